Context: an optimization exercise on an open-source flow, tuned for small area. The choices shown serve that exercise and are no tape-out recipe. Where RTL was checked, it was by simulation tests only, not by an equivalence proof against the original. The runs stand in the order in which they began. Some may have run side by side, so a run need not build on the results above it, and the first need not be the original design. Not every run is shown, and edits may drop behaviour that the tests do not exercise. The RTL of runs 3, 4, 8, 9, 12 and 16 to 18 was laid out without a check of its function.

==> flow/config.mk <==
export PLATFORM = sky130hd
export DESIGN_NAME = ARM
export DESIGN_NICKNAME = ARM
export VERILOG_FILES = /design/flow/design.v
export SDC_FILE = /design/flow/constraint.sdc
export NUM_CORES = 4
export LEC_CHECK = 0
export CAP_MARGIN = 20
export CORE_MARGIN = 2
export CORE_UTILIZATION = 40
export PLACE_DENSITY = 0.6
export SLEW_MARGIN = 20
==> flow/constraint.sdc <==
create_clock -name core_clock -period 12.0 [get_ports {clk}]
set_input_delay 2.4000 -clock core_clock [delete_from_list [all_inputs] [get_ports {clk}]]
set_output_delay 2.4000 -clock core_clock [all_outputs]
set_load 0.01 [all_outputs]
==> flow/design.v <==
module ALU(input [31:0] a,b,input [3:0] EXE_CMD,input c,v, output reg [31:0] result, output [3:0] SR);
  reg C,V;
  wire N,Z;
  always@(*)begin
    result=32'b0;
    C=c;
    V=v;
    if(EXE_CMD==4'b0001)
      result=b;
    else if(EXE_CMD==4'b1001)
      result=~b;
    else if(EXE_CMD==4'b0010) begin
      {C,result}=a+b;
      V=(a[31]==b[31])&(a[31]!=result[31]);
    end
    else if(EXE_CMD==4'b0011) begin
      {C,result}=a+b+{31'b0,c};
      V=(a[31]==b[31])&(a[31]!=result[31]);
    end
    else if(EXE_CMD==4'b0100) begin
      {C,result}=a-b;
      V=(a[31]!=b[31])&(a[31]!=result[31]);
    end
    else if(EXE_CMD==4'b0101) begin
      {C,result}=a-b-{31'b0,~c};
      V=(a[31]!=b[31])&(a[31]!=result[31]);
    end
    else if(EXE_CMD==4'b0110)
      result=a&b;
    else if(EXE_CMD==4'b0111)
      result=a|b;
    else if(EXE_CMD==4'b1000)
      result=a^b;
  end
  assign N=result[31];
  assign Z=(result==32'b0);
  assign SR={N,Z,C,V};
endmodule
module ARM(input clk,rst,
           output [31:0] imem_addr,
           input [31:0] imem_rdata,
           output [31:0] dmem_addr,dmem_wdata,
           output dmem_we,
           input [31:0] dmem_rdata);
  wire [3:0] Dest_wb,SR,new_status,src1,src2;
  wire [3:0] ID_Stage_EXE_CMD,ID_Stage_Dest;
  wire [3:0] EXE_Stage_EXE_CMD,EXE_Stage_Dest;
  wire [3:0] MEM_Stage_EXE_CMD,MEM_Stage_Dest;
  wire [11:0] Shift_operand_IN,Shift_operand;
  wire [23:0] Signed_imm_24_IN,Signed_imm_24;
  wire [31:0] ID_Stage_pc,EXE_Stage_pc;
  wire [31:0] IF_Stage_instruction,ID_Stage_instruction_In;
  wire [31:0] Val_Rn_IN,Val_Rm_IN,Val_Rn,Val_Rm,MEM_Stage_Val_Rm;
  wire [31:0] EXE_Stage_ALU_result,MEM_Stage_ALU_result,WB_Stage_ALU_result;
  wire [31:0] BranchAddr;
  wire [31:0] Result_WB;
  wire [31:0] MEM_result,WB_Stage_MEM_result;
  wire [31:0] IF_Stage_pc;
  wire [3:0] SR_cond;
  wire Hazard_Detected,Branch_taken,writeBackEn;
  wire ID_Stage_WB_EN,ID_Stage_MEM_R_EN,ID_Stage_MEM_W_EN,ID_Stage_B,ID_Stage_S;
  wire imm_IN,imm,Two_Src,Rn_is_valid;
  wire EXE_Stage_WB_EN,EXE_Stage_MEM_R_EN,EXE_Stage_MEM_W_EN,EXE_Stage_S;
  wire MEM_Stage_WB_EN,MEM_Stage_MEM_R_EN,MEM_Stage_MEM_W_EN;
  wire WB_Stage_MEM_R_EN;
  assign SR_cond=EXE_Stage_S ? new_status : SR;
  IF_Stage if_stage(.clk(clk),
        .rst(rst),
        .freeze(Hazard_Detected),
        .Branch_taken(Branch_taken),
        .BranchAddr(BranchAddr),
        .imem_rdata(imem_rdata),
        .imem_addr(imem_addr),
        .PC(IF_Stage_pc),
        .Instruction(IF_Stage_instruction));
  IF_Stage_Reg if_stage_reg(.clk(clk),
        .rst(rst),
        .freeze(Hazard_Detected),
        .flush(Branch_taken),
        .PC_in(IF_Stage_pc),
        .Instruction_in(IF_Stage_instruction),
        .PC(ID_Stage_pc),
        .Instruction(ID_Stage_instruction_In));
  ID_Stage id_stage(.clk(clk),
        .rst(rst),
        .Instruction(ID_Stage_instruction_In),
        .Result_WB(Result_WB),
        .writeBackEn(writeBackEn),
        .Dest_wb(Dest_wb),
        .hazard(Hazard_Detected),
        .SR(SR_cond),
        .WB_EN(ID_Stage_WB_EN),
        .MEM_R_EN(ID_Stage_MEM_R_EN),
        .MEM_W_EN(ID_Stage_MEM_W_EN),
        .B(ID_Stage_B),
        .S(ID_Stage_S),
        .EXE_CMD(ID_Stage_EXE_CMD),
        .Val_Rn(Val_Rn_IN),
        .Val_Rm(Val_Rm_IN),
        .imm(imm_IN),
        .Shift_operand(Shift_operand_IN),
        .Signed_imm_24(Signed_imm_24_IN),
        .Dest(ID_Stage_Dest),
        .src1(src1),
        .src2(src2),
        .Two_src(Two_Src),
        .Rn_is_valid(Rn_is_valid));
  ID_Stage_Reg id_stage_reg(.clk(clk),
        .rst(rst),
        .flush(Branch_taken),
        .WB_EN_IN(ID_Stage_WB_EN),
        .MEM_R_EN_IN(ID_Stage_MEM_R_EN),
        .MEM_W_EN_IN(ID_Stage_MEM_W_EN),
        .B_IN(ID_Stage_B),
        .S_IN(ID_Stage_S),
        .EXE_CMD_IN(ID_Stage_EXE_CMD),
        .PC_IN(ID_Stage_pc),
        .Val_Rn_IN(Val_Rn_IN),
        .Val_Rm_IN(Val_Rm_IN),
        .imm_IN(imm_IN),
        .Shift_operand_IN(Shift_operand_IN),
        .Signed_imm_24_IN(Signed_imm_24_IN),
        .Dest_IN(ID_Stage_Dest),
        .WB_EN(EXE_Stage_WB_EN),
        .MEM_R_EN(EXE_Stage_MEM_R_EN),
        .MEM_W_EN(EXE_Stage_MEM_W_EN),
        .B(Branch_taken),
        .S(EXE_Stage_S),
        .EXE_CMD(EXE_Stage_EXE_CMD),
        .PC(EXE_Stage_pc),
        .Val_Rn(Val_Rn),
        .Val_Rm(Val_Rm),
        .imm(imm),
        .Shift_operand(Shift_operand),
        .Signed_imm_24(Signed_imm_24),
        .Dest(EXE_Stage_Dest));
  EXE_Stage exe_stage(.clk(clk),
        .EXE_CMD(EXE_Stage_EXE_CMD),
        .MEM_R_EN(EXE_Stage_MEM_R_EN),
        .MEM_W_EN(EXE_Stage_MEM_W_EN),
        .PC(EXE_Stage_pc),
        .Val_Rn(Val_Rn),
        .Val_Rm(Val_Rm),
        .imm(imm),
        .Shift_operand(Shift_operand),
        .Signed_imm_24(Signed_imm_24),
        .SR(SR),
        .ALU_result(EXE_Stage_ALU_result),
        .Br_addr(BranchAddr),
        .status(new_status));
  EXE_Stage_Reg exe_stage_reg(.clk(clk),
        .rst(rst),
        .WB_en_in(EXE_Stage_WB_EN),
        .MEM_R_EN_in(EXE_Stage_MEM_R_EN),
        .MEM_W_EN_in(EXE_Stage_MEM_W_EN),
        .ALU_result_in(EXE_Stage_ALU_result),
        .ST_val_in(Val_Rm),
        .Dest_in(EXE_Stage_Dest),
        .WB_en(MEM_Stage_WB_EN),
        .MEM_R_EN(MEM_Stage_MEM_R_EN),
        .MEM_W_EN(MEM_Stage_MEM_W_EN),
        .ALU_result(MEM_Stage_ALU_result),
        .ST_val(MEM_Stage_Val_Rm),
        .Dest(MEM_Stage_Dest));
  assign dmem_addr=MEM_Stage_ALU_result;
  assign dmem_wdata=MEM_Stage_Val_Rm;
  assign dmem_we=MEM_Stage_MEM_W_EN;
  assign MEM_result=dmem_rdata;
  MEM_reg mem_reg(.clk(clk),
        .rst(rst),
        .WB_en_in(MEM_Stage_WB_EN),
        .MEM_R_en_in(MEM_Stage_MEM_R_EN),
        .ALU_result_in(MEM_Stage_ALU_result),
        .Mem_read_value_in(MEM_result),
        .Dest_in(MEM_Stage_Dest),
        .WB_en(writeBackEn),
        .MEM_R_en(WB_Stage_MEM_R_EN),
        .ALU_result(WB_Stage_ALU_result),
        .Mem_read_value(WB_Stage_MEM_result),
        .Dest(Dest_wb));
  WB_Stage wb_stage(.ALU_result(WB_Stage_ALU_result),
        .MEM_result(WB_Stage_MEM_result),
        .MEM_R_en(WB_Stage_MEM_R_EN),
        .out(Result_WB));
  HazardDetectionUnit hazard_detection_unit(.src1(src1),
        .src2(src2),
        .Two_Src(Two_Src),
        .Rn_is_valid(Rn_is_valid),
        .Exe_Dest(EXE_Stage_Dest),
        .Exe_WB_EN(EXE_Stage_WB_EN),
        .Mem_Dest(MEM_Stage_Dest),
        .Mem_WB_EN(MEM_Stage_WB_EN),
        .Hazard_Detected(Hazard_Detected));
  StatusRegister status_register(.clk(clk),
        .rst(rst),
        .change_status(EXE_Stage_S),
        .status_in(new_status),
        .status_out(SR));
endmodule
module Adder#(parameter n=32)(input [n-1:0] a,b, output [n-1:0] result);
  assign result = a+b;
endmodule
module ConditionCheck(input [3:0] condition,SR,
                      output reg condition_check_result);
  wire n,z,c,v;
  assign {n,z,c,v}=SR;
  always@(*)begin
    condition_check_result=1'b0;
    if(condition==4'd0)
      condition_check_result=z;
    else if(condition==4'd1)
      condition_check_result=!z;
    else if(condition==4'd2)
      condition_check_result=c;
    else if(condition==4'd3)
      condition_check_result=!c;
    else if(condition==4'd4)
      condition_check_result=n;
    else if(condition==4'd5)
      condition_check_result=!n;
    else if(condition==4'd6)
      condition_check_result=v;
    else if(condition==4'd7)
      condition_check_result=!v;
    else if(condition==4'd8)
      condition_check_result=c&!z;
    else if(condition==4'd9)
      condition_check_result=!c|z;
    else if(condition==4'd10)
      condition_check_result=(n==v);
    else if(condition==4'd11)
      condition_check_result=(n!=v);
    else if(condition==4'd12)
      condition_check_result=!z &(n==v);
    else if(condition==4'd13)
      condition_check_result=z|(n!=v);
    else if(condition==4'd14)
      condition_check_result=1'b1;
  end  
endmodule
module ControlUnit(input [1:0] mode,
                   input [3:0] opcode,
                   input s,
                   output reg [3:0] EXE_CMD,
                   output reg memory_read_en,memory_write_en,WB_Enable,B,S,Rn_is_valid);
  always@(*)begin
    EXE_CMD=4'b0000;
    memory_read_en=1'b0;
    memory_write_en=1'b0;
    WB_Enable=1'b0;
    B=1'b0;
    S=1'b0;
    Rn_is_valid=1'b0;
    if(mode==2'b00) begin
      if(opcode==4'b1101) begin  
        EXE_CMD=4'b0001;
        memory_read_en=1'b0;
        memory_write_en=1'b0;
        WB_Enable=1'b1;
        B=1'b0;
        S=s;
        Rn_is_valid=1'b0;
      end
      else if(opcode==4'b1111) begin
        EXE_CMD=4'b1001;
        memory_read_en=1'b0;
        memory_write_en=1'b0;
        WB_Enable=1'b1;
        B=1'b0;
        S=s;
        Rn_is_valid=1'b0;
      end
      else if(opcode==4'b0100) begin
        EXE_CMD=4'b0010;
        memory_read_en=1'b0;
        memory_write_en=1'b0;
        WB_Enable=1'b1;
        B=1'b0;
        S=s;
        Rn_is_valid=1'b1;
      end
      else if(opcode==4'b0101) begin
        EXE_CMD=4'b0011;
        memory_read_en=1'b0;
        memory_write_en=1'b0;
        WB_Enable=1'b1;
        B=1'b0;
        S=s;
        Rn_is_valid=1'b1;
      end
      else if(opcode==4'b0010) begin
        EXE_CMD=4'b0100;
        memory_read_en=1'b0;
        memory_write_en=1'b0;
        WB_Enable=1'b1;
        B=1'b0;
        S=s;
        Rn_is_valid=1'b1;
      end
      else if(opcode==4'b0110) begin
        EXE_CMD=4'b0101;
        memory_read_en=1'b0;
        memory_write_en=1'b0;
        WB_Enable=1'b1;
        B=1'b0;
        S=s;
        Rn_is_valid=1'b1;
      end
      else if(opcode==4'b0000) begin
        EXE_CMD=4'b0110;
        memory_read_en=1'b0;
        memory_write_en=1'b0;
        WB_Enable=1'b1;
        B=1'b0;
        S=s;
        Rn_is_valid=1'b1;
      end
      else if(opcode==4'b1100) begin
        EXE_CMD=4'b0111;
        memory_read_en=1'b0;
        memory_write_en=1'b0;
        WB_Enable=1'b1;
        B=1'b0;
        S=s;
        Rn_is_valid=1'b1;
      end
      else if(opcode==4'b0001) begin
        EXE_CMD=4'b1000;
        memory_read_en=1'b0;
        memory_write_en=1'b0;
        WB_Enable=1'b1;
        B=1'b0;
        S=s;
        Rn_is_valid=1'b1;
      end
      else if(opcode==4'b1010) begin
        EXE_CMD=4'b0100;
        memory_read_en=1'b0;
        memory_write_en=1'b0;
        WB_Enable=1'b0;
        B=1'b0;
        S=1'b1;
        Rn_is_valid=1'b1;
      end
      else if(opcode==4'b1000) begin
        EXE_CMD=4'b0110;
        memory_read_en=1'b0;
        memory_write_en=1'b0;
        WB_Enable=1'b0;
        B=1'b0;
        S=1'b1;
        Rn_is_valid=1'b1;
      end
    end
    else if(mode==2'b01 && opcode==4'b0100) begin
      if(s==1'b1) begin
        EXE_CMD=4'b0010;
        memory_read_en=1'b1;
        memory_write_en=1'b0;
        WB_Enable=1'b1;
        B=1'b0;
        S=1'b0;
        Rn_is_valid=1'b1;
      end
      else if(s==1'b0) begin
        EXE_CMD=4'b0010;
        memory_read_en=1'b0;
        memory_write_en=1'b1;
        WB_Enable=1'b0;
        B=1'b0;
        S=1'b0;
        Rn_is_valid=1'b1;
      end
    end
    else if(mode==2'b10) begin
      memory_read_en=1'b0;
      memory_write_en=1'b0;
      WB_Enable=1'b0;
      B=1'b1;
      S=1'b0;
      Rn_is_valid=1'b0;
    end
  end
endmodule
module EXE_Stage(input clk,
                input [3:0] EXE_CMD,
                input MEM_R_EN,MEM_W_EN,
                input [31:0] PC,Val_Rn,Val_Rm,
                input imm,
                input [11:0] Shift_operand,
                input [23:0] Signed_imm_24,
                input [3:0] SR,
                output [31:0] ALU_result,Br_addr,
                output [3:0] status);
  wire [31:0] alu_b;
  wire [31:0] branch_immediate;
  assign branch_immediate={{8{Signed_imm_24[23]}},Signed_imm_24}<<2;
  wire memory_type_instruction;
  or _or(memory_type_instruction,MEM_R_EN,MEM_W_EN);
  ALU alu(.a(Val_Rn),
        .b(alu_b),
        .EXE_CMD(EXE_CMD),
        .c(SR[1]),
        .v(SR[0]),
        .result(ALU_result),
        .SR(status));
  Shifter shifter(.Val_Rm(Val_Rm),
        .Shift_operand(Shift_operand),
        .imm(imm),
        .memory_type_instruction(memory_type_instruction),
        .alu_b(alu_b));
  Adder #(32) adder(.a(PC),
        .b(branch_immediate),
        .result(Br_addr));
endmodule
module EXE_Stage_Reg(
                input clk,rst,WB_en_in,MEM_R_EN_in,MEM_W_EN_in,
                input [31:0] ALU_result_in,ST_val_in,
                input [3:0] Dest_in,
                output reg WB_en,MEM_R_EN,MEM_W_EN,
                output reg [31:0] ALU_result,ST_val,
                output reg [3:0] Dest);
  always@(posedge clk,posedge rst)begin
    if(rst) begin
      WB_en<=1'b0;
      MEM_R_EN<=1'b0;
      MEM_W_EN<=1'b0;
      ALU_result<=32'd0;
      ST_val<=32'd0;
      Dest<=4'd0;
    end
    else begin
    WB_en<=WB_en_in;
    MEM_R_EN<=MEM_R_EN_in;
    MEM_W_EN<=MEM_W_EN_in;
    ALU_result<=ALU_result_in;
    ST_val<=ST_val_in;
    Dest<=Dest_in; 
    end
  end
endmodule
module HazardDetectionUnit(input [3:0] src1,src2,
                            input Two_Src,Rn_is_valid,
                            input [3:0] Exe_Dest,
                            input Exe_WB_EN,
                            input [3:0] Mem_Dest,
                            input Mem_WB_EN,
                            output Hazard_Detected);
  reg execution_stage_hazard,memory_stage_hazard;
  always@(*) begin
    execution_stage_hazard=1'b0;
    memory_stage_hazard=1'b0;
    if(Exe_WB_EN) begin
      if((src1==Exe_Dest && Rn_is_valid) || (src2==Exe_Dest && Two_Src))
        execution_stage_hazard=1'b1;
    end
    if(Mem_WB_EN) begin
      if((src1==Mem_Dest && Rn_is_valid) || (src2==Mem_Dest && Two_Src))
        memory_stage_hazard=1'b1;
    end
  end
  or _or(Hazard_Detected,execution_stage_hazard,memory_stage_hazard);
endmodule
module ID_Stage(input clk,rst,
                input [31:0] Instruction,Result_WB,
                input writeBackEn,
                input [3:0] Dest_wb,
                input hazard,
                input [3:0] SR,
                output WB_EN,MEM_R_EN,MEM_W_EN,B,S,
                output [3:0] EXE_CMD,
                output [31:0] Val_Rn,Val_Rm,
                output imm,
                output [11:0] Shift_operand,
                output [23:0] Signed_imm_24,
                output [3:0] Dest,src1,src2,
                output Two_src,Rn_is_valid);
    wire [3:0] pre_EXE_CMD;
    wire s,pre_MEM_R_EN,pre_MEM_W_EN,pre_WB_EN,pre_B,pre_S;
    wire condition_check_result,imm_not,control_signal_selector;
    assign Dest=Instruction[15:12];
    assign s=Instruction[20];
    assign imm=Instruction[25];
    assign Shift_operand=Instruction[11:0];
    assign Signed_imm_24=Instruction[23:0];
    assign src1=Instruction[19:16];
    RegisterFile register_file(.clk(clk),
          .rst(rst),
          .src1(src1),
          .src2(src2),
          .Dest_wb(Dest_wb),
          .Result_WB(Result_WB),
          .writeBackEn(writeBackEn),
          .reg1(Val_Rn),
          .reg2(Val_Rm));
    ControlUnit control_unit(.mode(Instruction[27:26]),
          .opcode(Instruction[24:21]),
          .s(s),
          .EXE_CMD(pre_EXE_CMD),
          .memory_read_en(pre_MEM_R_EN),
          .memory_write_en(pre_MEM_W_EN),
          .WB_Enable(pre_WB_EN),
          .B(pre_B),
          .S(pre_S),
          .Rn_is_valid(Rn_is_valid));
    ConditionCheck condition_check(.condition(Instruction[31:28]),
          .SR(SR),
          .condition_check_result(condition_check_result));
    not _not(imm_not,imm);
    or _or(Two_src,imm_not,pre_MEM_W_EN); 
    and _and(control_signal_selector,condition_check_result,!hazard);
    Mux#(4) _mux1(.a(Instruction[3:0]),
          .b(Dest),
          .selector(pre_MEM_W_EN),
          .result(src2));
    Mux#(9) _mux2(.a(9'b000000000),
          .b({pre_EXE_CMD,pre_MEM_R_EN,pre_MEM_W_EN,pre_WB_EN,pre_B,pre_S}),
          .selector(control_signal_selector),
          .result({EXE_CMD,MEM_R_EN,MEM_W_EN,WB_EN,B,S}));
endmodule
module ID_Stage_Reg(input clk,rst,flush,
                input WB_EN_IN,MEM_R_EN_IN,MEM_W_EN_IN,
                input B_IN,S_IN,
                input [3:0] EXE_CMD_IN,
                input [31:0] PC_IN,
                input [31:0] Val_Rn_IN,Val_Rm_IN,
                input imm_IN,
                input [11:0] Shift_operand_IN,
                input [23:0] Signed_imm_24_IN,
                input [3:0] Dest_IN,
                output reg WB_EN,MEM_R_EN,MEM_W_EN,B,S,
                output reg [3:0] EXE_CMD,
                output reg [31:0] PC,
                output reg [31:0] Val_Rn,Val_Rm,
                output reg imm,
                output reg [11:0] Shift_operand,
                output reg [23:0] Signed_imm_24,
                output reg [3:0] Dest);
  always@(posedge clk,posedge rst)begin
    if(rst)begin
      WB_EN<=1'b0;
      MEM_R_EN<=1'b0;
      MEM_W_EN<=1'b0;
      B<=1'b0;
      S<=1'b0;
      EXE_CMD<=4'd0;
      PC<=32'd0;
      Val_Rn<=32'd0;
      Val_Rm<=32'd0;
      imm<=1'b0;
      Shift_operand<=12'd0;
      Signed_imm_24<=24'd0;
      Dest<=4'd0;
    end
    else if(flush)begin
      WB_EN<=1'b0;
      MEM_R_EN<=1'b0;
      MEM_W_EN<=1'b0;
      B<=1'b0;
      S<=1'b0;
      EXE_CMD<=4'd0;
      PC<=32'd0;
      Val_Rn<=32'd0;
      Val_Rm<=32'd0;
      imm<=1'b0;
      Shift_operand<=12'd0;
      Signed_imm_24<=24'd0;
      Dest<=4'd0;
    end
    else begin
      WB_EN<=WB_EN_IN;
      MEM_R_EN<=MEM_R_EN_IN;
      MEM_W_EN<=MEM_W_EN_IN;
      B<=B_IN;
      S<=S_IN;
      EXE_CMD<=EXE_CMD_IN;
      PC<=PC_IN;
      Val_Rn<=Val_Rn_IN;
      Val_Rm<=Val_Rm_IN;
      imm<=imm_IN;
      Shift_operand<=Shift_operand_IN;
      Signed_imm_24<=Signed_imm_24_IN;
      Dest<=Dest_IN;
    end
  end
endmodule
module IF_Stage(input clk,rst,freeze,Branch_taken,
                input [31:0] BranchAddr,
                input [31:0] imem_rdata,
                output [31:0] imem_addr,
                output [31:0] PC,Instruction);
  wire [31:0] buffered_pc;
  assign imem_addr=buffered_pc;
  assign Instruction=imem_rdata;
  PC_Handler pc_handler(.clk(clk),
        .rst(rst),
        .freeze(freeze),
        .Branch_taken(Branch_taken),
        .BranchAddr(BranchAddr),
        .buffered_pc(buffered_pc));
  Adder #(32) adder(.a(buffered_pc),
        .b(32'd4),
        .result(PC));
endmodule
module IF_Stage_Reg(input clk,rst,freeze,flush,
                input [31:0] PC_in,Instruction_in,
                output reg [31:0] PC,Instruction);
  always@(posedge clk,posedge rst)begin
    if(rst) begin
      PC<=32'd0;
      Instruction<=32'd0;
    end
    else if(flush) begin
      PC<=32'd0;
      Instruction<=32'd0;
    end
    else begin
      if(freeze) begin
        PC<=PC;
        Instruction<=Instruction;
      end
      else begin
        PC<=PC_in;
        Instruction<=Instruction_in;
      end
    end
  end
endmodule
module MEM_reg(input clk,rst,WB_en_in,MEM_R_en_in,
               input [31:0] ALU_result_in, Mem_read_value_in,
               input [3:0] Dest_in,
               output reg WB_en,MEM_R_en,
               output reg [31:0] ALU_result,Mem_read_value,
               output reg [3:0] Dest);
  always@(posedge clk,posedge rst)begin
    if(rst) begin
      WB_en<=1'b0;
      MEM_R_en<=1'b0;
      Dest<=4'd0;
      ALU_result<=32'd0;
      Mem_read_value<=32'd0;
    end
    else begin
    WB_en<=WB_en_in;
    MEM_R_en<=MEM_R_en_in;
    Dest<=Dest_in;
    ALU_result<=ALU_result_in;
    Mem_read_value<=Mem_read_value_in;
    end
  end
endmodule
module Mux#(parameter n=9)(input [n-1:0] a,b,input selector,output [n-1:0]result);
  assign result = selector?b:a;
endmodule
module PC_Handler(input clk,rst,freeze,Branch_taken,
                  input [31:0] BranchAddr,
                  output [31:0] buffered_pc);
  reg [31:0] pc;
  always@(posedge clk,posedge rst)begin
    if(rst) begin
      pc<=32'b0;
    end
    else if(Branch_taken)
      pc<=BranchAddr;
    else begin
      if(freeze)
        pc<=pc;
      else
        pc<=pc+32'd4;
    end
  end
  assign buffered_pc=pc;
endmodule
module RegisterFile(input clk,rst,
                    input [3:0] src1,src2,Dest_wb,
                    input [31:0] Result_WB,
                    input writeBackEn,
                    output [31:0] reg1,reg2);
  reg [31:0] registers[0:14];
  integer i;
  always@(posedge clk,posedge rst)begin
    if(rst) begin
      for(i=0;i<15;i=i+1)
        registers[i]<=i;
    end
    else if(writeBackEn && Dest_wb!=4'd15)
      registers[Dest_wb]<=Result_WB;
  end
  assign reg1=(src1==4'd15) ? 32'd0 :
              (writeBackEn && Dest_wb==src1) ? Result_WB : registers[src1];
  assign reg2=(src2==4'd15) ? 32'd0 :
              (writeBackEn && Dest_wb==src2) ? Result_WB : registers[src2];
endmodule
module Shifter(input [31:0] Val_Rm,
               input [11:0] Shift_operand,
               input imm,memory_type_instruction,
               output reg [31:0] alu_b);
  reg [4:0] rotate_imm;
  reg [39:0] immed,first_pre_value;
  reg [63:0] second_pre_value;
  always@(*)begin
    alu_b=Val_Rm;
    rotate_imm=5'b0;
    first_pre_value=40'b0;
    second_pre_value=64'b0;
    if(memory_type_instruction)
      alu_b={{20{Shift_operand[11]}},Shift_operand};
    else if(imm) begin
      rotate_imm={Shift_operand[11:8],1'b0};
      first_pre_value = {Shift_operand[7:0],24'b000000000000000000000000,Shift_operand[7:0]}>>rotate_imm;
      alu_b=first_pre_value[31:0];
    end
    else if(Shift_operand[4]==0) begin
      if(Shift_operand[6:5]==2'b00)
        alu_b=Val_Rm<<Shift_operand[11:7];
      if(Shift_operand[6:5]==2'b01)
        alu_b=Val_Rm>>Shift_operand[11:7];
      if(Shift_operand[6:5]==2'b10)
        alu_b=$signed(Val_Rm)>>>Shift_operand[11:7];
      if(Shift_operand[6:5]==2'b11) begin
        second_pre_value={Val_Rm,Val_Rm}>>Shift_operand[11:7];
        alu_b=second_pre_value[31:0];
      end
    end
  end 
endmodule
module StatusRegister(input clk,rst,change_status,
                      input [3:0] status_in,
                      output reg [3:0] status_out);
  always@(posedge clk,posedge rst)begin
    if(rst)
	    status_out<=4'b0000;
    else if(change_status)
      status_out<=status_in;
  end
endmodule
module WB_Stage(input [31:0] ALU_result,MEM_result,
                input MEM_R_en,
                output [31:0] out);
  Mux #(32) _mux(.a(ALU_result),
        .b(MEM_result),
        .selector(MEM_R_en),
        .result(out));
endmodule
==> flow/run.sh <==
#!/bin/bash
# synth_recipe.tcl (not shown) runs the flow's synth.tcl, then flattens the netlist and writes it again
# the make line also repeats each setting of config.mk as NAME=value (left out here)
make -C /OpenROAD-flow-scripts/flow DESIGN_CONFIG=/design/flow/config.mk WORK_HOME=/design/flow/orfs CLKGATE_MAP_FILE= SYNTH_SCRIPT=/design/flow/synth_recipe.tcl finish
==> run_results.csv, run 1 <==
group,metric,value,unit
floorplanning,start_util,40.32,%
grt,grt_antenna_before_repair,19,
sta,rsz0062_at_grt,"no",
detailed_routing,wl,258100,um
grt,grt_start_max_net_pins,172,
critical_path,critPathMaxFanout,38,
clocking,postCtsSetupRepairBufs,0,
min_path,hold_class,"flip-flop to flip-flop",
status,status,"finished clean",
detailed_routing,wl_per_cell,32.01,um
grt,grt_pass1_vias,51600,
synthesis,synth_area,54620,sq um
sta,setup_ws,1543,ps
floorplanning,core_region_area,135500,sq um
placement,place.gp.congestion,1.067,
clocking,clk_pin_slew,70,ps
detailed_routing,ant_nets,0,
clocking,hold_buffers,0,
clocking,htree_levels,3,
critical_path,cp-start-kind,"flip-flop",
detailed_routing,drtIter0Drc,8337,
placement,dp_hpwl,169300,um
clocking,numCtsBuffers,96,
floorplanning,rows,135,
synthesis,syn_inst,6272,
synthesis,syn_avg_cell_area,8.708,sq um
placement,post-place-ws,2290,ps
cells_and_area,area_growth,13.03,%
placement,io_buffers,162,
clocking,cts-root-buf,"clkbuf_16",
grt,grt_util_met1,46.68,%
clocking,cts_resized,0,
sta,finalMaxSlewViolations,0,
sta,fin_crit_sh,87.14,%
cells_and_area,post-route-cell-area,61730,sq um
floorplanning,die_y,373.5,um
sta,setup_viol,0,
sta,hold_viol,0,
grt,grt_pass1_wl,369900,um
synthesis,ys_ff_latch,851,
floorplanning,io_pins,163,
sta,max_slew.worst_pin.slew,1274,ps
detailed_routing,drtPass1Iterations,12,
clocking,clk_latency,750,ps
synthesis,yosys_warnings,13,
critical_path,worstPathRequired,12560,ps
placement,place_area,58460,sq um
synthesis,ys.flop_type,"dfrtp_1",
sta,slew_headroom,14.27,%
grt,grt.met3_usage,11.88,%
detailed_routing,vias_per_cell,6.738,
synthesis,async_flop_share,100.0,%
run,drv_cap,0,
floorplanning,die_x,373.5,um
sta,fin_skew,66.65,ps
floorplanning,dieArea,139500,sq um
critical_path,cp.arrival,11020,ps
sta,fmax,95.63,MHz
cells_and_area,layout.nets,6397,
critical_path,reg2regPathDepth,26,
synthesis,yosysSeqAreaShare,39.06,%
critical_path,crit_type,"flip-flop to flip-flop",
clocking,clk_path_buf_depth,3,
min_path,hold_path_depth,0,
detailed_routing,via_count,54330,
grt,grt_usage,35.97,%
cells_and_area,drive_above_1_share,11.62,%
grt,grt-ovfl-total,0,
grt,use_met2,51.71,%
detailed_routing,post-route-drc-count,0,
sta,final.min_clock_period,10460,ps
clocking,cts.sinks,851,
synthesis,yosysUniqueCellTypes,103,
critical_path,setup.worst_path.end_class,"flip-flop",
clocking,cts_tree,"built",
synthesis,synth_edf_count,0,
grt,busiest_layer,"met2",
## cell families after synthesis
family	after synthesis	synth area share [%]
AOI/OAI and AO/OA	2053	24.38
and+or+nand+nor	2043	17.50
DFF	851	39.06
buffers and inverters	672	4.719
muxes	341	8.389
xor gates and xnor gates	179	2.870
adders and majority gates	133	3.088
## metal layers
metal	share of wire, %	wire, um	vias to the layer above
met5	0.048	124	-
met2	41	106500	3984
met4	7.3	18800	20
met3	13	34690	991
met1	38	97930	26360
li1	-	-	22970
## synthesized netlist by cell type (all sizes together), types with 28 or more instances
library cell | count | area, sq um
nor2b | 105 | 656.9
and3 | 33 | 206.5
or3 | 37 | 236.5
xnor2 | 119 | 1042
mux4 | 82 | 1847
nor2 | 730 | 2740
xor2 | 60 | 525.5
nand2b | 57 | 356.6
buf | 83 | 366.6
o21ai | 379 | 1897
inv | 142 | 533.0
dfstp | 28 | 735.7
a21oi | 646 | 3244
dfrtp | 823 | 20590
a22oi | 320 | 2402
mux2i | 145 | 1451
o21a | 32 | 240.2
a211oi | 68 | 515.5
a31oi | 48 | 300.3
clkbuf | 444 | 1667
o31ai | 29 | 231.5
a221oi | 39 | 341.6
o211ai | 49 | 367.9
a21o | 43 | 322.8
mux2 | 114 | 1284
nand2 | 507 | 1903
nand4 | 111 | 694.4
ha | 130 | 1627
nor3 | 109 | 555.5
o221ai | 28 | 245.2
nand3 | 170 | 868.3
nor4 | 42 | 262.8
o22ai | 89 | 556.8
a222oi | 55 | 550.5
## critical path: stages, from the launching register on
cell and delay [ps]:
dfrtp_4 720, clkinv_1 670, buf_4 490, nor2_1 170, a21oi_1 80, a21oi_1 670, a21oi_1 170, o31ai_1 840
inv_1 160, ha_1 570, nor4_1 540, nor2_1 120, a21oi_1 390, a2bb2oi_1 250, or4_1 670, nor4_1 690
nand3_1 190, xnor2_1 190, o221ai_1 140, nand4b_1 230, nor4b_1 610, nand4b_1 300, nor3_2 370, mux2i_1 230
o2111ai_1 180, o31ai_4 410, a21oi_1 160
## path summary, 6_finish.rpt
| check | end | slack (ps) | startpoint |
|---|---|---|---|
| worst min-delay path | mem_reg.MEM_R_en | 350 | exe_stage_reg.MEM_R_EN |
| worst max-delay path | id_stage_reg.MEM_R_EN | 1540 | id_stage_reg.Shift_operand[10] |
| worst min register to register | mem_reg.MEM_R_en | 350 | exe_stage_reg.MEM_R_EN |
| min in group asynchronous | exe_stage_reg.ST_val[24] | 2140 | rst |
| worst max register to register | id_stage_reg.MEM_R_EN | 1540 | id_stage_reg.Shift_operand[10] |
| max in group asynchronous | id_stage_reg.Signed_imm_24[21] | 7510 | rst |
## metrics by stage
stage / utilization [%] / setup TNS (ps) / cells / hold slack, ps
after detailed placement: 43.15 / 0 / 7881 / 336.3
after CTS: 45.55 / 0 / 8057 / 350.3
after global placement: 43.14 / 0 / 7881 / 332.5
final: 45.57 / 0 / 8063 / 348.5
after floorplan: - / -1704620 / 6272 / 331.2
after global routing: 45.56 / 0 / 8057 / 357.0
## placed cells by master, fill, tap and decap left out, types with 28 or more instances in the layout
master / netlist / routed
a211oi_1: 67 / 66
a21o_1: 43 / 43
a21oi_1: 645 / 645
a221oi_1: 39 / 39
a222oi_1: 55 / 55
a22oi_1: 320 / 320
a31oi_1: 48 / 48
and3_1: 33 / 33
buf_4: 3 / 186
clkbuf_16: 0 / 98
clkdlybuf4s50_1: 0 / 162
dfrtp_1: 823 / 814
dfstp_2: 28 / 28
ha_1: 130 / 130
inv_1: 139 / 137
mux2_2: 114 / 114
mux2i_1: 145 / 119
mux4_2: 82 / 82
nand2_1: 507 / 506
nand2b_1: 57 / 54
nand3_1: 168 / 168
nand4_1: 111 / 111
nor2_1: 730 / 697
nor2_4: 0 / 28
nor2b_1: 105 / 102
nor3_1: 107 / 101
nor4_1: 42 / 40
o211ai_1: 49 / 49
o21a_1: 32 / 32
o21ai_0: 374 / 371
o221ai_1: 28 / 28
o22ai_1: 89 / 89
o31ai_1: 28 / 28
or3_1: 36 / 35
xnor2_1: 119 / 119
xor2_1: 60 / 60
## flip-flops by register name (all words and copies together), names as in the netlist, 11 cells and up
name,count
id_stage_reg.Val_Rn,32
id_stage_reg.Signed_imm_24,13
id_stage_reg.PC,32
if_stage_reg.Instruction,32
exe_stage_reg.ST_val,32
if_stage_reg.PC,32
exe_stage_reg.ALU_result,32
id_stage.register_file.registers,480
mem_reg.ALU_result,32
if_stage.pc_handler.pc,32
id_stage_reg.Val_Rm,32
mem_reg.Mem_read_value,32
id_stage_reg.Shift_operand,11
## cell type report
cell class / count / area (sq um)
Fill cell: 13150 / 73730
Multi-Input combinational cell: 4749 / 31180
Sequential cell: 851 / 21350
Timing Repair Buffer: 355 / 3158
Clock buffer: 137 / 2829
Tap cell: 1781 / 2228
Inverter: 145 / 548.0
Clock inverter: 39 / 415.4
Antenna cell: 6 / 15.01
Power of run 1 is not shown: the default activity estimate is doubtful for this run.
==> run 2, diff against run 1 <==
==> flow/design.v (replaced) <==
module ALU(input [7:0] a,b,
           input [3:0] op,          
           input cin,
           output reg [7:0] result,
           output cout,
           output [7:0] bx);
  wire sub = (op==4'b0010)|(op==4'b0110)|(op==4'b1010);
  assign bx = b ^ {8{sub}};
  wire [8:0] sum = a + bx + cin;
  assign cout = sum[8];
  always@(*) begin
    case(op)
      4'b1101: result=b;
      4'b1111: result=~b;
      4'b0000,4'b1000: result=a&b;
      4'b1100: result=a|b;
      4'b0001: result=a^b;
      default: result=sum[7:0];
    endcase
  end
endmodule
module ARM(input clk,rst,
           output [31:0] imem_addr,
           input [31:0] imem_rdata,
           output [31:0] dmem_addr,dmem_wdata,
           output dmem_we,
           input [31:0] dmem_rdata);
  reg [1:0] ph;
  reg init, second, st_pend;
  reg [31:2] pc;
  reg N,Z,C,V;
  reg cy, zacc;
  reg [31:0] line;
  reg [31:0] addr;
  wire last = (ph==2'd3);
  wire first = ~init & ~second;
  wire [31:0] ins = imem_rdata;
  wire [1:0] mode = ins[27:26];
  wire I = ins[25];
  wire [3:0] opc = ins[24:21];
  wire S = ins[20];
  wire [3:0] Rn = ins[19:16];
  wire [3:0] Rd = ins[15:12];
  wire [11:0] op12 = ins[11:0];
  wire exec;
  ConditionCheck condition_check(.condition(ins[31:28]), .SR({N,Z,C,V}),
        .condition_check_result(exec));
  reg dp_ok, dp_wb, dp_flags;
  always@(*) begin
    dp_ok=1'b1; dp_wb=1'b1; dp_flags=S;
    case(opc)
      4'b1101,4'b1111,4'b0100,4'b0101,4'b0010,4'b0110,4'b0000,4'b1100,4'b0001: ;
      4'b1010,4'b1000: begin dp_wb=1'b0; dp_flags=1'b1; end
      default: begin dp_ok=1'b0; dp_wb=1'b0; dp_flags=1'b0; end
    endcase
  end
  wire dp = (mode==2'b00) & dp_ok;
  wire ldst = (mode==2'b01) & (opc==4'b0100);
  wire ld = ldst & S;
  wire st = ldst & ~S;
  wire br = (mode==2'b10);
  wire two_round = exec & (dp | ldst);
  wire stageA = first & exec & (dp | st);                   
  wire addr_round = (first & exec & ld) | (second & st);    
  wire exe_round = second & dp;                              
  wire wb_round = second & ld;                               
  wire [3:0] ra = stageA ? (st ? Rd : op12[3:0]) : Rn;
  wire [7:0] rdat;
  wire [7:0] res;
  wire [7:0] dslice = (ph==2'd0) ? dmem_rdata[7:0] :
                      (ph==2'd1) ? dmem_rdata[15:8] :
                      (ph==2'd2) ? dmem_rdata[23:16] : dmem_rdata[31:24];
  RegisterFile register_file(.clk(clk), .ph(ph), .init(init),
        .we((exe_round & dp_wb) | wb_round),
        .wa(Rd),
        .wd(wb_round ? dslice : res),
        .ra(ra),
        .rd(rdat));
  wire [7:0] streamA = (dp & I) ? ((ph==2'd0) ? op12[7:0] : 8'd0) : rdat;
  wire [4:0] amount = I ? {op12[11:8],1'b0} : (op12[4] ? 5'd0 : op12[11:7]);
  wire [1:0] kind = I ? 2'b11 : op12[6:5];
  wire [7:0] op2;
  Shifter shifter(.L(line), .ph(ph), .amount(amount), .kind(kind), .out(op2));
  wire [7:0] imm12 = (ph==2'd0) ? op12[7:0] :
                     (ph==2'd1) ? {{4{op12[11]}},op12[11:8]} : {8{op12[11]}};
  wire [3:0] aop = addr_round ? 4'b0100 : opc;
  wire usec = ~addr_round & ((opc==4'b0101)|(opc==4'b0110));
  wire subop = ~addr_round & ((opc==4'b0010)|(opc==4'b0110)|(opc==4'b1010));
  wire cin = (ph==2'd0) ? (usec ? C : subop) : cy;
  wire cout;
  wire [7:0] bx;
  ALU alu(.a(rdat), .b(addr_round ? imm12 : op2), .op(aop), .cin(cin),
        .result(res), .cout(cout), .bx(bx));
  wire arith = (opc==4'b0100)|(opc==4'b0101)|(opc==4'b0010)|(opc==4'b0110)|(opc==4'b1010);
  wire znow = ((ph==2'd0) | zacc) & (res==8'd0);
  always@(posedge clk) begin
    cy <= cout;
    zacc <= znow;
    line <= {stageA ? streamA : line[7:0], line[31:8]};
    if(addr_round)
      addr <= {res, addr[31:8]};
  end
  always@(posedge clk,posedge rst) begin
    if(rst) begin
      ph <= 2'd0;
      init <= 1'b1;
      second <= 1'b0;
      st_pend <= 1'b0;
      pc <= 30'd0;
      {N,Z,C,V} <= 4'd0;
    end
    else begin
      ph <= ph + 2'd1;
      st_pend <= last & second & st;
      if(last) begin
        init <= 1'b0;
        second <= first & two_round;
        if(~init & (second | ~two_round))
          pc <= pc + 30'd1 + ((br & exec) ? {{6{ins[23]}},ins[23:0]} : 30'd0);
        if(exe_round & dp_flags) begin
          N <= res[7];
          Z <= znow;
          if(arith) begin
            C <= cout ^ subop;
            V <= (rdat[7]==bx[7]) & (rdat[7]!=res[7]);
          end
        end
      end
    end
  end
  assign imem_addr = {pc,2'b00};
  assign dmem_addr = {addr[31:2],2'b00};
  assign dmem_wdata = line;
  assign dmem_we = st_pend;
endmodule
module ConditionCheck(input [3:0] condition,SR,
                      output reg condition_check_result);
  wire n,z,c,v;
  assign {n,z,c,v}=SR;
  always@(*)begin
    case(condition)
      4'd0: condition_check_result=z;
      4'd1: condition_check_result=!z;
      4'd2: condition_check_result=c;
      4'd3: condition_check_result=!c;
      4'd4: condition_check_result=n;
      4'd5: condition_check_result=!n;
      4'd6: condition_check_result=v;
      4'd7: condition_check_result=!v;
      4'd8: condition_check_result=c&!z;
      4'd9: condition_check_result=!c|z;
      4'd10: condition_check_result=(n==v);
      4'd11: condition_check_result=(n!=v);
      4'd12: condition_check_result=!z&(n==v);
      4'd13: condition_check_result=z|(n!=v);
      4'd14: condition_check_result=1'b1;
      default: condition_check_result=1'b0;
    endcase
  end
endmodule
module RegisterFile(input clk,
                    input [1:0] ph,
                    input init,           
                    input we,
                    input [3:0] wa,
                    input [7:0] wd,
                    input [3:0] ra,
                    output reg [7:0] rd);
  wire [7:0] low [0:15];
  genvar i;
  generate
    for(i=0;i<15;i=i+1) begin : r
      reg [31:0] q;
      wire wen = init | (we && wa==i);
      wire [7:0] wdi = init ? ((ph==2'd0) ? i : 8'd0) : wd;
      always@(posedge clk)
        q <= {wen ? wdi : q[7:0], q[31:8]};
      assign low[i] = q[7:0];
    end
  endgenerate
  assign low[15] = 8'd0;
  always@(*) rd = low[ra];
endmodule
module Shifter(input [31:0] L,
               input [1:0] ph,
               input [4:0] amount,
               input [1:0] kind,           
               output [7:0] out);
  wire [4:0] sr = (kind==2'd0) ? (5'd0-amount) : amount;
  wire [63:0] dbl = {L,L} >> sr;
  wire [7:0] rot = dbl[7:0];
  wire [5:0] base = {1'b0,ph,3'b000};
  reg sign;
  always@(*) case(ph)
    2'd0: sign=L[31];
    2'd1: sign=L[23];
    2'd2: sign=L[15];
    default: sign=L[7];
  endcase
  genvar b;
  generate
    for(b=0;b<8;b=b+1) begin : bit_
      wire in_r = (base + b + amount) < 6'd32;    
      wire in_l = (base + b) >= {1'b0,amount};    
      assign out[b] = (kind==2'd3) ? rot[b] :
                      (kind==2'd0) ? (in_l & rot[b]) :
                      in_r ? rot[b] : (kind==2'd2 & sign);
    end
  endgenerate
endmodule
==> run_results.csv, run 2 <==
group,metric,value,unit
sta,setup_viol,0,
critical_path,rrSetupSlack,4690,ps
placement,io_buffers,158,
synthesis,yosysUniqueCellTypes,103,
cells_and_area,final_common_cell,"dfxtp_1",
detailed_routing,wl_met1,30000,um
detailed_routing,wl,68060,um
clocking,postCtsSetupRepairBufs,0,
min_path,holdPathEnd,"register_file.r[8].q[1]",
detailed_routing,vias_per_cell,5.485,
synthesis,synth-compound-area-share,16.21,%
synthesis,yosysSeqAreaShare,54.86,%
critical_path,reg2regPathDepth,24,
clocking,cts_resized,0,
min_path,hold_path_depth,0,
synthesis,synth_common_cells,"dfxtp_1, o21ai_0, nand2_1, nor2_1, nand3_1",
critical_path,reg2reg_from,"C",
synthesis,synth_top_family_by_area,"compound AO/OA/AOI/OAI gates",
clocking,cts-root-buf,"clkbuf_16",
detailed_routing,wl_per_cell,21.99,um
cells_and_area,top_register,"register_file.r.q",
critical_path,cp-start-kind,"primary input",
floorplanning,start_util,40.34,%
min_path,min_from,"register_file.r[8].q[9]",
detailed_routing,drtIter0Drc,1973,
sta,fin_skew,38.85,ps
synthesis,synthXorXnorAreaFrac,1.343,%
grt,grt_pass1_wl,102400,um
cells_and_area,reg.largest.list,"register_file.r.q x480, line x32",
detailed_routing,via_count,16980,
sta,final.min_clock_period,9689,ps
grt,grt_usage,23.56,%
floorplanning,rows,86,
detailed_routing,routed.top_layer,"met4",
floorplanning,die_y,239.5,um
cells_and_area,antennaDiodeCount,0,
synthesis,synth_largest_area_cell,"dfxtp_1",
clocking,htree_levels,2,
sta,fmax,103.2,MHz
clocking,cts_tree,"built",
synthesis,synthTopCellsByArea,"dfxtp_1, mux2i_1, dfrtp_1",
synthesis,synth-simple-area-share,13.36,%
clocking,clk_path_buf_depth,3,
placement,place.gp.congestion,0.9046,
cells_and_area,final_cell_mix,"dfxtp_1, o21ai_0, nand2_1, clkdlybuf4s50_1, nor2_1",
synthesis,ys_ff_latch,583,
cells_and_area,largest_reg_flops,480,
detailed_routing,met3_length,3156,um
placement,dp_hpwl,48330,um
sta,max_slew.worst_pin.slew,1042,ps
detailed_routing,drtPass1Iterations,6,
synthesis,synthAdderAreaFrac,3.881,%
synthesis,async_flop_share,6.690,%
clocking,hold_buffers,0,
critical_path,critPathMaxFanout,29,
sta,fin_crit_sh,80.74,%
critical_path,crit_type,"primary input to flip-flop",
synthesis,syn_inst,2177,
detailed_routing,ant_nets,0,
clocking,cts.sinks,583,
synthesis,synth_area,22180,sq um
critical_path,r2r_end,"Z",
synthesis,ys.flop_type,"dfxtp_1",
synthesis,synth_edf_count,30,
synthesis,yosysMostFrequentCell,"dfxtp_1",
sta,hold_viol,0,
sta,rsz0062_at_grt,"no",
critical_path,cp.arrival,10210,ps
cells_and_area,drive_above_1_share,8.053,%
min_path,hold_class,"flip-flop to flip-flop",
floorplanning,die_x,239.5,um
status,status,"finished clean",
cells_and_area,fillers,5085,
synthesis,muxShareOfSynthArea,6.335,%
grt,grt_start_max_net_pins,63,
cells_and_area,layout.nets,2431,
grt,grt_antenna_before_repair,1,
sta,finalMaxSlewViolations,0,
detailed_routing,wl_met2,31950,um
critical_path,setup.worst_path.end_class,"flip-flop",
detailed_routing,post-route-drc-count,0,
synthesis,syn_avg_cell_area,10.19,sq um
sta,slew_headroom,30.30,%
synthesis,yosys_warnings,5,
clocking,numCtsBuffers,57,
floorplanning,io_pins,163,
synthesis,synth_top_area_share,46.40,%
cells_and_area,area_growth,18.85,%
grt,grt_pass1_vias,16590,
critical_path,worstPathRequired,12520,ps
clocking,clk_pin_slew,60,ps
sta,final.setup.tns,0,ps
clocking,clk_latency,640,ps
floorplanning,dieArea,57350,sq um
floorplanning,core_region_area,54990,sq um
grt,grt-ovfl-total,0,
run,drv_cap,0,
## run 2: final cells by class
type / count / area [sq um] / area share, %
Sequential cell: 583 / 12170 / 46.16
Multi-Input combinational cell: 1402 / 9174 / 34.80
Timing Repair Buffer: 188 / 1807 / 6.854
Clock buffer: 87 / 1693 / 6.422
Tap cell: 748 / 935.9 / 3.551
Clock inverter: 21 / 329.1 / 1.248
Inverter: 66 / 252.7 / 0.9588
## run 2: layer usage
metal	up-vias	GRT usage (%)
li1	8027	-
met1	8235	30.99
met2	570	39.09
met3	145	2.512
met4	0	10.66
met5	-	0
## run 2: through the flow
step / utilization (%) / hold slack (ps) / cells / worst slack, ps / area [sq um]
3_3_place_gp: 44.23 / 309.9 / 2985 / 1953 / 24320
3_5_place_dp: 44.23 / 312.1 / 2985 / 1627 / 24320
4_1_cts: 47.91 / 296.1 / 3093 / 2283 / 26340
6_report: 47.94 / 290.0 / 3095 / 2311 / 26360
5_1_grt: 47.94 / 309.9 / 3095 / 1823 / 26360
2_1_floorplan: - / 309.6 / 2180 / 3522 / 22190
## run 2: logic make-up after synthesis
logic type / after synthesis
other: 1
flip-flops: 583
buffers and inverters: 195
multiplexers: 132
AO/OA/AOI/OAI: 554
AND/OR/NAND/NOR: 611
XOR/XNOR: 34
adder cells (fa/ha/maj): 67
## run 2: critical path, stage by stage
cell and delay (ps):
clkdlybuf4s50_1 890, nor2_1 420, nand4b_1 250, o21ai_0 310, nand4_1 370, o21ai_1 580, nand2_1 720, o311a_1 370
a31o_2 220, a41oi_1 560, inv_1 180, fa_1 480, fa_1 400, nor2b_1 160, o21ai_0 90, nand2b_1 100
and2_1 150, o21a_1 110, nor2_1 50, xnor2_1 120, a21oi_1 150, o21ai_0 100, buf_4 170, or4_4 540
o41ai_2 310
## run 2: how the worst max path moves through the flow
| stage | start | end | slack (ps) |
|---|---|---|---|
| floorplan | imem_rdata[25] | Z | 3520 |
| global placement | imem_rdata[22] | register_file.r[10].q[30] | 1950 |
| detailed placement | imem_rdata[22] | register_file.r[14].q[30] | 1630 |
| CTS | imem_rdata[22] | register_file.r[2].q[30] | 2280 |
| global route | imem_rdata[22] | Z | 1820 |
| finish | imem_rdata[22] | Z | 2310 |
Power of run 2 is not shown: the default activity estimate is doubtful for this run.
==> run 3, diff against run 2 <==
--- a/flow/design.v
+++ b/flow/design.v
@@ -101,4 +101,6 @@
       addr <= {res, addr[31:8]};
   end
+  wire [29:0] boff = (br & exec) ? {{6{ins[23]}},ins[23:0]} : 30'd0;
+  wire [30:0] pc_next = {pc,1'b1} + {boff,1'b1};
   always@(posedge clk,posedge rst) begin
     if(rst) begin
@@ -117,5 +119,5 @@
         second <= first & two_round;
         if(~init & (second | ~two_round))
-          pc <= pc + 30'd1 + ((br & exec) ? {{6{ins[23]}},ins[23:0]} : 30'd0);
+          pc <= pc_next[30:1];
         if(exe_round & dp_flags) begin
           N <= res[7];
@@ -187,8 +189,32 @@
                input [1:0] kind,           
                output [7:0] out);
-  wire [4:0] sr = (kind==2'd0) ? (5'd0-amount) : amount;
-  wire [63:0] dbl = {L,L} >> sr;
-  wire [7:0] rot = dbl[7:0];
-  wire [5:0] base = {1'b0,ph,3'b000};
+  wire lsl = (kind==2'd0);
+  wire [4:0] sr = lsl ? (5'd0-amount) : amount;
+  wire [22:0] t1;
+  wire [14:0] t2;
+  wire [10:0] t3;
+  wire [8:0] t4;
+  wire [7:0] rot;
+  genvar i;
+  generate
+    for(i=0;i<23;i=i+1) begin : s16
+      assign t1[i] = sr[4] ? L[(i+16)%32] : L[i];
+    end
+    for(i=0;i<15;i=i+1) begin : s8
+      assign t2[i] = sr[3] ? t1[i+8] : t1[i];
+    end
+    for(i=0;i<11;i=i+1) begin : s4
+      assign t3[i] = sr[2] ? t2[i+4] : t2[i];
+    end
+    for(i=0;i<9;i=i+1) begin : s2
+      assign t4[i] = sr[1] ? t3[i+2] : t3[i];
+    end
+    for(i=0;i<8;i=i+1) begin : s1
+      assign rot[i] = sr[0] ? t4[i+1] : t4[i];
+    end
+  endgenerate
+  wire [5:0] y = lsl ? {1'b0,amount} : (6'd32-{1'b0,amount});
+  wire gt = (y[5:3] > {1'b0,ph});
+  wire eq = (y[5:3] == {1'b0,ph});
   reg sign;
   always@(*) case(ph)
@@ -198,12 +224,10 @@
     default: sign=L[7];
   endcase
-  genvar b;
   generate
-    for(b=0;b<8;b=b+1) begin : bit_
-      wire in_r = (base + b + amount) < 6'd32;    
-      wire in_l = (base + b) >= {1'b0,amount};    
-      assign out[b] = (kind==2'd3) ? rot[b] :
-                      (kind==2'd0) ? (in_l & rot[b]) :
-                      in_r ? rot[b] : (kind==2'd2 & sign);
+    for(i=0;i<8;i=i+1) begin : fill
+      wire below = gt | (eq & (i < y[2:0]));
+      assign out[i] = (kind==2'd3) ? rot[i] :
+                      lsl ? (~below & rot[i]) :
+                      below ? rot[i] : (kind==2'd2 & sign);
     end
   endgenerate
--- a/flow/config.mk
+++ b/flow/config.mk
@@ -6,7 +6,11 @@
 export NUM_CORES = 4
 export LEC_CHECK = 0
+export ABC_AREA = 1
 export CAP_MARGIN = 20
 export CORE_MARGIN = 2
-export CORE_UTILIZATION = 40
-export PLACE_DENSITY = 0.6
+export CORE_UTILIZATION = 60
+export CTS_BUF_LIST = sky130_fd_sc_hd__clkbuf_8
+export CTS_CLUSTER_DIAMETER = 50
+export CTS_CLUSTER_SIZE = 16
+export PLACE_DENSITY = 0.75
 export SLEW_MARGIN = 20
==> run_results.csv, run 3 <==
group,metric,value,unit
floorplanning,core_region_area,34370,sq um
sta,slew_headroom,26.09,%
critical_path,critPathMaxFanout,26,
synthesis,synth_top_family_by_area,"simple AND/OR/NAND/NOR gates",
critical_path,worstPathRequired,12510,ps
sta,final.setup.tns,0,ps
synthesis,synth-simple-area-share,20.22,%
grt,grt_pass1_vias,15060,
placement,io_buffers,158,
synthesis,synth-compound-area-share,10.75,%
clocking,cts.sinks,583,
synthesis,syn_avg_cell_area,9.296,sq um
cells_and_area,multi_input_area,7552,sq um
min_path,hold_class,"flip-flop to flip-flop",
detailed_routing,post-route-drc-count,0,
clocking,postCtsSetupRepairBufs,0,
synthesis,ys.flop_type,"dfxtp_1",
detailed_routing,drtIter0Drc,1232,
cells_and_area,top_register,"register_file.r.q",
cells_and_area,fillers,2770,
grt,grt.met3_usage,4.233,%
synthesis,yosysSeqAreaShare,58.33,%
critical_path,cp_slowest_cell,"clkdlybuf4s50_1",
floorplanning,dieArea,36280,sq um
synthesis,synth_edf_count,30,
cells_and_area,largest_reg_flops,480,
clocking,clk_pin_slew,90,ps
grt,grt_start_max_net_pins,58,
synthesis,ys_ff_latch,583,
synthesis,synthTopCellsByArea,"dfxtp_1, nand2_1, dfrtp_1",
synthesis,async_flop_share,6.690,%
critical_path,cp-start-kind,"primary input",
cells_and_area,reg.largest.list,"register_file.r.q x480, line x32",
detailed_routing,drtPass1Iterations,6,
sta,finalMaxSlewViolations,0,
sta,hold_viol,0,
floorplanning,start_util,60.69,%
synthesis,yosysMostFrequentCell,"dfxtp_1",
synthesis,synth_largest_area_cell,"dfxtp_1",
cells_and_area,seq_area,12170,sq um
synthesis,yosysUniqueCellTypes,68,
cells_and_area,final_cell_mix,"dfxtp_1, nand2_1, inv_1",
critical_path,rrSetupSlack,5880,ps
synthesis,muxShareOfSynthArea,0,%
critical_path,setup.worst_path.end_class,"flip-flop",
clocking,clk_path_buf_depth,3,
placement,place.gp.congestion,0.9198,
detailed_routing,via_count,15630,
floorplanning,die_x,190.5,um
clocking,hold_buffers,0,
cells_and_area,final_common_cell,"dfxtp_1",
detailed_routing,ant_nets,0,
detailed_routing,wl,52140,um
detailed_routing,wl_per_cell,18.17,um
synthesis,synthAdderAreaFrac,3.827,%
floorplanning,io_pins,163,
sta,fin_skew,25.98,ps
run,drv_cap,0,
clocking,htree_levels,2,
clocking,cts_tree,"built",
sta,max_slew.worst_pin.slew,1109,ps
synthesis,synth_area,20860,sq um
grt,grt_usage,28.99,%
placement,dp_hpwl,37970,um
critical_path,cp_slowest_stage_delay,530,ps
cells_and_area,area_growth,13.10,%
floorplanning,rows,68,
sta,setup_viol,0,
clocking,numCtsBuffers,48,
critical_path,crit_top_cell,"nand3_1",
clocking,cts_resized,0,
grt,busiest_layer,"met2",
floorplanning,die_y,190.5,um
synthesis,yosys_warnings,5,
synthesis,syn_inst,2244,
sta,rsz0062_at_grt,"no",
clocking,clk_latency,670,ps
clocking,cts-root-buf,"clkbuf_8",
synthesis,synthXorXnorAreaFrac,1.302,%
cells_and_area,antennaDiodeCount,0,
sta,final.min_clock_period,8119,ps
grt,use_met2,45.64,%
grt,grt_util_met1,40.44,%
grt,grt-ovfl-total,0,
synthesis,synth_common_cells,"dfxtp_1, nand2_1, nand3_1, inv_1, nor2_1",
critical_path,crit_type,"primary input to flip-flop",
cells_and_area,finalCoreUtilization,68.64,%
sta,fin_crit_sh,67.66,%
cells_and_area,layout.nets,2523,
synthesis,synth_top_area_share,49.33,%
detailed_routing,vias_per_cell,5.448,
grt,grt_pass1_wl,81720,um
cells_and_area,drive_above_1_share,9.155,%
grt,grt_antenna_before_repair,1,
sta,fmax,123.2,MHz
status,status,"finished clean",
critical_path,cp.arrival,8630,ps
## run 3: cell families (layout without fill, tap and decap cells)
kind of cell / Yosys count / in the layout
xor+xnor: 31 / 31
fa+ha+maj: 62 / 62
flops: 583 / 583
compound gates: 364 / 364
other cells: 1 / 4
buf+inv: 259 / 426
simple gates: 944 / 944
## run 3: path summary, 6_finish.rpt
kind / from / cells past startpoint / end
min: register_file.r[9].q[25] / 0 / register_file.r[9].q[17]
max in group asynchronous: rst / 3 / init
max: imem_rdata[4] / 30 / register_file.r[12].q[30]
min reg2reg: register_file.r[9].q[25] / 0 / register_file.r[9].q[17]
max reg2reg: N / 29 / register_file.r[12].q[30]
min in group asynchronous: rst / 3 / pc[2]
## run 3: metal layers
| layer | vias up | routed length [um] | part of all wire [%] |
|---|---|---|---|
| met5 | - | 0 | 0 |
| met4 | 0 | 1751 | 3.4 |
| met3 | 101 | 3336 | 6.4 |
| met2 | 546 | 23130 | 44 |
| met1 | 7361 | 23920 | 46 |
| li1 | 7621 | - | - |
## run 3: worst max-delay path: cells and delay by family
kind / cells / cell delay (ps)
and+or+nand+nor: 17 / 2860
adders and majority gates: 3 / 1300
AOI/OAI and AO/OA: 5 / 1080
buffers and inverters: 4 / 790
xor gates and xnor gates: 1 / 160
## run 3: layout make-up
type | count | area share (%)
flip-flops and latches | 583 | 51.57
clock buffers | 50 | 2.917
multi-input cells | 1405 | 32.01
well taps | 455 | 2.413
clock inverters | 19 | 0.8431
repair buffers | 174 | 7.328
inverters | 183 | 2.922
## run 3: metrics by stage
| step | hold WS, ps | setup slack [ps] | cells | area (sq um) |
|---|---|---|---|---|
| after floorplan | 309.6 | 5025 | 2247 | 20870 |
| after global placement | 309.7 | 3469 | 2798 | 22670 |
| after detailed placement | 312.1 | 3266 | 2799 | 22680 |
| after CTS | 320.6 | 3963 | 2868 | 23570 |
| after global routing | 323.3 | 3412 | 2869 | 23600 |
| final | 320.8 | 3881 | 2869 | 23600 |
Power of run 3 is not shown: the default activity estimate is doubtful for this run.
==> run 4, diff against run 3 <==
--- a/flow/config.mk
+++ b/flow/config.mk
@@ -9,8 +9,8 @@
 export CAP_MARGIN = 20
 export CORE_MARGIN = 2
-export CORE_UTILIZATION = 60
+export CORE_UTILIZATION = 40
 export CTS_BUF_LIST = sky130_fd_sc_hd__clkbuf_8
-export CTS_CLUSTER_DIAMETER = 50
-export CTS_CLUSTER_SIZE = 16
-export PLACE_DENSITY = 0.75
+export CTS_CLUSTER_DIAMETER = 60
+export CTS_CLUSTER_SIZE = 20
+export PLACE_DENSITY = 0.6
 export SLEW_MARGIN = 20
==> run_results.csv, run 4 <==
group,metric,value,unit
status,status,"finished clean",
detailed_routing,drtIter0Drc,1005,
synthesis,ys.flop_type,"dfxtp_1",
sta,fin_crit_sh,66.80,%
critical_path,worstPathRequired,12540,ps
min_path,hold_class,"flip-flop to flip-flop",
floorplanning,start_util,40.58,%
placement,place.gp.congestion,0.9239,
clocking,postCtsSetupRepairBufs,0,
cells_and_area,multi_input_area,7560,sq um
synthesis,synth_top_area_share,49.33,%
critical_path,critPathMaxFanout,15,
sta,setup_viol,0,
detailed_routing,drtPass1Iterations,5,
sta,rsz0062_at_grt,"no",
placement,dp_hpwl,39870,um
floorplanning,die_x,232.4,um
clocking,hold_buffers,0,
floorplanning,io_pins,163,
grt,grt_usage,20.12,%
grt,grt_pass1_wl,84340,um
run,drv_cap,0,
floorplanning,die_y,232.4,um
grt,grt_start_max_net_pins,58,
clocking,numCtsBuffers,45,
sta,max_slew.worst_pin.slew,991.7,ps
synthesis,synth_largest_area_cell,"dfxtp_1",
clocking,cts.sinks,583,
synthesis,synthTopCellsByArea,"dfxtp_1, nand2_1, dfrtp_1",
synthesis,yosysSeqAreaShare,58.33,%
clocking,clk_path_buf_depth,3,
cells_and_area,layout.nets,2523,
critical_path,crit_top_cell,"nand3_1",
clocking,cts_resized,0,
clocking,clk_pin_slew,110,ps
cells_and_area,top_register,"register_file.r.q",
critical_path,cp_slowest_stage_delay,680,ps
sta,final.setup.tns,0,ps
clocking,clk_latency,670,ps
clocking,htree_levels,2,
synthesis,yosys_warnings,5,
cells_and_area,drive_above_1_share,9.632,%
critical_path,crit_buf_inv,5,
critical_path,crit_type,"primary input to flip-flop",
synthesis,synth_edf_count,30,
detailed_routing,via_count,15170,
detailed_routing,ant_nets,0,
cells_and_area,final_common_cell,"dfxtp_1",
sta,hold_viol,0,
detailed_routing,vias_per_cell,4.890,
synthesis,yosysUniqueCellTypes,68,
cells_and_area,largest_reg_flops,480,
sta,fmax,124.8,MHz
sta,final.min_clock_period,8016,ps
synthesis,synth_common_cells,"dfxtp_1, nand2_1, nand3_1, inv_1, nor2_1",
synthesis,syn_inst,2244,
cells_and_area,seq_area,12170,sq um
synthesis,yosysMostFrequentCell,"dfxtp_1",
synthesis,ys_ff_latch,583,
floorplanning,rows,83,
detailed_routing,wl_per_cell,17.50,um
sta,slew_headroom,33.88,%
detailed_routing,wl,54280,um
cells_and_area,area_growth,14.77,%
critical_path,setup.worst_path.end_class,"flip-flop",
synthesis,synth_area,20860,sq um
sta,fin_skew,45.53,ps
grt,grt_pass1_vias,14800,
cells_and_area,fillers,4954,
synthesis,async_flop_share,6.690,%
floorplanning,core_region_area,51410,sq um
clocking,cts-root-buf,"clkbuf_8",
placement,io_buffers,158,
critical_path,cp_slowest_cell,"o21ai_1",
grt,grt_antenna_before_repair,3,
critical_path,cp.arrival,8560,ps
floorplanning,dieArea,54000,sq um
synthesis,syn_avg_cell_area,9.296,sq um
critical_path,cp-start-kind,"primary input",
critical_path,crit_family,"simple AND/OR/NAND/NOR gates",
cells_and_area,final_cell_mix,"dfxtp_1, nand2_1, inv_1",
grt,grt-ovfl-total,0,
sta,finalMaxSlewViolations,0,
cells_and_area,reg.largest.list,"register_file.r.q x480, line x32",
clocking,cts_tree,"built",
detailed_routing,post-route-drc-count,0,
run 4: path summary, 6_finish.rpt:
| kind | startpoint | to | slack (ps) | cells past startpoint |
|---|---|---|---|---|
| max in group asynchronous | rst | V | 9430 | 3 |
| worst max register to register | N | register_file.r[11].q[30] | 6050 | 27 |
| worst min-delay path | register_file.r[0].q[22] | register_file.r[0].q[14] | 310 | 0 |
| worst min register to register | register_file.r[0].q[22] | register_file.r[0].q[14] | 310 | 0 |
| worst max-delay path | imem_rdata[4] | register_file.r[11].q[30] | 3980 | 27 |
| min in group asynchronous | rst | pc[15] | 2180 | 3 |
run 4: final cells by class:
type	instances	area share, %
sequential	583	50.82
multi-input combinational	1405	31.58
timing repair buffer	177	7.201
tap	680	3.554
inverter	183	2.880
clock buffer	47	2.702
clock inverter	24	1.233
antenna	3	0.03136
run 4: kinds of logic (layout without fill, tap and decap cells):
group	Yosys count	in the layout	synth area share, %
compound gates	364	364	10.75
xor+xnor	31	31	1.302
fa+ha+maj	62	62	3.827
buf+inv	259	431	5.548
flops	583	583	58.33
other cells	1	7	0.01798
simple gates	944	944	20.22
run 4: worst register-to-register path, cell delays in order (launching register included):
cell and delay [ps]:
dfrtp_1 430, xor2_1 260, nand2_1 100, nand2_1 90, o211ai_1 100, nand2_2 170, nand3_4 340, o21ai_1 350
nor2_2 130, and2_0 340, nand2_1 130, nand4_1 90, nor2_1 250, nand3_1 230, nand2_1 170, inv_1 90
fa_1 440, fa_1 420, nand3_1 100, nand2_1 80, a21oi_1 120, o21ai_0 130, xor2_1 160, or2_2 290
nand2_1 90, inv_2 50, o21ai_4 480, o21ai_0 170
run 4: per-layer routing:
layer	share of wire (%)	global-route usage, %	vias up
li1	-	-	7626
met1	47	27.29	7088
met2	46	33.12	377
met3	4.9	2.941	79
met4	2.6	6.130	0
met5	0	0	-
run 4: metrics by stage:
stage                     hold slack, ps  util [%]  setup WS, ps  area [sq um]  std cells
after CTS                          305.9     46.55          4026         23930       3099
after floorplan                    309.6         -          5025         20870       2247
after global routing               293.7     46.57          3489         23940       3102
after detailed placement           312.1     44.72          3287         22990       3028
after global placement             310.0     44.72          3439         22990       3028
final                              310.3     46.57          3984         23940       3102
Power of run 4 is not shown: the default activity estimate is doubtful for this run.
==> run 5, diff against run 4 <==
--- a/flow/design.v
+++ b/flow/design.v
@@ -7,6 +7,13 @@
   wire sub = (op==4'b0010)|(op==4'b0110)|(op==4'b1010);
   assign bx = b ^ {8{sub}};
-  wire [8:0] sum = a + bx + cin;
-  assign cout = sum[8];
+  wire [8:0] c;
+  wire [7:0] sum;
+  assign c[0] = cin;
+  genvar i;
+  generate for(i=0;i<8;i=i+1) begin : rc
+    assign sum[i] = a[i] ^ bx[i] ^ c[i];
+    assign c[i+1] = (a[i] & bx[i]) | (c[i] & (a[i] ^ bx[i]));
+  end endgenerate
+  assign cout = c[8];
   always@(*) begin
     case(op)
@@ -27,5 +34,6 @@
            input [31:0] dmem_rdata);
   reg [1:0] ph;
-  reg init, second, st_pend;
+  reg [3:0] icnt;                
+  reg second, st_pend;
   reg [31:2] pc;
   reg N,Z,C,V;
@@ -34,4 +42,5 @@
   reg [31:0] addr;
   wire last = (ph==2'd3);
+  wire init = (icnt!=4'd15);
   wire first = ~init & ~second;
   wire [31:0] ins = imem_rdata;
@@ -71,8 +80,9 @@
                       (ph==2'd1) ? dmem_rdata[15:8] :
                       (ph==2'd2) ? dmem_rdata[23:16] : dmem_rdata[31:24];
-  RegisterFile register_file(.clk(clk), .ph(ph), .init(init),
-        .we((exe_round & dp_wb) | wb_round),
-        .wa(Rd),
-        .wd(wb_round ? dslice : res),
+  wire [7:0] wd = init ? ((ph==2'd0) ? {4'd0,icnt} : 8'd0) : (wb_round ? dslice : res);
+  RegisterFile register_file(.clk(clk),
+        .we(init | (exe_round & dp_wb) | wb_round),
+        .wa(init ? icnt : Rd),
+        .wd(wd),
         .ra(ra),
         .rd(rdat));
@@ -101,10 +111,20 @@
       addr <= {res, addr[31:8]};
   end
-  wire [29:0] boff = (br & exec) ? {{6{ins[23]}},ins[23:0]} : 30'd0;
-  wire [30:0] pc_next = {pc,1'b1} + {boff,1'b1};
+  wire pc_step = last & ~init & (second | ~two_round);
+  wire [29:0] boff = (pc_step & br & exec) ? {{6{ins[23]}},ins[23:0]} : 30'd0;
+  wire [30:0] pcc;
+  wire [29:0] pc_next;
+  assign pcc[0] = pc_step;
+  genvar gi;
+  generate
+    for(gi=0;gi<30;gi=gi+1) begin : pc_add
+      assign pc_next[gi] = pc[gi+2] ^ boff[gi] ^ pcc[gi];
+      assign pcc[gi+1] = (pc[gi+2] & boff[gi]) | (pcc[gi] & (pc[gi+2] ^ boff[gi]));
+    end
+  endgenerate
   always@(posedge clk,posedge rst) begin
     if(rst) begin
       ph <= 2'd0;
-      init <= 1'b1;
+      icnt <= 4'd0;
       second <= 1'b0;
       st_pend <= 1'b0;
@@ -114,10 +134,10 @@
     else begin
       ph <= ph + 2'd1;
+      pc <= pc_next;
       st_pend <= last & second & st;
       if(last) begin
-        init <= 1'b0;
+        if(init)
+          icnt <= icnt + 4'd1;
         second <= first & two_round;
-        if(~init & (second | ~two_round))
-          pc <= pc_next[30:1];
         if(exe_round & dp_flags) begin
           N <= res[7];
@@ -162,6 +182,4 @@
 endmodule
 module RegisterFile(input clk,
-                    input [1:0] ph,
-                    input init,           
                     input we,
                     input [3:0] wa,
@@ -174,8 +192,7 @@
     for(i=0;i<15;i=i+1) begin : r
       reg [31:0] q;
-      wire wen = init | (we && wa==i);
-      wire [7:0] wdi = init ? ((ph==2'd0) ? i : 8'd0) : wd;
+      wire wen = we && wa==i;
       always@(posedge clk)
-        q <= {wen ? wdi : q[7:0], q[31:8]};
+        q <= {wen ? wd : q[7:0], q[31:8]};
       assign low[i] = q[7:0];
     end
@@ -190,5 +207,16 @@
                output [7:0] out);
   wire lsl = (kind==2'd0);
-  wire [4:0] sr = lsl ? (5'd0-amount) : amount;
+  wire [4:0] na = ~amount;
+  wire [5:0] nc;
+  wire [4:0] neg;
+  assign nc[0] = 1'b1;
+  genvar i;
+  generate
+    for(i=0;i<5;i=i+1) begin : ng
+      assign neg[i] = na[i] ^ nc[i];
+      assign nc[i+1] = na[i] & nc[i];
+    end
+  endgenerate
+  wire [4:0] sr = lsl ? neg : amount;
   wire [22:0] t1;
   wire [14:0] t2;
@@ -196,5 +224,4 @@
   wire [8:0] t4;
   wire [7:0] rot;
-  genvar i;
   generate
     for(i=0;i<23;i=i+1) begin : s16
@@ -214,7 +241,7 @@
     end
   endgenerate
-  wire [5:0] y = lsl ? {1'b0,amount} : (6'd32-{1'b0,amount});
-  wire gt = (y[5:3] > {1'b0,ph});
-  wire eq = (y[5:3] == {1'b0,ph});
+  wire [4:0] t = lsl ? amount : na;
+  wire qgt = (ph > t[4:3]);
+  wire qeq = (ph == t[4:3]);
   reg sign;
   always@(*) case(ph)
@@ -226,9 +253,10 @@
   generate
     for(i=0;i<8;i=i+1) begin : fill
-      wire below = gt | (eq & (i < y[2:0]));
+      wire ge = qgt | (qeq & (i >= t[2:0]));
+      wire le = ~qgt & (~qeq | (i <= t[2:0]));
       assign out[i] = (kind==2'd3) ? rot[i] :
-                      lsl ? (~below & rot[i]) :
-                      below ? rot[i] : (kind==2'd2 & sign);
-    end
-  endgenerate
-endmodule
+                      lsl ? (ge & rot[i]) :
+                      le ? rot[i] : (kind==2'd2 & sign);
+    end
+  endgenerate
+endmodule
--- a/flow/config.mk
+++ b/flow/config.mk
@@ -9,8 +9,8 @@
 export CAP_MARGIN = 20
 export CORE_MARGIN = 2
-export CORE_UTILIZATION = 40
+export CORE_UTILIZATION = 60
 export CTS_BUF_LIST = sky130_fd_sc_hd__clkbuf_8
-export CTS_CLUSTER_DIAMETER = 60
-export CTS_CLUSTER_SIZE = 20
-export PLACE_DENSITY = 0.6
+export CTS_CLUSTER_DIAMETER = 50
+export CTS_CLUSTER_SIZE = 16
+export PLACE_DENSITY = 0.75
 export SLEW_MARGIN = 20
==> run_results.csv, run 5 <==
group,metric,value,unit
status,status,"finished with violations",
status,check.faults,"setup timing",
detailed_routing,vias_per_cell,5.291,
sta,rsz0062_at_grt,"yes",
grt,grt_pass1_vias,14070,
clocking,htree_levels,2,
floorplanning,rows,66,
detailed_routing,drtIter0Drc,1090,
critical_path,critPathMaxFanout,6,
cells_and_area,top_register,"register_file.r.q",
run,drv_cap,0,
clocking,clk_path_buf_depth,3,
cells_and_area,final_cell_mix,"nand2_1, dfxtp_1, nand3_1",
floorplanning,start_util,60.83,%
synthesis,ys.flop_type,"dfxtp_1",
grt,grt.met3_usage,4.778,%
cells_and_area,area_growth,15.87,%
cells_and_area,layout.nets,2381,
floorplanning,io_pins,163,
cells_and_area,final_common_cell,"nand2_1",
grt,grt_start_max_net_pins,43,
grt,grt_pass1_wl,75220,um
clocking,cts.sinks,586,
placement,dp_hpwl,35120,um
critical_path,reg2reg_from,"V",
synthesis,synth_area,19740,sq um
detailed_routing,wl_per_cell,17.92,um
detailed_routing,wl,48530,um
cells_and_area,reg.largest.list,"register_file.r.q x480, line x32",
floorplanning,dieArea,34370,sq um
min_path,hold_class,"flip-flop to flip-flop",
synthesis,yosys_warnings,5,
cells_and_area,antennaDiodeCount,0,
clocking,clk_pin_slew,100,ps
detailed_routing,drtPass1Iterations,6,
critical_path,r2r_end,"pc[31]",
grt,grt_antenna_before_repair,0,
clocking,numCtsBuffers,47,
critical_path,worstPathRequired,12470,ps
critical_path,cp-start-kind,"primary input",
synthesis,synth_common_cells,"nand2_1, dfxtp_1, nand3_1, inv_1, nor2_1",
grt,busiest_layer,"met2",
critical_path,rrSetupSlack,10,ps
synthesis,yosysMostFrequentCell,"nand2_1",
synthesis,yosysUniqueCellTypes,52,
synthesis,yosysSeqAreaShare,62.01,%
clocking,clk_latency,650,ps
synthesis,synth_largest_area_cell,"dfxtp_1",
sta,final.setup.tns,-4135,ps
synthesis,syn_inst,2051,
clocking,hold_buffers,0,
critical_path,cp.arrival,13920,ps
critical_path,crit_type,"primary input to flip-flop",
sta,hold_viol,0,
synthesis,syn_avg_cell_area,9.625,sq um
critical_path,startpoint,"imem_rdata[31]",
cells_and_area,drive_above_1_share,10.64,%
detailed_routing,ant_nets,0,
floorplanning,die_x,185.4,um
grt,grt_util_met1,37.38,%
cells_and_area,largest_reg_flops,480,
placement,place.gp.congestion,0.9436,
sta,setup_ws,-1450,ps
clocking,cts_tree,"built",
sta,setup_viol,5,
sta,slew_headroom,18.60,%
sta,max_slew.worst_pin.slew,1221,ps
synthesis,synth_edf_count,30,
synthesis,ys_ff_latch,586,
placement,io_buffers,158,
synthesis,synthTopCellsByArea,"dfxtp_1, nand2_1, dfrtp_1",
critical_path,cp_slowest_stage_delay,390,ps
critical_path,reg2regPathDepth,41,
sta,final.min_clock_period,13450,ps
sta,fin_crit_sh,112.1,%
grt,use_met2,47.06,%
sta,fmax,74.35,MHz
grt,grt-ovfl-total,0,
critical_path,cp_slowest_cell,"fa_2",
synthesis,synth_top_area_share,52.12,%
synthesis,async_flop_share,7.167,%
clocking,cts-root-buf,"clkbuf_8",
critical_path,crit_top_cell,"fa_2",
critical_path,setup.worst_path.end_class,"flip-flop",
floorplanning,core_region_area,32450,sq um
detailed_routing,post-route-drc-count,0,
detailed_routing,via_count,14330,
critical_path,cp-endpoint,"pc[31]",
floorplanning,die_y,185.4,um
grt,grt_usage,28.64,%
sta,fin_skew,21.82,ps
sta,finalMaxSlewViolations,0,
sta,hold_ws,313.8,ps
-- run 5: worst min path at each step --
stage,start,cells past startpoint,to
final,register_file.r[12].q[19],0,register_file.r[12].q[11]
after global routing,register_file.r[5].q[9],0,register_file.r[5].q[1]
after CTS,register_file.r[5].q[25],0,register_file.r[5].q[17]
after detailed placement,register_file.r[0].q[30],0,register_file.r[0].q[22]
after global placement,register_file.r[5].q[12],0,register_file.r[5].q[4]
after floorplan,register_file.r[0].q[8],0,register_file.r[0].q[0]
-- run 5: kinds of logic (layout without fill, tap and decap cells) --
family | after synthesis | count (layout) | synth area share, %
xor+xnor | 12 | 12 | 0.5705
buf+inv | 238 | 450 | 5.235
other cells | 1 | 4 | 0.01900
flops | 586 | 586 | 62.01
fa+ha+maj | 65 | 65 | 5.527
compound gates | 208 | 208 | 6.192
simple gates | 941 | 941 | 20.45
-- run 5: worst max-delay path, delay by kind of cell --
family                   cells  cell delay, ps
AND/OR/NAND/NOR              7             590
adder cells (fa/ha/maj)     29           10020
AO/OA/AOI/OAI                3             350
buffers and inverters        2             220
XOR/XNOR                     2             330
-- run 5: final cells by class --
cell class	count	area (sq um)
timing repair buffer	200	1886
tap	442	553.0
clock inverter	16	172.7
multi-input combinational	1230	6650
sequential	586	12240
clock buffer	49	674.4
fill	2525	9579
inverter	185	696.9
-- run 5: timing repair --
| item | 4_1_cts | 5_1_grt |
|---|---|---|
| endpoints found under the setup margin | 6 | 6 |
| gates resized for setup | 28 | 19 |
| pin swaps | 9 | 4 |
| buffers inserted | 3 | 2 |
-- run 5: per-layer routing --
metal	routed length [um]	vias up
met5	0	-
met1	20670	6742
met4	2052	0
met3	3425	132
li1	-	6890
met2	22380	565
-- run 5: per-stage QoR --
step                      utilization, %  instances  cell area, sq um  worst slack, ps
after CTS                          70.46       2707             22870            -1426
after global placement             67.70       2639             21970            -2186
after detailed placement           67.70       2639             21970            -2493
after floorplan                        -       2054             19890            -1498
after global routing               70.48       2708             22870            -1697
final                              70.48       2708             22870            -1450
Power of run 5 is not shown: the default activity estimate is doubtful for this run.
==> run 6, diff against run 5 <==
--- a/flow/design.v
+++ b/flow/design.v
@@ -111,16 +111,27 @@
       addr <= {res, addr[31:8]};
   end
-  wire pc_step = last & ~init & (second | ~two_round);
-  wire [29:0] boff = (pc_step & br & exec) ? {{6{ins[23]}},ins[23:0]} : 30'd0;
-  wire [30:0] pcc;
+  wire lastrnd = ~init & (second | ~two_round);     
+  wire pc_step = last & lastrnd;
+  wire [29:0] boff = (br & exec) ? {{6{ins[23]}},ins[23:0]} : 30'd0;
+  wire [29:0] bg = pc_step ? boff : 30'd0;
+  reg c10, c20;
+  wire [30:0] pcc, shc;
   wire [29:0] pc_next;
-  assign pcc[0] = pc_step;
   genvar gi;
   generate
     for(gi=0;gi<30;gi=gi+1) begin : pc_add
-      assign pc_next[gi] = pc[gi+2] ^ boff[gi] ^ pcc[gi];
-      assign pcc[gi+1] = (pc[gi+2] & boff[gi]) | (pcc[gi] & (pc[gi+2] ^ boff[gi]));
-    end
-  endgenerate
+      wire ci = (gi==0) ? pc_step : (gi==10) ? (pc_step & c10) : (gi==20) ? (pc_step & c20) : pcc[gi];
+      assign pc_next[gi] = pc[gi+2] ^ bg[gi] ^ ci;
+      assign pcc[gi+1] = (pc[gi+2] & bg[gi]) | (ci & (pc[gi+2] ^ bg[gi]));
+    end
+    for(gi=0;gi<20;gi=gi+1) begin : pc_carry
+      wire ci = (gi==0) ? 1'b1 : (gi==10) ? c10 : shc[gi];
+      assign shc[gi+1] = (pc[gi+2] & boff[gi]) | (ci & (pc[gi+2] | boff[gi]));
+    end
+  endgenerate
+  always@(posedge clk) begin
+    c10 <= shc[10];
+    c20 <= shc[20];
+  end
   always@(posedge clk,posedge rst) begin
     if(rst) begin
==> run_results.csv, run 6 <==
group,metric,value,unit
status,status,"finished clean",
cells_and_area,antennaDiodeCount,0,
clocking,postCtsSetupRepairBufs,0,
grt,grt_antenna_before_repair,0,
critical_path,crit_family,"adder cells",
synthesis,syn_inst,2195,
critical_path,crit_type,"primary input to flip-flop",
critical_path,crit_top_cell,"fa_1",
critical_path,cp.arrival,10600,ps
critical_path,worstPathRequired,12490,ps
synthesis,yosysUniqueCellTypes,53,
sta,final.min_clock_period,10110,ps
detailed_routing,post-route-drc-count,0,
sta,rsz0062_at_grt,"no",
clocking,clk_pin_slew,100,ps
floorplanning,rows,67,
run,drv_cap,0,
grt,grt_usage,27.63,%
floorplanning,die_x,187.7,um
clocking,clk_latency,650,ps
synthesis,synthTopCellsByArea,"dfxtp_1, nand2_1, dfrtp_1",
sta,fin_crit_sh,84.28,%
cells_and_area,layout.nets,2492,
critical_path,cp-start-kind,"primary input",
critical_path,setup.worst_path.end_class,"flip-flop",
detailed_routing,wl_per_cell,16.97,um
placement,io_buffers,158,
sta,final.setup.tns,0,ps
synthesis,synth_common_cells,"nand2_1, dfxtp_1, nand3_1, inv_1, nor2_1",
cells_and_area,final_common_cell,"nand2_1",
placement,dp_hpwl,35490,um
placement,dp_cells,2762,
critical_path,crit_buf_inv,9,
sta,setup_viol,0,
cells_and_area,finalNonFillerCells,2831,
clocking,clk_path_buf_depth,3,
floorplanning,core_region_area,33360,sq um
floorplanning,start_util,60.70,%
clocking,numCtsBuffers,47,
synthesis,ys_ff_latch,588,
synthesis,yosys_warnings,5,
sta,finalMaxSlewViolations,0,
synthesis,async_flop_share,7.143,%
detailed_routing,drtIter0Drc,1051,
cells_and_area,top_register,"register_file.r.q",
cells_and_area,largest_reg_flops,480,
clocking,cts-root-buf,"clkbuf_8",
clocking,cts_resized,0,
floorplanning,dieArea,35240,sq um
grt,grt-ovfl-total,0,
critical_path,rrSetupSlack,3870,ps
detailed_routing,drtPass1Iterations,6,
placement,place.gp.congestion,0.9445,
cells_and_area,area_growth,13.86,%
cells_and_area,drive_above_1_share,6.798,%
grt,grt_pass1_wl,76560,um
sta,fin_skew,26.95,ps
synthesis,synth_area,20250,sq um
synthesis,yosysSeqAreaShare,60.65,%
synthesis,ys.flop_type,"dfxtp_1",
sta,slew_headroom,26.63,%
sta,fmax,98.88,MHz
min_path,hold_class,"flip-flop to flip-flop",
sta,max_slew.worst_pin.slew,1101,ps
detailed_routing,wl,48040,um
grt,grt_start_max_net_pins,45,
cells_and_area,reg.largest.list,"register_file.r.q x480, line x32",
synthesis,synth_edf_count,30,
synthesis,synth_largest_area_cell,"dfxtp_1",
detailed_routing,vias_per_cell,5.201,
synthesis,yosysMostFrequentCell,"nand2_1",
synthesis,syn_avg_cell_area,9.226,sq um
critical_path,cp_slowest_stage_delay,570,ps
grt,grt_pass1_vias,14360,
clocking,hold_buffers,0,
clocking,htree_levels,2,
cells_and_area,final_cell_mix,"nand2_1, dfxtp_1, nand3_1",
detailed_routing,ant_nets,0,
synthesis,synth_top_area_share,51.01,%
floorplanning,die_y,187.7,um
critical_path,cp_slowest_cell,"o21ai_2",
sta,hold_viol,0,
cells_and_area,fillers,2712,
clocking,cts.sinks,588,
floorplanning,io_pins,163,
critical_path,critPathMaxFanout,24,
clocking,cts_tree,"built",
detailed_routing,via_count,14730,
[run 6: worst paths after layout]
path	to	cells past startpoint	startpoint
min in group asynchronous	pc[9]	3	rst
setup / recovery	register_file.r[6].q[31]	38	imem_rdata[4]
max in group asynchronous	pc[15]	3	rst
hold / removal	register_file.r[3].q[6]	0	register_file.r[3].q[14]
setup reg to reg	register_file.r[6].q[31]	33	icnt[0]
hold reg to reg	register_file.r[3].q[6]	0	register_file.r[3].q[14]
[run 6: kinds of logic (layout without fill, tap and decap cells)]
group | after synthesis | after routing | synth area share, %
adder cells (fa/ha/maj) | 63 | 63 | 5.190
flip-flops | 588 | 588 | 60.65
AO/OA/AOI/OAI | 188 | 188 | 5.375
multiplexers | 2 | 2 | 0.1050
buffers and inverters | 251 | 436 | 5.245
AND/OR/NAND/NOR | 1084 | 1084 | 22.64
XOR/XNOR | 18 | 18 | 0.7784
other | 1 | 4 | 0.01852
[run 6: final cells by class]
class	instances	area [sq um]	share of cell area, %
sequential	588	12280	53.26
inverter	199	747.0	3.239
timing repair buffer	168	1657	7.184
clock inverter	18	188.9	0.8194
tap	448	560.5	2.431
clock buffer	51	701.9	3.044
multi-input combinational	1359	6922	30.02
[run 6: layer usage]
| metal | global-route usage (%) | wire length (um) |
|---|---|---|
| met1 | 36.67 | 21000 |
| met2 | 44.03 | 21720 |
| met3 | 5.334 | 3164 |
| met4 | 12.81 | 2156 |
| met5 | 0 | 0 |
[run 6: metrics by stage]
step | setup slack [ps] | instance area, sq um | utilization (%) | hold slack, ps
2_1_floorplan | 3429 | 20260 | - | 309.6
3_3_place_gp | 1465 | 22170 | 66.44 | 309.7
3_5_place_dp | 1301 | 22170 | 66.44 | 312.1
4_1_cts | 1989 | 23060 | 69.11 | 321.9
5_1_grt | 1227 | 23060 | 69.11 | 323.5
6_report | 1887 | 23060 | 69.11 | 323.8
Power of run 6 is not shown: the default activity estimate is doubtful for this run.
==> run 7, diff against run 6 <==
==> flow/flow/run.sh (new file) <==
#!/bin/bash
# Standard layout (standard.sh, with its standard synthesis) with three changes:
#  - after floorplanning, OpenROAD's restructure re-maps the combinational logic for area
#    (flow/restructure.tcl); registers are not touched
#  - the input and output ports get sky130_fd_sc_hd__buf_1 port buffers
#  - clock tree: clkbuf_8 buffers, no dummy loads
set -euo pipefail
export BUFFER_PORTS_ARGS="-buffer_cell sky130_fd_sc_hd__buf_1"
export CTS_ARGS="-sink_clustering_enable -repair_clock_nets -sink_clustering_size 16 -sink_clustering_max_diameter 50 -buf_list sky130_fd_sc_hd__clkbuf_8 -dont_use_dummy_load"
bash standard.sh floorplan > standard_floorplan.log 2>&1
RES=orfs/results/$FLOW_PLATFORM/ARM/base
cp $RES/2_floorplan.odb restructure_in.odb
openroad -no_init -exit flow/restructure.tcl > restructure.log 2>&1
bash standard.sh finish > standard_finish.log 2>&1
==> flow/flow/restructure.tcl (new file) <==
# Re-map the combinational logic of the floorplanned design for area with OpenROAD's
# restructure (ABC); flip-flops and ports stay as they are.
set res orfs/results/$::env(FLOW_PLATFORM)/ARM/base
set lib $::env(FLOW_HOME)/platforms/$::env(FLOW_PLATFORM)/lib/sky130_fd_sc_hd__tt_025C_1v80.lib
read_db restructure_in.odb
read_liberty $lib
read_sdc $res/2_floorplan.sdc
set_dont_use {sky130_fd_sc_hd__probe_p_8 sky130_fd_sc_hd__probec_p_8 sky130_fd_sc_hd__lpflow_*}
report_design_area
file mkdir rmp_work
restructure -target area -liberty_file $lib -tielo_port sky130_fd_sc_hd__conb_1/LO -tiehi_port sky130_fd_sc_hd__conb_1/HI -work_dir rmp_work -abc_logfile rmp_work/abc.log
report_design_area
# refuse cells the platform marks don't-use
foreach inst [[ord::get_db_block] getInsts] {
  set m [[$inst getMaster] getName]
  if {[string match sky130_fd_sc_hd__lpflow_* $m] || [string match sky130_fd_sc_hd__probe* $m]} {
    error "restructure used don't-use cell $m"
  }
}
write_db $res/2_floorplan.odb
==> flow/standard.sh (new file) <==
#!/bin/bash
# synth_recipe.tcl (not shown) runs the flow's synth.tcl, then flattens the netlist and writes it again
# the make line also repeats each setting of config.mk as NAME=value (left out here)
make -C /OpenROAD-flow-scripts/flow DESIGN_CONFIG=/design/flow/config.mk WORK_HOME=/design/flow/orfs CLKGATE_MAP_FILE= SYNTH_SCRIPT=/design/flow/synth_recipe.tcl "${@:-finish}"
removed: flow/run.sh
==> run_results.csv, run 7 <==
group,metric,value,unit
synthesis,yosysMostFrequentCell,"nand2_1",
synthesis,synth_common_cells,"nand2_1, dfxtp_1, nand3_1, inv_1, nor2_1",
synthesis,synth_area,20250,sq um
cells_and_area,top_register,"register_file.r.q",
placement,post-place-ws,2518,ps
synthesis,yosysSeqAreaShare,60.65,%
sta,final.min_clock_period,9194,ps
synthesis,synth_largest_area_cell,"dfxtp_1",
clocking,clk_path_buf_depth,3,
clocking,clk_latency,630,ps
critical_path,crit_type,"primary input to flip-flop",
clocking,cts.sinks,588,
clocking,cts-root-buf,"clkbuf_8",
detailed_routing,vias_per_cell,5.770,
synthesis,yosys_warnings,5,
synthesis,synth-simple-area-share,22.64,%
detailed_routing,via_count,13760,
critical_path,worstPathRequired,12500,ps
clocking,cts_resized,0,
detailed_routing,ant_nets,0,
clocking,hold_buffers,0,
cells_and_area,layout.nets,2004,
cells_and_area,antennaDiodeCount,0,
grt,grt_pass1_wl,72370,um
detailed_routing,drtPass1Iterations,6,
synthesis,synth_edf_count,30,
run,drv_cap,0,
synthesis,yosysUniqueCellTypes,53,
clocking,cts_tree,"built",
floorplanning,core_region_area,33360,sq um
clocking,numCtsBuffers,47,
floorplanning,io_pins,163,
clocking,htree_levels,2,
grt,grt-ovfl-total,0,
synthesis,synthAdderAreaFrac,5.190,%
sta,slew_headroom,30.66,%
synthesis,ys_ff_latch,588,
detailed_routing,wl,47620,um
floorplanning,start_util,60.70,%
cells_and_area,largest_reg_flops,480,
synthesis,synthTopCellsByArea,"dfxtp_1, nand2_1, dfrtp_1",
status,status,"finished clean",
detailed_routing,drtIter0Drc,1519,
synthesis,syn_avg_cell_area,9.226,sq um
critical_path,cp_slowest_stage_delay,490,ps
cells_and_area,final_common_cell,"dfxtp_1",
floorplanning,dieArea,35240,sq um
synthesis,synth-compound-area-share,5.375,%
floorplanning,die_y,187.7,um
synthesis,muxShareOfSynthArea,0.1050,%
synthesis,synth_top_family_by_area,"simple AND/OR/NAND/NOR gates",
grt,grt_antenna_before_repair,0,
cells_and_area,drive_above_1_share,3.719,%
sta,setup_viol,0,
synthesis,async_flop_share,7.143,%
grt,grt_usage,26.47,%
floorplanning,die_x,187.7,um
placement,dp_hpwl,34970,um
cells_and_area,area_growth,-0.09887,%
critical_path,critPathMaxFanout,15,
clocking,clk_pin_slew,100,ps
grt,grt_start_max_net_pins,43,
critical_path,setup.worst_path.end_class,"flip-flop",
placement,place.gp.congestion,1.005,
sta,hold_viol,0,
sta,fmax,108.8,MHz
critical_path,cp_slowest_cell,"nor4_1",
synthesis,syn_inst,2195,
critical_path,cp-start-kind,"primary input",
clocking,postCtsSetupRepairBufs,0,
sta,setup_ws,2806,ps
cells_and_area,final_cell_mix,"dfxtp_1, clkinv_1, o22ai_1",
floorplanning,rows,67,
placement,io_buffers,158,
cells_and_area,reg.largest.list,"register_file.r.q x480, line x32",
grt,grt_pass1_vias,12570,
detailed_routing,wl_per_cell,19.98,um
min_path,hold_class,"flip-flop to flip-flop",
synthesis,ys.flop_type,"dfxtp_1",
critical_path,crit_top_cell,"nor2_1",
synthesis,synth_top_area_share,51.01,%
critical_path,cp.arrival,9700,ps
sta,fin_crit_sh,76.62,%
sta,final.setup.tns,0,ps
sta,max_slew.worst_pin.slew,1032,ps
sta,fin_skew,112.3,ps
sta,finalMaxSlewViolations,0,
detailed_routing,post-route-drc-count,0,
synthesis,synthXorXnorAreaFrac,0.7785,%
sta,rsz0062_at_grt,"no",
run 7: metrics by stage:
stage	util (%)	area [sq um]	hold slack [ps]	cells
6_report	60.64	20230	297.5	2384
3_3_place_gp	58.70	19590	309.6	2337
4_1_cts	60.64	20230	299.1	2384
5_1_grt	60.64	20230	296.7	2384
3_5_place_dp	58.70	19590	312.1	2337
2_1_floorplan	-	20260	309.6	2198
run 7: layout make-up:
cell class,count,area [sq um]
Fill cell,2799,13130
Sequential cell,588,12280
Multi-Input combinational cell,899,5151
Inverter,222,833.3
Timing Repair Buffer,180,758.2
Clock buffer,47,646.9
Tap cell,448,560.5
run 7: per-layer routing:
layer	global-route usage (%)	share of wire, %
met4	9.116	3.1
met1	37.66	44
met5	0	0
met3	4.454	9.3
met2	41.11	44
run 7: cell families after synthesis:
| group | after synthesis |
|---|---|
| XOR/XNOR | 18 |
| multiplexers | 2 |
| AO/OA/AOI/OAI | 188 |
| buffers and inverters | 251 |
| other | 1 |
| flip-flops | 588 |
| adder cells (fa/ha/maj) | 63 |
| AND/OR/NAND/NOR | 1084 |
run 7: worst paths after layout:
check	start	to	slack, ps	cells past startpoint
worst min-delay path	register_file.r[2].q[31]	register_file.r[2].q[23]	300	0
worst max-delay path	imem_rdata[31]	register_file.r[12].q[31]	2810	33
max in group asynchronous	rst	Z	9640	3
worst max register to register	icnt[0]	register_file.r[12].q[31]	4080	30
min in group asynchronous	rst	pc[30]	1870	3
worst min register to register	register_file.r[2].q[31]	register_file.r[2].q[23]	300	0
run 7: worst max-delay path: cells and delay by family:
kind                   cells  cell delay, ps
AND/OR/NAND/NOR           10            2350
AO/OA/AOI/OAI             17            3670
XOR/XNOR                   1              90
buffers and inverters      5            1180
Power of run 7 is not shown: the default activity estimate is doubtful for this run.
==> run 8, diff against run 7 <==
--- a/flow/design.v
+++ b/flow/design.v
@@ -39,4 +39,5 @@
   reg N,Z,C,V;
   reg cy, zacc;
+  reg pol;                       
   reg [31:0] line;
   reg [31:0] addr;
@@ -81,5 +82,5 @@
                       (ph==2'd2) ? dmem_rdata[23:16] : dmem_rdata[31:24];
   wire [7:0] wd = init ? ((ph==2'd0) ? {4'd0,icnt} : 8'd0) : (wb_round ? dslice : res);
-  RegisterFile register_file(.clk(clk),
+  RegisterFile register_file(.clk(clk), .pol(pol),
         .we(init | (exe_round & dp_wb) | wb_round),
         .wa(init ? icnt : Rd),
@@ -137,4 +138,5 @@
     if(rst) begin
       ph <= 2'd0;
+      pol <= 1'b0;
       icnt <= 4'd0;
       second <= 1'b0;
@@ -145,4 +147,5 @@
     else begin
       ph <= ph + 2'd1;
+      pol <= pol ^ last;
       pc <= pc_next;
       st_pend <= last & second & st;
@@ -193,10 +196,12 @@
 endmodule
 module RegisterFile(input clk,
+                    input pol,
                     input we,
                     input [3:0] wa,
                     input [7:0] wd,
                     input [3:0] ra,
-                    output reg [7:0] rd);
+                    output [7:0] rd);
   wire [7:0] low [0:15];
+  wire [7:0] wdp = wd ^ {8{~pol}};
   genvar i;
   generate
@@ -205,10 +210,10 @@
       wire wen = we && wa==i;
       always@(posedge clk)
-        q <= {wen ? wd : q[7:0], q[31:8]};
+        q <= {wen ? wdp : ~q[7:0], q[31:8]};
       assign low[i] = q[7:0];
     end
   endgenerate
-  assign low[15] = 8'd0;
-  always@(*) rd = low[ra];
+  assign low[15] = {8{pol}};
+  assign rd = low[ra] ^ {8{pol}};
 endmodule
 module Shifter(input [31:0] L,
--- a/flow/flow/run.sh
+++ b/flow/flow/run.sh
@@ -11,4 +11,5 @@
 RES=orfs/results/$FLOW_PLATFORM/ARM/base
 cp $RES/2_floorplan.odb restructure_in.odb
+python3 flow/filter_lib.py $FLOW_HOME/platforms/$FLOW_PLATFORM/lib/sky130_fd_sc_hd__tt_025C_1v80.lib restructure_lib.lib 'sky130_fd_sc_hd__lpflow_*' 'sky130_fd_sc_hd__probe*' > filter_lib.log 2>&1
 openroad -no_init -exit flow/restructure.tcl > restructure.log 2>&1
 bash standard.sh finish > standard_finish.log 2>&1
==> flow/flow/filter_lib.py (new file) <==
# Copy a Liberty file without the cells matching the given name patterns (the platform's
# don't-use cells), so that restructure cannot pick them.
import fnmatch, re, sys
src, dst = sys.argv[1], sys.argv[2]
pats = sys.argv[3:]
text = open(src).read()
out = []
pos = 0
for m in re.finditer(r'\n\s*cell\s*\(\s*"?([A-Za-z0-9_]+)"?\s*\)\s*\{', text):
    if m.start() < pos:
        continue
    name = m.group(1)
    if not any(fnmatch.fnmatch(name, p) for p in pats):
        continue
    depth = 0
    i = text.index('{', m.start())
    while True:
        c = text[i]
        if c == '{':
            depth += 1
        elif c == '}':
            depth -= 1
            if depth == 0:
                break
        i += 1
    out.append(text[pos:m.start()])
    pos = i + 1
out.append(text[pos:])
open(dst, 'w').write(''.join(out))
--- a/flow/flow/restructure.tcl
+++ b/flow/flow/restructure.tcl
@@ -5,9 +5,11 @@
 read_db restructure_in.odb
 read_liberty $lib
+# ABC maps onto a copy of the library without the don't-use cells (run.sh writes it)
+set maplib restructure_lib.lib
 read_sdc $res/2_floorplan.sdc
 set_dont_use {sky130_fd_sc_hd__probe_p_8 sky130_fd_sc_hd__probec_p_8 sky130_fd_sc_hd__lpflow_*}
 report_design_area
 file mkdir rmp_work
-restructure -target area -liberty_file $lib -tielo_port sky130_fd_sc_hd__conb_1/LO -tiehi_port sky130_fd_sc_hd__conb_1/HI -work_dir rmp_work -abc_logfile rmp_work/abc.log
+restructure -target area -liberty_file $maplib -tielo_port sky130_fd_sc_hd__conb_1/LO -tiehi_port sky130_fd_sc_hd__conb_1/HI -work_dir rmp_work -abc_logfile rmp_work/abc.log
 report_design_area
 # refuse cells the platform marks don't-use
==> run_results.csv, run 8 <==
group,metric,value,unit
critical_path,rrSetupSlack,3030,ps
detailed_routing,vias_per_cell,5.987,
synthesis,synth_area,20950,sq um
synthesis,yosys_warnings,5,
synthesis,ys_ff_latch,589,
floorplanning,start_util,60.79,%
floorplanning,dieArea,36420,sq um
clocking,clk_latency,600,ps
critical_path,crit_top_cell,"o21ai_0",
grt,grt-ovfl-total,0,
sta,fin_skew,58.78,ps
floorplanning,core_region_area,34460,sq um
placement,place.gp.congestion,1.018,
critical_path,r2r_end,"register_file.r[11].q[31]",
critical_path,worstPathRequired,12440,ps
cells_and_area,layout.nets,1907,
sta,hold_viol,0,
placement,dp_cells,2245,
synthesis,syn_avg_cell_area,9.377,sq um
min_path,holdPathEnd,"register_file.r[3].q[19]",
critical_path,cp.depth,34,
sta,fin_crit_sh,88.17,%
clocking,clk_pin_slew,90,ps
clocking,cts.sinks,589,
sta,setup_viol,0,
synthesis,yosysSeqAreaShare,58.75,%
placement,io_buffers,158,
grt,grt_pass1_wl,74170,um
floorplanning,die_y,190.9,um
floorplanning,io_pins,163,
detailed_routing,post-route-drc-count,0,
critical_path,setup.worst_path.end_class,"flip-flop",
sta,hold_ws,285.7,ps
detailed_routing,via_count,13740,
cells_and_area,largest_reg_flops,480,
min_path,min_from,"register_file.r[3].q[27]",
grt,grt_start_max_net_pins,44,
floorplanning,rows,68,
critical_path,cp.arrival,11020,ps
synthesis,async_flop_share,7.301,%
synthesis,synth_edf_count,30,
grt,grt_usage,26.70,%
grt,grt_pass1_vias,12890,
synthesis,synth_top_area_share,49.31,%
sta,max_slew.worst_pin.slew,1097,ps
critical_path,cp_slowest_cell,"nor2_1",
synthesis,synth_common_cells,"nand2_1, dfxtp_1, nand3_1, inv_1, nor2_1",
detailed_routing,wl_per_cell,21.62,um
synthesis,ys.flop_type,"dfxtp_1",
detailed_routing,ant_nets,0,
synthesis,synthTopCellsByArea,"dfxtp_1, nand2_1, nand3_1",
sta,final.min_clock_period,10580,ps
cells_and_area,top_register,"register_file.r.q",
critical_path,reg2reg_from,"N",
cells_and_area,final_common_cell,"dfxtp_1",
clocking,postCtsSetupRepairBufs,0,
sta,final.setup.tns,0,ps
cells_and_area,final_cell_mix,"dfxtp_1, o22ai_1, nor2_1",
critical_path,cp_slowest_stage_delay,930,ps
status,status,"finished clean",
min_path,hold_class,"flip-flop to flip-flop",
critical_path,reg2regPathDepth,34,
critical_path,crit_buf_inv,8,
synthesis,yosysMostFrequentCell,"nand2_1",
cells_and_area,drive_above_1_share,4.676,%
run,drv_cap,0,
critical_path,crit_family,"compound AO/OA/AOI/OAI gates",
cells_and_area,finalNonFillerCells,2294,
critical_path,critPathMaxFanout,15,
synthesis,synth_largest_area_cell,"dfxtp_1",
synthesis,syn_inst,2234,
clocking,numCtsBuffers,48,
clocking,cts_tree,"built",
cells_and_area,reg.largest.list,"register_file.r.q x480, line x32",
cells_and_area,finalCoreUtilization,58.78,%
sta,fmax,94.51,MHz
clocking,hold_buffers,0,
detailed_routing,drtPass1Iterations,6,
cells_and_area,antennaDiodeCount,0,
clocking,clk_path_buf_depth,3,
grt,grt_antenna_before_repair,0,
cells_and_area,area_growth,-3.315,%
detailed_routing,wl,49610,um
sta,finalMaxSlewViolations,0,
sta,rsz0062_at_grt,"no",
critical_path,crit_type,"primary input to flip-flop",
detailed_routing,drtIter0Drc,1517,
clocking,cts-root-buf,"clkbuf_8",
clocking,cts_resized,0,
clocking,htree_levels,2,
synthesis,yosysUniqueCellTypes,51,
min_path,hold_path_depth,0,
critical_path,cp-start-kind,"primary input",
placement,dp_hpwl,36110,um
sta,slew_headroom,26.17,%
floorplanning,die_x,190.9,um
## run 8: cell count changes in the layout (fill, tap and decap cells not counted), moves of 9 or more
cell	delta
clkinv_1	-87
nand2_1	-53
a22oi_1	+33
o21ai_0	-24
o22ai_1	-22
o32ai_1	+17
a22o_1	+16
or2_0	+16
buf_4	+12
nand2b_1	-11
a21oi_1	-10
a221oi_1	+9
## run 8: logic make-up after synthesis
family          count (synthesis)  synth area share (%)
compound gates                162                 4.480
xor+xnor                       19                0.7944
fa+ha+maj                      62                 4.958
buf+inv                       226                 4.922
flops                         589                 58.75
mux                             1               0.05375
other cells                     1               0.01790
simple gates                 1174                 26.02
## run 8: worst max-delay path by stage
stage                           endpoint      startpoint  slack, ps
3_3_place_gp    register_file.r[2].q[31]  imem_rdata[31]       1600
2_1_floorplan   register_file.r[0].q[31]  imem_rdata[25]       3240
4_1_cts        register_file.r[11].q[31]  imem_rdata[31]       1810
3_5_place_dp   register_file.r[11].q[31]  imem_rdata[31]       1210
6_report       register_file.r[11].q[31]  imem_rdata[31]       1420
5_1_grt         register_file.r[2].q[31]  imem_rdata[31]        730
## run 8: final cells by class
type	count	area, sq um
clock buffers	48	660.6
flip-flops and latches	589	12310
well taps	455	569.3
multi-input cells	874	5358
repair buffers	192	848.3
fillers	2880	14200
inverters	136	510.5
## run 8: per-stage QoR
step	cell area (sq um)	setup WS (ps)
2_1_floorplan	20960	3244
3_3_place_gp	19580	1601
3_5_place_dp	19580	1212
4_1_cts	20240	1811
5_1_grt	20250	734.5
6_report	20250	1419
## run 8: per-layer routing
layer  vias up  track usage (%)  part of all wire [%]
met3       160            4.361                   7.2
li1       6357                -                     -
met2       727            43.69                    46
met5         -                0                     0
met1      6491            34.41                    41
met4         0            13.24                   5.6
Power of run 8 is not shown: the default activity estimate is doubtful for this run.
==> run 9, diff against run 8 <==
--- a/flow/design.v
+++ b/flow/design.v
@@ -112,27 +112,16 @@
       addr <= {res, addr[31:8]};
   end
-  wire lastrnd = ~init & (second | ~two_round);     
-  wire pc_step = last & lastrnd;
-  wire [29:0] boff = (br & exec) ? {{6{ins[23]}},ins[23:0]} : 30'd0;
-  wire [29:0] bg = pc_step ? boff : 30'd0;
-  reg c10, c20;
-  wire [30:0] pcc, shc;
+  wire pc_step = last & ~init & (second | ~two_round);
+  wire [29:0] bg = (pc_step & br & exec) ? {{6{ins[23]}},ins[23:0]} : 30'd0;
+  wire [30:0] pcc;
   wire [29:0] pc_next;
+  assign pcc[0] = pc_step;
   genvar gi;
   generate
     for(gi=0;gi<30;gi=gi+1) begin : pc_add
-      wire ci = (gi==0) ? pc_step : (gi==10) ? (pc_step & c10) : (gi==20) ? (pc_step & c20) : pcc[gi];
-      assign pc_next[gi] = pc[gi+2] ^ bg[gi] ^ ci;
-      assign pcc[gi+1] = (pc[gi+2] & bg[gi]) | (ci & (pc[gi+2] ^ bg[gi]));
-    end
-    for(gi=0;gi<20;gi=gi+1) begin : pc_carry
-      wire ci = (gi==0) ? 1'b1 : (gi==10) ? c10 : shc[gi];
-      assign shc[gi+1] = (pc[gi+2] & boff[gi]) | (ci & (pc[gi+2] | boff[gi]));
-    end
-  endgenerate
-  always@(posedge clk) begin
-    c10 <= shc[10];
-    c20 <= shc[20];
-  end
+      assign pc_next[gi] = pc[gi+2] ^ bg[gi] ^ pcc[gi];
+      assign pcc[gi+1] = (pc[gi+2] & bg[gi]) | (pcc[gi] & (pc[gi+2] ^ bg[gi]));
+    end
+  endgenerate
   always@(posedge clk,posedge rst) begin
     if(rst) begin
==> run_results.csv, run 9 <==
group,metric,value,unit
grt,grt_pass1_wl,74240,um
detailed_routing,drtPass1Iterations,7,
cells_and_area,seq_area,12270,sq um
synthesis,syn_avg_cell_area,9.592,sq um
detailed_routing,vias_per_cell,5.801,
synthesis,synth_largest_area_cell,"dfxtp_1",
critical_path,setup.worst_path.end_class,"flip-flop",
grt,grt_antenna_before_repair,1,
synthesis,synthAdderAreaFrac,5.284,%
sta,rsz0062_at_grt,"no",
clocking,postCtsSetupRepairBufs,0,
critical_path,r2r_end,"pc[29]",
sta,final.setup.tns,0,ps
cells_and_area,finalCoreUtilization,62.49,%
detailed_routing,via_count,14000,
cells_and_area,final_cell_mix,"dfxtp_1, clkinv_1, buf_1",
sta,finalMaxSlewViolations,0,
synthesis,synthXorXnorAreaFrac,0.6437,%
critical_path,cp.arrival,11410,ps
synthesis,synthTopCellsByArea,"dfxtp_1, nand2_1, nand3_1",
floorplanning,die_x,188.4,um
grt,grt_usage,27.20,%
synthesis,yosys_warnings,5,
synthesis,syn_inst,2128,
clocking,clk_path_buf_depth,3,
grt,grt_pass1_vias,13230,
critical_path,reg2reg_from,"ph[0]",
detailed_routing,wl,49100,um
sta,setup_viol,0,
clocking,htree_levels,2,
critical_path,cp_slowest_stage_delay,280,ps
synthesis,synth-simple-area-share,23.82,%
critical_path,worstPathRequired,12470,ps
sta,slew_headroom,33.16,%
status,status,"finished clean",
cells_and_area,drive_above_1_share,6.819,%
clocking,clk_latency,640,ps
cells_and_area,area_growth,2.654,%
placement,dp_hpwl,35420,um
floorplanning,die_y,188.4,um
synthesis,async_flop_share,7.325,%
critical_path,startpoint,"imem_rdata[29]",
critical_path,cp-start-kind,"primary input",
synthesis,synth_top_area_share,50.41,%
cells_and_area,multi_input_area,5416,sq um
synthesis,synth_common_cells,"dfxtp_1, nand2_1, nand3_1, inv_1, nor2_1",
placement,place.gp.congestion,0.9718,
sta,final.min_clock_period,10930,ps
synthesis,yosysSeqAreaShare,60.10,%
sta,fmax,91.48,MHz
grt,grt-ovfl-total,0,
critical_path,cp-endpoint,"pc[29]",
synthesis,synth-compound-area-share,4.708,%
clocking,clk_pin_slew,80,ps
detailed_routing,drtIter0Drc,1411,
clocking,cts_tree,"built",
min_path,hold_class,"flip-flop to flip-flop",
clocking,cts-root-buf,"clkbuf_8",
clocking,hold_buffers,0,
critical_path,critPathMaxFanout,3,
synthesis,synth_area,20410,sq um
critical_path,crit_top_cell,"o21ai_1",
synthesis,yosysUniqueCellTypes,44,
placement,io_buffers,158,
clocking,cts.sinks,587,
synthesis,synth_top_family_by_area,"simple AND/OR/NAND/NOR gates",
cells_and_area,largest_reg_flops,480,
detailed_routing,post-route-drc-count,0,
critical_path,crit_type,"primary input to flip-flop",
synthesis,muxShareOfSynthArea,0.1103,%
synthesis,synth_edf_count,30,
cells_and_area,top_register,"register_file.r.q",
cells_and_area,fillers,2718,
sta,fin_crit_sh,91.09,%
floorplanning,dieArea,35510,sq um
cells_and_area,layout.nets,2033,
cells_and_area,final_common_cell,"dfxtp_1",
critical_path,cp_slowest_cell,"a222oi_1",
floorplanning,core_region_area,33530,sq um
synthesis,ys.flop_type,"dfxtp_1",
detailed_routing,ant_nets,0,
critical_path,reg2regPathDepth,65,
critical_path,rrSetupSlack,2430,ps
sta,fin_skew,79.61,ps
floorplanning,io_pins,163,
sta,hold_viol,0,
floorplanning,rows,67,
sta,max_slew.worst_pin.slew,993.5,ps
clocking,numCtsBuffers,48,
synthesis,ys_ff_latch,587,
floorplanning,start_util,60.87,%
cells_and_area,reg.largest.list,"register_file.r.q x480, line x32",
run,drv_cap,0,
synthesis,yosysMostFrequentCell,"dfxtp_1",
grt,grt_start_max_net_pins,44,
detailed_routing,wl_per_cell,20.34,um
[run 9: worst min-delay path by stage]
stage          cells past startpoint                  endpoint  slack [ps]                 startpoint
4_1_cts                            0  register_file.r[14].q[4]         290  register_file.r[14].q[12]
3_5_place_dp                       0   register_file.r[5].q[7]         310   register_file.r[5].q[15]
5_1_grt                            0  register_file.r[14].q[4]         290  register_file.r[14].q[12]
6_report                           0  register_file.r[13].q[6]         290  register_file.r[13].q[14]
2_1_floorplan                      0   register_file.r[0].q[0]         310    register_file.r[0].q[8]
3_3_place_gp                       0  register_file.r[6].q[18]         310   register_file.r[6].q[26]
[run 9: worst max-delay path: cells and delay by family]
kind / cells / cell delay [ps]
AOI/OAI and AO/OA: 28 / 4620
xor gates and xnor gates: 1 / 190
and+or+nand+nor: 28 / 2140
buffers and inverters: 15 / 1990
[run 9: stage by stage]
stage / cells / hold WS, ps / area, sq um / worst slack, ps
after floorplan: 2131 / 309.6 / 20560 / -1439
after global placement: 2365 / 309.5 / 20250 / -458.8
after detailed placement: 2365 / 312.1 / 20250 / -890.6
after CTS: 2413 / 288.5 / 20910 / 16.49
after global routing: 2414 / 287.4 / 20950 / 36.24
final: 2414 / 290.1 / 20950 / 1069
[run 9: what timing repair did]
item                                    4_1_cts  5_1_grt
pin swaps                                     0        1
endpoints found under the hold margin         0        0
endpoints found under the setup margin        4        9
gates resized for setup                       5       27
[run 9: metal layers]
metal | track usage (%) | wire length (um) | vias to the layer above
met5 | 0 | 0 | -
met4 | 13.85 | 2355 | 0
met2 | 41.61 | 21660 | 626
met1 | 37.49 | 21280 | 6658
li1 | - | - | 6558
met3 | 4.489 | 3801 | 162
[run 9: cell families after synthesis]
kind of cell / Yosys count
buffers and inverters: 234
adders and majority gates: 64
AOI/OAI and AO/OA: 176
muxes: 2
and+or+nand+nor: 1049
xor gates and xnor gates: 15
DFF: 587
other: 1
[run 9: cell type report]
class,count,share of cell area (%)
Clock buffer,48,3.153
Tap cell,448,2.675
Multi-Input combinational cell,860,25.85
Timing Repair Buffer,233,5.518
Antenna cell,1,0.01194
Sequential cell,587,58.55
Inverter,237,4.246
Power of run 9 is not shown: the default activity estimate is doubtful for this run.
==> run 10, diff against run 9 <==
==> flow/design.v: back to that of run 6 <==
--- a/flow/config.mk
+++ b/flow/config.mk
@@ -13,4 +13,5 @@
 export CTS_CLUSTER_DIAMETER = 50
 export CTS_CLUSTER_SIZE = 16
+export GPL_TIMING_DRIVEN = 0
 export PLACE_DENSITY = 0.75
 export SLEW_MARGIN = 20
==> run_results.csv, run 10 <==
group,metric,value,unit
status,status,"finished clean",
cells_and_area,fillers,2827,
grt,grt_start_max_net_pins,34,
synthesis,synth_largest_area_cell,"dfxtp_1",
placement,post-place-ws,1057,ps
cells_and_area,top_register,"register_file.r.q",
floorplanning,rows,67,
sta,finalMaxSlewViolations,0,
cells_and_area,largest_reg_flops,480,
clocking,cts_tree,"built",
clocking,clk_latency,640,ps
detailed_routing,drtPass1Iterations,7,
clocking,cts.sinks,588,
clocking,cts-root-buf,"clkbuf_8",
clocking,hold_buffers,0,
critical_path,critPathMaxFanout,12,
synthesis,yosysUniqueCellTypes,53,
synthesis,synth_area,20250,sq um
detailed_routing,drtIter0Drc,1078,
run,drv_cap,0,
critical_path,cp.arrival,11180,ps
clocking,clk_pin_slew,90,ps
floorplanning,start_util,60.70,%
synthesis,synthXorXnorAreaFrac,0.7785,%
sta,setup_ws,1361,ps
synthesis,synth_edf_count,30,
sta,final.min_clock_period,10640,ps
grt,grt_pass1_wl,71600,um
synthesis,synth_common_cells,"nand2_1, dfxtp_1, nand3_1, inv_1, nor2_1",
synthesis,synth_top_area_share,51.01,%
detailed_routing,wl,47180,um
min_path,hold_class,"flip-flop to flip-flop",
sta,max_slew.worst_pin.slew,1038,ps
clocking,postCtsSetupRepairBufs,0,
synthesis,yosysMostFrequentCell,"nand2_1",
detailed_routing,wl_per_cell,19.80,um
grt,grt-ovfl-total,0,
synthesis,yosys_warnings,5,
critical_path,cp_slowest_cell,"nor4_1",
cells_and_area,final_common_cell,"dfxtp_1",
floorplanning,die_y,187.7,um
floorplanning,io_pins,163,
synthesis,synthAdderAreaFrac,5.190,%
floorplanning,core_region_area,33360,sq um
floorplanning,dieArea,35240,sq um
cells_and_area,final_cell_mix,"dfxtp_1, clkinv_1, buf_1",
synthesis,ys.flop_type,"dfxtp_1",
critical_path,worstPathRequired,12540,ps
cells_and_area,antennaDiodeCount,0,
synthesis,yosysSeqAreaShare,60.65,%
placement,io_buffers,158,
critical_path,cp_slowest_stage_delay,820,ps
critical_path,rrSetupSlack,3070,ps
sta,fmax,94.00,MHz
synthesis,syn_avg_cell_area,9.226,sq um
synthesis,synth-compound-area-share,5.375,%
sta,setup_viol,0,
synthesis,async_flop_share,7.143,%
clocking,numCtsBuffers,48,
clocking,htree_levels,2,
detailed_routing,via_count,13620,
cells_and_area,reg.largest.list,"register_file.r.q x480, line x32",
synthesis,ys_ff_latch,588,
sta,fin_crit_sh,88.65,%
cells_and_area,area_growth,0.6551,%
critical_path,startpoint,"imem_rdata[21]",
critical_path,cp-start-kind,"primary input",
critical_path,cp-endpoint,"register_file.r[4].q[31]",
critical_path,crit_type,"primary input to flip-flop",
floorplanning,die_x,187.7,um
synthesis,synth_top_family_by_area,"simple AND/OR/NAND/NOR gates",
grt,grt_antenna_before_repair,0,
min_path,min_from,"register_file.r[3].q[21]",
detailed_routing,ant_nets,0,
critical_path,r2r_end,"register_file.r[4].q[31]",
placement,dp_hpwl,35270,um
synthesis,syn_inst,2195,
sta,hold_viol,0,
sta,rsz0062_at_grt,"no",
critical_path,crit_top_cell,"o21ai_0",
synthesis,synth-simple-area-share,22.64,%
critical_path,reg2regPathDepth,33,
grt,grt_pass1_vias,12980,
detailed_routing,vias_per_cell,5.714,
sta,slew_headroom,30.25,%
cells_and_area,finalCoreUtilization,61.10,%
clocking,cts_resized,0,
synthesis,muxShareOfSynthArea,0.1050,%
clocking,clk_path_buf_depth,3,
cells_and_area,drive_above_1_share,4.083,%
grt,grt_usage,26.09,%
sta,fin_skew,98.28,ps
synthesis,synthTopCellsByArea,"dfxtp_1, nand2_1, dfrtp_1",
detailed_routing,post-route-drc-count,0,
cells_and_area,layout.nets,2003,
critical_path,reg2reg_from,"N",
critical_path,setup.worst_path.end_class,"flip-flop",
placement,place.gp.congestion,0.9488,
run 10: cell count changes in the layout (fill, tap and decap cells not counted), sizes merged, moves of 12 or more:
cell     change
a21oi       -22
a2bb2oi     -12
buf         -53
clkinv      -18
nand2       +51
nor2        +13
nor3        +15
nor4        -14
o21ai       +39
o22a        -87
o22ai       +25
o32ai       -12
xor2        -14
run 10: area by class of cell:
class                           count  area, sq um  area share (%)
Clock buffer                       48        660.6           3.241
Inverter                          219        823.3           4.039
Multi-Input combinational cell    899         5293           25.96
Sequential cell                   588        12280           60.25
Timing Repair Buffer              178        754.5           3.701
Tap cell                          448        560.5           2.750
Buffer                              3        11.26         0.05524
run 10: worst min path at each step:
stage / end / slack, ps / cells past startpoint
after CTS: register_file.r[3].q[13] / 280 / 0
after global placement: register_file.r[8].q[15] / 310 / 0
after floorplan: register_file.r[0].q[0] / 310 / 0
after detailed placement: register_file.r[7].q[23] / 310 / 0
final: register_file.r[3].q[13] / 300 / 0
after global routing: register_file.r[3].q[13] / 300 / 0
run 10: worst max-delay path: cells and delay by family:
family / cells / cell delay [ps]
buffers and inverters: 8 / 2290
AND/OR/NAND/NOR: 6 / 2000
AO/OA/AOI/OAI: 16 / 4450
run 10: kinds of logic after synthesis:
family	count (synthesis)
xor+xnor	18
other cells	1
buf+inv	251
fa+ha+maj	63
compound gates	188
flops	588
mux	2
simple gates	1084
run 10: routing by layer:
layer  share of wire, %  up-vias  track usage (%)
met2                 46      570            43.32
met5                  0        -                0
met1                 42     6391            33.55
li1                   -     6509                -
met3                6.4      146            3.462
met4                5.2        0            13.48
run 10: through the flow:
| stage | TNS (ps) | hold WS [ps] | cells | cell area (sq um) |
|---|---|---|---|---|
| 2_1_floorplan | 0 | 309.6 | 2198 | 20260 |
| 3_3_place_gp | -112000 | 309.7 | 2315 | 19520 |
| 3_5_place_dp | 0 | 312.1 | 2335 | 19720 |
| 4_1_cts | 0 | 282.7 | 2383 | 20380 |
| 5_1_grt | 0 | 299.3 | 2383 | 20380 |
| 6_report | 0 | 295.3 | 2383 | 20380 |
Power of run 10 is not shown: the default activity estimate is doubtful for this run.
==> run 11, diff against run 10 <==
--- a/flow/flow/run.sh
+++ b/flow/flow/run.sh
@@ -4,8 +4,8 @@
 #    (flow/restructure.tcl); registers are not touched
 #  - the input and output ports get sky130_fd_sc_hd__buf_1 port buffers
-#  - clock tree: clkbuf_8 buffers, no dummy loads
+#  - clock tree: clkbuf_16 buffers, no dummy loads
 set -euo pipefail
 export BUFFER_PORTS_ARGS="-buffer_cell sky130_fd_sc_hd__buf_1"
-export CTS_ARGS="-sink_clustering_enable -repair_clock_nets -sink_clustering_size 16 -sink_clustering_max_diameter 50 -buf_list sky130_fd_sc_hd__clkbuf_8 -dont_use_dummy_load"
+export CTS_ARGS="-sink_clustering_enable -repair_clock_nets -sink_clustering_size 30 -sink_clustering_max_diameter 80 -buf_list sky130_fd_sc_hd__clkbuf_16 -dont_use_dummy_load"
 bash standard.sh floorplan > standard_floorplan.log 2>&1
 RES=orfs/results/$FLOW_PLATFORM/ARM/base
==> run_results.csv, run 11 <==
group,metric,value,unit
synthesis,synth_common_cells,"nand2_1, dfxtp_1, nand3_1, inv_1, nor2_1",
sta,fin_crit_sh,89.60,%
detailed_routing,ant_nets,0,
status,status,"finished clean",
synthesis,synthTopCellsByArea,"dfxtp_1, nand2_1, dfrtp_1",
synthesis,synth_top_area_share,51.01,%
critical_path,reg2regPathDepth,33,
critical_path,cp_slowest_stage_delay,860,ps
critical_path,crit_type,"primary input to flip-flop",
sta,final.setup.tns,0,ps
clocking,cts_resized,0,
critical_path,critPathMaxFanout,14,
placement,io_buffers,158,
sta,rsz0062_at_grt,"no",
critical_path,rrSetupSlack,3170,ps
detailed_routing,post-route-drc-count,0,
floorplanning,core_region_area,33360,sq um
sta,slew_headroom,29.83,%
cells_and_area,reg.largest.list,"register_file.r.q x480, line x32",
synthesis,syn_inst,2195,
synthesis,syn_avg_cell_area,9.226,sq um
floorplanning,dieArea,35240,sq um
critical_path,reg2reg_from,"N",
synthesis,async_flop_share,7.143,%
floorplanning,io_pins,163,
grt,grt_pass1_wl,70950,um
detailed_routing,via_count,13460,
cells_and_area,layout.nets,1979,
clocking,cts-root-buf,"clkbuf_16",
run,drv_cap,0,
detailed_routing,wl,46820,um
sta,setup_viol,0,
clocking,htree_levels,1,
floorplanning,die_x,187.7,um
placement,place.gp.congestion,0.9488,
cells_and_area,finalNonFillerCells,2359,
clocking,cts_tree,"built",
synthesis,synth_area,20250,sq um
grt,grt_start_max_net_pins,34,
sta,setup_ws,1248,ps
cells_and_area,largest_reg_flops,480,
synthesis,synth_largest_area_cell,"dfxtp_1",
critical_path,crit_top_cell,"o21ai_0",
placement,post-place-ws,1057,ps
floorplanning,rows,67,
critical_path,cp_slowest_cell,"o32ai_1",
synthesis,yosysUniqueCellTypes,53,
critical_path,cp-start-kind,"primary input",
grt,grt_antenna_before_repair,0,
synthesis,yosys_warnings,5,
cells_and_area,final_cell_mix,"dfxtp_1, clkinv_1, buf_1",
sta,hold_viol,0,
detailed_routing,vias_per_cell,5.705,
critical_path,worstPathRequired,12420,ps
grt,grt_usage,25.82,%
critical_path,startpoint,"imem_rdata[25]",
cells_and_area,top_register,"register_file.r.q",
critical_path,cp.arrival,11180,ps
synthesis,yosysSeqAreaShare,60.65,%
synthesis,ys_ff_latch,588,
grt,grt_pass1_vias,12730,
floorplanning,die_y,187.7,um
clocking,hold_buffers,0,
detailed_routing,drtPass1Iterations,6,
placement,dp_hpwl,35270,um
sta,fin_skew,95.67,ps
clocking,cts.sinks,588,
cells_and_area,drive_above_1_share,2.878,%
clocking,numCtsBuffers,24,
critical_path,r2r_end,"Z",
grt,grt-ovfl-total,0,
sta,final.min_clock_period,10750,ps
floorplanning,start_util,60.70,%
detailed_routing,wl_per_cell,19.85,um
sta,fmax,93.00,MHz
sta,hold_ws,263.6,ps
critical_path,cp-endpoint,"Z",
cells_and_area,antennaDiodeCount,0,
critical_path,setup.worst_path.end_class,"flip-flop",
synthesis,synth_edf_count,30,
clocking,clk_path_buf_depth,3,
detailed_routing,drtIter0Drc,1144,
sta,max_slew.worst_pin.slew,1044,ps
clocking,clk_pin_slew,100,ps
cells_and_area,final_common_cell,"dfxtp_1",
min_path,hold_class,"flip-flop to flip-flop",
clocking,postCtsSetupRepairBufs,0,
synthesis,ys.flop_type,"dfxtp_1",
cells_and_area,area_growth,0.3584,%
sta,finalMaxSlewViolations,0,
placement,dp_cells,2335,
synthesis,yosysMostFrequentCell,"nand2_1",
clocking,clk_latency,590,ps
-- run 11: cell counts after synthesis --
Identical to the previous run, type by type.
-- run 11: kinds of logic (layout without fill, tap and decap cells) --
family	Yosys count	after routing	share of synthesized area, %
other cells	1	8	0.01852
flops	588	588	60.65
buf+inv	251	424	5.245
mux	2	1	0.1050
compound gates	188	543	5.375
xor+xnor	18	14	0.7784
fa+ha+maj	63	0	5.190
simple gates	1084	333	22.64
-- run 11: layout make-up --
cell class / instances / area, sq um
flip-flops and latches: 588 / 12280
fillers: 2831 / 13040
repair buffers: 178 / 754.5
inverters: 219 / 823.3
clock buffers: 24 / 600.6
well taps: 448 / 560.5
multi-input cells: 899 / 5293
plain buffers: 3 / 11.26
-- run 11: metal layers --
metal / global-route usage, % / wire (um) / vias to the layer above
met5: 0 / 0 / -
met4: 11.18 / 2247 / 0
met3: 3.088 / 2643 / 115
met2: 43.63 / 21980 / 547
met1: 33.62 / 19950 / 6333
li1: - / - / 6462
-- run 11: how the worst min path moves through the flow --
stage                                        start                        to  slack [ps]  depth (start not counted)
after floorplan            register_file.r[0].q[8]   register_file.r[0].q[0]         310                          0
after global placement    register_file.r[8].q[23]  register_file.r[8].q[15]         310                          0
after detailed placement  register_file.r[7].q[31]  register_file.r[7].q[23]         310                          0
after CTS                  register_file.r[2].q[8]   register_file.r[2].q[0]         260                          0
after global routing       register_file.r[2].q[8]   register_file.r[2].q[0]         280                          0
final                      register_file.r[2].q[8]   register_file.r[2].q[0]         260                          0
-- run 11: critical path: cells and delay by family --
| family | cells | cell delay (ps) |
|---|---|---|
| compound gates | 18 | 4940 |
| buf+inv | 8 | 2250 |
| simple gates | 5 | 1580 |
-- run 11: stage by stage --
| step | utilization [%] | instance area, sq um |
|---|---|---|
| floorplan | - | 20260 |
| global placement | 58.49 | 19520 |
| detailed placement | 59.12 | 19720 |
| CTS | 60.92 | 20320 |
| global route | 60.92 | 20320 |
| finish | 60.92 | 20320 |
Power of run 11 is not shown: the default activity estimate is doubtful for this run.
==> run 12, diff against run 11 <==
--- a/flow/design.v
+++ b/flow/design.v
@@ -220,5 +220,5 @@
   wire [4:0] na = ~amount;
   wire [5:0] nc;
-  wire [4:0] neg;
+  wire [4:0] neg;                          
   assign nc[0] = 1'b1;
   genvar i;
@@ -230,44 +230,36 @@
   endgenerate
   wire [4:0] sr = lsl ? neg : amount;
-  wire [22:0] t1;
-  wire [14:0] t2;
-  wire [10:0] t3;
-  wire [8:0] t4;
-  wire [7:0] rot;
-  generate
-    for(i=0;i<23;i=i+1) begin : s16
-      assign t1[i] = sr[4] ? L[(i+16)%32] : L[i];
-    end
-    for(i=0;i<15;i=i+1) begin : s8
-      assign t2[i] = sr[3] ? t1[i+8] : t1[i];
-    end
-    for(i=0;i<11;i=i+1) begin : s4
-      assign t3[i] = sr[2] ? t2[i+4] : t2[i];
-    end
-    for(i=0;i<9;i=i+1) begin : s2
-      assign t4[i] = sr[1] ? t3[i+2] : t3[i];
-    end
-    for(i=0;i<8;i=i+1) begin : s1
-      assign rot[i] = sr[0] ? t4[i+1] : t4[i];
-    end
-  endgenerate
-  wire [4:0] t = lsl ? amount : na;
-  wire qgt = (ph > t[4:3]);
-  wire qeq = (ph == t[4:3]);
+  wire [1:0] a = sr[4:3];
+  wire [1:0] a1 = a + 2'd1;
+  reg [7:0] sa;
+  reg [6:0] sb;
   reg sign;
-  always@(*) case(ph)
-    2'd0: sign=L[31];
-    2'd1: sign=L[23];
-    2'd2: sign=L[15];
-    default: sign=L[7];
-  endcase
-  generate
-    for(i=0;i<8;i=i+1) begin : fill
-      wire ge = qgt | (qeq & (i >= t[2:0]));
-      wire le = ~qgt & (~qeq | (i <= t[2:0]));
-      assign out[i] = (kind==2'd3) ? rot[i] :
-                      lsl ? (ge & rot[i]) :
-                      le ? rot[i] : (kind==2'd2 & sign);
-    end
-  endgenerate
-endmodule
+  always@(*) begin
+    case(a)
+      2'd0: sa=L[7:0];
+      2'd1: sa=L[15:8];
+      2'd2: sa=L[23:16];
+      default: sa=L[31:24];
+    endcase
+    case(a1)
+      2'd0: sb=L[6:0];
+      2'd1: sb=L[14:8];
+      2'd2: sb=L[22:16];
+      default: sb=L[30:24];
+    endcase
+    case(ph)                               
+      2'd0: sign=L[31];
+      2'd1: sign=L[23];
+      2'd2: sign=L[15];
+      default: sign=L[7];
+    endcase
+  end
+  wire [2:0] u = {1'b0,ph} + {1'b0,a};
+  wire filling = (kind!=2'd3) & (amount!=5'd0);
+  wire va = ~filling | (lsl ? u[2] : ~u[2]);
+  wire vb = ~filling | (lsl ? (u[2] | (u[1]&u[0])) : (~u[2] & ~(u[1]&u[0])));
+  wire f = (kind==2'd2) & sign;
+  wire [14:0] w = {vb ? sb : {7{f}}, va ? sa : {8{f}}};
+  wire [14:0] ws = w >> sr[2:0];
+  assign out = ws[7:0];
+endmodule
--- a/flow/flow/run.sh
+++ b/flow/flow/run.sh
@@ -4,8 +4,8 @@
 #    (flow/restructure.tcl); registers are not touched
 #  - the input and output ports get sky130_fd_sc_hd__buf_1 port buffers
-#  - clock tree: clkbuf_16 buffers, no dummy loads
+#  - clock tree: clkbuf_8 buffers, no dummy loads
 set -euo pipefail
 export BUFFER_PORTS_ARGS="-buffer_cell sky130_fd_sc_hd__buf_1"
-export CTS_ARGS="-sink_clustering_enable -repair_clock_nets -sink_clustering_size 30 -sink_clustering_max_diameter 80 -buf_list sky130_fd_sc_hd__clkbuf_16 -dont_use_dummy_load"
+export CTS_ARGS="-sink_clustering_enable -repair_clock_nets -sink_clustering_size 16 -sink_clustering_max_diameter 50 -buf_list sky130_fd_sc_hd__clkbuf_8 -dont_use_dummy_load"
 bash standard.sh floorplan > standard_floorplan.log 2>&1
 RES=orfs/results/$FLOW_PLATFORM/ARM/base
--- a/flow/config.mk
+++ b/flow/config.mk
@@ -13,5 +13,4 @@
 export CTS_CLUSTER_DIAMETER = 50
 export CTS_CLUSTER_SIZE = 16
-export GPL_TIMING_DRIVEN = 0
 export PLACE_DENSITY = 0.75
 export SLEW_MARGIN = 20
==> run_results.csv, run 12 <==
group,metric,value,unit
clocking,cts_tree,"built",
synthesis,synth_edf_count,30,
critical_path,cp-start-kind,"primary input",
cells_and_area,reg.largest.list,"register_file.r.q x480, line x32",
status,status,"finished clean",
synthesis,synth_largest_area_cell,"dfxtp_1",
sta,finalMaxSlewViolations,0,
detailed_routing,vias_per_cell,5.905,
grt,grt_pass1_wl,74070,um
critical_path,cp.arrival,11090,ps
sta,hold_ws,284.6,ps
sta,fin_crit_sh,87.73,%
grt,grt_antenna_before_repair,0,
synthesis,syn_inst,2174,
synthesis,synth_area,20220,sq um
cells_and_area,area_growth,0.08068,%
synthesis,yosysMostFrequentCell,"nand2_1",
cells_and_area,drive_above_1_share,3.741,%
sta,rsz0062_at_grt,"no",
critical_path,crit_family,"compound AO/OA/AOI/OAI gates",
critical_path,worstPathRequired,12560,ps
critical_path,crit_top_cell,"clkinv_1",
placement,io_buffers,158,
placement,place_area,19560,sq um
clocking,numCtsBuffers,49,
detailed_routing,wl_per_cell,21.07,um
critical_path,crit_buf_inv,14,
cells_and_area,largest_reg_flops,480,
floorplanning,rows,67,
sta,slew_headroom,30.68,%
sta,setup_viol,0,
detailed_routing,drtPass1Iterations,6,
grt,grt_pass1_vias,12900,
critical_path,critPathMaxFanout,15,
placement,place.gp.congestion,0.9782,
synthesis,yosysSeqAreaShare,60.75,%
cells_and_area,top_register,"register_file.r.q",
clocking,hold_buffers,0,
detailed_routing,ant_nets,0,
floorplanning,start_util,60.59,%
detailed_routing,via_count,13690,
clocking,htree_levels,2,
detailed_routing,drtIter0Drc,1336,
synthesis,yosys_warnings,5,
synthesis,syn_avg_cell_area,9.299,sq um
cells_and_area,post-route-cell-area,20230,sq um
sta,fin_skew,114.8,ps
grt,grt-ovfl-total,0,
critical_path,crit_type,"primary input to flip-flop",
critical_path,setup.worst_path.end_class,"flip-flop",
floorplanning,core_region_area,33360,sq um
grt,grt_usage,27.35,%
floorplanning,die_x,187.6,um
synthesis,synthTopCellsByArea,"dfxtp_1, nand2_1, dfrtp_1",
detailed_routing,post-route-drc-count,0,
clocking,cts.sinks,588,
sta,fmax,94.99,MHz
synthesis,ys_ff_latch,588,
clocking,cts_resized,0,
critical_path,rrSetupSlack,2860,ps
sta,hold_viol,0,
synthesis,async_flop_share,7.143,%
clocking,postCtsSetupRepairBufs,0,
cells_and_area,final_common_cell,"dfxtp_1",
floorplanning,die_y,187.6,um
placement,dp_hpwl,35310,um
sta,max_slew.worst_pin.slew,1040,ps
run,drv_cap,0,
cells_and_area,antennaDiodeCount,0,
clocking,clk_path_buf_depth,3,
sta,final.min_clock_period,10530,ps
cells_and_area,layout.nets,1939,
clocking,clk_pin_slew,100,ps
sta,final.setup.tns,0,ps
synthesis,ys.flop_type,"dfxtp_1",
synthesis,synth_common_cells,"nand2_1, dfxtp_1, inv_1, nand3_1, nor2_1",
grt,grt_start_max_net_pins,43,
min_path,hold_class,"flip-flop to flip-flop",
synthesis,synth_top_area_share,51.10,%
floorplanning,dieArea,35180,sq um
cells_and_area,final_cell_mix,"dfxtp_1, clkinv_1, buf_1",
detailed_routing,wl,48870,um
synthesis,yosysUniqueCellTypes,54,
clocking,cts-root-buf,"clkbuf_8",
floorplanning,io_pins,163,
critical_path,cp_slowest_cell,"nor3_1",
critical_path,cp_slowest_stage_delay,830,ps
clocking,clk_latency,670,ps
## run 12: cell types whose count changed after synthesis, sizes merged, moves of 6 or more
| cell | change |
|---|---|
| nand4 | +12 |
| buf | +6 |
| o21ai | +9 |
| a21oi | -7 |
| nand3 | -32 |
| clkinv | -8 |
| inv | +6 |
## run 12: cell families (layout without fill, tap and decap cells)
kind of cell    after synthesis  count (layout)  share of synthesized area [%]
buf+inv                     256             395                          5.217
mux                           1               0                        0.05570
compound gates              194             532                          5.483
other cells                   1               8                        0.01855
xor+xnor                     17              13                         0.7365
fa+ha+maj                    63               0                          5.236
simple gates               1054             335                          22.50
flops                       588             588                          60.75
## run 12: metrics by stage
step	utilization (%)	setup WS (ps)	cells
after global routing	60.64	778.9	2319
after detailed placement	58.62	1281	2270
after global placement	58.62	1511	2270
after CTS	60.64	1896	2319
final	60.64	1473	2319
after floorplan	-	2158	2177
## run 12: final timing paths
check | from | endpoint | depth (start not counted)
setup / recovery | imem_rdata[23] | register_file.r[10].q[31] | 36
hold / removal | register_file.r[0].q[23] | register_file.r[0].q[15] | 0
setup reg to reg | icnt[0] | register_file.r[10].q[31] | 34
hold reg to reg | register_file.r[0].q[23] | register_file.r[0].q[15] | 0
max in group asynchronous | rst | pc[13] | 2
min in group asynchronous | rst | pc[18] | 2
## run 12: area by class of cell
type / count / area (sq um)
multi-input cells: 888 / 5346
well taps: 448 / 560.5
repair buffers: 177 / 735.7
inverters: 169 / 634.4
fillers: 2763 / 13130
flip-flops and latches: 588 / 12280
clock buffers: 49 / 674.4
## run 12: routing by layer
layer	vias to the layer above	GRT usage (%)	wire length, um
li1	6353	-	-
met1	6574	35.34	20600
met2	637	45.26	22720
met3	130	4.585	3379
met4	0	12.51	2173
met5	-	0	0
Power of run 12 is not shown: the default activity estimate is doubtful for this run.
==> run 13, diff against run 12 <==
--- a/flow/design.v
+++ b/flow/design.v
@@ -5,23 +5,25 @@
            output cout,
            output [7:0] bx);
-  wire sub = (op==4'b0010)|(op==4'b0110)|(op==4'b1010);
+  wire mov = (op==4'b1101)|(op==4'b1111);
+  wire sub = (op==4'b0010)|(op==4'b0110)|(op==4'b1010)|(op==4'b1111);
+  wire [7:0] ax = mov ? 8'd0 : a;
   assign bx = b ^ {8{sub}};
+  wire [7:0] p = ax ^ bx;
+  wire [7:0] g = ax & bx;
   wire [8:0] c;
-  wire [7:0] sum;
   assign c[0] = cin;
   genvar i;
-  generate for(i=0;i<8;i=i+1) begin : rc
-    assign sum[i] = a[i] ^ bx[i] ^ c[i];
-    assign c[i+1] = (a[i] & bx[i]) | (c[i] & (a[i] ^ bx[i]));
-  end endgenerate
+  generate
+    for(i=0;i<8;i=i+1) begin : rc
+      assign c[i+1] = g[i] | (p[i] & c[i]);
+    end
+  endgenerate
   assign cout = c[8];
   always@(*) begin
     case(op)
-      4'b1101: result=b;
-      4'b1111: result=~b;
-      4'b0000,4'b1000: result=a&b;
-      4'b1100: result=a|b;
-      4'b0001: result=a^b;
-      default: result=sum[7:0];
+      4'b0000,4'b1000: result=g;
+      4'b1100: result=p|g;
+      4'b0001: result=p;
+      default: result=p^c[7:0];
     endcase
   end
@@ -77,7 +79,6 @@
   wire [7:0] rdat;
   wire [7:0] res;
-  wire [7:0] dslice = (ph==2'd0) ? dmem_rdata[7:0] :
-                      (ph==2'd1) ? dmem_rdata[15:8] :
-                      (ph==2'd2) ? dmem_rdata[23:16] : dmem_rdata[31:24];
+  wire ld_take = wb_round & (ph==2'd0);
+  wire [7:0] dslice = (ph==2'd0) ? dmem_rdata[7:0] : line[7:0];
   wire [7:0] wd = init ? ((ph==2'd0) ? {4'd0,icnt} : 8'd0) : (wb_round ? dslice : res);
   RegisterFile register_file(.clk(clk),
@@ -107,7 +108,9 @@
     cy <= cout;
     zacc <= znow;
-    line <= {stageA ? streamA : line[7:0], line[31:8]};
-    if(addr_round)
-      addr <= {res, addr[31:8]};
+    if(ld_take)
+      line <= {dmem_rdata[7:0], dmem_rdata[31:8]};
+    else
+      line <= {stageA ? streamA : line[7:0], line[31:8]};
+    addr <= {res, addr[31:8]};
   end
   wire lastrnd = ~init & (second | ~two_round);     
--- a/flow/config.mk
+++ b/flow/config.mk
@@ -13,4 +13,5 @@
 export CTS_CLUSTER_DIAMETER = 50
 export CTS_CLUSTER_SIZE = 16
+export GPL_TIMING_DRIVEN = 0
 export PLACE_DENSITY = 0.75
 export SLEW_MARGIN = 20
==> run_results.csv, run 13 <==
group,metric,value,unit
synthesis,yosysSeqAreaShare,60.69,%
critical_path,crit_type,"primary input to flip-flop",
detailed_routing,wl_met1,19390,um
grt,grt_antenna_before_repair,0,
detailed_routing,via_count,13240,
sta,hold_viol,0,
critical_path,worstPathRequired,12510,ps
clocking,hold_buffers,0,
sta,rsz0062_at_grt,"no",
detailed_routing,wl_met2,21250,um
cells_and_area,reg.largest.list,"register_file.r.q x480, line x32",
synthesis,synth_common_cells,"dfxtp_1, nand2_1, nand3_1, inv_1, o21ai_0",
detailed_routing,post-route-drc-count,0,
run,drv_cap,0,
detailed_routing,routed.top_layer,"met4",
clocking,clk_path_buf_depth,3,
min_path,hold_class,"flip-flop to flip-flop",
grt,grt_pass1_wl,69470,um
sta,fin_crit_sh,92.94,%
sta,max_slew.worst_pin.slew,1064,ps
critical_path,reg2regPathDepth,34,
floorplanning,core_region_area,32450,sq um
grt,grt_pass1_vias,12690,
synthesis,yosysUniqueCellTypes,52,
detailed_routing,wl_per_cell,19.69,um
detailed_routing,vias_per_cell,5.736,
sta,final.min_clock_period,11150,ps
critical_path,crit_top_cell,"clkinv_1",
detailed_routing,ant_nets,0,
floorplanning,dieArea,34370,sq um
cells_and_area,final_cell_mix,"dfxtp_1, buf_1, nor2_1",
placement,place_area,19220,sq um
synthesis,synth_largest_area_cell,"dfxtp_1",
sta,finalMaxSlewViolations,0,
detailed_routing,drtPass1Iterations,7,
floorplanning,die_y,185.4,um
floorplanning,die_x,185.4,um
grt,grt_usage,26.45,%
synthesis,synth_edf_count,0,
critical_path,cp_slowest_stage_delay,600,ps
floorplanning,rows,66,
clocking,cts-root-buf,"clkbuf_8",
detailed_routing,drtIter0Drc,1308,
clocking,clk_latency,620,ps
grt,grt-ovfl-total,0,
cells_and_area,top_register,"register_file.r.q",
detailed_routing,met3_length,3005,um
sta,fmax,89.67,MHz
floorplanning,start_util,60.83,%
cells_and_area,largest_reg_flops,480,
cells_and_area,finalNonFillerCells,2308,
sta,fin_skew,85.62,ps
synthesis,ys_ff_latch,588,
synthesis,synth_area,19740,sq um
clocking,cts_tree,"built",
critical_path,cp-start-kind,"primary input",
cells_and_area,fillers,2687,
sta,slew_headroom,29.04,%
synthesis,synth_top_area_share,55.36,%
placement,io_buffers,158,
synthesis,async_flop_share,7.143,%
synthesis,yosysMostFrequentCell,"dfxtp_1",
cells_and_area,antennaDiodeCount,0,
clocking,numCtsBuffers,50,
critical_path,cp.arrival,11660,ps
critical_path,critPathMaxFanout,12,
synthesis,yosys_warnings,5,
placement,post-place-ws,-521.1,ps
cells_and_area,seq_area,11980,sq um
critical_path,setup.worst_path.end_class,"flip-flop",
placement,dp_hpwl,33220,um
synthesis,synthTopCellsByArea,"dfxtp_1, nand2_1, nand3_1",
synthesis,ys.flop_type,"dfxtp_1",
sta,setup_ws,847.5,ps
detailed_routing,wl,45430,um
cells_and_area,layout.nets,1934,
synthesis,syn_avg_cell_area,9.247,sq um
sta,final.setup.tns,0,ps
placement,place.gp.congestion,0.9469,
clocking,htree_levels,2,
cells_and_area,multi_input_area,5431,sq um
cells_and_area,drive_above_1_share,3.698,%
cells_and_area,post-route-cell-area,19950,sq um
clocking,cts.sinks,588,
grt,grt_start_max_net_pins,39,
floorplanning,io_pins,163,
cells_and_area,final_common_cell,"dfxtp_1",
min_path,hold_path_depth,0,
status,status,"finished clean",
synthesis,syn_inst,2135,
placement,dp_cells,2255,
critical_path,cp_slowest_cell,"a2111oi_1",
sta,setup_viol,0,
cells_and_area,area_growth,1.046,%
clocking,clk_pin_slew,90,ps
-- run 13: cell type report --
cell class,instances,share of cell area [%]
Clock buffer,50,3.450
Timing Repair Buffer,167,3.588
Multi-Input combinational cell,908,27.23
Inverter,150,2.847
Buffer,3,0.05645
Tap cell,442,2.772
Sequential cell,588,60.06
-- run 13: worst paths after layout --
path	slack, ps	end	startpoint
setup reg to reg	2410	register_file.r[13].q[31]	icnt[1]
hold reg to reg	280	register_file.r[4].q[6]	register_file.r[4].q[14]
setup / recovery	850	register_file.r[13].q[31]	imem_rdata[7]
max in group asynchronous	9860	icnt[0]	rst
hold / removal	280	register_file.r[4].q[6]	register_file.r[4].q[14]
min in group asynchronous	1610	pc[16]	rst
-- run 13: what timing repair did --
| item | in CTS | in global routing |
|---|---|---|
| buffers inserted | 0 | 3 |
| endpoints found under the setup margin | 0 | 16 |
| gates resized for setup | 0 | 3 |
-- run 13: cell families (layout without fill, tap and decap cells) --
kind of cell    Yosys count  in the layout  share of synthesized area [%]
xor+xnor                 10             12                         0.4436
simple gates            950            379                          20.81
buf+inv                 271            370                          5.628
mux                       0              2                              0
fa+ha+maj                62              0                          5.298
compound gates          253            507                          7.117
other cells               1              8                        0.01899
flops                   588            588                          60.69
-- run 13: worst max-delay path, delay by kind of cell --
kind	cells	cell delay [ps]
and+or+nand+nor	6	1320
buffers and inverters	9	2030
xor gates and xnor gates	1	160
AOI/OAI and AO/OA	18	5410
muxes	1	330
-- run 13: layer usage --
metal	global-route usage (%)	vias up
met4	11.08	0
li1	-	6292
met5	0	-
met2	44.84	557
met3	4.011	114
met1	33.75	6275
-- run 13: stage by stage --
stage | utilization [%] | hold WS (ps)
final | 61.47 | 278.5
after CTS | 61.34 | 283.8
after floorplan | - | 309.6
after global placement | 58.84 | 309.7
after detailed placement | 59.22 | 312.1
after global routing | 61.47 | 286.6
Power of run 13 is not shown: the default activity estimate is doubtful for this run.
==> run 14, diff against run 13 <==
--- a/flow/design.v
+++ b/flow/design.v
@@ -36,5 +36,5 @@
            input [31:0] dmem_rdata);
   reg [1:0] ph;
-  reg [3:0] icnt;                
+  reg init;                      
   reg second, st_pend;
   reg [31:2] pc;
@@ -44,5 +44,4 @@
   reg [31:0] addr;
   wire last = (ph==2'd3);
-  wire init = (icnt!=4'd15);
   wire first = ~init & ~second;
   wire [31:0] ins = imem_rdata;
@@ -81,8 +80,9 @@
   wire ld_take = wb_round & (ph==2'd0);
   wire [7:0] dslice = (ph==2'd0) ? dmem_rdata[7:0] : line[7:0];
-  wire [7:0] wd = init ? ((ph==2'd0) ? {4'd0,icnt} : 8'd0) : (wb_round ? dslice : res);
+  wire [7:0] wd = wb_round ? dslice : res;
   RegisterFile register_file(.clk(clk),
-        .we(init | (exe_round & dp_wb) | wb_round),
-        .wa(init ? icnt : Rd),
+        .ph(ph), .init(init),
+        .we((exe_round & dp_wb) | wb_round),
+        .wa(Rd),
         .wd(wd),
         .ra(ra),
@@ -140,5 +140,5 @@
     if(rst) begin
       ph <= 2'd0;
-      icnt <= 4'd0;
+      init <= 1'b1;
       second <= 1'b0;
       st_pend <= 1'b0;
@@ -151,6 +151,5 @@
       st_pend <= last & second & st;
       if(last) begin
-        if(init)
-          icnt <= icnt + 4'd1;
+        init <= 1'b0;
         second <= first & two_round;
         if(exe_round & dp_flags) begin
@@ -196,4 +195,6 @@
 endmodule
 module RegisterFile(input clk,
+                    input [1:0] ph,
+                    input init,
                     input we,
                     input [3:0] wa,
@@ -206,7 +207,10 @@
     for(i=0;i<15;i=i+1) begin : r
       reg [31:0] q;
-      wire wen = we && wa==i;
+      wire wen = init | (we && wa==i);
+      wire [3:0] iv = i;
+      wire [7:0] wdi = {wd[7:4] & {4{~init}},
+                        init ? ({4{ph==2'd0}} & iv) : wd[3:0]};
       always@(posedge clk)
-        q <= {wen ? wd : q[7:0], q[31:8]};
+        q <= {wen ? wdi : q[7:0], q[31:8]};
       assign low[i] = q[7:0];
     end
==> run_results.csv, run 14 <==
group,metric,value,unit
synthesis,yosysSeqAreaShare,61.14,%
sta,fmax,89.32,MHz
floorplanning,core_region_area,31800,sq um
critical_path,cp_slowest_cell,"clkinvlp_4",
synthesis,ys_ff_latch,585,
floorplanning,die_y,184.2,um
detailed_routing,ant_nets,0,
min_path,hold_class,"flip-flop to flip-flop",
grt,grt.met3_usage,5.335,%
synthesis,muxShareOfSynthArea,0.1156,%
synthesis,yosysMostFrequentCell,"nand2_1",
detailed_routing,wl,47130,um
sta,max_slew.worst_pin.slew,1199,ps
clocking,clk_latency,610,ps
grt,grt_antenna_before_repair,0,
synthesis,synthAdderAreaFrac,5.242,%
synthesis,syn_inst,2104,
clocking,htree_levels,2,
critical_path,cp-start-kind,"primary input",
run,drv_cap,0,
floorplanning,start_util,61.25,%
critical_path,crit_family,"compound AO/OA/AOI/OAI gates",
cells_and_area,top_register,"register_file.r.q",
critical_path,r2r_end,"register_file.r[1].q[31]",
cells_and_area,final_cell_mix,"dfxtp_1, clkinv_1, buf_1",
placement,dp_cells,2267,
placement,place.gp.congestion,0.9339,
grt,grt-ovfl-total,0,
min_path,hold_path_depth,0,
critical_path,reg2regPathDepth,36,
detailed_routing,via_count,13350,
clocking,numCtsBuffers,47,
critical_path,crit_type,"primary input to flip-flop",
critical_path,reg2reg_from,"N",
cells_and_area,area_growth,0.9250,%
grt,grt_util_met1,39.37,%
sta,slew_headroom,19.20,%
sta,hold_viol,0,
sta,fin_crit_sh,93.29,%
synthesis,yosys_warnings,5,
critical_path,worstPathRequired,12430,ps
sta,hold_ws,282.5,ps
critical_path,critPathMaxFanout,16,
cells_and_area,layout.nets,1947,
synthesis,ys.flop_type,"dfxtp_1",
critical_path,crit_top_cell,"o21ai_0",
grt,grt_start_max_net_pins,40,
placement,io_buffers,158,
cells_and_area,antennaDiodeCount,0,
synthesis,synth_area,19480,sq um
detailed_routing,wl_per_cell,20.37,um
status,status,"finished clean",
cells_and_area,finalCoreUtilization,61.82,%
cells_and_area,final_common_cell,"dfxtp_1",
sta,fin_skew,85.03,ps
synthesis,synth-compound-area-share,7.143,%
detailed_routing,drtIter0Drc,1391,
critical_path,rrSetupSlack,2370,ps
synthesis,synth_common_cells,"nand2_1, dfxtp_1, inv_1, nand3_1, o21ai_0",
detailed_routing,drtPass1Iterations,7,
critical_path,cp_slowest_stage_delay,570,ps
cells_and_area,largest_reg_flops,480,
cells_and_area,reg.largest.list,"register_file.r.q x480, line x32",
grt,grt_pass1_wl,71370,um
cells_and_area,finalNonFillerCells,2314,
sta,finalMaxSlewViolations,0,
floorplanning,die_x,184.2,um
min_path,min_from,"register_file.r[13].q[14]",
floorplanning,io_pins,163,
synthesis,syn_avg_cell_area,9.257,sq um
critical_path,crit_buf_inv,7,
grt,grt_pass1_vias,12470,
placement,dp_hpwl,34160,um
synthesis,yosysUniqueCellTypes,51,
synthesis,synth_largest_area_cell,"dfxtp_1",
synthesis,async_flop_share,6.667,%
synthesis,synth_edf_count,0,
min_path,holdPathEnd,"register_file.r[13].q[6]",
floorplanning,rows,65,
clocking,cts.sinks,585,
sta,final.min_clock_period,11200,ps
clocking,clk_pin_slew,100,ps
synthesis,synth-simple-area-share,20.56,%
grt,grt_usage,27.51,%
clocking,cts_tree,"built",
cells_and_area,fillers,2622,
sta,rsz0062_at_grt,"no",
grt,use_met2,42.70,%
synthesis,synth_top_area_share,56.12,%
synthesis,synthTopCellsByArea,"dfxtp_1, nand2_1, dfrtp_1",
clocking,clk_path_buf_depth,3,
sta,setup_viol,0,
detailed_routing,vias_per_cell,5.770,
detailed_routing,post-route-drc-count,0,
synthesis,synthXorXnorAreaFrac,0.4047,%
critical_path,setup.worst_path.end_class,"flip-flop",
grt,busiest_layer,"met2",
cells_and_area,drive_above_1_share,3.459,%
critical_path,cp.arrival,11630,ps
clocking,cts-root-buf,"clkbuf_8",
floorplanning,dieArea,33920,sq um
synthesis,synth_top_family_by_area,"simple AND/OR/NAND/NOR gates",
run 14: changes by cell type after synthesis, sizes merged, moves of 3 or more:
cell / before / now
nand3: 216 / 155
nand2: 530 / 575
a31oi: 5 / 25
o21ai: 175 / 159
buf: 36 / 21
nor2: 154 / 144
o2111ai: 0 / 6
o221ai: 6 / 0
o22ai: 6 / 0
o211ai: 12 / 17
dfrtp: 42 / 38
nor3: 10 / 14
a221oi: 4 / 1
nand4: 26 / 29
run 14: worst max path at each step:
stage	start	endpoint	slack (ps)	cells after the start
2_1_floorplan	imem_rdata[25]	Z	1760	42
3_5_place_dp	imem_rdata[21]	register_file.r[1].q[31]	-80	33
4_1_cts	imem_rdata[21]	register_file.r[1].q[31]	520	33
6_report	imem_rdata[31]	register_file.r[1].q[31]	800	35
3_3_place_gp	imem_rdata[7]	register_file.r[10].q[31]	-340	33
5_1_grt	imem_rdata[31]	register_file.r[1].q[31]	250	34
run 14: logic make-up (layout without fill, tap and decap cells):
| kind of cell | Yosys count | count (layout) |
|---|---|---|
| XOR/XNOR | 9 | 18 |
| flip-flops | 585 | 585 |
| adder cells (fa/ha/maj) | 60 | 0 |
| multiplexers | 2 | 1 |
| other | 1 | 8 |
| buffers and inverters | 259 | 402 |
| AND/OR/NAND/NOR | 936 | 327 |
| AO/OA/AOI/OAI | 252 | 538 |
run 14: routing by layer:
layer  vias to the layer above  part of all wire (%)
li1                       6317                     -
met1                      6376                    45
met2                       582                    44
met3                        77                   8.6
met4                         0                   2.5
met5                         -                     0
run 14: stage by stage:
| stage | area [sq um] | worst slack (ps) | TNS, ps |
|---|---|---|---|
| 4_1_cts | 19640 | 517.2 | 0 |
| 3_5_place_dp | 18990 | -76.36 | -245.0 |
| 6_report | 19660 | 804.6 | 0 |
| 3_3_place_gp | 18920 | -344.0 | -3945 |
| 2_1_floorplan | 19490 | 1761 | 0 |
| 5_1_grt | 19660 | 253.8 | 0 |
run 14: final cells by class:
| class | count | area [sq um] | area share (%) |
|---|---|---|---|
| sequential | 585 | 11910 | 60.58 |
| multi-input combinational | 892 | 5216 | 26.54 |
| inverter | 193 | 729.5 | 3.711 |
| clock buffer | 47 | 646.9 | 3.291 |
| timing repair buffer | 160 | 605.6 | 3.081 |
| tap | 435 | 544.3 | 2.769 |
| buffer | 2 | 7.507 | 0.03819 |
run 14: what timing repair did:
action / in CTS / in global routing
endpoints found under the setup margin: 0 / 11
setup buffers: 0 / 0
hold buffers: 0 / 0
gates resized for setup: 0 / 2
Power of run 14 is not shown: the default activity estimate is doubtful for this run.
==> run 15, diff against run 14 <==
--- a/flow/flow/run.sh
+++ b/flow/flow/run.sh
@@ -4,8 +4,8 @@
 #    (flow/restructure.tcl); registers are not touched
 #  - the input and output ports get sky130_fd_sc_hd__buf_1 port buffers
-#  - clock tree: clkbuf_8 buffers, no dummy loads
+#  - clock tree: clkbuf_4 buffers, no dummy loads
 set -euo pipefail
 export BUFFER_PORTS_ARGS="-buffer_cell sky130_fd_sc_hd__buf_1"
-export CTS_ARGS="-sink_clustering_enable -repair_clock_nets -sink_clustering_size 16 -sink_clustering_max_diameter 50 -buf_list sky130_fd_sc_hd__clkbuf_8 -dont_use_dummy_load"
+export CTS_ARGS="-sink_clustering_enable -repair_clock_nets -sink_clustering_size 10 -sink_clustering_max_diameter 40 -buf_list sky130_fd_sc_hd__clkbuf_4 -dont_use_dummy_load"
 bash standard.sh floorplan > standard_floorplan.log 2>&1
 RES=orfs/results/$FLOW_PLATFORM/ARM/base
--- a/flow/config.mk
+++ b/flow/config.mk
@@ -10,7 +10,4 @@
 export CORE_MARGIN = 2
 export CORE_UTILIZATION = 60
-export CTS_BUF_LIST = sky130_fd_sc_hd__clkbuf_8
-export CTS_CLUSTER_DIAMETER = 50
-export CTS_CLUSTER_SIZE = 16
 export GPL_TIMING_DRIVEN = 0
 export PLACE_DENSITY = 0.75
==> run_results.csv, run 15 <==
group,metric,value,unit
synthesis,ys_ff_latch,585,
floorplanning,core_region_area,31800,sq um
sta,hold_viol,0,
placement,place_area,18990,sq um
synthesis,yosysMostFrequentCell,"nand2_1",
sta,fin_skew,114.7,ps
clocking,numCtsBuffers,73,
sta,fmax,88.68,MHz
clocking,cts_tree,"built",
synthesis,synth_area,19480,sq um
cells_and_area,final_common_cell,"dfxtp_1",
grt,grt_start_max_net_pins,40,
cells_and_area,layout.nets,1973,
grt,grt_antenna_before_repair,1,
critical_path,cp-start-kind,"primary input",
floorplanning,die_x,184.2,um
cells_and_area,area_growth,0.4239,%
synthesis,synth_largest_area_cell,"dfxtp_1",
clocking,hold_buffers,0,
floorplanning,dieArea,33920,sq um
clocking,htree_levels,3,
sta,max_slew.worst_pin.slew,1216,ps
floorplanning,rows,65,
critical_path,r2r_end,"register_file.r[10].q[31]",
cells_and_area,drive_above_1_share,4.724,%
status,status,"finished clean",
sta,fin_crit_sh,93.97,%
sta,final.min_clock_period,11280,ps
floorplanning,die_y,184.2,um
critical_path,setup.worst_path.end_class,"flip-flop",
detailed_routing,drtIter0Drc,1610,
detailed_routing,post-route-drc-count,0,
grt,grt_usage,27.91,%
cells_and_area,seq_area,11910,sq um
detailed_routing,via_count,13590,
synthesis,synthTopCellsByArea,"dfxtp_1, nand2_1, dfrtp_1",
critical_path,worstPathRequired,12530,ps
cells_and_area,reg.largest.list,"register_file.r.q x480, line x32",
critical_path,reg2regPathDepth,36,
detailed_routing,ant_nets,0,
detailed_routing,drtPass1Iterations,7,
critical_path,cp.arrival,11800,ps
clocking,clk_latency,750,ps
cells_and_area,largest_reg_flops,480,
synthesis,syn_avg_cell_area,9.257,sq um
sta,finalMaxSlewViolations,0,
critical_path,cp_slowest_stage_delay,660,ps
floorplanning,start_util,61.25,%
critical_path,cp_slowest_cell,"a21o_1",
synthesis,syn_inst,2104,
critical_path,crit_type,"primary input to flip-flop",
sta,final.setup.tns,0,ps
sta,slew_headroom,18.10,%
critical_path,critPathMaxFanout,16,
cells_and_area,multi_input_area,5215,sq um
clocking,clk_path_buf_depth,3,
sta,setup_viol,0,
synthesis,yosys_warnings,5,
placement,io_buffers,158,
detailed_routing,vias_per_cell,5.806,
grt,grt_pass1_wl,71990,um
clocking,cts.sinks,585,
synthesis,synth_top_area_share,56.12,%
synthesis,yosysUniqueCellTypes,51,
critical_path,reg2reg_from,"N",
sta,rsz0062_at_grt,"no",
cells_and_area,post-route-cell-area,19560,sq um
min_path,holdPathEnd,"register_file.r[7].q[19]",
synthesis,ys.flop_type,"dfxtp_1",
floorplanning,io_pins,163,
placement,place.gp.congestion,0.9339,
critical_path,crit_top_cell,"o21ai_0",
detailed_routing,wl,47450,um
synthesis,synth_common_cells,"nand2_1, dfxtp_1, inv_1, nand3_1, o21ai_0",
grt,grt-ovfl-total,0,
run,drv_cap,0,
clocking,cts_resized,0,
min_path,min_from,"register_file.r[7].q[27]",
clocking,clk_pin_slew,100,ps
placement,dp_hpwl,34160,um
cells_and_area,fillers,2637,
synthesis,synth_edf_count,0,
min_path,hold_class,"flip-flop to flip-flop",
clocking,postCtsSetupRepairBufs,0,
min_path,hold_path_depth,0,
critical_path,rrSetupSlack,2200,ps
cells_and_area,final_cell_mix,"dfxtp_1, clkinv_1, buf_1",
cells_and_area,top_register,"register_file.r.q",
grt,grt_pass1_vias,12700,
synthesis,yosysSeqAreaShare,61.14,%
detailed_routing,wl_per_cell,20.27,um
clocking,cts-root-buf,"clkbuf_4",
synthesis,async_flop_share,6.667,%
-- run 15: kinds of logic (layout without fill, tap and decap cells) --
kind of cell | count (synthesis) | in the layout | share of synthesized area (%)
flip-flops | 585 | 585 | 61.14
AO/OA/AOI/OAI | 252 | 538 | 7.143
other | 1 | 9 | 0.01925
AND/OR/NAND/NOR | 936 | 327 | 20.56
adder cells (fa/ha/maj) | 60 | 0 | 5.242
multiplexers | 2 | 1 | 0.1156
buffers and inverters | 259 | 428 | 5.377
XOR/XNOR | 9 | 18 | 0.4047
-- run 15: per-layer routing --
layer  vias to the layer above  share of wire [%]  track usage, %
met5                         -                  0               0
li1                       6385                  -               -
met4                         0                2.5           9.440
met1                      6449                 44           39.71
met2                       669                 44           42.64
met3                        88                9.3           5.710
-- run 15: worst max-delay path: cells and delay by family --
kind            cells  cell delay (ps)
compound gates     19             5840
xor+xnor            1              160
buf+inv             7             1890
simple gates        7             1490
-- run 15: cell type report --
class                           count  share of cell area [%]
Antenna cell                        1                 0.01279
Buffer                              2                 0.03838
Clock buffer                       73                   2.802
Inverter                          193                   3.729
Multi-Input combinational cell    892                   26.66
Sequential cell                   585                   60.88
Tap cell                          435                   2.783
Timing Repair Buffer              160                   3.096
-- run 15: how the worst max path moves through the flow --
stage	cells past startpoint	to	start	slack [ps]
after floorplan	42	Z	imem_rdata[25]	1760
after global placement	33	register_file.r[10].q[31]	imem_rdata[7]	-340
after detailed placement	33	register_file.r[1].q[31]	imem_rdata[21]	-80
after CTS	33	register_file.r[10].q[31]	imem_rdata[21]	650
after global routing	34	register_file.r[10].q[31]	imem_rdata[31]	110
final	34	register_file.r[10].q[31]	imem_rdata[31]	720
-- run 15: through the flow --
| step | utilization [%] | instances | hold slack (ps) | setup slack [ps] |
|---|---|---|---|---|
| 2_1_floorplan | - | 2107 | 309.6 | 1761 |
| 3_3_place_gp | 59.51 | 2265 | 309.6 | -344.0 |
| 3_5_place_dp | 59.73 | 2267 | 312.1 | -76.36 |
| 4_1_cts | 61.45 | 2340 | 287.8 | 652.8 |
| 5_1_grt | 61.51 | 2341 | 283.0 | 110.6 |
| 6_report | 61.51 | 2341 | 287.5 | 723.3 |
Power of run 15 is not shown: the default activity estimate is doubtful for this run.
==> run 16, diff against run 15 <==
--- a/flow/design.v
+++ b/flow/design.v
@@ -118,23 +118,22 @@
   wire [29:0] boff = (br & exec) ? {{6{ins[23]}},ins[23:0]} : 30'd0;
   wire [29:0] bg = pc_step ? boff : 30'd0;
-  reg c10, c20;
-  wire [30:0] pcc, shc;
+  reg c15;
+  wire [30:0] pcc;
+  wire [15:0] shc;
   wire [29:0] pc_next;
   genvar gi;
   generate
     for(gi=0;gi<30;gi=gi+1) begin : pc_add
-      wire ci = (gi==0) ? pc_step : (gi==10) ? (pc_step & c10) : (gi==20) ? (pc_step & c20) : pcc[gi];
+      wire ci = (gi==0) ? pc_step : (gi==15) ? (pc_step & c15) : pcc[gi];
       assign pc_next[gi] = pc[gi+2] ^ bg[gi] ^ ci;
       assign pcc[gi+1] = (pc[gi+2] & bg[gi]) | (ci & (pc[gi+2] ^ bg[gi]));
     end
-    for(gi=0;gi<20;gi=gi+1) begin : pc_carry
-      wire ci = (gi==0) ? 1'b1 : (gi==10) ? c10 : shc[gi];
+    for(gi=0;gi<15;gi=gi+1) begin : pc_carry
+      wire ci = (gi==0) ? 1'b1 : shc[gi];
       assign shc[gi+1] = (pc[gi+2] & boff[gi]) | (ci & (pc[gi+2] | boff[gi]));
     end
   endgenerate
-  always@(posedge clk) begin
-    c10 <= shc[10];
-    c20 <= shc[20];
-  end
+  always@(posedge clk)
+    c15 <= shc[15];
   always@(posedge clk,posedge rst) begin
     if(rst) begin
==> run_results.csv, run 16 <==
group,metric,value,unit
detailed_routing,via_count,13500,
synthesis,yosysUniqueCellTypes,53,
synthesis,synth_common_cells,"dfxtp_1, nand2_1, o21ai_0, inv_1, nor2_1",
placement,dp_cells,2230,
critical_path,setup.worst_path.end_class,"flip-flop",
sta,fmax,89.20,MHz
synthesis,synth_edf_count,0,
critical_path,reg2reg_from,"V",
clocking,postCtsSetupRepairBufs,0,
grt,grt_start_max_net_pins,33,
clocking,clk_path_buf_depth,3,
sta,rsz0062_at_grt,"no",
grt,grt_pass1_wl,71420,um
sta,hold_viol,0,
critical_path,crit_type,"primary input to flip-flop",
detailed_routing,drtPass1Iterations,9,
critical_path,reg2regPathDepth,32,
grt,grt_usage,28.09,%
detailed_routing,drtIter0Drc,1402,
critical_path,cp-endpoint,"register_file.r[2].q[30]",
floorplanning,dieArea,32590,sq um
critical_path,cp_slowest_cell,"nor2_1",
clocking,cts.sinks,584,
clocking,htree_levels,3,
grt,grt_util_met1,36.75,%
critical_path,rrSetupSlack,3190,ps
critical_path,critPathMaxFanout,15,
floorplanning,io_pins,163,
sta,setup_ws,788.9,ps
sta,finalMaxSlewViolations,0,
cells_and_area,finalNonFillerCells,2306,
detailed_routing,wl,46130,um
synthesis,async_flop_share,6.678,%
detailed_routing,wl_per_cell,20.01,um
sta,final.min_clock_period,11210,ps
cells_and_area,fillers,2527,
floorplanning,die_y,180.5,um
floorplanning,rows,64,
cells_and_area,reg.largest.list,"register_file.r.q x480, line x32",
sta,hold_ws,289.1,ps
detailed_routing,vias_per_cell,5.854,
clocking,cts_tree,"built",
placement,post-place-ws,-253.1,ps
sta,setup_viol,0,
min_path,hold_class,"flip-flop to flip-flop",
grt,grt-ovfl-total,0,
clocking,numCtsBuffers,74,
synthesis,synth_area,18700,sq um
status,status,"finished clean",
floorplanning,core_region_area,30670,sq um
critical_path,worstPathRequired,12530,ps
detailed_routing,post-route-drc-count,0,
grt,grt_pass1_vias,12900,
cells_and_area,drive_above_1_share,4.400,%
synthesis,ys_ff_latch,584,
sta,slew_headroom,17.51,%
critical_path,crit_top_cell,"nor2_1",
cells_and_area,seq_area,11890,sq um
sta,fin_skew,121.5,ps
grt,grt.met3_usage,5.053,%
sta,fin_crit_sh,93.43,%
floorplanning,start_util,60.97,%
critical_path,cp_slowest_stage_delay,730,ps
cells_and_area,post-route-cell-area,19510,sq um
cells_and_area,final_cell_mix,"dfxtp_1, clkinv_1, o21ai_0",
placement,dp_hpwl,34020,um
synthesis,synthTopCellsByArea,"dfxtp_1, nand2_1, dfrtp_1",
clocking,clk_pin_slew,90,ps
grt,use_met2,46.21,%
cells_and_area,final_common_cell,"dfxtp_1",
synthesis,syn_avg_cell_area,9.878,sq um
clocking,clk_latency,770,ps
cells_and_area,largest_reg_flops,480,
clocking,hold_buffers,0,
synthesis,yosys_warnings,5,
synthesis,synth_largest_area_cell,"dfxtp_1",
cells_and_area,multi_input_area,5202,sq um
synthesis,yosysSeqAreaShare,63.57,%
synthesis,ys.flop_type,"dfxtp_1",
sta,max_slew.worst_pin.slew,1224,ps
synthesis,synth_top_area_share,58.35,%
min_path,min_from,"register_file.r[1].q[11]",
cells_and_area,layout.nets,1977,
grt,grt_antenna_before_repair,1,
clocking,cts-root-buf,"clkbuf_4",
synthesis,yosysMostFrequentCell,"dfxtp_1",
cells_and_area,top_register,"register_file.r.q",
placement,place.gp.congestion,0.9504,
clocking,cts_resized,0,
detailed_routing,ant_nets,0,
placement,io_buffers,158,
synthesis,syn_inst,1893,
critical_path,r2r_end,"register_file.r[2].q[30]",
placement,place_area,18930,sq um
run,drv_cap,0,
critical_path,cp.arrival,11740,ps
grt,busiest_layer,"met2",
floorplanning,die_x,180.5,um
cells_and_area,area_growth,4.336,%
critical_path,startpoint,"imem_rdata[23]",
critical_path,cp-start-kind,"primary input",
-- run 16: critical path: cells and delay by family --
family                    cells  cell delay (ps)
AOI/OAI and AO/OA            12             3820
and+or+nand+nor              12             2830
buffers and inverters         8             2520
xor gates and xnor gates      1              150
-- run 16: layout make-up --
cell class,count,share of cell area [%]
sequential,584,60.93
buffer,2,0.03848
timing repair buffer,161,3.322
clock buffer,74,2.847
antenna,1,0.01283
inverter,189,3.643
multi-input combinational,899,26.67
tap,396,2.540
-- run 16: logic make-up (layout without fill, tap and decap cells) --
kind of cell	Yosys count	in the layout	share of synthesized area, %
AOI/OAI and AO/OA	333	538	10.45
xor gates and xnor gates	14	17	0.6558
adders and majority gates	61	0	5.567
buffers and inverters	229	426	4.737
DFF	584	584	63.57
muxes	5	0	0.2810
other	1	9	0.02005
and+or+nand+nor	666	336	14.71
-- run 16: how the worst min path moves through the flow --
stage	endpoint	slack, ps	cells after the start
after global routing	register_file.r[10].q[19]	270	0
final	register_file.r[1].q[3]	290	0
after detailed placement	register_file.r[4].q[3]	310	0
after CTS	register_file.r[10].q[19]	280	0
after floorplan	register_file.r[0].q[0]	310	0
after global placement	register_file.r[6].q[2]	310	0
-- run 16: per-layer routing --
| layer | vias to the layer above | part of all wire (%) |
|---|---|---|
| met5 | - | 0 |
| met4 | 0 | 4.0 |
| met3 | 142 | 8.0 |
| met2 | 672 | 46 |
| met1 | 6300 | 42 |
| li1 | 6386 | - |
-- run 16: stage by stage --
step                      utilization (%)  setup TNS [ps]
after CTS                           63.54               0
after global routing                63.61               0
after floorplan                         -               0
final                               63.61               0
after detailed placement            61.73           -5245
after global placement              61.51           -8242
Power of run 16 is not shown: the default activity estimate is doubtful for this run.
==> run 17, diff against run 16 <==
--- a/flow/design.v
+++ b/flow/design.v
@@ -41,4 +41,5 @@
   reg N,Z,C,V;
   reg cy, zacc;
+  reg pol;                       
   reg [31:0] line;
   reg [31:0] addr;
@@ -82,5 +83,5 @@
   wire [7:0] wd = wb_round ? dslice : res;
   RegisterFile register_file(.clk(clk),
-        .ph(ph), .init(init),
+        .ph(ph), .pol(pol), .init(init),
         .we((exe_round & dp_wb) | wb_round),
         .wa(Rd),
@@ -139,4 +140,5 @@
     if(rst) begin
       ph <= 2'd0;
+      pol <= 1'b0;
       init <= 1'b1;
       second <= 1'b0;
@@ -147,4 +149,5 @@
     else begin
       ph <= ph + 2'd1;
+      pol <= pol ^ last;
       pc <= pc_next;
       st_pend <= last & second & st;
@@ -195,4 +198,5 @@
 module RegisterFile(input clk,
                     input [1:0] ph,
+                    input pol,
                     input init,
                     input we,
@@ -200,5 +204,5 @@
                     input [7:0] wd,
                     input [3:0] ra,
-                    output reg [7:0] rd);
+                    output [7:0] rd);
   wire [7:0] low [0:15];
   genvar i;
@@ -211,10 +215,10 @@
                         init ? ({4{ph==2'd0}} & iv) : wd[3:0]};
       always@(posedge clk)
-        q <= {wen ? wdi : q[7:0], q[31:8]};
+        q <= {wen ? (wdi ^ {8{~pol}}) : ~q[7:0], q[31:8]};
       assign low[i] = q[7:0];
     end
   endgenerate
-  assign low[15] = 8'd0;
-  always@(*) rd = low[ra];
+  assign low[15] = {8{pol}};
+  assign rd = low[ra] ^ {8{pol}};
 endmodule
 module Shifter(input [31:0] L,
==> run_results.csv, run 17 <==
group,metric,value,unit
cells_and_area,final_cell_mix,"dfxtp_1, o22ai_1, buf_1",
synthesis,synth_top_family_by_area,"simple AND/OR/NAND/NOR gates",
synthesis,synth_top_area_share,56.97,%
sta,fin_crit_sh,92.64,%
synthesis,synth-simple-area-share,15.44,%
critical_path,crit_top_cell,"nor2_1",
detailed_routing,drtPass1Iterations,6,
synthesis,syn_inst,1963,
clocking,cts-root-buf,"clkbuf_4",
clocking,cts_tree,"built",
synthesis,synth_largest_area_cell,"dfxtp_1",
placement,dp_hpwl,32700,um
sta,final.min_clock_period,11120,ps
sta,hold_ws,276.9,ps
detailed_routing,via_count,13230,
run,drv_cap,0,
cells_and_area,largest_reg_flops,480,
synthesis,ys.flop_type,"dfxtp_1",
critical_path,worstPathRequired,12530,ps
placement,place.gp.congestion,0.9426,
detailed_routing,post-route-drc-count,0,
critical_path,cp.arrival,11640,ps
critical_path,crit_buf_inv,9,
critical_path,critPathMaxFanout,13,
grt,grt_util_met1,34.64,%
cells_and_area,drive_above_1_share,6.382,%
detailed_routing,drtIter0Drc,1231,
synthesis,syn_avg_cell_area,9.756,sq um
grt,grt_antenna_before_repair,1,
clocking,clk_latency,710,ps
min_path,hold_class,"flip-flop to flip-flop",
grt,grt_pass1_wl,68650,um
grt,busiest_layer,"met2",
synthesis,async_flop_share,6.838,%
clocking,htree_levels,3,
cells_and_area,top_register,"register_file.r.q",
clocking,clk_path_buf_depth,3,
cells_and_area,layout.nets,1870,
critical_path,cp_slowest_cell,"o22ai_2",
critical_path,crit_type,"primary input to flip-flop",
synthesis,yosysUniqueCellTypes,53,
sta,max_slew.worst_pin.slew,1246,ps
grt,grt.met3_usage,4.091,%
synthesis,synth-compound-area-share,9.003,%
critical_path,cp_slowest_stage_delay,550,ps
synthesis,ys_ff_latch,585,
sta,finalMaxSlewViolations,0,
cells_and_area,seq_area,11910,sq um
synthesis,synth_common_cells,"dfxtp_1, nand2_1, inv_1, o21ai_0, nand3_1",
floorplanning,die_y,182.7,um
synthesis,synthAdderAreaFrac,5.436,%
synthesis,muxShareOfSynthArea,1.673,%
grt,use_met2,43.86,%
synthesis,synthTopCellsByArea,"dfxtp_1, nand2_1, dfrtp_1",
floorplanning,core_region_area,31470,sq um
sta,rsz0062_at_grt,"no",
floorplanning,dieArea,33360,sq um
synthesis,synth_area,19150,sq um
floorplanning,die_x,182.7,um
grt,grt_start_max_net_pins,33,
detailed_routing,wl,45480,um
cells_and_area,final_common_cell,"dfxtp_1",
critical_path,rrSetupSlack,2510,ps
synthesis,synth_edf_count,0,
sta,setup_ws,882.6,ps
clocking,hold_buffers,0,
critical_path,crit_family,"compound AO/OA/AOI/OAI gates",
status,status,"finished clean",
clocking,cts.sinks,585,
grt,grt-ovfl-total,0,
cells_and_area,multi_input_area,5389,sq um
placement,io_buffers,158,
detailed_routing,wl_per_cell,20.63,um
floorplanning,rows,65,
critical_path,cp-start-kind,"primary input",
placement,post-place-ws,-630.2,ps
critical_path,setup.worst_path.end_class,"flip-flop",
sta,setup_viol,0,
grt,grt_usage,26.67,%
sta,slew_headroom,16.96,%
floorplanning,io_pins,163,
synthesis,yosys_warnings,5,
detailed_routing,vias_per_cell,6.000,
synthesis,yosysSeqAreaShare,62.20,%
clocking,numCtsBuffers,76,
sta,fmax,89.95,MHz
synthesis,yosysMostFrequentCell,"dfxtp_1",
clocking,clk_pin_slew,100,ps
sta,fin_skew,85.10,ps
cells_and_area,reg.largest.list,"register_file.r.q x480, line x32",
synthesis,synthXorXnorAreaFrac,1.052,%
detailed_routing,ant_nets,0,
cells_and_area,area_growth,1.855,%
floorplanning,start_util,60.85,%
cells_and_area,fillers,2562,
grt,grt_pass1_vias,12390,
sta,hold_viol,0,
-- run 17: cell types whose count changed after synthesis, moves of 11 or more --
| cell | change |
|---|---|
| a31oi_1 | -19 |
| inv_1 | +24 |
| mux2i_1 | +29 |
| nand2_1 | +38 |
| nand3_1 | +26 |
| nor2_1 | -33 |
| o21ai_0 | -11 |
-- run 17: cells by family (layout without fill, tap and decap cells) --
| group | after synthesis | count (layout) |
|---|---|---|
| other cells | 1 | 9 |
| mux | 32 | 0 |
| fa+ha+maj | 61 | 0 |
| compound gates | 300 | 533 |
| simple gates | 706 | 309 |
| flops | 585 | 585 |
| buf+inv | 255 | 354 |
| xor+xnor | 23 | 13 |
-- run 17: per-layer routing --
layer  vias to the layer above  wire length [um]
met4                         0              2053
met5                         -                 0
met1                      6232             19320
li1                       6235                 -
met2                       622             21000
met3                       142              3108
-- run 17: what timing repair did --
item | CTS | global route
gates resized for setup | 0 | 14
buffers inserted | 0 | 2
endpoints found under the setup margin | 0 | 35
-- run 17: path summary, 6_finish.rpt --
kind                                           start                   endpoint  depth (start not counted)
min                        register_file.r[11].q[23]  register_file.r[11].q[15]                          0
max in group asynchronous                        rst                       init                          3
max reg2reg                                        N  register_file.r[10].q[31]                         39
max                                   imem_rdata[31]  register_file.r[10].q[31]                         41
min reg2reg                register_file.r[11].q[23]  register_file.r[11].q[15]                          0
min in group asynchronous                        rst                      pc[7]                          2
-- run 17: stage by stage --
stage / util (%) / TNS, ps / cells / instance area, sq um
floorplan: - / 0 / 1966 / 19160
global placement: 59.19 / -128440 / 2116 / 18630
detailed placement: 59.89 / -7846 / 2124 / 18850
CTS: 61.70 / 0 / 2200 / 19420
global route: 61.98 / 0 / 2205 / 19510
finish: 61.98 / 0 / 2205 / 19510
-- run 17: final cells by class --
type	instances	share of cell area, %
repair buffers	170	3.682
diodes	1	0.01283
inverters	106	2.065
multi-input cells	863	27.63
clock buffers	76	2.925
flip-flops and latches	585	61.07
well taps	402	2.579
plain buffers	2	0.03849
Power of run 17 is not shown: the default activity estimate is doubtful for this run.
==> run 18, diff against run 17 <==
--- a/flow/design.v
+++ b/flow/design.v
@@ -72,6 +72,6 @@
   wire br = (mode==2'b10);
   wire two_round = exec & (dp | ldst);
-  wire stageA = first & exec & (dp | st);                   
-  wire addr_round = (first & exec & ld) | (second & st);    
+  wire stageA = first & (dp | st);                          
+  wire addr_round = (first & ld) | (second & st);           
   wire exe_round = second & dp;                              
   wire wb_round = second & ld;                               
==> run_results.csv, run 18 <==
group,metric,value,unit
detailed_routing,wl,45410,um
synthesis,synth_largest_area_cell,"dfxtp_1",
sta,slew_headroom,24.08,%
sta,finalMaxSlewViolations,0,
placement,place_area,19000,sq um
critical_path,cp.arrival,11290,ps
critical_path,cp_slowest_stage_delay,680,ps
cells_and_area,finalNonFillerCells,2223,
grt,grt_pass1_vias,12570,
sta,setup_ws,1296,ps
sta,hold_ws,293.4,ps
clocking,postCtsSetupRepairBufs,0,
detailed_routing,drtIter0Drc,1337,
min_path,hold_class,"flip-flop to flip-flop",
sta,fin_skew,119.6,ps
cells_and_area,drive_above_1_share,5.614,%
clocking,cts_resized,0,
critical_path,cp-start-kind,"primary input",
grt,grt_usage,27.25,%
critical_path,setup.worst_path.end_class,"flip-flop",
clocking,htree_levels,3,
placement,dp_cells,2145,
detailed_routing,ant_nets,0,
cells_and_area,layout.nets,1885,
critical_path,reg2regPathDepth,28,
synthesis,syn_avg_cell_area,9.933,sq um
floorplanning,io_pins,163,
cells_and_area,reg.largest.list,"register_file.r.q x480, line x32",
synthesis,ys_ff_latch,585,
synthesis,yosysUniqueCellTypes,54,
synthesis,synth_common_cells,"dfxtp_1, nand2_1, inv_1, o21ai_0, nor2_1",
synthesis,synthTopCellsByArea,"dfxtp_1, nand2_1, dfrtp_1",
synthesis,syn_inst,1919,
run,drv_cap,0,
floorplanning,core_region_area,31390,sq um
cells_and_area,largest_reg_flops,480,
synthesis,ys.flop_type,"dfxtp_1",
critical_path,cp_slowest_cell,"o22ai_1",
synthesis,yosys_warnings,5,
clocking,cts-root-buf,"clkbuf_4",
placement,io_buffers,158,
synthesis,synth_edf_count,0,
clocking,cts_tree,"built",
synthesis,yosysMostFrequentCell,"dfxtp_1",
cells_and_area,final_cell_mix,"dfxtp_1, buf_1, o22ai_1",
placement,post-place-ws,820.5,ps
sta,fin_crit_sh,89.20,%
clocking,clk_latency,790,ps
min_path,hold_path_depth,0,
clocking,clk_path_buf_depth,3,
critical_path,crit_type,"primary input to flip-flop",
cells_and_area,area_growth,2.665,%
synthesis,yosysSeqAreaShare,62.49,%
clocking,hold_buffers,0,
synthesis,async_flop_share,6.838,%
sta,setup_viol,0,
detailed_routing,post-route-drc-count,0,
sta,max_slew.worst_pin.slew,1127,ps
cells_and_area,top_register,"register_file.r.q",
grt,grt-ovfl-total,0,
critical_path,critPathMaxFanout,10,
floorplanning,die_x,182.2,um
floorplanning,die_y,182.2,um
grt,grt_antenna_before_repair,2,
detailed_routing,wl_per_cell,20.43,um
status,status,"finished clean",
clocking,cts.sinks,585,
sta,rsz0062_at_grt,"no",
floorplanning,dieArea,33210,sq um
cells_and_area,final_common_cell,"dfxtp_1",
floorplanning,rows,65,
grt,grt_pass1_wl,69740,um
floorplanning,start_util,60.72,%
clocking,numCtsBuffers,74,
cells_and_area,post-route-cell-area,19570,sq um
cells_and_area,fillers,2575,
synthesis,synth_top_area_share,57.24,%
detailed_routing,vias_per_cell,5.945,
placement,dp_hpwl,33100,um
synthesis,synth_area,19060,sq um
detailed_routing,drtPass1Iterations,9,
clocking,clk_pin_slew,100,ps
sta,final.min_clock_period,10700,ps
detailed_routing,via_count,13220,
critical_path,worstPathRequired,12590,ps
grt,grt_start_max_net_pins,38,
sta,fmax,93.42,MHz
sta,hold_viol,0,
placement,place.gp.congestion,0.9414,
run 18: changes by cell type after synthesis, moves of 7 or more:
| cell | delta |
|---|---|
| nand2_1 | -58 |
| mux2i_1 | -10 |
| a221oi_1 | +14 |
| o21ai_1 | +11 |
| a31oi_1 | +7 |
| nand3_1 | -10 |
| o2111ai_1 | -10 |
| o22ai_1 | +19 |
| o21ai_0 | -11 |
run 18: final timing paths:
path | start | end | slack (ps)
setup / recovery | imem_rdata[22] | register_file.r[2].q[30] | 1300
hold / removal | register_file.r[10].q[14] | register_file.r[10].q[6] | 290
setup reg to reg | init | register_file.r[2].q[30] | 3490
hold reg to reg | register_file.r[10].q[14] | register_file.r[10].q[6] | 290
max in group asynchronous | rst | init | 10020
min in group asynchronous | rst | pc[9] | 1510
run 18: kinds of logic (layout without fill, tap and decap cells):
family          after synthesis  in the layout  synth area share (%)
simple gates                632            302                 13.86
flops                       585            585                 62.49
compound gates              337            545                 10.45
buf+inv                     254            365                 5.277
fa+ha+maj                    61              0                 5.461
xor+xnor                     27             12                 1.280
mux                          22              0                 1.155
other cells                   1             12               0.01967
run 18: metrics by stage:
stage / setup TNS [ps] / util, %
finish: 0 / 62.34
global placement: -148240 / 59.61
global route: 0 / 62.34
floorplan: 0 / -
detailed placement: 0 / 60.52
CTS: 0 / 62.29
run 18: area by class of cell:
type / instances / area (sq um) / share of cell area (%)
multi-input cells: 867 / 5388 / 27.53
diodes: 4 / 10.01 / 0.05115
plain buffers: 2 / 7.507 / 0.03836
flip-flops and latches: 585 / 11910 / 60.87
repair buffers: 171 / 749.5 / 3.830
well taps: 402 / 503.0 / 2.570
clock buffers: 74 / 555.5 / 2.839
inverters: 118 / 444.2 / 2.270
run 18: worst max-delay path: cells and delay by family:
kind	cells	cell delay, ps
compound gates	18	5300
buf+inv	8	2060
simple gates	6	1540
run 18: routing by layer:
layer	global-route usage, %	share of wire, %	vias to the layer above
li1	-	-	6284
met1	35.40	43	6230
met2	43.53	46	571
met3	5.548	7.0	130
met4	13.77	4.4	0
met5	0	0	-
Power of run 18 is not shown: the default activity estimate is doubtful for this run.
==> run 19, diff against run 18 <==
--- a/flow/design.v
+++ b/flow/design.v
@@ -41,5 +41,4 @@
   reg N,Z,C,V;
   reg cy, zacc;
-  reg pol;                       
   reg [31:0] line;
   reg [31:0] addr;
@@ -83,5 +82,5 @@
   wire [7:0] wd = wb_round ? dslice : res;
   RegisterFile register_file(.clk(clk),
-        .ph(ph), .pol(pol), .init(init),
+        .ph(ph), .init(init),
         .we((exe_round & dp_wb) | wb_round),
         .wa(Rd),
@@ -140,5 +139,4 @@
     if(rst) begin
       ph <= 2'd0;
-      pol <= 1'b0;
       init <= 1'b1;
       second <= 1'b0;
@@ -149,5 +147,4 @@
     else begin
       ph <= ph + 2'd1;
-      pol <= pol ^ last;
       pc <= pc_next;
       st_pend <= last & second & st;
@@ -198,5 +195,4 @@
 module RegisterFile(input clk,
                     input [1:0] ph,
-                    input pol,
                     input init,
                     input we,
@@ -204,5 +200,5 @@
                     input [7:0] wd,
                     input [3:0] ra,
-                    output [7:0] rd);
+                    output reg [7:0] rd);
   wire [7:0] low [0:15];
   genvar i;
@@ -215,10 +211,10 @@
                         init ? ({4{ph==2'd0}} & iv) : wd[3:0]};
       always@(posedge clk)
-        q <= {wen ? (wdi ^ {8{~pol}}) : ~q[7:0], q[31:8]};
+        q <= {wen ? wdi : q[7:0], q[31:8]};
       assign low[i] = q[7:0];
     end
   endgenerate
-  assign low[15] = {8{pol}};
-  assign rd = low[ra] ^ {8{pol}};
+  assign low[15] = 8'd0;
+  always@(*) rd = low[ra];
 endmodule
 module Shifter(input [31:0] L,
--- a/flow/flow/run.sh
+++ b/flow/flow/run.sh
@@ -7,5 +7,5 @@
 set -euo pipefail
 export BUFFER_PORTS_ARGS="-buffer_cell sky130_fd_sc_hd__buf_1"
-export CTS_ARGS="-sink_clustering_enable -repair_clock_nets -sink_clustering_size 10 -sink_clustering_max_diameter 40 -buf_list sky130_fd_sc_hd__clkbuf_4 -dont_use_dummy_load"
+export CTS_ARGS="-sink_clustering_enable -repair_clock_nets -sink_clustering_size 9 -sink_clustering_max_diameter 35 -buf_list sky130_fd_sc_hd__clkbuf_4 -dont_use_dummy_load"
 bash standard.sh floorplan > standard_floorplan.log 2>&1
 RES=orfs/results/$FLOW_PLATFORM/ARM/base
==> run_results.csv, run 19 <==
group,metric,value,unit
clocking,postCtsSetupRepairBufs,0,
synthesis,syn_avg_cell_area,10.02,sq um
critical_path,cp_slowest_stage_delay,780,ps
detailed_routing,wl,45600,um
cells_and_area,finalNonFillerCells,2320,
run,drv_cap,0,
clocking,hold_buffers,0,
critical_path,cp.arrival,11380,ps
clocking,cts_resized,0,
sta,hold_ws,279.1,ps
detailed_routing,post-route-drc-count,0,
critical_path,cp_slowest_cell,"o21ai_1",
detailed_routing,via_count,13440,
synthesis,synthTopCellsByArea,"dfxtp_1, nand2_1, dfrtp_1",
critical_path,critPathMaxFanout,15,
cells_and_area,final_cell_mix,"dfxtp_1, clkinv_1, o21ai_0",
clocking,cts_tree,"built",
critical_path,cp-start-kind,"primary input",
placement,dp_cells,2230,
sta,fmax,92.15,MHz
sta,final.min_clock_period,10850,ps
sta,hold_viol,0,
clocking,htree_levels,3,
cells_and_area,area_growth,4.808,%
synthesis,synth_largest_area_cell,"dfxtp_1",
cells_and_area,drive_above_1_share,4.839,%
synthesis,ys.flop_type,"dfxtp_1",
placement,place.gp.congestion,0.9613,
cells_and_area,final_common_cell,"dfxtp_1",
min_path,hold_class,"flip-flop to flip-flop",
synthesis,async_flop_share,6.678,%
min_path,holdPathEnd,"register_file.r[11].q[19]",
placement,io_buffers,158,
placement,dp_hpwl,33220,um
sta,finalMaxSlewViolations,0,
floorplanning,start_util,61.08,%
grt,grt_pass1_vias,13080,
floorplanning,dieArea,32570,sq um
clocking,cts.sinks,584,
clocking,clk_latency,760,ps
floorplanning,core_region_area,30590,sq um
synthesis,yosys_warnings,5,
grt,grt_start_max_net_pins,40,
sta,max_slew.worst_pin.slew,1095,ps
detailed_routing,vias_per_cell,5.792,
grt,grt.met3_usage,6.710,%
synthesis,ys_ff_latch,584,
cells_and_area,reg.largest.list,"register_file.r.q x480, line x32",
cells_and_area,post-route-cell-area,19580,sq um
cells_and_area,fillers,2539,
critical_path,reg2regPathDepth,29,
clocking,cts-root-buf,"clkbuf_4",
synthesis,synth_edf_count,0,
critical_path,reg2reg_from,"init",
synthesis,synth_top_area_share,58.39,%
grt,grt_antenna_before_repair,2,
cells_and_area,layout.nets,1990,
placement,place_area,18920,sq um
clocking,numCtsBuffers,88,
clocking,clk_path_buf_depth,3,
sta,final.setup.tns,0,ps
sta,rsz0062_at_grt,"no",
grt,use_met2,42.23,%
grt,busiest_layer,"met2",
floorplanning,io_pins,163,
grt,grt_util_met1,39.41,%
clocking,clk_pin_slew,60,ps
floorplanning,die_x,180.5,um
synthesis,yosysSeqAreaShare,63.62,%
grt,grt_usage,27.81,%
sta,fin_skew,112.6,ps
detailed_routing,drtIter0Drc,1303,
cells_and_area,top_register,"register_file.r.q",
floorplanning,rows,64,
synthesis,syn_inst,1865,
detailed_routing,wl_per_cell,19.66,um
synthesis,synth_area,18690,sq um
critical_path,setup.worst_path.end_class,"flip-flop",
sta,slew_headroom,26.65,%
critical_path,rrSetupSlack,3430,ps
critical_path,crit_type,"primary input to flip-flop",
sta,fin_crit_sh,90.44,%
cells_and_area,largest_reg_flops,480,
sta,setup_viol,0,
synthesis,synth_common_cells,"dfxtp_1, nand2_1, inv_1, o21ai_0, nor2_1",
grt,grt_pass1_wl,71180,um
critical_path,r2r_end,"register_file.r[12].q[31]",
min_path,hold_path_depth,0,
grt,grt-ovfl-total,0,
detailed_routing,drtPass1Iterations,6,
critical_path,worstPathRequired,12530,ps
min_path,min_from,"register_file.r[11].q[27]",
floorplanning,die_y,180.5,um
synthesis,yosysMostFrequentCell,"dfxtp_1",
status,status,"finished clean",
detailed_routing,ant_nets,0,
synthesis,yosysUniqueCellTypes,54,
-- run 19: cell count changes after synthesis, moves of 11 or more --
| cell | previous run | this run |
|---|---|---|
| a31oi_1 | 11 | 23 |
| inv_1 | 191 | 166 |
| mux2i_1 | 22 | 4 |
| nand2_1 | 412 | 383 |
| nor2_1 | 82 | 105 |
| o21ai_0 | 149 | 160 |
| o21ai_1 | 24 | 35 |
| o22ai_1 | 32 | 16 |
| xor2_1 | 22 | 11 |
-- run 19: layout make-up --
class | count | area (sq um) | share of cell area [%]
Clock buffer | 88 | 660.6 | 3.373
Inverter | 203 | 763.2 | 3.897
Timing Repair Buffer | 158 | 593.1 | 3.028
Buffer | 2 | 7.507 | 0.03833
Tap cell | 396 | 495.5 | 2.530
Multi-Input combinational cell | 887 | 5171 | 26.41
Sequential cell | 584 | 11890 | 60.70
Antenna cell | 2 | 5.005 | 0.02556
-- run 19: worst max path at each step --
| stage | end | cells past startpoint | from | slack, ps |
|---|---|---|---|---|
| 6_report | register_file.r[12].q[31] | 34 | imem_rdata[21] | 1150 |
| 5_1_grt | register_file.r[1].q[30] | 32 | imem_rdata[21] | 770 |
| 4_1_cts | register_file.r[12].q[31] | 35 | imem_rdata[7] | 1440 |
| 3_5_place_dp | register_file.r[5].q[31] | 34 | imem_rdata[7] | 690 |
| 3_3_place_gp | register_file.r[5].q[31] | 34 | imem_rdata[7] | 230 |
| 2_1_floorplan | register_file.r[8].q[31] | 40 | imem_rdata[25] | 2310 |
-- run 19: cell families after synthesis --
logic type	Yosys count	share of synthesized area [%]
and+or+nand+nor	609	13.62
buffers and inverters	238	4.989
xor gates and xnor gates	13	0.6094
DFF	584	63.62
muxes	4	0.2143
other	1	0.02007
AOI/OAI and AO/OA	355	11.36
adders and majority gates	61	5.571
-- run 19: worst max-delay path, delay by kind of cell --
family	cells	cell delay, ps
compound gates	23	5920
buf+inv	6	1550
simple gates	5	1450
-- run 19: through the flow --
step                      worst slack [ps]  utilization [%]
after global routing                 772.9            64.02
after CTS                             1444            64.01
final                                 1148            64.02
after floorplan                       2308                -
after global placement               226.7            61.78
after detailed placement             690.0            61.85
-- run 19: layer usage --
metal,up-vias,share of wire [%]
li1,6439,-
met1,6345,45
met2,576,44
met3,77,9.2
met4,0,2.0
met5,-,0
Power of run 19 is not shown: the default activity estimate is doubtful for this run.
==> run 20, diff against run 19 <==
--- a/flow/flow/run.sh
+++ b/flow/flow/run.sh
@@ -7,5 +7,5 @@
 set -euo pipefail
 export BUFFER_PORTS_ARGS="-buffer_cell sky130_fd_sc_hd__buf_1"
-export CTS_ARGS="-sink_clustering_enable -repair_clock_nets -sink_clustering_size 9 -sink_clustering_max_diameter 35 -buf_list sky130_fd_sc_hd__clkbuf_4 -dont_use_dummy_load"
+export CTS_ARGS="-sink_clustering_enable -repair_clock_nets -sink_clustering_size 10 -sink_clustering_max_diameter 40 -buf_list sky130_fd_sc_hd__clkbuf_4 -dont_use_dummy_load"
 bash standard.sh floorplan > standard_floorplan.log 2>&1
 RES=orfs/results/$FLOW_PLATFORM/ARM/base
==> run_results.csv, run 20 <==
group,metric,value,unit
placement,io_buffers,158,
synthesis,ys.flop_type,"dfxtp_1",
synthesis,yosys_warnings,5,
synthesis,synth_largest_area_cell,"dfxtp_1",
critical_path,reg2reg_from,"init",
cells_and_area,layout.nets,1979,
cells_and_area,final_common_cell,"dfxtp_1",
placement,dp_cells,2230,
clocking,clk_pin_slew,120,ps
synthesis,ys_ff_latch,584,
cells_and_area,finalNonFillerCells,2308,
min_path,holdPathEnd,"register_file.r[11].q[19]",
cells_and_area,seq_area,11890,sq um
placement,place.gp.congestion,0.9613,
synthesis,async_flop_share,6.678,%
floorplanning,start_util,61.08,%
clocking,cts_tree,"built",
placement,dp_hpwl,33220,um
detailed_routing,post-route-drc-count,0,
synthesis,synthTopCellsByArea,"dfxtp_1, nand2_1, dfrtp_1",
cells_and_area,reg.largest.list,"register_file.r.q x480, line x32",
synthesis,synth_top_area_share,58.39,%
clocking,hold_buffers,0,
synthesis,synth_common_cells,"dfxtp_1, nand2_1, inv_1, o21ai_0, nor2_1",
detailed_routing,ant_nets,0,
clocking,cts-root-buf,"clkbuf_4",
critical_path,rrSetupSlack,3460,ps
sta,hold_viol,0,
critical_path,cp.arrival,11360,ps
cells_and_area,fillers,2546,
critical_path,cp-start-kind,"primary input",
synthesis,synth_area,18690,sq um
synthesis,yosysMostFrequentCell,"dfxtp_1",
critical_path,cp_slowest_cell,"o21ai_1",
synthesis,synth_edf_count,0,
cells_and_area,multi_input_area,5171,sq um
sta,rsz0062_at_grt,"no",
cells_and_area,finalCoreUtilization,63.74,%
sta,setup_viol,0,
cells_and_area,top_register,"register_file.r.q",
min_path,min_from,"register_file.r[11].q[27]",
min_path,hold_class,"flip-flop to flip-flop",
synthesis,yosysSeqAreaShare,63.62,%
grt,grt_antenna_before_repair,1,
synthesis,yosysUniqueCellTypes,54,
floorplanning,die_y,180.5,um
critical_path,setup.worst_path.end_class,"flip-flop",
status,status,"finished clean",
detailed_routing,wl,45490,um
clocking,postCtsSetupRepairBufs,0,
clocking,htree_levels,3,
synthesis,syn_avg_cell_area,10.02,sq um
clocking,cts.sinks,584,
clocking,clk_path_buf_depth,3,
critical_path,worstPathRequired,12510,ps
grt,grt_usage,27.79,%
floorplanning,dieArea,32570,sq um
grt,grt_pass1_vias,13000,
cells_and_area,largest_reg_flops,480,
critical_path,critPathMaxFanout,15,
critical_path,r2r_end,"register_file.r[12].q[31]",
floorplanning,io_pins,163,
critical_path,crit_type,"primary input to flip-flop",
floorplanning,die_x,180.5,um
detailed_routing,drtPass1Iterations,6,
detailed_routing,via_count,13370,
cells_and_area,area_growth,4.352,%
critical_path,reg2regPathDepth,29,
clocking,numCtsBuffers,77,
detailed_routing,drtIter0Drc,1409,
grt,grt_pass1_wl,71170,um
grt,grt-ovfl-total,0,
sta,finalMaxSlewViolations,0,
clocking,cts_resized,0,
run,drv_cap,0,
detailed_routing,wl_per_cell,19.71,um
sta,fin_skew,126.0,ps
floorplanning,core_region_area,30590,sq um
clocking,clk_latency,760,ps
min_path,hold_path_depth,0,
cells_and_area,drive_above_1_share,4.291,%
floorplanning,rows,64,
sta,max_slew.worst_pin.slew,1090,ps
detailed_routing,vias_per_cell,5.792,
sta,fmax,92.15,MHz
sta,final.setup.tns,0,ps
sta,slew_headroom,26.99,%
synthesis,syn_inst,1865,
critical_path,cp_slowest_stage_delay,810,ps
cells_and_area,final_cell_mix,"dfxtp_1, clkinv_1, o21ai_0",
grt,grt_start_max_net_pins,40,
sta,fin_crit_sh,90.43,%
sta,final.min_clock_period,10850,ps
[run 20: cell counts after synthesis]
Identical to the previous run, type by type.
[run 20: worst max path at each step]
stage,slack (ps),from,end
2_1_floorplan,2310,imem_rdata[25],register_file.r[8].q[31]
3_3_place_gp,230,imem_rdata[7],register_file.r[5].q[31]
3_5_place_dp,690,imem_rdata[7],register_file.r[5].q[31]
4_1_cts,1410,imem_rdata[7],register_file.r[12].q[31]
5_1_grt,730,imem_rdata[21],register_file.r[1].q[30]
6_report,1150,imem_rdata[21],register_file.r[12].q[31]
[run 20: final cells by class]
| type | count | area share [%] |
|---|---|---|
| diodes | 1 | 0.01283 |
| plain buffers | 2 | 0.03850 |
| clock buffers | 77 | 2.965 |
| inverters | 203 | 3.914 |
| multi-input cells | 887 | 26.52 |
| flip-flops and latches | 584 | 60.97 |
| well taps | 396 | 2.541 |
| repair buffers | 158 | 3.042 |
[run 20: stage by stage]
step | instance area (sq um) | setup slack (ps) | hold slack (ps)
floorplan | 18700 | 2308 | 309.6
global placement | 18900 | 226.7 | 309.6
detailed placement | 18920 | 690.0 | 312.1
CTS | 19500 | 1409 | 218.6
global route | 19500 | 729.6 | 210.6
finish | 19500 | 1148 | 216.0
[run 20: cells by family after synthesis]
logic type / after synthesis / synth area share (%)
compound gates: 355 / 11.36
xor+xnor: 13 / 0.6094
fa+ha+maj: 61 / 5.571
buf+inv: 238 / 4.989
flops: 584 / 63.62
mux: 4 / 0.2143
other cells: 1 / 0.02007
simple gates: 609 / 13.62
[run 20: layer usage]
layer  global-route usage, %  share of wire (%)  vias up
met5                       0                  0        -
met4                   8.355                1.9        0
met3                   6.002                9.0       75
met2                   42.44                 44      583
met1                   39.86                 45     6310
li1                        -                  -     6400
[run 20: critical path: cells and delay by family]
kind            cells  cell delay [ps]
compound gates     23             5970
simple gates        5             1420
buf+inv             6             1550
Power of run 20 is not shown: the default activity estimate is doubtful for this run.
==> run 21, diff against run 20 <==
--- a/flow/design.v
+++ b/flow/design.v
@@ -169,27 +169,21 @@
 endmodule
 module ConditionCheck(input [3:0] condition,SR,
-                      output reg condition_check_result);
+                      output condition_check_result);
   wire n,z,c,v;
   assign {n,z,c,v}=SR;
-  always@(*)begin
-    case(condition)
-      4'd0: condition_check_result=z;
-      4'd1: condition_check_result=!z;
-      4'd2: condition_check_result=c;
-      4'd3: condition_check_result=!c;
-      4'd4: condition_check_result=n;
-      4'd5: condition_check_result=!n;
-      4'd6: condition_check_result=v;
-      4'd7: condition_check_result=!v;
-      4'd8: condition_check_result=c&!z;
-      4'd9: condition_check_result=!c|z;
-      4'd10: condition_check_result=(n==v);
-      4'd11: condition_check_result=(n!=v);
-      4'd12: condition_check_result=!z&(n==v);
-      4'd13: condition_check_result=z|(n!=v);
-      4'd14: condition_check_result=1'b1;
-      default: condition_check_result=1'b0;
-    endcase
-  end
+  reg even;
+  always@(*) begin
+    case(condition[3:1])
+      3'd0: even=z;
+      3'd1: even=c;
+      3'd2: even=n;
+      3'd3: even=v;
+      3'd4: even=c&!z;
+      3'd5: even=(n==v);
+      3'd6: even=!z&(n==v);
+      default: even=1'b1;
+    endcase
+  end
+  assign condition_check_result = even ^ condition[0];
 endmodule
 module RegisterFile(input clk,
==> run_results.csv, run 21 <==
group,metric,value,unit
clocking,clk_path_buf_depth,3,
floorplanning,io_pins,163,
cells_and_area,largest_reg_flops,480,
grt,grt_pass1_wl,70850,um
min_path,holdPathEnd,"register_file.r[1].q[23]",
synthesis,synth_area,18580,sq um
clocking,htree_levels,3,
sta,rsz0062_at_grt,"no",
grt,grt_antenna_before_repair,1,
sta,setup_viol,0,
cells_and_area,finalNonFillerCells,2276,
detailed_routing,wl,46120,um
sta,fmax,88.15,MHz
cells_and_area,reg.largest.list,"register_file.r.q x480, line x32",
grt,grt_usage,27.97,%
floorplanning,start_util,60.90,%
cells_and_area,fillers,2517,
detailed_routing,post-route-drc-count,0,
critical_path,cp_slowest_stage_delay,870,ps
floorplanning,die_x,180.0,um
placement,place.gp.congestion,0.9188,
critical_path,worstPathRequired,12530,ps
run,drv_cap,0,
synthesis,synth_top_area_share,58.72,%
detailed_routing,vias_per_cell,5.835,
detailed_routing,drtIter0Drc,1342,
critical_path,r2r_end,"register_file.r[3].q[31]",
grt,grt_pass1_vias,12810,
clocking,numCtsBuffers,73,
detailed_routing,drtPass1Iterations,8,
critical_path,rrSetupSlack,3770,ps
clocking,cts-root-buf,"clkbuf_4",
sta,final.min_clock_period,11340,ps
clocking,postCtsSetupRepairBufs,0,
synthesis,async_flop_share,6.678,%
cells_and_area,multi_input_area,5137,sq um
critical_path,cp-start-kind,"primary input",
critical_path,setup.worst_path.end_class,"flip-flop",
clocking,cts_resized,0,
synthesis,syn_avg_cell_area,10.00,sq um
clocking,clk_pin_slew,100,ps
cells_and_area,area_growth,4.437,%
critical_path,cp.arrival,11880,ps
sta,final.setup.tns,0,ps
critical_path,cp_slowest_cell,"o21ai_0",
critical_path,reg2regPathDepth,26,
sta,fin_skew,84.84,ps
min_path,min_from,"register_file.r[1].q[31]",
synthesis,ys_ff_latch,584,
cells_and_area,final_common_cell,"dfxtp_1",
cells_and_area,layout.nets,1947,
cells_and_area,drive_above_1_share,4.417,%
clocking,cts_tree,"built",
synthesis,synth_largest_area_cell,"dfxtp_1",
sta,setup_ws,655.1,ps
synthesis,yosysUniqueCellTypes,52,
grt,grt_start_max_net_pins,40,
floorplanning,core_region_area,30510,sq um
sta,finalMaxSlewViolations,0,
status,status,"finished clean",
detailed_routing,via_count,13280,
synthesis,synth_edf_count,0,
min_path,hold_class,"flip-flop to flip-flop",
clocking,clk_latency,710,ps
synthesis,syn_inst,1858,
critical_path,crit_top_cell,"o21ai_0",
synthesis,synthTopCellsByArea,"dfxtp_1, nand2_1, dfrtp_1",
sta,hold_viol,0,
cells_and_area,top_register,"register_file.r.q",
synthesis,synth_common_cells,"dfxtp_1, nand2_1, o21ai_0, inv_1, nor2_1",
floorplanning,die_y,180.0,um
critical_path,crit_type,"primary input to flip-flop",
sta,max_slew.worst_pin.slew,1131,ps
placement,io_buffers,158,
critical_path,crit_buf_inv,5,
sta,fin_crit_sh,94.54,%
cells_and_area,seq_area,11890,sq um
clocking,cts.sinks,584,
synthesis,yosysSeqAreaShare,63.98,%
critical_path,crit_family,"compound AO/OA/AOI/OAI gates",
detailed_routing,ant_nets,0,
clocking,hold_buffers,0,
synthesis,yosysMostFrequentCell,"dfxtp_1",
grt,grt-ovfl-total,0,
detailed_routing,wl_per_cell,20.26,um
placement,dp_hpwl,33800,um
floorplanning,dieArea,32390,sq um
critical_path,reg2reg_from,"ph[1]",
min_path,hold_path_depth,0,
floorplanning,rows,64,
cells_and_area,final_cell_mix,"dfxtp_1, clkinv_1, buf_1",
placement,post-place-ws,213.6,ps
critical_path,critPathMaxFanout,15,
sta,slew_headroom,23.78,%
synthesis,ys.flop_type,"dfxtp_1",
placement,dp_cells,2202,
synthesis,yosys_warnings,5,
run 21: cell types whose count changed after synthesis, sizes merged, moves of 6 or more:
cell	change
o211ai	-8
nand4	+7
o21ai	+12
clkbuf	+14
nand3	-10
inv	-9
nand2	-6
run 21: logic make-up (layout without fill, tap and decap cells):
family / after synthesis / after routing / share of synthesized area, %
buffers and inverters: 237 / 420 / 5.003
xor gates and xnor gates: 15 / 14 / 0.7475
AOI/OAI and AO/OA: 358 / 532 / 11.25
and+or+nand+nor: 600 / 320 / 13.29
muxes: 2 / 1 / 0.1145
adders and majority gates: 61 / 0 / 5.602
DFF: 584 / 584 / 63.98
other: 1 / 9 / 0.02018
run 21: per-stage QoR:
step                      util [%]  hold slack (ps)  area [sq um]
final                        63.61            280.0         19410
after global routing         63.61            278.5         19410
after CTS                    63.58            277.7         19400
after detailed placement     61.78            312.1         18850
after global placement       61.55            309.6         18780
after floorplan                  -            309.6         18590
run 21: worst max-delay path by stage:
stage	startpoint	to	slack [ps]	cells after the start
floorplan	imem_rdata[25]	register_file.r[4].q[31]	1810	37
global placement	imem_rdata[25]	register_file.r[4].q[31]	-1200	34
detailed placement	imem_rdata[25]	register_file.r[5].q[31]	210	34
CTS	imem_rdata[25]	register_file.r[3].q[31]	970	34
global route	imem_rdata[25]	register_file.r[5].q[31]	130	34
finish	imem_rdata[25]	register_file.r[3].q[31]	660	34
run 21: area by class of cell:
class	instances	area share, %
multi-input combinational	875	26.47
clock buffer	73	2.824
timing repair buffer	161	3.275
inverter	184	3.565
sequential	584	61.26
tap	396	2.553
buffer	2	0.03868
antenna	1	0.01289
run 21: metal layers:
metal	part of all wire (%)	up-vias	GRT usage [%]	wire length (um)
met4	4.0	0	12.42	1837
li1	-	6309	-	-
met5	0	-	0	0
met1	43	6202	38.41	20020
met2	44	645	43.45	20480
met3	8.2	124	5.186	3771
run 21: worst register-to-register path, stage by stage, from the launching register on:
cell,delay (ps)
dfrtp_1,450
nor2_1,490
a22oi_1,200
a2111oi_1,1000
nor2_1,390
a31oi_1,460
a21oi_1,160
o32a_1,210
o21ai_0,150
a21oi_1,60
a31oi_1,220
a2bb2oi_1,320
nor2b_1,300
clkinv_1,140
o21a_1,160
o21a_1,210
o21a_1,200
o21ai_0,290
o21a_1,190
o22ai_1,100
a21oi_1,250
a2bb2oi_1,90
o21ai_0,410
clkinv_1,310
a22oi_1,240
a21o_1,760
o21ai_0,280
Power of run 21 is not shown: the default activity estimate is doubtful for this run.
==> run 22, diff against run 21 <==
--- a/flow/design.v
+++ b/flow/design.v
@@ -41,4 +41,5 @@
   reg N,Z,C,V;
   reg cy, zacc;
+  reg pol;                       
   reg [31:0] line;
   reg [31:0] addr;
@@ -82,5 +83,5 @@
   wire [7:0] wd = wb_round ? dslice : res;
   RegisterFile register_file(.clk(clk),
-        .ph(ph), .init(init),
+        .ph(ph), .pol(pol), .init(init),
         .we((exe_round & dp_wb) | wb_round),
         .wa(Rd),
@@ -139,4 +140,5 @@
     if(rst) begin
       ph <= 2'd0;
+      pol <= 1'b0;
       init <= 1'b1;
       second <= 1'b0;
@@ -147,4 +149,5 @@
     else begin
       ph <= ph + 2'd1;
+      pol <= pol ^ last;
       pc <= pc_next;
       st_pend <= last & second & st;
@@ -189,4 +192,5 @@
 module RegisterFile(input clk,
                     input [1:0] ph,
+                    input pol,
                     input init,
                     input we,
@@ -194,5 +198,5 @@
                     input [7:0] wd,
                     input [3:0] ra,
-                    output reg [7:0] rd);
+                    output [7:0] rd);
   wire [7:0] low [0:15];
   genvar i;
@@ -205,10 +209,10 @@
                         init ? ({4{ph==2'd0}} & iv) : wd[3:0]};
       always@(posedge clk)
-        q <= {wen ? wdi : q[7:0], q[31:8]};
+        q <= {wen ? (wdi ^ {8{~pol}}) : ~q[7:0], q[31:8]};
       assign low[i] = q[7:0];
     end
   endgenerate
-  assign low[15] = 8'd0;
-  always@(*) rd = low[ra];
+  assign low[15] = {8{pol}};
+  assign rd = low[ra] ^ {8{pol}};
 endmodule
 module Shifter(input [31:0] L,
==> run_results.csv, run 22 <==
group,metric,value,unit
status,status,"finished clean",
critical_path,cp.arrival,11630,ps
synthesis,synth_edf_count,0,
detailed_routing,ant_nets,0,
floorplanning,die_x,181.8,um
sta,setup_ws,883.1,ps
floorplanning,start_util,60.57,%
detailed_routing,drtIter0Drc,1173,
synthesis,synth_top_area_share,57.53,%
sta,fin_crit_sh,92.64,%
clocking,numCtsBuffers,75,
sta,max_slew.worst_pin.slew,1066,ps
clocking,clk_path_buf_depth,3,
sta,setup_viol,0,
clocking,postCtsSetupRepairBufs,0,
sta,rsz0062_at_grt,"no",
grt,grt-ovfl-total,0,
sta,finalMaxSlewViolations,0,
cells_and_area,fillers,2583,
floorplanning,core_region_area,31310,sq um
placement,place.gp.congestion,0.9536,
detailed_routing,drtPass1Iterations,7,
placement,io_buffers,158,
critical_path,crit_buf_inv,8,
sta,hold_viol,0,
detailed_routing,post-route-drc-count,0,
synthesis,async_flop_share,6.838,%
detailed_routing,via_count,13110,
min_path,hold_class,"flip-flop to flip-flop",
cells_and_area,layout.nets,1852,
floorplanning,dieArea,33050,sq um
cells_and_area,drive_above_1_share,5.942,%
synthesis,yosysMostFrequentCell,"dfxtp_1",
clocking,cts_tree,"built",
floorplanning,io_pins,163,
synthesis,yosysUniqueCellTypes,53,
critical_path,cp-start-kind,"primary input",
cells_and_area,largest_reg_flops,480,
critical_path,cp_slowest_stage_delay,620,ps
synthesis,synth_common_cells,"dfxtp_1, nand2_1, inv_1, o21ai_0, nor2_1",
grt,grt_antenna_before_repair,1,
grt,grt_pass1_wl,68720,um
placement,post-place-ws,55.00,ps
synthesis,synthTopCellsByArea,"dfxtp_1, nand2_1, dfrtp_1",
synthesis,ys_ff_latch,585,
detailed_routing,vias_per_cell,5.996,
critical_path,critPathMaxFanout,17,
synthesis,synth_area,18970,sq um
detailed_routing,wl,44420,um
critical_path,worstPathRequired,12510,ps
run,drv_cap,0,
cells_and_area,final_common_cell,"dfxtp_1",
floorplanning,die_y,181.8,um
synthesis,syn_inst,1891,
placement,dp_hpwl,32150,um
synthesis,ys.flop_type,"dfxtp_1",
clocking,cts-root-buf,"clkbuf_4",
detailed_routing,wl_per_cell,20.31,um
floorplanning,rows,65,
cells_and_area,final_cell_mix,"dfxtp_1, buf_1, o22ai_1",
critical_path,setup.worst_path.end_class,"flip-flop",
critical_path,cp_slowest_cell,"a222oi_1",
clocking,cts.sinks,585,
synthesis,synth_largest_area_cell,"dfxtp_1",
sta,fin_skew,105.0,ps
synthesis,yosys_warnings,5,
synthesis,syn_avg_cell_area,10.03,sq um
cells_and_area,top_register,"register_file.r.q",
cells_and_area,area_growth,2.626,%
cells_and_area,reg.largest.list,"register_file.r.q x480, line x32",
clocking,htree_levels,3,
clocking,clk_latency,760,ps
sta,final.min_clock_period,11120,ps
sta,fmax,89.95,MHz
sta,slew_headroom,28.95,%
grt,grt_start_max_net_pins,34,
critical_path,crit_family,"compound AO/OA/AOI/OAI gates",
synthesis,yosysSeqAreaShare,62.81,%
grt,grt_pass1_vias,12670,
critical_path,crit_type,"primary input to flip-flop",
grt,grt_usage,26.71,%
clocking,clk_pin_slew,100,ps
## run 22: cell count changes after synthesis, sizes merged, moves of 8 or more
cell / change
inv: +30
clkbuf: -23
a31oi: -16
o21ai: -28
o211ai: +8
nand2: +19
nor2: -22
xor2: +12
nand3: +11
mux2i: +19
a21oi: +16
## run 22: path summary, 6_finish.rpt
| path | start | end | slack [ps] | depth (start not counted) |
|---|---|---|---|---|
| worst min register to register | register_file.r[7].q[22] | register_file.r[7].q[14] | 270 | 0 |
| worst min-delay path | register_file.r[7].q[22] | register_file.r[7].q[14] | 270 | 0 |
| worst max register to register | init | register_file.r[3].q[31] | 3210 | 29 |
| max in group asynchronous | rst | init | 9960 | 3 |
| min in group asynchronous | rst | pc[8] | 1580 | 2 |
| worst max-delay path | imem_rdata[7] | register_file.r[3].q[31] | 880 | 39 |
## run 22: per-layer routing
layer | global-route usage, % | up-vias | part of all wire (%) | wire [um]
met5 | 0 | - | 0 | 0
met2 | 42.80 | 557 | 45 | 20200
met1 | 34.59 | 6266 | 43 | 19160
met4 | 13.63 | 0 | 4.5 | 2001
met3 | 5.335 | 139 | 6.9 | 3051
li1 | - | 6152 | - | -
## run 22: cell families (layout without fill, tap and decap cells)
group                      Yosys count  count (layout)  synth area share (%)
and+or+nand+nor                    602             304                 13.31
DFF                                585             585                 62.81
AOI/OAI and AO/OA                  335             520                 10.53
buffers and inverters              256             344                 5.317
adders and majority gates           61               0                 5.489
xor gates and xnor gates            31              23                 1.471
muxes                               20               0                 1.056
other                                1               9               0.01977
## run 22: through the flow
stage	utilization, %	std cells	setup TNS, ps	area (sq um)	hold slack [ps]
CTS	62.11	2186	0	19450	271.3
global placement	59.38	2097	-107730	18590	309.5
finish	62.16	2187	0	19460	271.8
detailed placement	60.31	2111	0	18880	312.1
global route	62.16	2187	0	19460	265.1
floorplan	-	1894	0	18980	309.6
## run 22: worst register-to-register path, delay by kind of cell (launching register included)
| kind | cells | cell delay, ps |
|---|---|---|
| simple gates | 8 | 1730 |
| xor+xnor | 1 | 170 |
| buf+inv | 4 | 1140 |
| flops | 1 | 880 |
| compound gates | 16 | 4650 |
## run 22: final cells by class
class / count / area [sq um] / area share [%]
Sequential cell: 585 / 11910 / 61.20
Multi-Input combinational cell: 855 / 5369 / 27.58
Timing Repair Buffer: 172 / 748.2 / 3.844
Clock buffer: 75 / 563.0 / 2.893
Tap cell: 402 / 503.0 / 2.584
Inverter: 95 / 357.8 / 1.839
Buffer: 2 / 7.507 / 0.03857
Antenna cell: 1 / 2.502 / 0.01286
## run 22: repair_timing
action | in CTS | in global routing
endpoints found under the setup margin | 0 | 11
gates resized for setup | 0 | 2
hold buffers | 0 | 0
Power of run 22 is not shown: the default activity estimate is doubtful for this run.
==> run 23, diff against run 22 <==
--- a/flow/design.v
+++ b/flow/design.v
@@ -41,5 +41,4 @@
   reg N,Z,C,V;
   reg cy, zacc;
-  reg pol;                       
   reg [31:0] line;
   reg [31:0] addr;
@@ -83,5 +82,5 @@
   wire [7:0] wd = wb_round ? dslice : res;
   RegisterFile register_file(.clk(clk),
-        .ph(ph), .pol(pol), .init(init),
+        .ph(ph), .init(init),
         .we((exe_round & dp_wb) | wb_round),
         .wa(Rd),
@@ -140,5 +139,4 @@
     if(rst) begin
       ph <= 2'd0;
-      pol <= 1'b0;
       init <= 1'b1;
       second <= 1'b0;
@@ -149,5 +147,4 @@
     else begin
       ph <= ph + 2'd1;
-      pol <= pol ^ last;
       pc <= pc_next;
       st_pend <= last & second & st;
@@ -192,5 +189,4 @@
 module RegisterFile(input clk,
                     input [1:0] ph,
-                    input pol,
                     input init,
                     input we,
@@ -198,5 +194,5 @@
                     input [7:0] wd,
                     input [3:0] ra,
-                    output [7:0] rd);
+                    output reg [7:0] rd);
   wire [7:0] low [0:15];
   genvar i;
@@ -209,10 +205,10 @@
                         init ? ({4{ph==2'd0}} & iv) : wd[3:0]};
       always@(posedge clk)
-        q <= {wen ? (wdi ^ {8{~pol}}) : ~q[7:0], q[31:8]};
+        q <= {wen ? wdi : q[7:0], q[31:8]};
       assign low[i] = q[7:0];
     end
   endgenerate
-  assign low[15] = {8{pol}};
-  assign rd = low[ra] ^ {8{pol}};
+  assign low[15] = 8'd0;
+  always@(*) rd = low[ra];
 endmodule
 module Shifter(input [31:0] L,
--- a/flow/config.mk
+++ b/flow/config.mk
@@ -7,8 +7,8 @@
 export LEC_CHECK = 0
 export ABC_AREA = 1
-export CAP_MARGIN = 20
+export CAP_MARGIN = 0
 export CORE_MARGIN = 2
 export CORE_UTILIZATION = 60
 export GPL_TIMING_DRIVEN = 0
 export PLACE_DENSITY = 0.75
-export SLEW_MARGIN = 20
+export SLEW_MARGIN = 0
==> run_results.csv, run 23 <==
group,metric,value,unit
floorplanning,io_pins,163,
placement,dp_cells,2203,
floorplanning,core_region_area,30510,sq um
clocking,numCtsBuffers,74,
synthesis,synthTopCellsByArea,"dfxtp_1, nand2_1, dfrtp_1",
synthesis,yosysSeqAreaShare,63.98,%
synthesis,async_flop_share,6.678,%
synthesis,ys.flop_type,"dfxtp_1",
clocking,cts.sinks,584,
critical_path,cp_slowest_cell,"o21ai_0",
clocking,cts_tree,"built",
synthesis,synth_area,18580,sq um
sta,max_slew.worst_pin.slew,1410,ps
clocking,hold_buffers,0,
placement,place.gp.congestion,0.9188,
synthesis,ys_ff_latch,584,
critical_path,setup.worst_path.end_class,"flip-flop",
detailed_routing,post-route-drc-count,0,
clocking,clk_latency,720,ps
cells_and_area,area_growth,4.309,%
clocking,clk_path_buf_depth,3,
synthesis,syn_avg_cell_area,10.00,sq um
floorplanning,rows,64,
synthesis,syn_inst,1858,
sta,rsz0062_at_grt,"no",
clocking,htree_levels,3,
critical_path,cp-start-kind,"primary input",
sta,finalMaxSlewViolations,0,
grt,grt-ovfl-total,0,
synthesis,synth_common_cells,"dfxtp_1, nand2_1, o21ai_0, inv_1, nor2_1",
clocking,cts-root-buf,"clkbuf_4",
critical_path,critPathMaxFanout,17,
sta,fmax,89.05,MHz
detailed_routing,ant_nets,0,
cells_and_area,finalNonFillerCells,2278,
cells_and_area,largest_reg_flops,480,
clocking,clk_pin_slew,100,ps
min_path,hold_class,"flip-flop to flip-flop",
synthesis,synthXorXnorAreaFrac,0.7474,%
grt,grt_antenna_before_repair,2,
critical_path,cp.arrival,11770,ps
synthesis,synth_edf_count,0,
status,status,"finished clean",
floorplanning,dieArea,32390,sq um
clocking,postCtsSetupRepairBufs,0,
detailed_routing,via_count,13330,
cells_and_area,drive_above_1_share,4.359,%
sta,hold_ws,285.3,ps
synthesis,synth_top_family_by_area,"simple AND/OR/NAND/NOR gates",
grt,grt_usage,28.28,%
critical_path,crit_top_cell,"o21ai_0",
sta,fin_skew,108.5,ps
synthesis,muxShareOfSynthArea,0.1145,%
placement,dp_hpwl,33830,um
sta,fin_crit_sh,93.58,%
synthesis,yosys_warnings,5,
cells_and_area,fillers,2505,
detailed_routing,drtIter0Drc,1532,
placement,io_buffers,158,
grt,grt_pass1_vias,12870,
sta,slew_headroom,5.011,%
cells_and_area,finalCoreUtilization,63.53,%
cells_and_area,final_common_cell,"dfxtp_1",
detailed_routing,drtPass1Iterations,6,
synthesis,yosysMostFrequentCell,"dfxtp_1",
synthesis,yosysUniqueCellTypes,52,
sta,setup_viol,0,
floorplanning,die_x,180.0,um
cells_and_area,layout.nets,1949,
detailed_routing,wl,46270,um
sta,final.min_clock_period,11230,ps
clocking,cts_resized,0,
detailed_routing,wl_per_cell,20.31,um
critical_path,crit_type,"primary input to flip-flop",
floorplanning,die_y,180.0,um
critical_path,worstPathRequired,12540,ps
synthesis,synthAdderAreaFrac,5.602,%
grt,grt_start_max_net_pins,40,
synthesis,synth-simple-area-share,13.29,%
critical_path,cp_slowest_stage_delay,910,ps
synthesis,synth-compound-area-share,11.25,%
run,drv_cap,0,
synthesis,synth_top_area_share,58.72,%
sta,hold_viol,0,
grt,grt_pass1_wl,71440,um
cells_and_area,reg.largest.list,"register_file.r.q x480, line x32",
synthesis,synth_largest_area_cell,"dfxtp_1",
cells_and_area,top_register,"register_file.r.q",
detailed_routing,vias_per_cell,5.852,
cells_and_area,final_cell_mix,"dfxtp_1, clkinv_1, buf_1",
floorplanning,start_util,60.90,%
run 23: changes by cell type in the layout (fill, tap and decap cells not counted), moves of 16 or more:
cell / change
o21ai_0: +55
o22a_1: +16
o22ai_1: -27
a222oi_1: -17
nand2_1: +38
clkinv_1: +89
run 23: through the flow:
stage / TNS [ps] / setup WS, ps / cell area [sq um]
floorplan: 0 / 1808 / 18590
global placement: -28710 / -1200 / 18780
detailed placement: 0 / 367.0 / 18820
CTS: 0 / 1119 / 19380
global route: 0 / 203.5 / 19380
finish: 0 / 770.2 / 19380
run 23: final timing paths:
| check | startpoint | to | slack, ps | cells after the start |
|---|---|---|---|---|
| min in group asynchronous | rst | ph[1] | 1770 | 2 |
| max in group asynchronous | rst | Z | 9710 | 2 |
| min | register_file.r[9].q[15] | register_file.r[9].q[7] | 290 | 0 |
| max | imem_rdata[25] | register_file.r[3].q[31] | 770 | 35 |
| max reg2reg | ph[1] | register_file.r[3].q[31] | 3880 | 26 |
| min reg2reg | register_file.r[9].q[15] | register_file.r[9].q[7] | 290 | 0 |
run 23: layout make-up:
type | count | area, sq um | area share [%]
flip-flops and latches | 584 | 11890 | 61.33
multi-input cells | 875 | 5114 | 26.38
inverters | 184 | 691.9 | 3.570
repair buffers | 162 | 628.1 | 3.241
clock buffers | 74 | 555.5 | 2.866
well taps | 396 | 495.5 | 2.556
plain buffers | 2 | 7.507 | 0.03873
diodes | 1 | 2.502 | 0.01291
run 23: cell families after synthesis:
kind of cell | Yosys count
AND/OR/NAND/NOR | 600
buffers and inverters | 237
other | 1
flip-flops | 584
adder cells (fa/ha/maj) | 61
multiplexers | 2
AO/OA/AOI/OAI | 358
XOR/XNOR | 15
run 23: critical path: cells and delay by family:
family | cells | cell delay (ps)
AOI/OAI and AO/OA | 24 | 6340
xor gates and xnor gates | 1 | 430
buffers and inverters | 6 | 1440
and+or+nand+nor | 4 | 1130
run 23: routing by layer:
| metal | track usage [%] | vias up | routed length [um] |
|---|---|---|---|
| met3 | 4.639 | 127 | 3739 |
| met5 | 0 | - | 0 |
| met4 | 11.93 | 0 | 1853 |
| met2 | 44.12 | 641 | 20490 |
| met1 | 39.29 | 6258 | 20190 |
| li1 | - | 6304 | - |
Power of run 23 is not shown: the default activity estimate is doubtful for this run.
==> run 24, diff against run 23 <==
--- a/flow/design.v
+++ b/flow/design.v
@@ -41,4 +41,5 @@
   reg N,Z,C,V;
   reg cy, zacc;
+  reg pol;                       
   reg [31:0] line;
   reg [31:0] addr;
@@ -82,5 +83,5 @@
   wire [7:0] wd = wb_round ? dslice : res;
   RegisterFile register_file(.clk(clk),
-        .ph(ph), .init(init),
+        .ph(ph), .pol(pol), .init(init),
         .we((exe_round & dp_wb) | wb_round),
         .wa(Rd),
@@ -139,4 +140,5 @@
     if(rst) begin
       ph <= 2'd0;
+      pol <= 1'b0;
       init <= 1'b1;
       second <= 1'b0;
@@ -147,4 +149,5 @@
     else begin
       ph <= ph + 2'd1;
+      pol <= pol ^ last;
       pc <= pc_next;
       st_pend <= last & second & st;
@@ -189,4 +192,5 @@
 module RegisterFile(input clk,
                     input [1:0] ph,
+                    input pol,
                     input init,
                     input we,
@@ -194,5 +198,5 @@
                     input [7:0] wd,
                     input [3:0] ra,
-                    output reg [7:0] rd);
+                    output [7:0] rd);
   wire [7:0] low [0:15];
   genvar i;
@@ -205,10 +209,10 @@
                         init ? ({4{ph==2'd0}} & iv) : wd[3:0]};
       always@(posedge clk)
-        q <= {wen ? wdi : q[7:0], q[31:8]};
+        q <= {wen ? (wdi ^ {8{~pol}}) : ~q[7:0], q[31:8]};
       assign low[i] = q[7:0];
     end
   endgenerate
-  assign low[15] = 8'd0;
-  always@(*) rd = low[ra];
+  assign low[15] = {8{pol}};
+  assign rd = low[ra] ^ {8{pol}};
 endmodule
 module Shifter(input [31:0] L,
==> run_results.csv, run 24 <==
group,metric,value,unit
floorplanning,die_x,181.8,um
sta,finalMaxSlewViolations,0,
critical_path,crit_family,"compound AO/OA/AOI/OAI gates",
cells_and_area,largest_reg_flops,480,
sta,hold_viol,0,
cells_and_area,multi_input_area,5355,sq um
grt,grt_start_max_net_pins,48,
cells_and_area,seq_area,11910,sq um
clocking,cts-root-buf,"clkbuf_4",
grt,grt_pass1_wl,68160,um
status,status,"finished clean",
critical_path,cp_slowest_stage_delay,640,ps
clocking,numCtsBuffers,76,
detailed_routing,wl_per_cell,20.29,um
grt,grt_usage,26.50,%
critical_path,cp_slowest_cell,"a222oi_1",
critical_path,crit_type,"primary input to flip-flop",
synthesis,syn_avg_cell_area,10.03,sq um
cells_and_area,layout.nets,1845,
synthesis,synth_top_area_share,57.53,%
clocking,clk_latency,730,ps
clocking,cts.sinks,585,
clocking,cts_resized,0,
clocking,cts_tree,"built",
sta,final.setup.tns,0,ps
detailed_routing,drtPass1Iterations,7,
critical_path,critPathMaxFanout,17,
critical_path,crit_top_cell,"o21a_1",
clocking,hold_buffers,0,
clocking,postCtsSetupRepairBufs,0,
placement,io_buffers,158,
synthesis,async_flop_share,6.838,%
floorplanning,core_region_area,31310,sq um
synthesis,synth_largest_area_cell,"dfxtp_1",
clocking,htree_levels,3,
placement,dp_hpwl,31390,um
critical_path,cp-start-kind,"primary input",
grt,grt_pass1_vias,12320,
cells_and_area,final_common_cell,"dfxtp_1",
critical_path,setup.worst_path.end_class,"flip-flop",
grt,grt-ovfl-total,0,
synthesis,syn_inst,1891,
floorplanning,die_y,181.8,um
sta,fmax,88.39,MHz
cells_and_area,area_growth,2.059,%
floorplanning,dieArea,33050,sq um
sta,slew_headroom,9.655,%
detailed_routing,post-route-drc-count,0,
run,drv_cap,0,
cells_and_area,top_register,"register_file.r.q",
synthesis,yosys_warnings,5,
cells_and_area,drive_above_1_share,5.515,%
critical_path,cp.arrival,11770,ps
sta,rsz0062_at_grt,"no",
sta,max_slew.worst_pin.slew,1341,ps
floorplanning,io_pins,163,
synthesis,synth_area,18970,sq um
sta,fin_crit_sh,94.28,%
placement,place.gp.congestion,0.9536,
min_path,hold_class,"flip-flop to flip-flop",
synthesis,synth_common_cells,"dfxtp_1, nand2_1, inv_1, o21ai_0, nor2_1",
critical_path,crit_buf_inv,7,
synthesis,ys.flop_type,"dfxtp_1",
grt,grt_antenna_before_repair,2,
cells_and_area,reg.largest.list,"register_file.r.q x480, line x32",
critical_path,worstPathRequired,12460,ps
detailed_routing,drtIter0Drc,1215,
detailed_routing,ant_nets,0,
floorplanning,rows,65,
sta,final.min_clock_period,11310,ps
detailed_routing,via_count,12960,
cells_and_area,fillers,2577,
detailed_routing,wl,44260,um
clocking,clk_path_buf_depth,3,
cells_and_area,final_cell_mix,"dfxtp_1, buf_1, o22ai_1",
synthesis,yosysUniqueCellTypes,53,
detailed_routing,vias_per_cell,5.943,
sta,setup_viol,0,
sta,fin_skew,96.73,ps
synthesis,ys_ff_latch,585,
synthesis,yosysMostFrequentCell,"dfxtp_1",
floorplanning,start_util,60.57,%
synthesis,yosysSeqAreaShare,62.81,%
clocking,clk_pin_slew,90,ps
synthesis,synthTopCellsByArea,"dfxtp_1, nand2_1, dfrtp_1",
synthesis,synth_edf_count,0,
## run 24: changes by cell type after synthesis, moves of 10 or more
cell	before	now
a21oi_1	36	52
a31oi_1	26	10
clkbuf_1	45	22
inv_1	165	194
mux2i_1	1	20
nand2_2	4	14
nand3_1	58	70
nor2_1	109	81
o21ai_0	180	145
xor2_1	12	24
## run 24: metal layers
metal  up-vias  GRT usage, %  part of all wire [%]
met5         -             0                     0
met4         0         13.37                   4.3
met3       133         4.372                   6.9
met2       583         42.64                    46
met1      6099         34.85                    43
li1       6147             -                     -
## run 24: cell type report
class | instances | share of cell area, %
Sequential cell | 585 | 61.54
Tap cell | 402 | 2.599
Multi-Input combinational cell | 855 | 27.67
Timing Repair Buffer | 164 | 3.310
Clock buffer | 76 | 2.948
Buffer | 2 | 0.03878
Antenna cell | 2 | 0.02586
Inverter | 95 | 1.868
## run 24: stage by stage
| step | instances | setup slack [ps] | util, % | hold WS, ps | instance area (sq um) |
|---|---|---|---|---|---|
| floorplan | 1894 | 501.9 | - | 309.6 | 18980 |
| global placement | 2097 | -2167 | 59.38 | 309.5 | 18590 |
| detailed placement | 2102 | -100.3 | 59.92 | 312.1 | 18760 |
| CTS | 2178 | 586.4 | 61.74 | 286.3 | 19330 |
| global route | 2181 | 68.94 | 61.82 | 290.3 | 19360 |
| finish | 2181 | 686.5 | 61.82 | 289.6 | 19360 |
## run 24: final timing paths
path	from	end	slack, ps	cells after the start
max in group asynchronous	rst	second	9710	2
worst max-delay path	imem_rdata[7]	register_file.r[14].q[31]	690	38
worst min-delay path	register_file.r[7].q[22]	register_file.r[7].q[14]	290	0
worst max register to register	init	register_file.r[14].q[31]	2940	28
min in group asynchronous	rst	pc[9]	1770	2
worst min register to register	register_file.r[7].q[22]	register_file.r[7].q[14]	290	0
## run 24: worst register-to-register path, delay by kind of cell, from the launching register on
family / cells / cell delay [ps]
AO/OA/AOI/OAI: 16 / 5150
AND/OR/NAND/NOR: 8 / 1740
buffers and inverters: 3 / 940
flip-flops: 1 / 880
XOR/XNOR: 1 / 170
## run 24: cells by family after synthesis
family	count (synthesis)	share of synthesized area, %
AOI/OAI and AO/OA	335	10.53
xor gates and xnor gates	31	1.471
adders and majority gates	61	5.489
buffers and inverters	256	5.317
DFF	585	62.81
muxes	20	1.056
other	1	0.01977
and+or+nand+nor	602	13.31
Power of run 24 is not shown: the default activity estimate is doubtful for this run.
==> run 25, diff against run 24 <==
--- a/flow/config.mk
+++ b/flow/config.mk
@@ -9,6 +9,6 @@
 export CAP_MARGIN = 0
 export CORE_MARGIN = 2
-export CORE_UTILIZATION = 60
+export CORE_UTILIZATION = 80
 export GPL_TIMING_DRIVEN = 0
-export PLACE_DENSITY = 0.75
+export PLACE_DENSITY = 0.9
 export SLEW_MARGIN = 0
==> run_results.csv, run 25 <==
group,metric,value,unit
synthesis,ys.flop_type,"dfxtp_1",
detailed_routing,post-route-drc-count,0,
critical_path,cp-start-kind,"primary input",
detailed_routing,ant_nets,0,
sta,max_slew.worst_pin.slew,1249,ps
floorplanning,core_region_area,23400,sq um
clocking,htree_levels,3,
floorplanning,die_y,158.0,um
sta,rsz0062_at_grt,"no",
grt,grt-ovfl-total,0,
cells_and_area,reg.largest.list,"register_file.r.q x480, line x32",
sta,setup_ws,513.7,ps
clocking,hold_buffers,0,
cells_and_area,area_growth,1.227,%
critical_path,worstPathRequired,12520,ps
critical_path,crit_type,"primary input to flip-flop",
cells_and_area,finalNonFillerCells,2095,
synthesis,synth_largest_area_cell,"dfxtp_1",
sta,hold_ws,278.5,ps
sta,final.min_clock_period,11490,ps
critical_path,cp.arrival,12000,ps
clocking,cts-root-buf,"clkbuf_4",
grt,grt_start_max_net_pins,48,
cells_and_area,top_register,"register_file.r.q",
detailed_routing,wl,43700,um
synthesis,synth_area,18970,sq um
critical_path,critPathMaxFanout,17,
critical_path,setup.worst_path.end_class,"flip-flop",
synthesis,synth_edf_count,0,
grt,grt_pass1_vias,12590,
critical_path,rrSetupSlack,3120,ps
sta,hold_viol,0,
synthesis,yosys_warnings,5,
cells_and_area,drive_above_1_share,5.242,%
detailed_routing,via_count,13340,
clocking,cts_tree,"built",
synthesis,synth_top_area_share,57.53,%
synthesis,syn_avg_cell_area,10.03,sq um
run,drv_cap,0,
sta,slew_headroom,15.85,%
clocking,cts_resized,0,
clocking,clk_path_buf_depth,3,
grt,grt_usage,34.59,%
critical_path,cp_slowest_cell,"nor3_1",
clocking,postCtsSetupRepairBufs,0,
grt,grt_pass1_wl,66060,um
floorplanning,dieArea,24950,sq um
synthesis,synthTopCellsByArea,"dfxtp_1, nand2_1, dfrtp_1",
cells_and_area,layout.nets,1842,
clocking,cts.sinks,585,
cells_and_area,fillers,1411,
synthesis,yosysSeqAreaShare,62.81,%
synthesis,yosysUniqueCellTypes,53,
status,status,"finished clean",
placement,dp_hpwl,31360,um
placement,post-place-ws,243.9,ps
sta,fmax,87.06,MHz
critical_path,cp_slowest_stage_delay,660,ps
sta,fin_crit_sh,95.72,%
placement,place_area,18650,sq um
synthesis,ys_ff_latch,585,
sta,setup_viol,0,
min_path,hold_class,"flip-flop to flip-flop",
floorplanning,io_pins,163,
placement,place.gp.congestion,0.9831,
floorplanning,rows,56,
cells_and_area,final_common_cell,"dfxtp_1",
synthesis,async_flop_share,6.838,%
synthesis,yosysMostFrequentCell,"dfxtp_1",
clocking,numCtsBuffers,71,
sta,finalMaxSlewViolations,0,
synthesis,synth_common_cells,"dfxtp_1, nand2_1, inv_1, o21ai_0, nor2_1",
sta,fin_skew,78.21,ps
cells_and_area,largest_reg_flops,480,
floorplanning,start_util,81.04,%
placement,dp_cells,2021,
clocking,clk_pin_slew,110,ps
cells_and_area,multi_input_area,5316,sq um
detailed_routing,vias_per_cell,6.368,
detailed_routing,wl_per_cell,20.86,um
floorplanning,die_x,158.0,um
detailed_routing,drtPass1Iterations,12,
critical_path,crit_top_cell,"clkinv_1",
cells_and_area,post-route-cell-area,19200,sq um
grt,grt_antenna_before_repair,1,
cells_and_area,seq_area,11910,sq um
cells_and_area,final_cell_mix,"dfxtp_1, buf_1, o22ai_1",
clocking,clk_latency,720,ps
placement,io_buffers,158,
synthesis,syn_inst,1891,
detailed_routing,drtIter0Drc,1664,
[run 25: cell types whose count changed in the layout (fill, tap and decap cells not counted), moves of 2 or more]
cell	change
o32ai_4	-3
clkbuf_4	-5
nor2_1	+2
o32ai_2	+3
o21ai_0	+2
nor2_2	-2
o21ai_1	-2
[run 25: path summary, 6_finish.rpt]
check / start / to / cells after the start
min in group asynchronous: rst / pc[2] / 2
worst max-delay path: imem_rdata[7] / register_file.r[14].q[31] / 40
max in group asynchronous: rst / st_pend / 2
worst min register to register: register_file.r[0].q[24] / register_file.r[0].q[16] / 0
worst min-delay path: register_file.r[0].q[24] / register_file.r[0].q[16] / 0
worst max register to register: init / register_file.r[14].q[31] / 29
[run 25: kinds of logic after synthesis]
family,count (synthesis),share of synthesized area [%]
and+or+nand+nor,602,13.31
DFF,585,62.81
AOI/OAI and AO/OA,335,10.53
buffers and inverters,256,5.317
adders and majority gates,61,5.489
xor gates and xnor gates,31,1.471
muxes,20,1.056
other,1,0.01977
[run 25: through the flow]
stage / setup TNS [ps] / utilization (%)
2_1_floorplan: 0 / -
3_3_place_gp: -58670 / 79.01
3_5_place_dp: 0 / 79.69
4_1_cts: 0 / 81.97
5_1_grt: 0 / 82.03
6_report: 0 / 82.04
[run 25: area by class of cell]
| class | instances | share of cell area [%] |
|---|---|---|
| Antenna cell | 2 | 0.02607 |
| Buffer | 2 | 0.03910 |
| Clock buffer | 71 | 2.776 |
| Inverter | 95 | 1.864 |
| Multi-Input combinational cell | 855 | 27.69 |
| Sequential cell | 585 | 62.05 |
| Tap cell | 319 | 2.079 |
| Timing Repair Buffer | 166 | 3.474 |
[run 25: routing by layer]
layer | up-vias | share of wire, % | global-route usage [%]
li1 | 6134 | - | -
met5 | - | 0 | 0
met1 | 6202 | 40 | 43.85
met3 | 189 | 9.0 | 7.145
met2 | 817 | 46 | 56.05
met4 | 0 | 5.2 | 18.66
[run 25: critical path: cells and delay by family]
kind,cells,cell delay (ps)
and+or+nand+nor,11,2450
buffers and inverters,9,2150
AOI/OAI and AO/OA,19,4800
xor gates and xnor gates,1,170
Power of run 25 is not shown: the default activity estimate is doubtful for this run.
==> run 26, diff against run 25 <==
--- a/flow/config.mk
+++ b/flow/config.mk
@@ -9,6 +9,6 @@
 export CAP_MARGIN = 0
 export CORE_MARGIN = 2
-export CORE_UTILIZATION = 80
+export CORE_UTILIZATION = 72
 export GPL_TIMING_DRIVEN = 0
-export PLACE_DENSITY = 0.9
+export PLACE_DENSITY = 0.85
 export SLEW_MARGIN = 0
==> run_results.csv, run 26 <==
group,metric,value,unit
placement,io_buffers,158,
synthesis,synth-compound-area-share,10.53,%
clocking,cts_resized,0,
sta,fin_crit_sh,95.10,%
clocking,htree_levels,3,
min_path,hold_class,"flip-flop to flip-flop",
clocking,cts.sinks,585,
grt,grt_antenna_before_repair,1,
floorplanning,start_util,72.99,%
critical_path,cp_slowest_stage_delay,640,ps
sta,finalMaxSlewViolations,0,
critical_path,crit_type,"primary input to flip-flop",
synthesis,ys.flop_type,"dfxtp_1",
synthesis,synth-simple-area-share,13.31,%
synthesis,synth_edf_count,0,
clocking,clk_path_buf_depth,3,
detailed_routing,wl,43590,um
placement,dp_hpwl,31230,um
clocking,numCtsBuffers,72,
clocking,cts_tree,"built",
critical_path,cp_slowest_cell,"a222oi_1",
synthesis,synth_area,18970,sq um
cells_and_area,layout.nets,1840,
cells_and_area,fillers,1865,
cells_and_area,drive_above_1_share,5.305,%
critical_path,cp.depth,39,
clocking,hold_buffers,0,
status,status,"finished clean",
synthesis,ys_ff_latch,585,
synthesis,async_flop_share,6.838,%
floorplanning,rows,59,
detailed_routing,via_count,13260,
cells_and_area,reg.largest.list,"register_file.r.q x480, line x32",
detailed_routing,drtIter0Drc,1710,
synthesis,synth_top_family_by_area,"simple AND/OR/NAND/NOR gates",
cells_and_area,top_register,"register_file.r.q",
critical_path,cp-start-kind,"primary input",
synthesis,synth_top_area_share,57.53,%
synthesis,synthXorXnorAreaFrac,1.471,%
synthesis,synth_largest_area_cell,"dfxtp_1",
grt,grt_pass1_wl,67630,um
synthesis,syn_avg_cell_area,10.03,sq um
critical_path,critPathMaxFanout,17,
critical_path,cp.arrival,11890,ps
floorplanning,io_pins,163,
critical_path,rrSetupSlack,2930,ps
sta,final.min_clock_period,11410,ps
synthesis,synthTopCellsByArea,"dfxtp_1, nand2_1, dfrtp_1",
critical_path,reg2regPathDepth,28,
grt,grt_pass1_vias,12630,
critical_path,crit_family,"compound AO/OA/AOI/OAI gates",
floorplanning,die_x,166.3,um
sta,setup_viol,0,
clocking,postCtsSetupRepairBufs,0,
floorplanning,die_y,166.3,um
run,drv_cap,0,
synthesis,yosysMostFrequentCell,"dfxtp_1",
detailed_routing,wl_per_cell,20.68,um
synthesis,synthAdderAreaFrac,5.489,%
cells_and_area,area_growth,1.379,%
cells_and_area,largest_reg_flops,480,
sta,hold_viol,0,
critical_path,setup.worst_path.end_class,"flip-flop",
synthesis,synth_common_cells,"dfxtp_1, nand2_1, inv_1, o21ai_0, nor2_1",
sta,rsz0062_at_grt,"no",
clocking,cts-root-buf,"clkbuf_4",
synthesis,yosys_warnings,5,
detailed_routing,drtPass1Iterations,8,
floorplanning,core_region_area,25980,sq um
synthesis,muxShareOfSynthArea,1.056,%
detailed_routing,ant_nets,0,
grt,grt_start_max_net_pins,48,
critical_path,worstPathRequired,12480,ps
synthesis,yosysSeqAreaShare,62.81,%
sta,max_slew.worst_pin.slew,1302,ps
clocking,clk_pin_slew,90,ps
grt,grt_usage,30.84,%
sta,hold_ws,297.2,ps
clocking,clk_latency,700,ps
detailed_routing,vias_per_cell,6.292,
grt,grt-ovfl-total,0,
critical_path,reg2reg_from,"init",
critical_path,cp-endpoint,"register_file.r[11].q[31]",
cells_and_area,finalCoreUtilization,73.99,%
sta,slew_headroom,12.26,%
detailed_routing,post-route-drc-count,0,
placement,place.gp.congestion,0.9615,
synthesis,yosysUniqueCellTypes,53,
critical_path,crit_buf_inv,8,
cells_and_area,final_cell_mix,"dfxtp_1, buf_1, o22ai_1",
critical_path,r2r_end,"register_file.r[11].q[31]",
floorplanning,dieArea,27660,sq um
cells_and_area,final_common_cell,"dfxtp_1",
sta,fmax,87.62,MHz
synthesis,syn_inst,1891,
critical_path,startpoint,"imem_rdata[7]",
sta,fin_skew,84.63,ps
## run 26: cell counts after synthesis
No cell type changed its count.
## run 26: metal layers
metal / vias up / routed length, um / GRT usage [%]
li1: 6128 / - / -
met1: 6282 / 18090 / 40.04
met2: 720 / 20170 / 50.32
met3: 133 / 3374 / 5.458
met4: 0 / 1956 / 15.33
met5: - / 0 / 0
## run 26: area by class of cell
| cell class | count | area, sq um | share of cell area [%] |
|---|---|---|---|
| antenna | 1 | 2.502 | 0.01301 |
| buffer | 2 | 7.507 | 0.03904 |
| clock buffer | 72 | 540.5 | 2.811 |
| inverter | 95 | 361.6 | 1.881 |
| multi-input combinational | 855 | 5341 | 27.78 |
| sequential | 585 | 11910 | 61.96 |
| tap | 335 | 419.2 | 2.180 |
| timing repair buffer | 163 | 641.9 | 3.338 |
## run 26: how the worst min path moves through the flow
stage                                         start                         to  slack [ps]  depth (start not counted)
final                      register_file.r[3].q[20]   register_file.r[3].q[12]         300                          0
after global routing      register_file.r[14].q[31]  register_file.r[14].q[23]         300                          0
after CTS                  register_file.r[9].q[26]   register_file.r[9].q[18]         300                          0
after detailed placement   register_file.r[4].q[14]    register_file.r[4].q[6]         310                          0
after global placement     register_file.r[1].q[20]   register_file.r[1].q[12]         310                          0
after floorplan             register_file.r[0].q[8]    register_file.r[0].q[0]         310                          0
## run 26: kinds of logic after synthesis
kind of cell,count (synthesis)
flops,585
buf+inv,256
mux,20
compound gates,335
simple gates,602
other cells,1
xor+xnor,31
fa+ha+maj,61
## run 26: through the flow
step                      cell area [sq um]  setup WS [ps]  setup TNS [ps]  instances
after floorplan                       18980          501.9               0       1894
after global placement                18510          -2050          -89470       2030
after detailed placement              18670         -205.9           -2347       2035
after CTS                             19210          456.2               0       2107
after global routing                  19230          145.4               0       2108
final                                 19230          587.6               0       2108
Power of run 26 is not shown: the default activity estimate is doubtful for this run.
==> run 27, diff against run 26 <==
--- a/flow/design.v
+++ b/flow/design.v
@@ -109,8 +109,6 @@
     cy <= cout;
     zacc <= znow;
-    if(ld_take)
-      line <= {dmem_rdata[7:0], dmem_rdata[31:8]};
-    else
-      line <= {stageA ? streamA : line[7:0], line[31:8]};
+    line[31:24] <= stageA ? streamA : line[7:0];
+    line[23:0] <= ld_take ? dmem_rdata[31:8] : line[31:8];
     addr <= {res, addr[31:8]};
   end
--- a/flow/config.mk
+++ b/flow/config.mk
@@ -7,8 +7,8 @@
 export LEC_CHECK = 0
 export ABC_AREA = 1
-export CAP_MARGIN = 0
+export CAP_MARGIN = 10
 export CORE_MARGIN = 2
-export CORE_UTILIZATION = 72
+export CORE_UTILIZATION = 60
 export GPL_TIMING_DRIVEN = 0
-export PLACE_DENSITY = 0.85
-export SLEW_MARGIN = 0
+export PLACE_DENSITY = 0.75
+export SLEW_MARGIN = 10
==> run_results.csv, run 27 <==
group,metric,value,unit
placement,dp_hpwl,33060,um
critical_path,cp_slowest_stage_delay,780,ps
clocking,numCtsBuffers,74,
cells_and_area,layout.nets,1852,
clocking,hold_buffers,0,
cells_and_area,final_cell_mix,"dfxtp_1, buf_1, o22ai_1",
cells_and_area,top_register,"register_file.r.q",
synthesis,yosysUniqueCellTypes,55,
detailed_routing,post-route-drc-count,0,
critical_path,cp.arrival,11760,ps
critical_path,cp-endpoint,"register_file.r[10].q[31]",
synthesis,yosys_warnings,5,
sta,fin_skew,113.4,ps
critical_path,crit_top_cell,"clkinv_1",
critical_path,r2r_end,"register_file.r[10].q[31]",
detailed_routing,via_count,13150,
critical_path,crit_type,"primary input to flip-flop",
floorplanning,dieArea,32950,sq um
sta,final.min_clock_period,11270,ps
critical_path,startpoint,"imem_rdata[22]",
clocking,cts_tree,"built",
placement,io_buffers,158,
clocking,htree_levels,3,
clocking,clk_latency,710,ps
synthesis,synth_common_cells,"dfxtp_1, nand2_1, inv_1, o21ai_0, nor2_1",
critical_path,rrSetupSlack,2730,ps
floorplanning,die_y,181.5,um
sta,slew_headroom,15.26,%
synthesis,synthTopCellsByArea,"dfxtp_1, nand2_1, dfrtp_1",
detailed_routing,vias_per_cell,6.009,
grt,grt_antenna_before_repair,2,
grt,grt_pass1_vias,12640,
sta,hold_ws,262.9,ps
grt,grt_usage,27.46,%
synthesis,yosysMostFrequentCell,"dfxtp_1",
floorplanning,rows,65,
detailed_routing,wl,45580,um
detailed_routing,ant_nets,0,
synthesis,synth_area,18910,sq um
synthesis,ys.flop_type,"dfxtp_1",
critical_path,crit_family,"compound AO/OA/AOI/OAI gates",
clocking,cts_resized,0,
cells_and_area,largest_reg_flops,480,
critical_path,worstPathRequired,12490,ps
critical_path,critPathMaxFanout,9,
critical_path,cp-start-kind,"primary input",
sta,hold_viol,0,
synthesis,async_flop_share,6.838,%
critical_path,reg2reg_from,"init",
sta,fin_crit_sh,93.88,%
clocking,cts-root-buf,"clkbuf_4",
run,drv_cap,0,
status,status,"finished clean",
critical_path,cp_slowest_cell,"o211ai_1",
min_path,hold_class,"flip-flop to flip-flop",
grt,grt-ovfl-total,0,
sta,rsz0062_at_grt,"no",
critical_path,reg2regPathDepth,29,
cells_and_area,reg.largest.list,"register_file.r.q x480, line x32",
floorplanning,die_x,181.5,um
sta,fmax,88.76,MHz
clocking,clk_pin_slew,90,ps
clocking,postCtsSetupRepairBufs,0,
detailed_routing,wl_per_cell,20.82,um
cells_and_area,area_growth,2.746,%
synthesis,syn_inst,1844,
detailed_routing,drtPass1Iterations,6,
min_path,min_from,"register_file.r[9].q[21]",
synthesis,ys_ff_latch,585,
synthesis,synth_edf_count,0,
grt,grt_pass1_wl,70040,um
floorplanning,io_pins,163,
critical_path,crit_buf_inv,8,
sta,max_slew.worst_pin.slew,1258,ps
synthesis,synth_largest_area_cell,"dfxtp_1",
cells_and_area,final_common_cell,"dfxtp_1",
floorplanning,start_util,60.40,%
placement,place.gp.congestion,0.9637,
synthesis,yosysSeqAreaShare,62.99,%
detailed_routing,drtIter0Drc,1252,
synthesis,synth_top_area_share,57.69,%
cells_and_area,drive_above_1_share,6.278,%
critical_path,cp.depth,33,
floorplanning,core_region_area,31310,sq um
clocking,cts.sinks,585,
sta,setup_viol,0,
sta,finalMaxSlewViolations,0,
clocking,clk_path_buf_depth,3,
critical_path,setup.worst_path.end_class,"flip-flop",
synthesis,syn_avg_cell_area,10.26,sq um
grt,grt_start_max_net_pins,41,
-- run 27: metrics by stage --
stage | area [sq um] | util [%] | TNS [ps] | setup WS [ps] | std cells
floorplan | 18920 | - | 0 | 860.2 | 1847
global placement | 18620 | 59.47 | -121280 | -2358 | 2097
detailed placement | 18840 | 60.17 | -8173 | -592.6 | 2112
CTS | 19390 | 61.94 | 0 | 76.08 | 2186
global route | 19430 | 62.05 | 0 | 60.48 | 2189
finish | 19430 | 62.05 | 0 | 734.2 | 2189
-- run 27: cell type report --
type / count / area, sq um
inverter: 113 / 425.4
clock buffer: 74 / 555.5
fill: 2562 / 11880
timing repair buffer: 173 / 718.2
sequential: 585 / 11910
multi-input combinational: 837 / 5300
buffer: 2 / 7.507
antenna: 3 / 7.507
tap: 402 / 503.0
-- run 27: worst min path at each step --
stage / endpoint / cells after the start
after global placement: register_file.r[10].q[12] / 0
final: register_file.r[9].q[13] / 0
after detailed placement: register_file.r[11].q[2] / 0
after CTS: register_file.r[9].q[13] / 0
after floorplan: register_file.r[0].q[0] / 0
after global routing: register_file.r[9].q[13] / 0
-- run 27: layer usage --
metal / up-vias / track usage, % / share of wire, %
met4: 2 / 13.59 / 4.4
li1: 6147 / - / -
met1: 6245 / 37.66 / 43
met5: - / 0 / 0.029
met2: 637 / 42.15 / 44
met3: 123 / 4.974 / 8.4
-- run 27: logic make-up (layout without fill, tap and decap cells) --
| kind of cell | after synthesis | count (layout) | share of synthesized area [%] |
|---|---|---|---|
| mux | 31 | 1 | 1.733 |
| simple gates | 508 | 260 | 11.83 |
| flops | 585 | 585 | 62.99 |
| buf+inv | 262 | 362 | 5.372 |
| other cells | 1 | 11 | 0.01983 |
| fa+ha+maj | 61 | 0 | 5.505 |
| compound gates | 364 | 541 | 11.06 |
| xor+xnor | 32 | 27 | 1.482 |
-- run 27: worst register-to-register path: cells and delay by family (launching register included) --
family | cells | cell delay (ps)
xor gates and xnor gates | 3 | 1060
AOI/OAI and AO/OA | 14 | 4310
buffers and inverters | 6 | 2100
and+or+nand+nor | 6 | 1090
DFF | 1 | 570
Power of run 27 is not shown: the default activity estimate is doubtful for this run.
==> run 28, diff against run 27 <==
--- a/flow/config.mk
+++ b/flow/config.mk
@@ -9,6 +9,6 @@
 export CAP_MARGIN = 10
 export CORE_MARGIN = 2
-export CORE_UTILIZATION = 60
+export CORE_UTILIZATION = 66
 export GPL_TIMING_DRIVEN = 0
-export PLACE_DENSITY = 0.75
+export PLACE_DENSITY = 0.8
 export SLEW_MARGIN = 10
==> run_results.csv, run 28 <==
group,metric,value,unit
detailed_routing,drtIter0Drc,1339,
grt,grt_antenna_before_repair,3,
grt,grt_pass1_wl,70040,um
grt,grt_start_max_net_pins,41,
sta,fin_crit_sh,96.15,%
critical_path,critPathMaxFanout,9,
synthesis,yosysSeqAreaShare,62.99,%
sta,fmax,86.67,MHz
synthesis,synth_common_cells,"dfxtp_1, nand2_1, inv_1, o21ai_0, nor2_1",
cells_and_area,layout.nets,1852,
synthesis,ys.flop_type,"dfxtp_1",
cells_and_area,finalCoreUtilization,69.32,%
cells_and_area,largest_reg_flops,480,
synthesis,yosys_warnings,5,
sta,fin_skew,107.3,ps
clocking,htree_levels,3,
grt,grt_usage,29.97,%
synthesis,yosysMostFrequentCell,"dfxtp_1",
min_path,hold_class,"flip-flop to flip-flop",
synthesis,async_flop_share,6.838,%
cells_and_area,final_common_cell,"dfxtp_1",
cells_and_area,fillers,2123,
synthesis,yosysUniqueCellTypes,55,
detailed_routing,via_count,13320,
critical_path,cp.arrival,12040,ps
sta,finalMaxSlewViolations,0,
cells_and_area,final_cell_mix,"dfxtp_1, buf_1, o22ai_1",
synthesis,synth_largest_area_cell,"dfxtp_1",
critical_path,crit_type,"primary input to flip-flop",
floorplanning,dieArea,30020,sq um
critical_path,cp_slowest_cell,"o21ai_0",
floorplanning,start_util,67.51,%
placement,place.gp.congestion,0.9861,
floorplanning,core_region_area,28010,sq um
floorplanning,io_pins,163,
clocking,numCtsBuffers,73,
critical_path,setup.worst_path.end_class,"flip-flop",
clocking,clk_pin_slew,90,ps
cells_and_area,area_growth,2.680,%
detailed_routing,drtPass1Iterations,6,
synthesis,syn_avg_cell_area,10.26,sq um
floorplanning,die_x,173.3,um
synthesis,synthTopCellsByArea,"dfxtp_1, nand2_1, dfrtp_1",
critical_path,crit_top_cell,"clkinv_1",
sta,hold_viol,0,
synthesis,synth_top_area_share,57.69,%
sta,rsz0062_at_grt,"no",
cells_and_area,drive_above_1_share,6.334,%
clocking,clk_path_buf_depth,3,
cells_and_area,top_register,"register_file.r.q",
floorplanning,die_y,173.3,um
sta,max_slew.worst_pin.slew,1341,ps
critical_path,worstPathRequired,12500,ps
clocking,clk_latency,720,ps
critical_path,rrSetupSlack,2350,ps
sta,slew_headroom,8.273,%
synthesis,synth_edf_count,0,
synthesis,ys_ff_latch,585,
grt,grt-ovfl-total,0,
clocking,cts.sinks,585,
clocking,cts-root-buf,"clkbuf_4",
synthesis,syn_inst,1844,
detailed_routing,wl_per_cell,21.24,um
clocking,cts_tree,"built",
cells_and_area,reg.largest.list,"register_file.r.q x480, line x32",
grt,grt_pass1_vias,12700,
run,drv_cap,0,
placement,io_buffers,158,
detailed_routing,ant_nets,0,
placement,dp_cells,2084,
status,status,"finished clean",
floorplanning,rows,61,
placement,dp_hpwl,33340,um
critical_path,cp_slowest_stage_delay,810,ps
sta,setup_viol,0,
cells_and_area,finalNonFillerCells,2165,
detailed_routing,wl,45990,um
synthesis,synth_area,18910,sq um
detailed_routing,vias_per_cell,6.153,
sta,final.min_clock_period,11540,ps
detailed_routing,post-route-drc-count,0,
critical_path,cp-start-kind,"primary input",
clocking,hold_buffers,0,
[run 28: changes by cell type in the layout (fill, tap and decap cells not counted)]
cell | previous run | this run
nor3_2 | 6 | 7
o21ai_0 | 94 | 97
clkbuf_4 | 74 | 73
nor3_1 | 25 | 24
buf_8 | 2 | 3
buf_4 | 7 | 9
o21ai_1 | 13 | 10
clkbuf_2 | 0 | 1
buf_2 | 4 | 1
[run 28: repair_timing]
action                     in CTS  in global routing
resized for setup               1                  4
setup buffers                   0                  3
pin swaps                       0                  1
setup endpoints to repair       2                 15
[run 28: metal layers]
layer | share of wire [%] | GRT usage [%]
met4 | 4.7 | 14.41
met1 | 42 | 40.21
met2 | 44 | 47.12
met3 | 8.3 | 5.702
met5 | 0 | 0
[run 28: final timing paths]
path,start,end,cells after the start
setup / recovery,imem_rdata[22],register_file.r[5].q[31],33
hold / removal,register_file.r[8].q[30],register_file.r[8].q[22],0
setup reg to reg,init,register_file.r[5].q[31],29
hold reg to reg,register_file.r[8].q[30],register_file.r[8].q[22],0
max in group asynchronous,rst,pc[6],2
min in group asynchronous,rst,pc[30],2
[run 28: worst max-delay path: cells and delay by family]
family | cells | cell delay [ps]
simple gates | 6 | 1050
buf+inv | 8 | 1970
xor+xnor | 3 | 1090
compound gates | 16 | 5460
[run 28: through the flow]
step	setup TNS [ps]	setup WS [ps]	hold WS (ps)	instance area, sq um
3_5_place_dp	-8163	-645.3	312.1	18790
6_report	0	461.9	286.1	19420
4_1_cts	0	161.9	284.9	19340
3_3_place_gp	-80490	-2137	309.7	18590
5_1_grt	0	39.21	273.3	19410
2_1_floorplan	0	860.2	309.6	18920
[run 28: area by class of cell]
| cell class | instances | area, sq um | area share, % |
|---|---|---|---|
| Inverter | 113 | 425.4 | 2.191 |
| Sequential cell | 585 | 11910 | 61.35 |
| Timing Repair Buffer | 174 | 738.2 | 3.802 |
| Antenna cell | 3 | 7.507 | 0.03866 |
| Multi-Input combinational cell | 837 | 5305 | 27.32 |
| Buffer | 2 | 7.507 | 0.03866 |
| Tap cell | 378 | 473.0 | 2.436 |
| Clock buffer | 73 | 548.0 | 2.822 |
[run 28: cells by family (layout without fill, tap and decap cells)]
family	after synthesis	count (layout)	share of synthesized area, %
adders and majority gates	61	0	5.505
AOI/OAI and AO/OA	364	541	11.06
muxes	31	1	1.733
other	1	11	0.01983
and+or+nand+nor	508	260	11.83
xor gates and xnor gates	32	27	1.482
buffers and inverters	262	362	5.372
DFF	585	585	62.99
Power of run 28 is not shown: the default activity estimate is doubtful for this run.
==> run 29, diff against run 28 <==
--- a/flow/config.mk
+++ b/flow/config.mk
@@ -7,8 +7,8 @@
 export LEC_CHECK = 0
 export ABC_AREA = 1
-export CAP_MARGIN = 10
+export CAP_MARGIN = 0
 export CORE_MARGIN = 2
-export CORE_UTILIZATION = 66
+export CORE_UTILIZATION = 60
 export GPL_TIMING_DRIVEN = 0
-export PLACE_DENSITY = 0.8
-export SLEW_MARGIN = 10
+export PLACE_DENSITY = 0.75
+export SLEW_MARGIN = 0
==> run_results.csv, run 29 <==
group,metric,value,unit
synthesis,synth_common_cells,"dfxtp_1, nand2_1, inv_1, o21ai_0, nor2_1",
cells_and_area,post-route-cell-area,19440,sq um
sta,max_slew.worst_pin.slew,1379,ps
synthesis,ys.flop_type,"dfxtp_1",
synthesis,yosys_warnings,5,
cells_and_area,final_cell_mix,"dfxtp_1, buf_1, o22ai_1",
critical_path,r2r_end,"register_file.r[8].q[31]",
floorplanning,io_pins,163,
placement,place.gp.congestion,0.9637,
synthesis,synth_area,18910,sq um
floorplanning,dieArea,32950,sq um
critical_path,critPathMaxFanout,18,
synthesis,synth_top_area_share,57.69,%
clocking,htree_levels,3,
critical_path,cp-start-kind,"primary input",
grt,grt_start_max_net_pins,41,
floorplanning,die_x,181.5,um
critical_path,worstPathRequired,12490,ps
sta,setup_viol,0,
detailed_routing,drtIter0Drc,1234,
cells_and_area,largest_reg_flops,480,
detailed_routing,drtPass1Iterations,7,
sta,rsz0062_at_grt,"no",
synthesis,yosysSeqAreaShare,62.99,%
critical_path,cp_slowest_cell,"o21ai_0",
critical_path,rrSetupSlack,2870,ps
cells_and_area,top_register,"register_file.r.q",
sta,fin_skew,111.7,ps
sta,final.min_clock_period,11110,ps
critical_path,reg2reg_from,"init",
critical_path,setup.worst_path.end_class,"flip-flop",
run,drv_cap,0,
synthesis,syn_avg_cell_area,10.26,sq um
synthesis,synth_largest_area_cell,"dfxtp_1",
synthesis,synthTopCellsByArea,"dfxtp_1, nand2_1, dfrtp_1",
sta,slew_headroom,7.101,%
cells_and_area,area_growth,2.786,%
cells_and_area,fillers,2540,
min_path,hold_class,"flip-flop to flip-flop",
grt,grt_pass1_wl,69880,um
sta,fmax,90.02,MHz
cells_and_area,layout.nets,1850,
detailed_routing,wl_met2,20050,um
sta,hold_viol,0,
cells_and_area,reg.largest.list,"register_file.r.q x480, line x32",
placement,io_buffers,158,
floorplanning,core_region_area,31310,sq um
detailed_routing,vias_per_cell,6.009,
detailed_routing,wl,45600,um
floorplanning,die_y,181.5,um
clocking,clk_pin_slew,100,ps
critical_path,cp.arrival,11600,ps
clocking,cts.sinks,585,
status,status,"finished clean",
min_path,hold_path_depth,0,
grt,grt_pass1_vias,12710,
detailed_routing,ant_nets,0,
detailed_routing,wl_met1,19760,um
floorplanning,start_util,60.40,%
detailed_routing,via_count,13140,
critical_path,cp_slowest_stage_delay,730,ps
grt,grt_antenna_before_repair,2,
clocking,clk_path_buf_depth,3,
detailed_routing,wl_per_cell,20.86,um
min_path,holdPathEnd,"register_file.r[4].q[1]",
detailed_routing,routed.top_layer,"met4",
cells_and_area,drive_above_1_share,6.341,%
detailed_routing,met3_length,3819,um
critical_path,crit_type,"primary input to flip-flop",
placement,dp_hpwl,32880,um
sta,fin_crit_sh,92.58,%
min_path,min_from,"register_file.r[4].q[9]",
synthesis,yosysUniqueCellTypes,55,
clocking,cts_tree,"built",
grt,grt_usage,27.33,%
placement,place_area,18790,sq um
clocking,cts-root-buf,"clkbuf_4",
clocking,clk_latency,730,ps
critical_path,reg2regPathDepth,28,
clocking,hold_buffers,0,
detailed_routing,post-route-drc-count,0,
grt,grt-ovfl-total,0,
cells_and_area,final_common_cell,"dfxtp_1",
synthesis,syn_inst,1844,
synthesis,async_flop_share,6.838,%
synthesis,ys_ff_latch,585,
sta,finalMaxSlewViolations,0,
clocking,numCtsBuffers,74,
floorplanning,rows,65,
synthesis,yosysMostFrequentCell,"dfxtp_1",
synthesis,synth_edf_count,0,
-- run 29: changes by cell type in the layout (fill, tap and decap cells not counted), sizes merged --
| cell | before | now |
|---|---|---|
| clkinv | 113 | 112 |
| diode | 3 | 2 |
| clkinvlp | 0 | 1 |
| buf | 175 | 173 |
-- run 29: metal layers --
| metal | vias up | GRT usage [%] |
|---|---|---|
| li1 | 6131 | - |
| met1 | 6255 | 36.94 |
| met2 | 632 | 42.41 |
| met3 | 118 | 5.596 |
| met4 | 0 | 12.81 |
| met5 | - | 0 |
-- run 29: worst max-delay path by stage --
stage | cells past startpoint | endpoint | slack (ps) | from
2_1_floorplan | 40 | register_file.r[0].q[31] | 860 | imem_rdata[25]
3_3_place_gp | 28 | register_file.r[10].q[31] | -2360 | imem_rdata[22]
3_5_place_dp | 36 | register_file.r[9].q[31] | -540 | imem_rdata[7]
4_1_cts | 37 | register_file.r[8].q[31] | 130 | imem_rdata[7]
5_1_grt | 37 | register_file.r[10].q[31] | 60 | imem_rdata[7]
6_report | 36 | register_file.r[8].q[31] | 890 | imem_rdata[7]
-- run 29: cell type report --
| cell class | instances | area (sq um) | area share, % |
|---|---|---|---|
| inverter | 113 | 429.2 | 2.208 |
| timing repair buffer | 171 | 713.2 | 3.669 |
| multi-input combinational | 837 | 5311 | 27.33 |
| antenna | 2 | 5.005 | 0.02575 |
| sequential | 585 | 11910 | 61.29 |
| tap | 402 | 503.0 | 2.588 |
| clock buffer | 74 | 555.5 | 2.858 |
| buffer | 2 | 7.507 | 0.03862 |
-- run 29: critical path: cells and delay by family --
kind	cells	cell delay, ps
and+or+nand+nor	8	1680
xor gates and xnor gates	3	1080
AOI/OAI and AO/OA	19	4990
buffers and inverters	6	1430
-- run 29: timing repair --
action | CTS | global route
setup buffers | 0 | 2
endpoints found under the setup margin | 0 | 15
resized for setup | 0 | 8
hold endpoints to repair | 0 | 0
-- run 29: kinds of logic after synthesis --
group / count (synthesis) / share of synthesized area, %
DFF: 585 / 62.99
and+or+nand+nor: 508 / 11.83
AOI/OAI and AO/OA: 364 / 11.06
buffers and inverters: 262 / 5.372
adders and majority gates: 61 / 5.505
xor gates and xnor gates: 32 / 1.482
muxes: 31 / 1.733
other: 1 / 0.01983
-- run 29: per-stage QoR --
step,hold slack [ps],utilization (%),worst slack [ps],cells,setup TNS (ps)
2_1_floorplan,309.6,-,860.2,1847,0
3_3_place_gp,309.6,59.47,-2358,2097,-121280
3_5_place_dp,312.1,60.02,-535.7,2108,-7089
4_1_cts,248.3,61.79,125.8,2182,0
5_1_grt,252.9,62.08,56.96,2186,0
6_report,253.3,62.08,890.8,2186,0
Power of run 29 is not shown: the default activity estimate is doubtful for this run.
==> run 30, diff against run 29 <==
--- a/flow/config.mk
+++ b/flow/config.mk
@@ -7,8 +7,8 @@
 export LEC_CHECK = 0
 export ABC_AREA = 1
-export CAP_MARGIN = 0
+export CAP_MARGIN = 5
 export CORE_MARGIN = 2
 export CORE_UTILIZATION = 60
 export GPL_TIMING_DRIVEN = 0
 export PLACE_DENSITY = 0.75
-export SLEW_MARGIN = 0
+export SLEW_MARGIN = 5
==> run_results.csv, run 30 <==
group,metric,value,unit
sta,fin_skew,108.3,ps
cells_and_area,reg.largest.list,"register_file.r.q x480, line x32",
clocking,postCtsSetupRepairBufs,0,
run,drv_cap,0,
critical_path,setup.worst_path.end_class,"flip-flop",
synthesis,yosysUniqueCellTypes,55,
synthesis,synth_edf_count,0,
sta,slew_headroom,11.81,%
clocking,htree_levels,3,
detailed_routing,wl,45540,um
synthesis,yosys_warnings,5,
sta,rsz0062_at_grt,"no",
clocking,clk_path_buf_depth,3,
critical_path,worstPathRequired,12550,ps
cells_and_area,final_cell_mix,"dfxtp_1, buf_1, o22ai_1",
grt,grt_pass1_vias,12550,
critical_path,crit_top_cell,"clkinv_1",
synthesis,ys.flop_type,"dfxtp_1",
placement,dp_hpwl,32780,um
synthesis,syn_avg_cell_area,10.26,sq um
clocking,cts-root-buf,"clkbuf_4",
synthesis,yosysSeqAreaShare,62.99,%
synthesis,ys_ff_latch,585,
cells_and_area,seq_area,11910,sq um
detailed_routing,ant_nets,0,
synthesis,async_flop_share,6.838,%
cells_and_area,top_register,"register_file.r.q",
cells_and_area,multi_input_area,5305,sq um
synthesis,yosysMostFrequentCell,"dfxtp_1",
critical_path,crit_type,"primary input to flip-flop",
detailed_routing,wl_met2,20050,um
sta,finalMaxSlewViolations,0,
detailed_routing,post-route-drc-count,0,
sta,hold_ws,279.4,ps
detailed_routing,vias_per_cell,6.030,
synthesis,synth_common_cells,"dfxtp_1, nand2_1, inv_1, o21ai_0, nor2_1",
cells_and_area,final_common_cell,"dfxtp_1",
critical_path,critPathMaxFanout,9,
detailed_routing,wl_per_cell,20.87,um
critical_path,cp-start-kind,"primary input",
synthesis,synthTopCellsByArea,"dfxtp_1, nand2_1, dfrtp_1",
sta,setup_viol,0,
clocking,cts_resized,0,
clocking,cts_tree,"built",
cells_and_area,layout.nets,1846,
critical_path,cp.arrival,11800,ps
floorplanning,dieArea,32950,sq um
critical_path,cp_slowest_cell,"o211ai_1",
floorplanning,core_region_area,31310,sq um
floorplanning,die_x,181.5,um
status,status,"finished clean",
cells_and_area,post-route-cell-area,19390,sq um
clocking,clk_latency,740,ps
critical_path,cp_slowest_stage_delay,770,ps
floorplanning,io_pins,163,
cells_and_area,area_growth,2.561,%
detailed_routing,wl_met1,19890,um
sta,fmax,88.88,MHz
grt,grt-ovfl-total,0,
detailed_routing,drtIter0Drc,1320,
detailed_routing,via_count,13160,
grt,grt_usage,27.32,%
detailed_routing,routed.top_layer,"met4",
placement,place_area,18790,sq um
detailed_routing,met3_length,3520,um
clocking,cts.sinks,585,
placement,place.gp.congestion,0.9637,
synthesis,synth_top_area_share,57.69,%
clocking,hold_buffers,0,
synthesis,syn_inst,1844,
floorplanning,die_y,181.5,um
synthesis,synth_area,18910,sq um
sta,final.min_clock_period,11250,ps
cells_and_area,fillers,2490,
sta,hold_viol,0,
clocking,clk_pin_slew,100,ps
sta,max_slew.worst_pin.slew,1309,ps
grt,grt_antenna_before_repair,2,
grt,grt_pass1_wl,69600,um
cells_and_area,largest_reg_flops,480,
cells_and_area,drive_above_1_share,6.018,%
detailed_routing,drtPass1Iterations,5,
min_path,hold_class,"flip-flop to flip-flop",
placement,io_buffers,158,
floorplanning,start_util,60.40,%
synthesis,synth_largest_area_cell,"dfxtp_1",
clocking,numCtsBuffers,73,
grt,grt_start_max_net_pins,41,
floorplanning,rows,65,
sta,fin_crit_sh,93.76,%
## run 30: cell count changes in the layout (fill, tap and decap cells not counted)
cell and delta:
buf_4 -4, clkbuf_4 -1, o22ai_2 -1, o22ai_1 +1, clkinv_1 +1, clkinvlp_4 -1
o21ai_1 +6, o21ai_0 -6, buf_2 +1
## run 30: cells by family after synthesis
| kind of cell | Yosys count | synth area share (%) |
|---|---|---|
| flip-flops | 585 | 62.99 |
| AND/OR/NAND/NOR | 508 | 11.83 |
| AO/OA/AOI/OAI | 364 | 11.06 |
| buffers and inverters | 262 | 5.372 |
| adder cells (fa/ha/maj) | 61 | 5.505 |
| XOR/XNOR | 32 | 1.482 |
| multiplexers | 31 | 1.733 |
| other | 1 | 0.01983 |
## run 30: area by class of cell
| cell class | instances | area share, % |
|---|---|---|
| flip-flops and latches | 585 | 61.42 |
| multi-input cells | 837 | 27.35 |
| repair buffers | 168 | 3.548 |
| plain buffers | 2 | 0.03871 |
| inverters | 113 | 2.193 |
| well taps | 402 | 2.593 |
| clock buffers | 73 | 2.826 |
| diodes | 2 | 0.02580 |
## run 30: metal layers
| metal | vias to the layer above | track usage [%] |
|---|---|---|
| li1 | 6123 | - |
| met1 | 6300 | 37.53 |
| met2 | 608 | 42.01 |
| met3 | 127 | 4.834 |
| met4 | 0 | 13.40 |
| met5 | - | 0 |
## run 30: path summary, 6_finish.rpt
check | cells past startpoint | endpoint | slack [ps] | from
max reg2reg | 28 | register_file.r[8].q[31] | 2670 | init
max | 32 | register_file.r[8].q[31] | 750 | imem_rdata[22]
min reg2reg | 0 | register_file.r[0].q[19] | 280 | register_file.r[0].q[27]
max in group asynchronous | 2 | pc[16] | 9750 | rst
min | 0 | register_file.r[0].q[19] | 280 | register_file.r[0].q[27]
min in group asynchronous | 2 | pc[20] | 1770 | rst
## run 30: through the flow
step	std cells	TNS, ps	setup WS [ps]	utilization [%]
6_report	2182	0	749.2	61.94
5_1_grt	2182	0	269.1	61.94
4_1_cts	2179	0	180.7	61.76
3_5_place_dp	2106	-6599	-525.7	60.01
3_3_place_gp	2097	-121280	-2358	59.47
2_1_floorplan	1847	0	860.2	-
## run 30: critical path: cells and delay by family
kind	cells	cell delay, ps
simple gates	6	1100
xor+xnor	3	1040
buf+inv	7	1930
compound gates	16	5330
Power of run 30 is not shown: the default activity estimate is doubtful for this run.

==> re-timing with driven ports <==
Ports are ideal in the flow. The routed layouts listed here were re-timed in OpenROAD. Step 1: set_driving_cell puts a clkbuf_16 on clk and a buf_2 on each other input, an assumption about the parent block. Step 2 adds t to the input delays and takes it off the output delays; t is the mean of the earliest and latest rising clock arrival at the registers after step 1. Input paths then give back, and output paths get back, about the clock's delay inside the block. a / b / c = ideal ports / drivers / drivers and shift; a / b = the first two.
run | t, ns | slack for setup (ns) | worst slew at a driven data input, ns
run 1 | 0.790 | 1.543 / 1.543 / 1.543 | 0.18
run 2 | 0.676 | 2.311 / 2.326 / 1.650 | 0.10
run 3 | 0.703 | 3.881 / 3.903 / 3.200 | 0.07
run 4 | 0.709 | 3.984 / 4.013 / 3.304 | 0.07
run 5 | 0.686 | -1.450 / -1.429 / -2.115 | 0.06
run 6 | 0.684 | 1.887 / 1.908 / 1.223 | 0.06
run 7 | 0.630 | 2.806 / 2.835 / 2.205 | 0.05
run 8 | 0.625 | 1.419 / 1.441 / 0.816 | 0.04
run 9 | 0.641 | 1.069 / 1.091 / 0.450 | 0.07
run 10 | 0.639 | 1.361 / 1.360 / 0.721 | 0.07
run 11 | 0.600 | 1.248 / 1.273 / 0.673 | 0.07
run 12 | 0.664 | 1.473 / 1.477 / 0.813 | 0.07
run 13 | 0.631 | 0.848 / 0.872 / 0.241 | 0.06
run 14 | 0.618 | 0.805 / 0.829 / 0.211 | 0.05
run 15 | 0.738 | 0.723 / 0.742 / 0.004 | 0.05
run 16 | 0.753 | 0.789 / 0.792 / 0.039 | 0.06
run 17 | 0.716 | 0.883 / 0.897 / 0.182 | 0.06
run 18 | 0.773 | 1.296 / 1.298 / 0.524 | 0.06
run 19 | 0.752 | 1.148 / 1.142 / 0.391 | 0.06
run 20 | 0.746 | 1.148 / 1.140 / 0.394 | 0.06
run 21 | 0.723 | 0.655 / 0.683 / -0.039 | 0.05
run 22 | 0.752 | 0.883 / 0.896 / 0.144 | 0.08
run 23 | 0.718 | 0.770 / 0.797 / 0.080 | 0.07
run 24 | 0.733 | 0.686 / 0.699 / -0.034 | 0.07
run 25 | 0.723 | 0.514 / 0.525 / -0.197 | 0.06
run 26 | 0.701 | 0.588 / 0.598 / -0.102 | 0.07
run 27 | 0.706 | 0.734 / 0.742 / 0.036 | 0.09
run 28 | 0.714 | 0.462 / 0.469 / -0.245 | 0.08
run 29 | 0.719 | 0.891 / 0.911 / 0.192 | 0.08
run 30 | 0.733 | 0.749 / 0.746 / 0.013 | 0.08
With both steps, setup timing fails in 5 of these runs, where it was met with ideal ports. The setup slack of run 18, which loses most, moves by +0.002 ns with the drivers and by -0.772 ns with both steps.
